Source: an optimization exercise on an open RTL-to-GDS flow (aim: small area). Production flows keep margins and buffers that such runs may drop. Function was checked by simulation only, so behaviour that the tests miss may differ from the original. Runs are listed by start time; runs that overlapped did not see each other's results, and the first one shown may already differ from the original design. The series may have gaps, and a smaller design here may also do less where the tests do not look. Power and IR drop assume default switching activity.

==> flow/design.v <==
`default_nettype none
 `default_nettype none
module j4( input  wire clk
         , input  wire rst                       
         , output reg  [12:0] pc
         , input  wire [15:0] instr
         , output wire io_we                     
         , output wire io_re                     
         , output wire [16-1:0] io_ptr
         , input  wire [16-1:0] io_in
         , output wire [16-1:0] io_out
    );
reg  ds_we;                          
reg  [16-1:0] dst0, _dst0;       
wire [16-1:0] dst1;              
reg  [4-1:0] dsp, _dsp;         
reg  [16-1:0] ds_data [(2**4)-1:0];
always @(posedge clk) begin
    if (ds_we) begin
        ds_data[_dsp] <= dst0;
    end
end
assign dst1 = ds_data[dsp];
always @(*) begin
    casez ({instr[15:13]})
        3'b1??:  
            {ds_we, _dsp} = {1'b1, dsp + 4'b0001};     
        3'b000:  
            {ds_we, _dsp} = {1'b0, dsp + 4'b0000};     
        3'b001:  
            {ds_we, _dsp} = {1'b0, dsp + 4'b0000};     
        3'b010:  
            {ds_we, _dsp} = {1'b0, dsp + 4'b0000};     
        3'b011:  
            {ds_we, _dsp} = {instr[7], dsp + {instr[1], instr[1], instr[1:0]}};
    endcase
end
reg  rs_we;                          
wire [16-1:0] rst0;              
reg  [16-1:0] _rst0;             
reg  [4-1:0] rsp, _rsp;         
reg  [16-1:0] rs_data [(2**4)-1:0];
always @(posedge clk) begin
    if (rs_we) begin
        rs_data[_rsp] <= _rst0;
    end
end
assign rst0 = rs_data[rsp];
always @(*) begin
    casez ({instr[15:13]})
        3'b1??:  
            {rs_we, _rsp} = {1'b0, rsp + 4'b0000};     
        3'b000:  
            {rs_we, _rsp} = {1'b0, rsp + 4'b0000};     
        3'b001:  
            {rs_we, _rsp} = {1'b0, rsp + 4'b0000};     
        3'b010:  
            {rs_we, _rsp} = {1'b1, rsp + 4'b0001};     
        3'b011:  
            {rs_we, _rsp} = {instr[6], rsp + {instr[3], instr[3], instr[3:2]}};
    endcase
end
always @* begin
    casez ({instr[15:8]})
        8'b1??_?_????:
            {_dst0, _rst0} =
                { {{(16 - 15){1'b0}}, instr[14:0]},    
                  rst0                                     
                };
        8'b000_?_????,  
        8'b001_?_????:  
            {_dst0, _rst0} = {dst0, rst0};                 
        8'b010_?_????:  
            {_dst0, _rst0} =
                { dst0,                                    
                  {{(16 - 13){1'b0}}, pc_inc}          
                };
        8'b011_?_0000:
            {_dst0, _rst0} = {dst0, rst0};                 
        8'b011_?_0001:
            {_dst0, _rst0} = {dst1, rst0};                 
        8'b011_?_0010:
            {_dst0, _rst0} = {dst0 + dst1, rst0};          
        8'b011_?_0011:
            {_dst0, _rst0} = {dst0 & dst1, rst0};          
        8'b011_?_0100:
            {_dst0, _rst0} = {dst0 | dst1, rst0};          
        8'b011_?_0101:
            {_dst0, _rst0} = {dst0 ^ dst1, rst0};          
        8'b011_?_0110:
            {_dst0, _rst0} = {~dst0, rst0};                
        8'b011_?_0111:
            {_dst0, _rst0} =
                { {16{(dst0 == dst1)}},                    
                  rst0                                     
                };
        8'b011_?_1000:
            {_dst0, _rst0} =
                { {16{($signed(dst1) < $signed(dst0))}},   
                  rst0                                     
                };
        8'b011_?_1001:
            {_dst0, _rst0} = { dst0 >> 1, rst0};           
        8'b011_?_1010:
            {_dst0, _rst0} = {dst0 - 16'h1, rst0};     
        8'b011_?_1011:
            {_dst0, _rst0} = {rst0, rst0};                 
        8'b011_?_1100:
            {_dst0, _rst0} = {io_in, rst0};                
        8'b011_?_1101:
            {_dst0, _rst0} = {dst0 << 1, rst0};            
        8'b011_?_1110:
            {_dst0, _rst0} =
                { {{(16 - 8){1'b0}}, rsp, dsp},        
                  rst0                                     
                };
        8'b011_?_1111:
            {_dst0, _rst0} =
                { {16{(dst1 < dst0)}},                     
                  rst0                                     
                };
    endcase
end
reg  [12:0] _pc;         
wire [12:0] pc_inc;
assign pc_inc = pc + 1;
always @(*) begin
    casez ({instr[15:13]})
        3'b1??:  
            _pc = pc_inc;
        3'b000:  
            _pc = instr[12:0];
        3'b001:  
            _pc = (|dst0 == 0) ? instr[12:0] : pc_inc;
        3'b010:  
            _pc = instr[12:0];
        3'b011:  
            _pc =  instr[12] ? rst0[12:0] : pc_inc;
    endcase
end
assign io_we = (instr[15:13] == 3'b011) & instr[5];
assign io_re = (instr[15:13] == 3'b011) & (instr[11:8] == 4'hc) & (|dst0[15:14]);
assign io_ptr = dst0;
assign io_out = dst1;
always @(posedge clk) begin
    if (rst)
        { pc , dst0 , dsp , rsp } <= 0;
    else
        { pc , dst0 , dsp , rsp } <= { _pc , _dst0 , _dsp , _rsp };
end
endmodule
==> flow/run.sh <==
#!/bin/bash
# synth_recipe.tcl (not shown) runs the flow's synth.tcl, then flattens the netlist and writes it again
# the make line also repeats each setting of config.mk as NAME=value (left out here)
make -C /OpenROAD-flow-scripts/flow DESIGN_CONFIG=/design/flow/config.mk WORK_HOME=/design/flow/orfs CLKGATE_MAP_FILE= SYNTH_SCRIPT=/design/flow/synth_recipe.tcl finish
==> flow/config.mk <==
export PLATFORM = sky130hd
export DESIGN_NAME = j4
export DESIGN_NICKNAME = j4
export VERILOG_FILES = /design/flow/design.v
export SDC_FILE = /design/flow/constraint.sdc
export NUM_CORES = 4
export LEC_CHECK = 0
export CAP_MARGIN = 20
export CORE_MARGIN = 2
export CORE_UTILIZATION = 40
export SLEW_MARGIN = 20
==> flow/constraint.sdc <==
create_clock -name core_clock -period 6.0 [get_ports {clk}]
set_input_delay 1.2000 -clock core_clock [delete_from_list [all_inputs] [get_ports {clk}]]
set_output_delay 1.2000 -clock core_clock [all_outputs]
set_load 0.01 [all_outputs]
==> results of run 1 <==
[cells in the mapped netlist, types with 9 or more instances]
cell type	count	area share [%]
edfxtp_1	512	62
mux4_2	152	14
nor2_1	95	1.4
nand2_1	81	1.2
ha_1	75	3.8
a21oi_1	57	1.2
o21ai_0	55	1.1
clkbuf_1	49	0.75
inv_1	45	0.69
dfxtp_1	37	3.0
nand3_1	30	0.61
xnor2_1	26	0.93
a221oi_1	25	0.89
a211oi_1	22	0.67
a22oi_1	22	0.67
buf_1	16	0.24
nand2b_1	14	0.36
nor3_1	14	0.28
o22ai_1	13	0.33
nor4_1	12	0.31
xor2_1	12	0.43
nor2b_1	9	0.23
[state kept, by name, indices dropped and copies added (netlist names)]
register  flops
rs_data     256
dst0         16
dsp           4
ds_data     256
pc           13
rsp           4
[power groups by stage]
stage / clock network [uW] / logic (uW) / registers [uW]
4_1_cts: 3420 / 1420 / 4410
6_report: 3350 / 1420 / 4410
3_3_place_gp: 0 / 1390 / 4490
2_1_floorplan: 0 / 868 / 4470
3_5_place_dp: 0 / 1410 / 4490
5_1_grt: 3570 / 1540 / 4420
[cells by family after synthesis]
logic type,after synthesis
AO/OA/AOI/OAI,248
XOR/XNOR,39
adder cells (fa/ha/maj),78
buffers and inverters,120
flip-flops,549
multiplexers,164
AND/OR/NAND/NOR,298
[layout make-up]
class / count / area [um2] / area share, %
Inverter: 47 / 176 / 0.613
Timing Repair Buffer: 182 / 1670 / 5.79
Sequential cell: 549 / 16100 / 56.0
Tap cell: 782 / 978 / 3.40
Multi-Input combinational cell: 827 / 8090 / 28.1
Clock inverter: 37 / 285 / 0.991
Clock buffer: 68 / 1470 / 5.10
[worst max-delay path, stage by stage, from the launching register on]
cell and delay, ns:
dfxtp_4 0.83, mux4_2 0.59, a22o_1 0.24, a221oi_1 0.21
buf_4 0.22, inv_1 0.14, nor2_1 0.25, nand3_1 0.13
xnor2_1 0.16, nand2_1 0.09, ha_1 0.31, a21oi_1 0.19
nand2_1 0.08, o221ai_1 0.36, o21ai_0 0.22, a41oi_1 0.36
o21ai_0 0.19, xnor3_1 0.37, a211oi_1 0.24, nor2_1 0.06
[worst min-delay path by stage]
stage	startpoint	endpoint	slack (ns)	depth (start not counted)
after floorplan	pc[0]$_SDFF_PP0_	pc[0]$_SDFF_PP0_	0.60	1
after global placement	dst0[6]$_SDFFE_PP0P_	dst0[6]$_SDFFE_PP0P_	0.51	2
after detailed placement	dst0[6]$_SDFFE_PP0P_	dst0[6]$_SDFFE_PP0P_	0.54	2
after CTS	dst0[6]$_SDFFE_PP0P_	dst0[6]$_SDFFE_PP0P_	0.55	2
after global routing	dst0[6]$_SDFFE_PP0P_	dst0[6]$_SDFFE_PP0P_	0.58	2
final	dst0[6]$_SDFFE_PP0P_	dst0[6]$_SDFFE_PP0P_	0.56	2
[stage by stage]
stage | utilization (%) | power (uW) | cell area [um2]
final | 47.5 | 9180 | 28800
after global routing | 47.5 | 9520 | 28800
after CTS | 47.5 | 9240 | 28800
after detailed placement | 44.6 | 5900 | 27000
after global placement | 44.6 | 5880 | 27000
after floorplan | - | 5330 | 24600
[metal layers]
metal  wire, um  vias to the layer above
met5          0                        -
met4       1430                        0
li1           -                     6382
met3       4730                       95
met1      28600                     7599
met2      32900                      573
==> metrics.yaml, run 1 <==
postCtsSetupBuffers: 0
holdWs_ns: 0.557
fin_nets: 1775
grt_usage_pct: 21.5
wire_per_inst_um: 27.1
synth_compound_area_share_pct: 6.76
dp_hpwl_um: 44000
tns_ns: 0
period_needed_ns: 5.45
finalCritPeriodShare_pct: 90.8
drv_slew: 0
critPathKind: "reg2reg"
p_comb_share_pct: 15.5
hold_buffers: 0
synth_simple_gate_area_share_pct: 5.71
design.core.area_um2: 60600
async_flop_share_pct: 0
final_cell_mix: "edfxtp_1, mux4_2, buf_4"
cts_buffers: 56
synth_seq_cells: 549
drc: 0
clkTransAtPathRegs_ns: 0.07
antenna_left: 0
setup_viol: 0
worst-r2r-setup-slack_ns: 0.55
cts_resized: 0
internal_power_uw: 6820
max_freq_mhz: 183
irDropWorstVdd_v: 0.000262
final-hold-violation-count: 0
die_w_um: 252
initial_core_util_pct: 40.6
placed_cells: 2385
firstDrtPassIters: 5
power_frac_clock_pct: 36.5
cp-start-kind: "register"
port_buffers: 80
vias: 14600
num_rows: 90
p_sw_uw: 2360
setup_ws_ns: 0.550
synth_xor_area_share_pct: 1.44
synth_adder_area_share_pct: 4.06
synth_top_family_by_area: "multiplexers"
cp-startpoint: "dsp[0]$_SDFF_PP0_"
cp-end-kind: "register"
reg2reg_depth: 19
synth_top_flop_cell: "edfxtp_1"
p_per_area_nw_per_um2: 319
vias_per_cell: 5.88
synth_warnings: 1
grt_pass1_wl_um: 100000
cts_buffer_depth: 3
critPathArrivalTime_ns: 5.91
n_fill_cell: 5187
status: "finished clean"
min_path_type: "reg2reg"
synth_edf_count: 512
syn_area_um2: 24600
area_growth_pct: 17.0
grt_util_met1_pct: 30.1
grt_use_met3_pct: 3.18
netlist_instances: 1496
clk_latency_ns: 0.61
wl_um: 67700
met2_usage_pct: 35.5
crit_required_ns: 6.46
cts_root_buffer: "clkbuf_16"
gp_congestion: 0.888
final_common_cell: "edfxtp_1"
htreeDepth: 2
rr_startpoint: "dsp[0]$_SDFF_PP0_"
relSlewSlack_pct: 23.4
cts_tree: "built"
p_seq_share_pct: 48.0
grt_overflow_total: 0
cts_sinks: 549
switching_share_pct: 25.7
avgSynthCellArea_um2: 16.4
cp-endpoint: "dst0[15]$_SDFFE_PP0P_"
drv_cap: 0
rsz0062_at_grt: "false"
finalClockSkew_ns: 0.0278
ys_seq_area_share_pct: 65.5
die_h_um: 252
drt_iter0_drc: 1275
yosysUniqueCellTypes: 64
io_pins: 81
gr-max-usage-layer: "met2"
grt_max_degree: 46
pre_cts_ws_ns: 0.440
power.leakage_uw: 0.00954
fin_cells: 2492
fp.dieArea_um2: 63500
worst_pin_slew_ns: 1.14
synthMuxAreaShare_pct: 14.5
antenna_found_initial: 0
drive_above_1_share_pct: 22.5
antennaDiodeCount: 0
grt_pass1_vias: 14800
path_max_fanout: 36
worstReg2RegEnd: "dst0[15]$_SDFFE_PP0P_"
==> run 2, diff against run 1 <==
==> flow/design.v (replaced) <==
`default_nettype none
 `default_nettype none
module j4( input  wire clk
         , input  wire rst                       
         , output reg  [12:0] pc
         , input  wire [15:0] instr
         , output wire io_we                     
         , output wire io_re                     
         , output wire [16-1:0] io_ptr
         , input  wire [16-1:0] io_in
         , output wire [16-1:0] io_out
    );
reg  [16-1:0] T;
reg  [4-1:0] dsp, rsp;
reg  [16-1:0] ds [0:15];
reg  [12:0]       rs [0:15];
wire is_lit  = instr[15];
wire is_jmp  = instr[15:13] == 3'b000;
wire is_cjmp = instr[15:13] == 3'b001;
wire is_call = instr[15:13] == 3'b010;
wire is_alu  = instr[15:13] == 3'b011;
wire [3:0] op = instr[11:8];
reg  [16-1:0] N;
reg  [12:0] R;
integer i;
always @* begin
    N = 0;
    R = 0;
    for (i = 0; i < 16; i = i + 1) begin
        N = N | (ds[i] & {16{dsp == i}});
        R = R | (rs[i] & {13{rsp == i}});
    end
end
wire [3:0] dsp_n = dsp + (is_lit ? 4'd1 : is_alu ? {{2{instr[1]}}, instr[1:0]} : 4'd0);
wire [3:0] rsp_n = rsp + (is_call ? 4'd1 : is_alu ? {{2{instr[3]}}, instr[3:2]} : 4'd0);
wire ds_we = is_lit | (is_alu & instr[7]);
wire rs_we = is_call | (is_alu & instr[6]);
wire [12:0] pc_inc = pc + 13'd1;
wire [12:0] rs_wd = is_call ? pc_inc : R;
always @(posedge clk) begin
    for (i = 0; i < 16; i = i + 1) begin
        if (ds_we && dsp_n == i) ds[i] <= T;
        if (rs_we && rsp_n == i) rs[i] <= rs_wd;
    end
end
wire sub = op[3];                                    
wire [16:0] sum = {1'b0, T ^ {16{sub}}} + {1'b0, N} + {16'd0, sub};
wire ult = ~sum[16];                                 
wire slt = (N[15] ^ T[15]) ? N[15] : ult;            
wire eq  = T == N;
reg [16-1:0] alu;
always @* begin
    case (op)
        4'b0000: alu = T;
        4'b0001: alu = N;
        4'b0010: alu = sum[15:0];
        4'b0011: alu = T & N;
        4'b0100: alu = T | N;
        4'b0101: alu = T ^ N;
        4'b0110: alu = ~T;
        4'b0111: alu = {16{eq}};
        4'b1000: alu = {16{slt}};
        4'b1001: alu = {1'b0, T[15:1]};
        4'b1010: alu = T - 16'd1;
        4'b1011: alu = {3'b000, R};
        4'b1100: alu = io_in;
        4'b1101: alu = {T[14:0], 1'b0};
        4'b1110: alu = {8'd0, rsp, dsp};
        default: alu = {16{ult}};
    endcase
end
wire [16-1:0] T_n = is_lit ? {1'b0, instr[14:0]} : is_alu ? alu : T;
reg [12:0] pc_n;
always @* begin
    if (is_lit)       pc_n = pc_inc;
    else if (is_alu)  pc_n = instr[12] ? R : pc_inc;
    else if (is_cjmp) pc_n = (T == 0) ? instr[12:0] : pc_inc;
    else              pc_n = instr[12:0];
end
assign io_we  = is_alu & instr[5];
assign io_re  = is_alu & (op == 4'hc) & (|T[15:14]);
assign io_ptr = T;
assign io_out = N;
always @(posedge clk) begin
    if (rst) begin
        pc <= 0; T <= 0; dsp <= 0; rsp <= 0;
    end else begin
        pc <= pc_n; T <= T_n; dsp <= dsp_n; rsp <= rsp_n;
    end
end
endmodule
==> run 2 against run 1 <==
Effect of this change:
- global-route usage grew 3.2 points
- maximum frequency grew 8.0%
- design area down 7.9%
- cell count grew 6.6%
- combinational power rose by 19%
- count of clock-buffer cells in the layout shrank 5
- sequential share of layout area shrank 0.69 points
- via count is 11% higher
- clock skew up 0.0091 ns
- clock power decreased by 3%
- worst setup slack improved by 0.40 ns
- first-iteration DRC count grew 43%
- critical path type unchanged
==> metrics.yaml, run 2 <==
initial_core_util_pct: 40.3
wire_per_inst_um: 27.9
firstDrtPassIters: 5
holdWs_ns: 0.683
yosysUniqueCellTypes: 89
design.core.area_um2: 56100
tns_ns: 0
postCtsSetupBuffers: 0
vias_per_cell: 6.13
period_needed_ns: 5.05
die_h_um: 242
htreeDepth: 2
num_rows: 87
max_freq_mhz: 198
cts_resized: 0
path_max_fanout: 22
final_cell_area_um2: 26500
critPathKind: "reg2reg"
io_pins: 81
synth_top_area_share_pct: 61.7
grt_max_degree: 35
dp_hpwl_um: 49900
cts_sinks: 501
cts_buffer_depth: 3
largest_register_ff_count: 256
fin_nets: 1944
grt_util_met1_pct: 32.9
drive_above_1_share_pct: 12.7
cts_root_buffer: "clkbuf_16"
area_growth_pct: 17.5
power.leakage_uw: 0.00900
setup_viol: 0
antenna_found_initial: 3
synth_top_flop_cell: "edfxtp_1"
ys_top_cells_by_area: "edfxtp_1, a22oi_1, dfxtp_1"
crit_required_ns: 6.46
cts_buffers: 53
drc: 0
cp-end-kind: "register"
worst_pin_slew_ns: 1.13
clk_latency_ns: 0.62
drv_slew: 0
clkTransAtPathRegs_ns: 0.07
gp_congestion: 0.914
finalCritPeriodShare_pct: 84.1
min_path_type: "reg2reg"
antenna_left: 0
die_w_um: 242
grt_usage_pct: 24.8
synth_edf_count: 464
synth_warnings: 3
synthTopCellsByCount: "edfxtp_1, nor2_1, a22oi_1"
yosysMostFrequentCell: "edfxtp_1"
cp-start-kind: "register"
critPathArrivalTime_ns: 5.51
final_common_cell: "edfxtp_1"
vias: 16300
fp.dieArea_um2: 58300
grt_pass1_vias: 15900
irDropWorstVdd_v: 0.000267
status: "finished clean"
drv_cap: 0
p_per_area_nw_per_um2: 339
regMostFlops: "ds"
yosysTopAreaCell: "edfxtp_1"
setup_ws_ns: 0.953
syn_area_um2: 22600
pre_cts_ws_ns: 0.948
final-hold-violation-count: 0
async_flop_share_pct: 0
drt_iter0_drc: 1826
netlist_instances: 1718
hold_buffers: 0
met2_usage_pct: 40.5
grt_overflow_total: 0
grt_pass1_wl_um: 108000
rsz0062_at_grt: "false"
synth_seq_cells: 501
final_cell_mix: "edfxtp_1, nor2_1, a22oi_1"
cts_tree: "built"
ys_seq_area_share_pct: 65.0
avgSynthCellArea_um2: 13.1
gr-max-usage-layer: "met2"
grt_use_met3_pct: 4.55
port_buffers: 80
wl_um: 74200
relSlewSlack_pct: 24.6
post_dp_cell_area_um2: 24800
finalClockSkew_ns: 0.0369
run 2: cell types whose count changed in the layout (fill, tap and decap cells not counted), moves of 19 or more:
cell / before / now
mux4_2: 152 / 1
mux2i_1: 8 / 27
edfxtp_1: 512 / 464
a221oi_1: 25 / 57
nor2_1: 63 / 127
ha_1: 75 / 52
a22oi_1: 22 / 127
a22o_1: 8 / 35
nand3_1: 29 / 68
run 2: final cells by class:
class	instances	area, um2
Clock inverter	37	370
Tap cell	756	946
Inverter	47	176
Antenna cell	1	2.50
Fill cell	4912	29500
Multi-Input combinational cell	1065	7380
Sequential cell	501	14700
Timing Repair Buffer	187	1620
Clock buffer	63	1360
run 2: where the power goes:
group	switching [uW]	internal [uW]	total, uW
Clock	1400	1860	3250
Combinational	1110	576	1690
Sequential	54.4	4000	4060
run 2: routing by layer:
layer / part of all wire, % / wire (um)
met3: 8.5 / 6320
met1: 40 / 29800
met2: 47 / 35200
met4: 3.8 / 2810
met5: 0.031 / 23
run 2: path summary, 6_finish.rpt:
kind,from,end,slack [ns],depth (start not counted)
setup / recovery,dsp[1]$_SDFF_PP0_,T[5]$_SDFFE_PP0P_,0.95,19
hold / removal,pc[0]$_SDFF_PP0_,pc[0]$_SDFF_PP0_,0.68,3
setup reg to reg,dsp[1]$_SDFF_PP0_,T[5]$_SDFFE_PP0P_,0.95,19
hold reg to reg,pc[0]$_SDFF_PP0_,pc[0]$_SDFF_PP0_,0.68,3
run 2: critical path, cell delays in order (launching register included):
cell       delay [ns]
dfxtp_1          0.66
buf_4            0.40
nor4bb_2         0.12
buf_4            0.19
a22o_1           0.23
a221oi_1         0.22
nand3_1          0.10
nor2_1           0.31
inv_1            0.16
ha_1             0.41
a21o_1           0.21
a21o_1           0.17
a21oi_1          0.12
o21ai_0          0.10
a211oi_1         0.24
and2b_1          0.22
a41oi_2          0.25
a211o_2          0.40
a2111oi_1        0.09
a2111oi_0        0.30
run 2: cells by family (layout without fill, tap and decap cells):
| family | count (synthesis) | after routing | synth area share (%) |
|---|---|---|---|
| flops | 501 | 501 | 65.0 |
| compound gates | 464 | 464 | 15.3 |
| simple gates | 462 | 462 | 10.2 |
| buf+inv | 152 | 334 | 2.86 |
| fa+ha+maj | 55 | 55 | 3.15 |
| xor+xnor | 51 | 51 | 1.98 |
| mux | 33 | 33 | 1.54 |
| other cells | 0 | 1 | 0 |
run 2: metrics by stage:
step,util (%),total power (uW),cells
CTS,47.3,9010,2656
floorplan,-,5090,1718
global placement,44.2,5760,2554
detailed placement,44.2,5790,2556
finish,47.3,9000,2657
global route,47.3,9290,2656
==> run 3, diff against run 2 <==
--- a/flow/config.mk
+++ b/flow/config.mk
@@ -9,3 +9,4 @@
 export CORE_MARGIN = 2
-export CORE_UTILIZATION = 40
+export CORE_UTILIZATION = 65
+export CTS_BUF_LIST = sky130_fd_sc_hd__clkbuf_4 sky130_fd_sc_hd__clkbuf_8
 export SLEW_MARGIN = 20
==> run 3 against run 2 <==
Effect of this change:
- clock power decreased by 12%
- die area decreased by 38%
- design area is 2.4% lower
- total power decreased by 4.3%
- critical endpoint is now T[4]$_SDFFE_PP0P_
- largest power group unchanged
==> metrics.yaml, run 3 <==
grt_usage_pct: 39.8
port_buffers: 80
grt_overflow_total: 0
status: "finished clean"
path_max_fanout: 21
synth_edf_count: 464
grt_max_degree: 35
clkTransAtPathRegs_ns: 0.06
final-hold-violation-count: 0
clk_latency_ns: 0.65
antenna_found_initial: 1
cts_buffer_depth: 3
irDropWorstVdd_v: 0.000250
yosysTopAreaCell: "edfxtp_1"
drive_above_1_share_pct: 14.3
htreeDepth: 3
finalCritPeriodShare_pct: 86.4
synth_top_area_share_pct: 61.7
min_path_type: "reg2reg"
synthTopCellsByCount: "edfxtp_1, nor2_1, a22oi_1"
synth_top_flop_cell: "edfxtp_1"
ys_seq_area_share_pct: 65.0
initial_core_util_pct: 65.7
fp.dieArea_um2: 36200
yosysUniqueCellTypes: 89
antenna_left: 0
fin_nets: 1963
rsz0062_at_grt: "false"
critPathArrivalTime_ns: 5.68
largest_register_ff_count: 256
synth_warnings: 3
p_per_area_nw_per_um2: 332
drv_cap: 0
crit_chain: "nand2b_1 > nor3_1 > buf_4 > a22o_1 > a221oi_1 > nand3_1 > nor2_1 > inv_1 > ha_1 > a21o_1 > a21oi_1 > o21bai_1 > a21oi_1 > a31oi_4 > a41oi_2 > a211o_2 > a2111oi_0 > o21ai_1"
gp_congestion: 0.945
synth_seq_cells: 501
critPathSlowestCell: "dfxtp_1"
tns_ns: 0
firstDrtPassIters: 6
wire_per_inst_um: 29.6
design.core.area_um2: 34400
cts_resized: 0
cts_sinks: 501
cp-start-kind: "register"
drc: 0
max_stage_delay_ns: 0.82
critPathKind: "reg2reg"
crit_required_ns: 6.50
vias_per_cell: 6.98
async_flop_share_pct: 0
final_cell_mix: "edfxtp_1, nor2_1, a22oi_1"
power.leakage_uw: 0.00892
vias: 16700
cts_buffers: 77
netlist_instances: 1718
num_rows: 68
worst_pin_slew_ns: 1.19
wl_um: 70800
period_needed_ns: 5.18
yosysMostFrequentCell: "edfxtp_1"
hold_buffers: 0
io_pins: 81
path_common_cell: "a21oi_1"
grt_pass1_vias: 16200
max_freq_mhz: 193
drt_iter0_drc: 2592
final_common_cell: "edfxtp_1"
grt_pass1_wl_um: 104000
regMostFlops: "ds"
cts_root_buffer: "clkbuf_8"
avgSynthCellArea_um2: 13.1
ys_top_cells_by_area: "edfxtp_1, a22oi_1, dfxtp_1"
relSlewSlack_pct: 20.1
die_h_um: 190
dp_hpwl_um: 47500
syn_area_um2: 22600
utilization_pct: 75.3
postCtsSetupBuffers: 0
cp-end-kind: "register"
die_w_um: 190
cts_tree: "built"
finalClockSkew_ns: 0.0358
drv_slew: 0
area_growth_pct: 14.7
setup_viol: 0
run 3: cell counts after synthesis:
Identical to the previous run, type by type.
run 3: path summary, 6_finish.rpt:
kind / start / end / slack [ns] / depth (start not counted)
max reg2reg: dsp[0]$_SDFF_PP0_ / T[4]$_SDFFE_PP0P_ / 0.82 / 18
max: dsp[0]$_SDFF_PP0_ / T[4]$_SDFFE_PP0P_ / 0.82 / 18
min: pc[0]$_SDFF_PP0_ / pc[0]$_SDFF_PP0_ / 0.63 / 3
min reg2reg: pc[0]$_SDFF_PP0_ / pc[0]$_SDFF_PP0_ / 0.63 / 3
run 3: kinds of logic (layout without fill, tap and decap cells):
group	Yosys count	count (layout)	share of synthesized area, %
AO/OA/AOI/OAI	464	464	15.3
flip-flops	501	501	65.0
adder cells (fa/ha/maj)	55	55	3.15
other	0	1	0
XOR/XNOR	51	51	1.98
AND/OR/NAND/NOR	462	462	10.2
multiplexers	33	33	1.54
buffers and inverters	152	368	2.86
run 3: where the power goes:
group	leakage, uW	switching, uW	internal [uW]
Combinational	0.00355	1120	576
Clock	0.000812	1320	1540
Sequential	0.00455	57.9	4000
run 3: stage by stage:
step / cells / total power [uW] / setup WS [ns] / hold WS (ns) / cell area (um2)
after floorplan: 1718 / 5090 / 1.33 / 0.592 / 22600
after global placement: 2249 / 5740 / 1.06 / 0.524 / 24300
after detailed placement: 2250 / 5760 / 0.979 / 0.595 / 24300
after CTS: 2389 / 8570 / 0.909 / 0.620 / 25900
after global routing: 2390 / 8850 / 0.523 / 0.649 / 25900
final: 2390 / 8610 / 0.816 / 0.625 / 25900
run 3: per-layer routing:
metal	routed length (um)	vias up	track usage (%)
met3	9150	210	8.83
met5	0	-	0
li1	-	7101	-
met4	3200	0	17.4
met1	27000	8071	56.9
met2	31400	1302	59.5
run 3: layout make-up:
class | count | area [um2]
Clock buffer | 106 | 1290
Fill cell | 2194 | 8480
Clock inverter | 33 | 254
Antenna cell | 1 | 2.50
Sequential cell | 501 | 14700
Tap cell | 455 | 569
Inverter | 47 | 176
Timing Repair Buffer | 182 | 1580
Multi-Input combinational cell | 1065 | 7350
run 3: critical path, delay by kind of cell (launching register included):
kind / cells / cell delay [ns]
adder cells (fa/ha/maj): 1 / 0.41
buffers and inverters: 2 / 0.43
flip-flops: 1 / 0.82
AND/OR/NAND/NOR: 4 / 0.91
AO/OA/AOI/OAI: 11 / 2.44
==> run 4, diff against run 3 <==
==> flow/design.v (replaced) <==
`default_nettype none
 `default_nettype none
module j4( input  wire clk
         , input  wire rst                       
         , output reg  [12:0] pc
         , input  wire [15:0] instr
         , output wire io_we                     
         , output wire io_re                     
         , output wire [16-1:0] io_ptr
         , input  wire [16-1:0] io_in
         , output wire [16-1:0] io_out
    );
reg  [16-1:0] T;
reg  [4-1:0] dsp, rsp;
wire is_lit  = instr[15];
wire is_jmp  = instr[15:13] == 3'b000;
wire is_cjmp = instr[15:13] == 3'b001;
wire is_call = instr[15:13] == 3'b010;
wire is_alu  = instr[15:13] == 3'b011;
wire [3:0] op = instr[11:8];
wire [15:0] aop = {16{is_alu}} & (16'd1 << op);   
wire [1:0] dd = is_lit ? 2'b01 : is_alu ? instr[1:0] : 2'b00;
wire [1:0] ee = is_call ? 2'b01 : is_alu ? instr[3:2] : 2'b00;
wire [3:0] dsp_n = dsp + {{2{dd[1]}}, dd};
wire [3:0] rsp_n = rsp + {{2{ee[1]}}, ee};
wire ds_we = is_lit | (is_alu & instr[7]);
wire rs_we = is_call | (is_alu & instr[6]);
wire [15:0] ds_wr, rs_wr;        
wire [15:0] ds_sn, rs_sn;        
genvar g, b;
generate for (g = 0; g < 16; g = g + 1) begin: DEC
    assign ds_wr[g] = ds_we & (dsp_n == g);
    assign rs_wr[g] = rs_we & (rsp_n == g);
    assign ds_sn[g] = ~(dsp == g);
    assign rs_sn[g] = ~((rsp == g) & ~is_call);
end endgenerate
wire [12:0] pc_inc = pc + 13'd1;
wire [16-1:0] N;
wire [12:0] R;                   
wire [16-1:0] ds_q [0:15];
wire [12:0]       rs_q [0:15];
generate for (g = 0; g < 16; g = g + 1) begin: DS
    reg [16-1:0] q;
    always @(posedge clk) if (ds_wr[g]) q <= T;
    assign ds_q[g] = q;
end endgenerate
generate for (g = 0; g < 16; g = g + 1) begin: RS
    reg [12:0] q;
    always @(posedge clk) if (rs_wr[g]) q <= R;
    assign rs_q[g] = q;
end endgenerate
generate for (b = 0; b < 16; b = b + 1) begin: NRD
    wire [15:0] col;
    for (g = 0; g < 16; g = g + 1) begin: C
        assign col[g] = ds_q[g][b];
    end
    wire [7:0] t;
    wire lo, hi;
    for (g = 0; g < 8; g = g + 1) begin: P
        j4_o22ai u (.a1(ds_sn[2*g]), .a2(col[2*g]), .b1(ds_sn[2*g+1]), .b2(col[2*g+1]), .y(t[g]));
    end
    j4_nor4 u0 (.a(t[0]), .b(t[1]), .c(t[2]), .d(t[3]), .y(lo));
    j4_nor4 u1 (.a(t[4]), .b(t[5]), .c(t[6]), .d(t[7]), .y(hi));
    assign N[b] = lo & hi;
end endgenerate
generate for (b = 0; b < 13; b = b + 1) begin: RRD
    wire [15:0] col;
    for (g = 0; g < 16; g = g + 1) begin: C
        assign col[g] = rs_q[g][b];
    end
    wire [7:0] t;
    wire lo, hi;
    for (g = 0; g < 8; g = g + 1) begin: P
        j4_o22ai u (.a1(rs_sn[2*g]), .a2(col[2*g]), .b1(rs_sn[2*g+1]), .b2(col[2*g+1]), .y(t[g]));
    end
    j4_nor4 u0 (.a(t[0]), .b(t[1]), .c(t[2]), .d(t[3]), .y(lo));
    j4_nor4 u1 (.a(t[4]), .b(t[5]), .c(t[6]), .d(t[7]), .y(hi));
    assign R[b] = lo & hi & (~is_call | pc_inc[b]);
end endgenerate
wire sub = aop[7] | aop[8] | aop[15];
wire dec = aop[10];
wire bsel1 = ~sub | dec;         
wire bsel0 = sub | dec;          
wire [16-1:0] B;
wire [16:0] cy;
wire [16-1:0] sum;
assign cy[0] = sub;
generate for (b = 0; b < 16; b = b + 1) begin: ADD
    j4_mux2i ub (.a0(~bsel0), .a1(~bsel1), .s(N[b]), .y(B[b]));
    j4_fa    uf (.a(T[b]), .b(B[b]), .ci(cy[b]), .s(sum[b]), .co(cy[b+1]));
end endgenerate
wire eq  = ~|sum;                                
wire ult = cy[16] & ~eq;                     
wire slt = (N[15] ^ T[15]) ? N[15] : ult;        
wire cmp = (aop[7] & eq) | (aop[8] & slt) | (aop[15] & ult);
wire keep = ~rst & ~is_lit & ~is_alu;            
wire [3:0] tt = rst ? 4'b0000 :
                keep ? 4'b1010 :
                {4{cmp}} |
                ({4{aop[0]}} & 4'b1010) |
                ({4{aop[1]}} & 4'b1100) |
                ({4{aop[3]}} & 4'b1000) |
                ({4{aop[4]}} & 4'b1110) |
                ({4{aop[5]}} & 4'b0110) |
                ({4{aop[6]}} & 4'b0101);
wire e_add = ~rst & (aop[2] | aop[10]);
wire e_shr = ~rst & aop[9];
wire e_shl = ~rst & aop[13];
wire e_r   = ~rst & aop[11];
wire e_in  = ~rst & aop[12];
wire e_lit = ~rst & is_lit;
wire e_ptr = ~rst & aop[14];
wire [16-1:0] Tsh = {1'b0, T[15:1]};
wire [16-1:0] Tsl = {T[14:0], 1'b0};
wire [16-1:0] Rx  = {3'b000, R};
wire [16-1:0] Lx  = {1'b0, instr[14:0]};
wire [16-1:0] Px  = {8'd0, rsp, dsp};
wire [16-1:0] T_n;
generate for (b = 0; b < 16; b = b + 1) begin: TN
    wire lut_n;
    j4_mux4 ul (.d0(~tt[0]), .d1(~tt[1]), .d2(~tt[2]), .d3(~tt[3]), .s0(T[b]), .s1(N[b]), .y(lut_n));
    assign T_n[b] = ~lut_n
                  | (sum[b] & e_add) | (Tsh[b] & e_shr) | (Tsl[b] & e_shl)
                  | (Rx[b] & e_r) | (io_in[b] & e_in) | (Lx[b] & e_lit) | (Px[b] & e_ptr);
end endgenerate
wire tz = ~|T;
wire s_jmp = ~rst & (is_jmp | is_call | (is_cjmp & tz));
wire s_ret = ~rst & is_alu & instr[12];
wire s_inc = ~rst & ~s_jmp & ~s_ret;
wire [12:0] pc_n = ({13{s_inc}} & pc_inc) | ({13{s_jmp}} & instr[12:0]) | ({13{s_ret}} & R);
assign io_we  = is_alu & instr[5];
assign io_re  = aop[12] & (|T[15:14]);
assign io_ptr = T;
assign io_out = N;
always @(posedge clk) begin
    pc  <= pc_n;
    T   <= T_n;
    dsp <= rst ? 4'd0 : dsp_n;
    rsp <= rst ? 4'd0 : rsp_n;
end
endmodule
module j4_o22ai(input wire a1, input wire a2, input wire b1, input wire b2, output wire y);
    assign y = ~((a1 | a2) & (b1 | b2));
endmodule
module j4_nor4(input wire a, input wire b, input wire c, input wire d, output wire y);
    assign y = ~(a | b | c | d);
endmodule
module j4_mux2i(input wire a0, input wire a1, input wire s, output wire y);
    assign y = ~(s ? a1 : a0);
endmodule
module j4_mux4(input wire d0, input wire d1, input wire d2, input wire d3,
               input wire s0, input wire s1, output wire y);
    assign y = s1 ? (s0 ? d3 : d2) : (s0 ? d1 : d0);
endmodule
module j4_fa(input wire a, input wire b, input wire ci, output wire s, output wire co);
    assign {co, s} = a + b + ci;
endmodule
--- a/flow/config.mk
+++ b/flow/config.mk
@@ -9,4 +9,4 @@
 export CORE_MARGIN = 2
-export CORE_UTILIZATION = 65
-export CTS_BUF_LIST = sky130_fd_sc_hd__clkbuf_4 sky130_fd_sc_hd__clkbuf_8
+export CORE_UTILIZATION = 40
 export SLEW_MARGIN = 20
+export SYNTH_HIERARCHICAL = 1
==> run 4 against run 3 <==
Effect of this change:
- now fails the layout checks on setup timing
- sequential power about the same
- critical path depth is 12 higher
- flip-flop and latch count is the same
- synthesized cell count shrank 26%
- maximum frequency decreased by 45%
- largest cell class unchanged
- first-iteration DRC count decreased by 50%
- design area is 3.0% lower
==> metrics.yaml, run 4 <==
status: "complete, but fails checks"
so_faults: "setup timing"
fp.dieArea_um2: 52300
finalClockSkew_ns: 0.0282
path_max_fanout: 6
critPathSlowestCell: "fa_1"
finalCritPeriodShare_pct: 158
grt_usage_pct: 23.2
syn_area_um2: 20200
cts_tree: "built"
gp_congestion: 0.909
drive_above_1_share_pct: 25.5
path_common_cell: "fa_2"
post_dp_cell_area_um2: 23200
internal_power_uw: 6480
relSlewSlack_pct: 21.1
avgSynthCellArea_um2: 16.0
path_depth: 30
crit_family: "adder cells"
largest_register_ff_count: 256
final_common_cell: "edfxtp_1"
synth_top_flop_cell: "edfxtp_1"
yosysUniqueCellTypes: 65
setup_viol: 16
yosysTopAreaCell: "edfxtp_1"
grt_max_degree: 27
num_rows: 82
synthTopCellsByCount: "edfxtp_1, o22ai_1, nand2_1"
drt_iter0_drc: 1285
wl_um: 61500
die_h_um: 229
irDropWorstVdd_v: 0.000293
clkTransAtPathRegs_ns: 0.07
design.core.area_um2: 50000
vias_per_cell: 5.78
whs_path_depth: 3
antenna_left: 0
die_w_um: 229
htreeDepth: 2
crit_required_ns: 6.49
switching_share_pct: 25.5
dp_hpwl_um: 41500
port_buffers: 80
max_stage_delay_ns: 0.46
cp-start-kind: "input pin"
cts_sinks: 501
fin_nets: 1613
drv_slew: 0
max_freq_mhz: 106
async_flop_share_pct: 0
synth_top_area_share_pct: 69.0
p_per_area_nw_per_um2: 346
final_cell_area_um2: 25100
utilization_pct: 50.3
power_frac_clock_pct: 36.7
drc: 0
ys_seq_area_share_pct: 72.6
grt_overflow_total: 0
p_sw_uw: 2220
period_needed_ns: 9.45
n_fill_cell: 4239
worst_pin_slew_ns: 1.17
final-hold-violation-count: 0
critPathKind: "in2reg"
critPathArrivalTime_ns: 9.94
worst-r2r-setup-slack_ns: -3.44
ys_top_cells_by_area: "edfxtp_1, o22ai_1, dfxtp_1"
final_cell_mix: "edfxtp_1, o22ai_1, buf_4"
synth_edf_count: 464
rsz0062_at_grt: "true"
p_seq_share_pct: 46.9
holdWs_ns: 0.670
cts_buffers: 51
grt_pass1_vias: 12800
clk_latency_ns: 0.60
cp-end-kind: "register"
p_comb_share_pct: 16.4
cts_root_buffer: "clkbuf_16"
drv_cap: 0
power.leakage_uw: 0.00834
netlist_instances: 1264
firstDrtPassIters: 6
yosysMostFrequentCell: "edfxtp_1"
setup_ws_ns: -3.45
antenna_found_initial: 4
multi_input_area_um2: 5670
area_growth_pct: 24.4
regMostFlops: "DS.q"
min_path_type: "reg2reg"
cp.buffers_inverters: 2
vias: 13100
synth_seq_cells: 501
wire_per_inst_um: 27.1
io_pins: 81
synth_warnings: 7
initial_core_util_pct: 40.4
cts_buffer_depth: 3
area.sequential_um2: 14700
reg2reg_depth: 32
grt_pass1_wl_um: 88200
-- run 4: cell count changes in the layout (fill, tap and decap cells not counted), moves of 55 or more --
cell / previous run / this run
nand3_1: 68 / 13
o22ai_1: 21 / 233
a22oi_1: 127 / 12
a221oi_1: 57 / 2
nor4_2: 3 / 58
nor2_1: 129 / 54
buf_4: 100 / 163
clkbuf_8: 79 / 1
-- run 4: area by class of cell --
class,instances,share of cell area (%)
timing repair buffer,258,8.69
antenna,1,0.00996
clock buffer,61,5.35
tap,672,3.35
clock inverter,32,1.31
multi-input combinational,724,22.5
sequential,501,58.5
inverter,18,0.269
-- run 4: path summary, 6_finish.rpt --
path                      from            to
max                   instr[8]  T[7]$_DFF_P_
min          dsp[0]$_SDFF_PP0_  T[0]$_DFF_P_
max reg2reg  dsp[0]$_SDFF_PP0_  T[7]$_DFF_P_
min reg2reg  dsp[0]$_SDFF_PP0_  T[0]$_DFF_P_
-- run 4: worst register-to-register path, delay by kind of cell (launching register included) --
kind                     cells  cell delay (ns)
AO/OA/AOI/OAI                6             0.97
flip-flops                   1             0.39
multiplexers                 3             0.67
adder cells (fa/ha/maj)     16             5.73
AND/OR/NAND/NOR              6             1.46
buffers and inverters        1             0.11
-- run 4: through the flow --
step                total power [uW]  setup TNS [ns]  setup WS (ns)  instances
floorplan                       4770          -58.24          -3.83       1264
global placement                5520          -68.79          -4.37       2167
detailed placement              5530          -70.05          -4.46       2167
CTS                             8700          -53.41          -3.43       2263
global route                    8950          -57.40          -3.67       2266
finish                          8690          -53.68          -3.45       2267
-- run 4: power groups by stage --
stage | Clock [uW] | Sequential [uW] | Combinational, uW
after global placement | 0 | 4150 | 1370
after CTS | 3220 | 4080 | 1400
after floorplan | 0 | 4180 | 593
after detailed placement | 0 | 4150 | 1380
after global routing | 3350 | 4090 | 1510
final | 3190 | 4080 | 1430
-- run 4: cells by family after synthesis --
group	Yosys count	synth area share [%]
AO/OA/AOI/OAI	340	11.1
multiplexers	36	2.79
adder cells (fa/ha/maj)	26	2.27
XOR/XNOR	15	0.799
AND/OR/NAND/NOR	307	9.60
buffers and inverters	39	0.861
flip-flops	501	72.6
-- run 4: per-module statistics from Yosys, one instance, submodules excluded --
module / copies in the design / area, um2 / flip-flops and latches / cells
j4_o22ai: 232 / 6.26 / 0 / 1
j4_mux2i: 16 / 10.0 / 0 / 1
j4: 1 / 17200 / 501 / 926
j4_nor4: 58 / 12.5 / 0 / 1
j4_mux4: 16 / 22.5 / 0 / 1
j4_fa: 16 / 20.0 / 0 / 1
-- run 4: repair_timing --
item | 4_1_cts | 5_1_grt
hold buffers | 0 | 0
setup endpoints to repair | 16 | 16
gates resized for setup | 61 | 21
pin swaps | 6 | 3
setup buffers | 4 | 3
-- run 4: per-layer routing --
| layer | wire (um) | vias to the layer above | part of all wire (%) | track usage [%] |
|---|---|---|---|---|
| met2 | 30300 | 500 | 49 | 39.3 |
| li1 | - | 5822 | - | - |
| met3 | 4130 | 106 | 6.7 | 4.02 |
| met1 | 24800 | 6672 | 40 | 30.3 |
| met5 | 29 | - | 0.047 | 0 |
| met4 | 2130 | 4 | 3.5 | 8.05 |
==> run 5, diff against run 4 <==
--- a/flow/design.v
+++ b/flow/design.v
@@ -57,3 +57,2 @@
     wire [7:0] t;
-    wire lo, hi;
     for (g = 0; g < 8; g = g + 1) begin: P
@@ -61,5 +60,3 @@
     end
-    j4_nor4 u0 (.a(t[0]), .b(t[1]), .c(t[2]), .d(t[3]), .y(lo));
-    j4_nor4 u1 (.a(t[4]), .b(t[5]), .c(t[6]), .d(t[7]), .y(hi));
-    assign N[b] = lo & hi;
+    j4_nor8 u0 (.a(t), .y(N[b]));
 end endgenerate
@@ -71,3 +68,2 @@
     wire [7:0] t;
-    wire lo, hi;
     for (g = 0; g < 8; g = g + 1) begin: P
@@ -75,5 +71,5 @@
     end
-    j4_nor4 u0 (.a(t[0]), .b(t[1]), .c(t[2]), .d(t[3]), .y(lo));
-    j4_nor4 u1 (.a(t[4]), .b(t[5]), .c(t[6]), .d(t[7]), .y(hi));
-    assign R[b] = lo & hi & (~is_call | pc_inc[b]);
+    wire rd;
+    j4_nor8 u0 (.a(t), .y(rd));
+    assign R[b] = rd & (~is_call | pc_inc[b]);
 end endgenerate
@@ -84,11 +80,10 @@
 wire [16-1:0] B;
-wire [16:0] cy;
 wire [16-1:0] sum;
-assign cy[0] = sub;
+wire cout;
 generate for (b = 0; b < 16; b = b + 1) begin: ADD
     j4_mux2i ub (.a0(~bsel0), .a1(~bsel1), .s(N[b]), .y(B[b]));
-    j4_fa    uf (.a(T[b]), .b(B[b]), .ci(cy[b]), .s(sum[b]), .co(cy[b+1]));
 end endgenerate
-wire eq  = ~|sum;                                
-wire ult = cy[16] & ~eq;                     
+assign {cout, sum} = {1'b0, T} + {1'b0, B} + {16'd0, sub};
+wire eq  = &(T ^ B);                             
+wire ult = cout & ~eq;                           
 wire slt = (N[15] ^ T[15]) ? N[15] : ult;        
@@ -121,5 +116,7 @@
     j4_mux4 ul (.d0(~tt[0]), .d1(~tt[1]), .d2(~tt[2]), .d3(~tt[3]), .s0(T[b]), .s1(N[b]), .y(lut_n));
-    assign T_n[b] = ~lut_n
-                  | (sum[b] & e_add) | (Tsh[b] & e_shr) | (Tsl[b] & e_shl)
-                  | (Rx[b] & e_r) | (io_in[b] & e_in) | (Lx[b] & e_lit) | (Px[b] & e_ptr);
+    wire x1, x2, x3;
+    j4_a222oi ua (.a1(sum[b]), .a2(e_add), .b1(Tsh[b]), .b2(e_shr), .c1(Tsl[b]), .c2(e_shl), .y(x1));
+    j4_a222oi ub (.a1(Rx[b]), .a2(e_r), .b1(io_in[b]), .b2(e_in), .c1(Lx[b]), .c2(e_lit), .y(x2));
+    assign x3 = ~(Px[b] & e_ptr);
+    j4_nand4 un (.a(x1), .b(x2), .c(x3), .d(lut_n), .y(T_n[b]));
 end endgenerate
@@ -129,3 +126,8 @@
 wire s_inc = ~rst & ~s_jmp & ~s_ret;
-wire [12:0] pc_n = ({13{s_inc}} & pc_inc) | ({13{s_jmp}} & instr[12:0]) | ({13{s_ret}} & R);
+wire [12:0] pc_n;
+generate for (b = 0; b < 13; b = b + 1) begin: PCN
+    wire x;
+    j4_a222oi u (.a1(pc_inc[b]), .a2(s_inc), .b1(instr[b]), .b2(s_jmp), .c1(R[b]), .c2(s_ret), .y(x));
+    assign pc_n[b] = ~x;
+end endgenerate
 assign io_we  = is_alu & instr[5];
@@ -144,4 +146,4 @@
 endmodule
-module j4_nor4(input wire a, input wire b, input wire c, input wire d, output wire y);
-    assign y = ~(a | b | c | d);
+module j4_nor8(input wire [7:0] a, output wire y);
+    assign y = ~|a;
 endmodule
@@ -157 +159,8 @@
 endmodule
+module j4_a222oi(input wire a1, input wire a2, input wire b1, input wire b2,
+                 input wire c1, input wire c2, output wire y);
+    assign y = ~((a1 & a2) | (b1 & b2) | (c1 & c2));
+endmodule
+module j4_nand4(input wire a, input wire b, input wire c, input wire d, output wire y);
+    assign y = ~(a & b & c & d);
+endmodule
==> flow/flow/run.sh (new file) <==
#!/bin/bash
# Layout flow: the standard ORFS flow (standard synthesis unchanged), with
#  - single-drive buf_1 cells as the port buffers,
#  - a clock tree of clkbuf_4/clkbuf_8 with larger sink clusters and no dummy loads.
# make's full output goes to orfs_make.log in the work folder.
set -euo pipefail
bash standard.sh \
  "BUFFER_PORTS_ARGS=-buffer_cell sky130_fd_sc_hd__buf_1" \
  "CTS_ARGS=-sink_clustering_enable -repair_clock_nets -dont_use_dummy_load -sink_clustering_size 20 -sink_clustering_max_diameter 60 -buf_list {sky130_fd_sc_hd__clkbuf_4 sky130_fd_sc_hd__clkbuf_8}" \
  finish > orfs_make.log 2>&1
==> flow/standard.sh (new file) <==
#!/bin/bash
# synth_recipe.tcl (not shown) runs the flow's synth.tcl, then flattens the netlist and writes it again
# the make line also repeats each setting of config.mk as NAME=value (left out here)
make -C /OpenROAD-flow-scripts/flow DESIGN_CONFIG=/design/flow/config.mk WORK_HOME=/design/flow/orfs CLKGATE_MAP_FILE= SYNTH_SCRIPT=/design/flow/synth_recipe.tcl "${@:-finish}"
--- a/flow/config.mk
+++ b/flow/config.mk
@@ -9,3 +9,3 @@
 export CORE_MARGIN = 2
-export CORE_UTILIZATION = 40
+export CORE_UTILIZATION = 65
 export SLEW_MARGIN = 20
removed: flow/run.sh
==> run 5 against run 4 <==
Effect of this change:
- the run now finishes clean
- worst hold slack worse by 0.057 ns
- non-clock buffer count is 97 lower
- critical path depth is 12 lower
- flip-flop and latch count stayed put
- via count is 2.4% lower
- worst setup slack better by 4.2 ns
- first-iteration DRC count is 31% higher
- global-route usage is 9.3 points higher
==> metrics.yaml, run 5 <==
num_rows: 64
cts_tree: "built"
max_stage_delay_ns: 0.54
avgSynthCellArea_um2: 15.8
finalClockSkew_ns: 0.0692
final_cell_mix: "edfxtp_1, o22ai_1, nor2_1"
initial_core_util_pct: 65.7
hold_end: "T[4]$_DFF_P_"
vias_per_cell: 6.87
fp.dieArea_um2: 32200
grt_pass1_vias: 12000
wl_um: 51600
die_h_um: 179
syn_area_um2: 20000
antenna_left: 0
pre_cts_ws_ns: 0.579
worstReg2RegEnd: "T[10]$_DFF_P_"
min_path_type: "reg2reg"
finalCritPeriodShare_pct: 87.1
reg2reg_depth: 18
setup_viol: 0
crit_chain: "nor2b_1 > nand2_1 > buf_4 > o22ai_1 > or4_1 > nor2_1 > mux2i_1 > fa_1 > fa_1 > nand3_1 > a21oi_1 > or3_1 > a21oi_4 > o32ai_1 > o41ai_2 > buf_4 > mux4_2 > nand4_1"
area_growth_pct: 9.43
power_uw: 6690
cp.buffers_inverters: 2
irDropWorstVdd_v: 0.000296
final-hold-violation-count: 0
setup_ws_ns: 0.776
rr_startpoint: "dsp[1]$_SDFF_PP0_"
clk_latency_ns: 0.59
min_from: "rsp[0]$_SDFF_PP0_"
drive_above_1_share_pct: 9.90
worst-r2r-setup-slack_ns: 0.78
yosysUniqueCellTypes: 62
synth_edf_count: 464
crit_family: "simple AND/OR/NAND/NOR gates"
synth_top_flop_cell: "edfxtp_1"
cts_resized: 0
ys_seq_area_share_pct: 73.4
grt_pass1_wl_um: 75100
largest_register_ff_count: 256
htreeDepth: 2
antenna_found_initial: 1
cp-end-kind: "register"
synthTopCellsByCount: "edfxtp_1, o22ai_1, nor2_1"
drc: 0
yosysTopAreaCell: "edfxtp_1"
dp_hpwl_um: 34100
path_max_fanout: 16
fin_nets: 1527
cp-start-kind: "register"
tns_ns: 0
hold_buffers: 0
grt_max_degree: 24
critPathSlowestCell: "dfxtp_1"
firstDrtPassIters: 12
drt_iter0_drc: 1678
power.leakage_uw: 0.00734
regMostFlops: "DS.q"
clkTransAtPathRegs_ns: 0.10
p_per_area_nw_per_um2: 306
max_freq_mhz: 191
rsz0062_at_grt: "false"
relSlewSlack_pct: 21.1
critPathKind: "reg2reg"
crit_required_ns: 6.36
cts_root_buffer: "clkbuf_8"
synth_warnings: 7
postCtsSetupBuffers: 0
die_w_um: 179
wire_per_inst_um: 27.7
synth_seq_cells: 501
cts_sinks: 501
whs_path_depth: 2
final_common_cell: "edfxtp_1"
cts_buffer_depth: 3
cts_buffers: 34
gp_congestion: 0.924
critPathArrivalTime_ns: 5.59
yosysMostFrequentCell: "edfxtp_1"
status: "finished clean"
design.core.area_um2: 30400
port_buffers: 80
grt_overflow_total: 0
netlist_instances: 1266
drv_cap: 0
drv_slew: 0
period_needed_ns: 5.22
vias: 12800
worst_pin_slew_ns: 1.18
io_pins: 81
grt_usage_pct: 32.5
async_flop_share_pct: 0
synth_top_area_share_pct: 69.7
ys_top_cells_by_area: "edfxtp_1, o22ai_1, dfxtp_1"
## run 5: cell count changes after synthesis, sizes merged, moves of 14 or more
| cell | before | now |
|---|---|---|
| fa | 18 | 4 |
| a222oi | 10 | 45 |
| nand4 | 4 | 20 |
| nand2 | 88 | 53 |
| or4 | 4 | 59 |
| ha | 7 | 23 |
| nor2 | 59 | 85 |
| o211ai | 15 | 0 |
| nor4 | 66 | 3 |
## run 5: tightest hold or removal path, cell delays in order, from the launching register on
cell and delay (ns):
dfxtp_1 0.36, nand2_1 0.09, nand4_1 0.09
## run 5: layout make-up
type	instances	area [um2]
flip-flops and latches	501	14700
repair buffers	161	908
inverters	22	82.6
diodes	1	2.50
clock buffers	34	468
fillers	1995	8570
well taps	396	495
multi-input cells	746	5230
## run 5: cells by family after synthesis
logic type	Yosys count	synth area share [%]
simple gates	298	8.05
compound gates	345	12.0
other cells	2	0.0376
flops	501	73.4
fa+ha+maj	27	1.84
buf+inv	31	0.695
xor+xnor	30	1.32
mux	32	2.61
## run 5: per-layer routing
layer / GRT usage [%] / up-vias / part of all wire, %
li1: - / 5715 / -
met1: 43.4 / 6273 / 36
met2: 54.0 / 695 / 50
met3: 5.43 / 107 / 9.5
met4: 13.0 / 0 / 4.2
met5: 0 / - / 0
## run 5: power breakdown
group	switching (uW)	total, uW	internal (uW)
combinational	765	1140	376
clock	955	1470	514
sequential	58.7	4080	4020
total	1780	6690	4910
## run 5: through the flow
step	std cells	util, %	area [um2]	hold WS [ns]
2_1_floorplan	1278	-	20000	0.518
3_3_place_gp	1826	70.3	21400	0.570
3_5_place_dp	1826	70.3	21400	0.592
4_1_cts	1860	71.8	21900	0.624
5_1_grt	1861	71.8	21900	0.651
6_report	1861	71.8	21900	0.614
## run 5: how the worst max path moves through the flow
stage                 startpoint  slack (ns)            end  cells past startpoint
2_1_floorplan          instr[11]        0.26   T[0]$_DFF_P_                     16
3_3_place_gp           instr[14]        0.74   T[5]$_DFF_P_                     16
3_5_place_dp           instr[14]        0.58  T[13]$_DFF_P_                     16
4_1_cts        dsp[1]$_SDFF_PP0_        0.78   T[5]$_DFF_P_                     18
5_1_grt        dsp[1]$_SDFF_PP0_        0.37  T[10]$_DFF_P_                     18
6_report       dsp[1]$_SDFF_PP0_        0.78  T[10]$_DFF_P_                     18
## run 5: Yosys stat by module, one instance, submodules excluded
module / cells inside / copies in the design / cell area [um2]
j4_nand4: 1 / 16 / 6.26
j4_mux4: 1 / 16 / 22.5
j4_nor8: 3 / 29 / 18.8
j4_a222oi: 1 / 45 / 10.0
j4: 854 / 1 / 16900
j4_mux2i: 1 / 16 / 10.0
j4_o22ai: 1 / 232 / 6.26
==> run 6, diff against run 5 <==
--- a/flow/config.mk
+++ b/flow/config.mk
@@ -10,2 +10,3 @@
 export CORE_UTILIZATION = 65
+export GPL_TIMING_DRIVEN = 0
 export SLEW_MARGIN = 20
==> run 6 against run 5 <==
Effect of this change:
- clock skew is 0.012 ns lower
- die area unchanged
- sequential power is 2% higher
- critical path depth unchanged
- flip-flop and latch count unchanged
- via count shrank 0.23%
- wire length down 0.68%
- synthesized area stayed put
- register-to-register slack got worse by 0.46 ns
- total power rose by 0.19%
- critical path type unchanged
- largest power group unchanged
- highest routed layer unchanged
==> metrics.yaml, run 6 <==
status: "finished clean"
rr_startpoint: "dsp[1]$_SDFF_PP0_"
firstDrtPassIters: 12
n_fill_cell: 2017
drc: 0
max_freq_mhz: 176
holdWs_ns: 0.619
power.leakage_uw: 0.00718
final_cell_mix: "edfxtp_1, o22ai_1, buf_1"
clkTransAtPathRegs_ns: 0.10
grt_usage_pct: 32.2
cts_buffers: 36
setup_viol: 0
drive_above_1_share_pct: 10.9
p_per_area_nw_per_um2: 306
crit_family: "simple AND/OR/NAND/NOR gates"
synth_edf_count: 464
avgSynthCellArea_um2: 15.8
fp.dieArea_um2: 32200
whs_path_depth: 2
min_from: "rsp[0]$_SDFF_PP0_"
crit_required_ns: 6.38
setup_ws_ns: 0.312
yosysTopAreaCell: "edfxtp_1"
hold_end: "T[4]$_DFF_P_"
syn_area_um2: 20000
cts_buffer_depth: 3
irDropWorstVdd_v: 0.000278
final_cell_area_um2: 21900
regMostFlops: "DS.q"
area_growth_pct: 9.66
period_needed_ns: 5.69
worst-r2r-setup-slack_ns: 0.31
multi_input_area_um2: 5470
cts_tree: "built"
ys_top_cells_by_area: "edfxtp_1, o22ai_1, dfxtp_1"
relSlewSlack_pct: 31.6
fin_nets: 1485
gp_congestion: 0.894
antennaDiodeCount: 0
yosysMostFrequentCell: "edfxtp_1"
max_stage_delay_ns: 0.63
die_w_um: 179
utilization_pct: 72.0
ys_seq_area_share_pct: 73.4
finalCritPeriodShare_pct: 94.8
worst_pin_slew_ns: 1.03
design.core.area_um2: 30400
final-hold-violation-count: 0
die_h_um: 179
drt_iter0_drc: 1601
path_common_cell: "fa_1"
cp.buffers_inverters: 2
cp-start-kind: "register"
post_dp_cell_area_um2: 21300
vias_per_cell: 7.02
critPathSlowestCell: "dfxtp_1"
critPathKind: "reg2reg"
critPathArrivalTime_ns: 6.07
yosysUniqueCellTypes: 62
synth_warnings: 7
cp-end-kind: "register"
initial_core_util_pct: 65.7
synth_top_area_share_pct: 69.7
final_common_cell: "edfxtp_1"
reg2reg_depth: 18
clk_latency_ns: 0.59
cts_root_buffer: "clkbuf_8"
synth_seq_cells: 501
finalClockSkew_ns: 0.0571
grt_pass1_wl_um: 74600
antenna_left: 0
crit_chain: "nor2b_1 > nand2_2 > o22ai_1 > or4_1 > nor2_2 > mux2i_1 > fa_1 > fa_1 > nand3_1 > a21oi_1 > or3_1 > buf_4 > a21oi_4 > o21ai_2 > o31ai_4 > buf_6 > mux4_2 > nand4_1"
pre_cts_ws_ns: -0.608
port_buffers: 80
htreeDepth: 2
io_pins: 81
cts_sinks: 501
grt_pass1_vias: 12100
min_path_type: "reg2reg"
worstReg2RegEnd: "T[8]$_DFF_P_"
placed_cells: 1776
grt_max_degree: 24
synth_top_flop_cell: "edfxtp_1"
num_rows: 64
drv_cap: 0
synthTopCellsByCount: "edfxtp_1, o22ai_1, nor2_1"
vias: 12800
path_max_fanout: 16
fin_cells: 1818
largest_register_ff_count: 256
netlist_instances: 1266
wl_um: 51200
grt_overflow_total: 0
async_flop_share_pct: 0
antenna_found_initial: 0
drv_slew: 0
dp_hpwl_um: 33200
wire_per_inst_um: 28.2
area.sequential_um2: 14700
-- run 6: metrics by stage --
stage	power, uW	TNS, ns
after floorplan	4830	0
after global placement	5160	-27.35
after detailed placement	5210	-9.54
after CTS	6680	0
after global routing	6910	-0.0368
final	6700	0
-- run 6: logic make-up after synthesis --
kind of cell,count (synthesis),share of synthesized area [%]
other cells,2,0.0376
mux,32,2.61
compound gates,345,12.0
xor+xnor,30,1.32
fa+ha+maj,27,1.84
flops,501,73.4
buf+inv,31,0.695
simple gates,298,8.05
-- run 6: per-module statistics from Yosys, one instance, submodules excluded --
module / times used / cells inside / area [um2]
j4_o22ai: 232 / 1 / 6.26
j4_nor8: 29 / 3 / 18.8
j4: 1 / 854 / 16900
j4_nand4: 16 / 1 / 6.26
j4_mux4: 16 / 1 / 22.5
j4_mux2i: 16 / 1 / 10.0
j4_a222oi: 45 / 1 / 10.0
-- run 6: report_power, final --
group          switching (uW)  total (uW)  leakage (uW)  internal, uW
Sequential                130        4150       0.00451          4020
Clock                     988        1530      0.000259           542
Combinational             664        1020       0.00241           354
-- run 6: area by class of cell --
type,instances,area share [%]
buffer,9,0.257
sequential,501,67.0
inverter,22,0.377
tap,396,2.26
clock buffer,36,2.26
timing repair buffer,108,2.92
multi-input combinational,746,24.9
-- run 6: worst max path at each step --
stage,start,endpoint,slack [ns],depth (start not counted)
6_report,dsp[1]$_SDFF_PP0_,T[8]$_DFF_P_,0.31,18
5_1_grt,dsp[1]$_SDFF_PP0_,T[9]$_DFF_P_,-0.02,18
3_3_place_gp,instr[14],T[2]$_DFF_P_,-1.73,16
2_1_floorplan,instr[11],T[0]$_DFF_P_,0.26,16
4_1_cts,dsp[1]$_SDFF_PP0_,T[8]$_DFF_P_,0.009,18
3_5_place_dp,instr[11],T[3]$_DFF_P_,-0.61,17
-- run 6: what timing repair did --
item                                    in CTS  in global routing
pin swaps                                    3                  2
hold buffers                                 0                  0
gates resized for setup                     13                  8
setup buffers                                4                  2
endpoints found under the setup margin      16                 16
-- run 6: worst register-to-register path, cell delays in order (launching register included) --
cell	delay [ns]
dfxtp_1	0.63
nor2b_1	0.25
nand2_2	0.38
o22ai_1	0.13
or4_1	0.59
nor2_2	0.34
mux2i_1	0.19
fa_1	0.51
fa_1	0.43
nand3_1	0.11
a21oi_1	0.08
or3_1	0.35
buf_4	0.17
a21oi_4	0.15
o21ai_2	0.18
o31ai_4	0.48
buf_6	0.21
mux4_2	0.24
nand4_1	0.09
-- run 6: metal layers --
| metal | vias up | GRT usage (%) | routed length, um |
|---|---|---|---|
| met5 | - | 0 | 0 |
| met4 | 0 | 15.3 | 2510 |
| met3 | 131 | 4.16 | 4380 |
| met2 | 738 | 54.2 | 25600 |
| met1 | 6264 | 42.2 | 18700 |
| li1 | 5627 | - | - |
==> run 7, diff against run 6 <==
--- a/flow/config.mk
+++ b/flow/config.mk
@@ -7,7 +7,6 @@
 export LEC_CHECK = 0
-export CAP_MARGIN = 20
+export CAP_MARGIN = 5
 export CORE_MARGIN = 2
 export CORE_UTILIZATION = 65
-export GPL_TIMING_DRIVEN = 0
-export SLEW_MARGIN = 20
+export SLEW_MARGIN = 5
 export SYNTH_HIERARCHICAL = 1
==> run 7 against run 6 <==
Effect of this change:
- clock skew is 0.0092 ns higher
- sequential power is 2% lower
- cell count grew 2.4%
- critical path depth unchanged
- critical endpoint is now T[10]$_DFF_P_
- global-route usage grew 0.29 points
- die area unchanged
- register-to-register slack better by 0.47 ns
- flip-flop and latch count stayed put
- via count up 0.67%
- clock power down 4%
==> metrics.yaml, run 7 <==
ys_top_cells_by_area: "edfxtp_1, o22ai_1, dfxtp_1"
fin_nets: 1527
finalClockSkew_ns: 0.0663
largest_register_ff_count: 256
firstDrtPassIters: 14
synth_simple_gate_area_share_pct: 8.05
clk_latency_ns: 0.58
tns_ns: 0
ys_seq_area_share_pct: 73.4
wl_um: 51500
status: "finished clean"
synth_warnings: 7
postCtsSetupBuffers: 0
rsz0062_at_grt: "false"
wire_per_inst_um: 27.7
antenna_found_initial: 1
relSlewSlack_pct: 19.4
grt_pass1_wl_um: 75100
grt_pass1_vias: 12000
synth_xor_area_share_pct: 1.32
syn_area_um2: 20000
regMostFlops: "DS.q"
initial_core_util_pct: 65.7
yosysUniqueCellTypes: 62
antenna_left: 0
synthMuxAreaShare_pct: 2.61
critPathKind: "reg2reg"
max_freq_mhz: 192
cp-end-kind: "register"
synth_top_area_share_pct: 69.7
grt_overflow_total: 0
power.leakage_uw: 0.00734
drv_slew: 0
utilization_pct: 71.8
dp_hpwl_um: 34100
placed_cells: 1826
final_cell_mix: "edfxtp_1, o22ai_1, nor2_1"
synthTopCellsByCount: "edfxtp_1, o22ai_1, nor2_1"
grt_max_degree: 24
cts_tree: "built"
cts_buffers: 34
setup_viol: 0
clkTransAtPathRegs_ns: 0.10
num_rows: 64
worst_pin_slew_ns: 1.20
final_common_cell: "edfxtp_1"
holdWs_ns: 0.622
cts_root_buffer: "clkbuf_8"
fin_cells: 1861
synth_top_family_by_area: "compound AO/OA/AOI/OAI gates"
cts_resized: 0
io_pins: 81
yosysTopAreaCell: "edfxtp_1"
cts_sinks: 501
grt_usage_pct: 32.5
fp.dieArea_um2: 32200
design.core.area_um2: 30400
area_growth_pct: 9.40
drv_cap: 0
cp-start-kind: "register"
die_h_um: 179
power_uw: 6680
cts_buffer_depth: 3
crit_required_ns: 6.37
gp_congestion: 0.924
vias_per_cell: 6.90
final-hold-violation-count: 0
irDropWorstVdd_v: 0.000296
p_per_area_nw_per_um2: 306
synth_adder_area_share_pct: 1.84
avgSynthCellArea_um2: 15.8
hold_buffers: 0
min_path_type: "reg2reg"
port_buffers: 80
netlist_instances: 1266
synth_top_flop_cell: "edfxtp_1"
synth_edf_count: 464
drc: 0
htreeDepth: 2
period_needed_ns: 5.21
die_w_um: 179
path_max_fanout: 16
critPathArrivalTime_ns: 5.58
synth_compound_area_share_pct: 12.0
async_flop_share_pct: 0
drt_iter0_drc: 1677
synth_seq_cells: 501
drive_above_1_share_pct: 9.77
finalCritPeriodShare_pct: 86.9
vias: 12800
yosysMostFrequentCell: "edfxtp_1"
## run 7: stage by stage
step	worst slack (ns)	instance area, um2
after floorplan	0.259	20000
after global placement	0.742	21400
after detailed placement	0.579	21400
after CTS	0.785	21900
after global routing	0.371	21900
final	0.786	21900
## run 7: report_power, final
| part | switching [uW] | internal, uW | total [uW] |
|---|---|---|---|
| Sequential | 59.2 | 4020 | 4080 |
| Combinational | 763 | 375 | 1140 |
| Clock | 953 | 514 | 1470 |
## run 7: logic make-up after synthesis
family / after synthesis
adders and majority gates: 27
AOI/OAI and AO/OA: 345
muxes: 32
buffers and inverters: 31
DFF: 501
and+or+nand+nor: 298
other: 2
xor gates and xnor gates: 30
## run 7: critical path: stages, from the launching register on
cell and delay (ns):
dfxtp_1 0.54, nor2b_1 0.14, nand2_1 0.10, buf_4 0.24, o22ai_1 0.11, or4_1 0.46, nor2_1 0.29, mux2i_1 0.18
fa_1 0.49, fa_1 0.45, nand3_1 0.11, a21oi_1 0.07, or3_1 0.48, a21oi_4 0.20, o32ai_1 0.16, o41ai_2 0.39
buf_4 0.25, mux4_2 0.25, nand4_1 0.10
## run 7: modules after synthesis, one instance, submodules excluded, excerpt
| module | area [um2] | cells | flip-flops and latches |
|---|---|---|---|
| j4 | 16900 | 854 | 501 |
| j4_mux4 | 22.5 | 1 | 0 |
| j4_nor8 | 18.8 | 3 | 0 |
| j4_mux2i | 10.0 | 1 | 0 |
| j4_a222oi | 10.0 | 1 | 0 |
| j4_o22ai | 6.26 | 1 | 0 |
## run 7: routing by layer
| metal | track usage (%) | share of wire (%) | up-vias |
|---|---|---|---|
| li1 | - | - | 5716 |
| met1 | 43.4 | 37 | 6322 |
| met2 | 54.0 | 50 | 689 |
| met3 | 5.43 | 9.1 | 118 |
| met4 | 13.0 | 4.4 | 0 |
| met5 | 0 | 0 | - |
## run 7: final timing paths
path              slack [ns]  cells after the start             to         startpoint
setup / recovery        0.79                     18  T[10]$_DFF_P_  dsp[1]$_SDFF_PP0_
hold / removal          0.62                      2   T[4]$_DFF_P_  rsp[0]$_SDFF_PP0_
setup reg to reg        0.79                     18  T[10]$_DFF_P_  dsp[1]$_SDFF_PP0_
hold reg to reg         0.62                      2   T[4]$_DFF_P_  rsp[0]$_SDFF_PP0_
## run 7: area by class of cell
cell class / count / area, um2
Sequential cell: 501 / 14700
Tap cell: 396 / 495
Multi-Input combinational cell: 746 / 5230
Antenna cell: 1 / 2.50
Clock buffer: 34 / 468
Timing Repair Buffer: 161 / 908
Fill cell: 1997 / 8570
Inverter: 22 / 82.6
==> run 8, diff against run 7 <==
--- a/flow/flow/run.sh
+++ b/flow/flow/run.sh
@@ -9,2 +9,3 @@
   "CTS_ARGS=-sink_clustering_enable -repair_clock_nets -dont_use_dummy_load -sink_clustering_size 20 -sink_clustering_max_diameter 60 -buf_list {sky130_fd_sc_hd__clkbuf_4 sky130_fd_sc_hd__clkbuf_8}" \
+  RECOVER_POWER=100 \
   finish > orfs_make.log 2>&1
--- a/flow/config.mk
+++ b/flow/config.mk
@@ -7,6 +7,6 @@
 export LEC_CHECK = 0
-export CAP_MARGIN = 5
+export CAP_MARGIN = 20
 export CORE_MARGIN = 2
 export CORE_UTILIZATION = 65
-export SLEW_MARGIN = 5
+export SLEW_MARGIN = 20
 export SYNTH_HIERARCHICAL = 1
==> run 8 against run 7 <==
Effect of this change:
- worst setup slack lost 0.14 ns
- clock skew about the same
- maximum frequency shrank 2.6%
- via count rose by 0.15%
- count of clock-buffer cells in the layout unchanged
- non-clock buffer count is the same
- synthesized cell count unchanged
- register-to-register slack got worse by 0.14 ns
- flip-flop and latch count unchanged
- largest cell class unchanged
==> metrics.yaml, run 8 <==
status: "finished clean"
final-hold-violation-count: 0
ys_top_cells_by_area: "edfxtp_1, o22ai_1, dfxtp_1"
largest_register_ff_count: 256
vias: 12900
yosysTopAreaCell: "edfxtp_1"
finalClockSkew_ns: 0.0659
design.core.area_um2: 30400
regMostFlops: "DS.q"
io_pins: 81
switching_share_pct: 26.7
drc: 0
critPathKind: "reg2reg"
internal_power_uw: 4890
drive_above_1_share_pct: 6.15
wl_um: 51500
power_uw: 6670
max_stage_delay_ns: 0.54
setup_viol: 0
area_growth_pct: 8.39
die_w_um: 179
finalCritPeriodShare_pct: 89.2
cts_resized: 0
min_from: "rsp[0]$_SDFF_PP0_"
vias_per_cell: 6.91
hold_buffers: 0
synth_edf_count: 464
crit_required_ns: 6.37
gp_congestion: 0.924
path_max_fanout: 16
wire_per_inst_um: 27.7
async_flop_share_pct: 0
cts_buffers: 34
cp-start-kind: "register"
p_comb_share_pct: 16.7
relSlewSlack_pct: 17.1
period_needed_ns: 5.35
crit_chain: "nor2b_1 > nand2_1 > buf_4 > o22ai_1 > or4_1 > nor2_1 > mux2i_1 > fa_1 > fa_1 > nand3_1 > a21oi_1 > or3_1 > a21oi_4 > o32ai_1 > o41ai_2 > clkbuf_2 > mux4_2 > nand4_1"
clkTransAtPathRegs_ns: 0.10
ys_seq_area_share_pct: 73.4
antenna_left: 0
path_common_cell: "fa_1"
htreeDepth: 2
antenna_found_initial: 1
cp.buffers_inverters: 2
final_common_cell: "edfxtp_1"
syn_area_um2: 20000
avgSynthCellArea_um2: 15.8
p_per_area_nw_per_um2: 308
postCtsSetupBuffers: 0
synth_top_flop_cell: "edfxtp_1"
cts_sinks: 501
cts_tree: "built"
power_frac_clock_pct: 22.1
grt_max_degree: 24
cts_root_buffer: "clkbuf_8"
crit_family: "simple AND/OR/NAND/NOR gates"
die_h_um: 179
netlist_instances: 1266
yosysUniqueCellTypes: 62
power.leakage_uw: 0.00712
final_cell_mix: "edfxtp_1, o22ai_1, nor2_1"
p_sw_uw: 1780
dp_hpwl_um: 34100
synth_seq_cells: 501
tns_ns: 0
clk_latency_ns: 0.59
grt_pass1_wl_um: 75100
synth_warnings: 7
grt_overflow_total: 0
synth_top_area_share_pct: 69.7
initial_core_util_pct: 65.7
p_seq_share_pct: 61.2
fp.dieArea_um2: 32200
num_rows: 64
irDropWorstVdd_v: 0.000295
critPathSlowestCell: "dfxtp_1"
worst_pin_slew_ns: 1.24
port_buffers: 80
cp-startpoint: "dsp[1]$_SDFF_PP0_"
synthTopCellsByCount: "edfxtp_1, o22ai_1, nor2_1"
rsz0062_at_grt: "false"
drv_cap: 0
cp-end-kind: "register"
cts_buffer_depth: 3
drt_iter0_drc: 1620
fin_nets: 1527
critPathArrivalTime_ns: 5.72
firstDrtPassIters: 14
max_freq_mhz: 187
grt_usage_pct: 32.5
grt_pass1_vias: 12000
yosysMostFrequentCell: "edfxtp_1"
min_path_type: "reg2reg"
drv_slew: 0
rr_startpoint: "dsp[1]$_SDFF_PP0_"
## run 8: cell counts after synthesis
No cell type changed its count.
## run 8: final cells by class
| type | instances | area [um2] |
|---|---|---|
| clock buffer | 34 | 468 |
| antenna | 1 | 2.50 |
| sequential | 501 | 14700 |
| fill | 2057 | 8770 |
| tap | 396 | 495 |
| multi-input combinational | 746 | 5230 |
| timing repair buffer | 161 | 707 |
| inverter | 22 | 82.6 |
## run 8: kinds of logic (layout without fill, tap and decap cells)
group / after synthesis / in the layout / share of synthesized area, %
flip-flops: 501 / 501 / 73.4
AO/OA/AOI/OAI: 345 / 345 / 12.0
AND/OR/NAND/NOR: 298 / 298 / 8.05
multiplexers: 32 / 32 / 2.61
buffers and inverters: 31 / 217 / 0.695
XOR/XNOR: 30 / 30 / 1.32
adder cells (fa/ha/maj): 27 / 27 / 1.84
other: 2 / 15 / 0.0376
## run 8: modules after synthesis (local to each module, per instance)
module,copies in the design,cells inside
j4,1,854
j4_mux4,16,1
j4_nor8,29,3
j4_a222oi,45,1
j4_mux2i,16,1
j4_nand4,16,1
j4_o22ai,232,1
## run 8: worst register-to-register path, delay by kind of cell (launching register included)
family / cells / cell delay (ns)
multiplexers: 2 / 0.47
AND/OR/NAND/NOR: 7 / 1.70
flip-flops: 1 / 0.54
buffers and inverters: 2 / 0.58
adder cells (fa/ha/maj): 2 / 0.94
AO/OA/AOI/OAI: 5 / 0.92
## run 8: worst paths after layout
path / depth (start not counted) / slack, ns / end
worst max-delay path: 18 / 0.65 / T[10]$_DFF_P_
worst min register to register: 2 / 0.61 / T[4]$_DFF_P_
worst min-delay path: 2 / 0.61 / T[4]$_DFF_P_
worst max register to register: 18 / 0.65 / T[10]$_DFF_P_
## run 8: power by group through the flow
| stage | logic, uW | clock network [uW] | registers [uW] |
|---|---|---|---|
| after global placement | 1100 | 0 | 4150 |
| after floorplan | 647 | 0 | 4180 |
| after detailed placement | 1120 | 0 | 4160 |
| after global routing | 1200 | 1600 | 4090 |
| after CTS | 1120 | 1490 | 4080 |
| final | 1110 | 1470 | 4080 |
## run 8: per-stage QoR
stage / utilization (%) / cells / hold slack [ns] / instance area, um2 / setup slack [ns]
2_1_floorplan: - / 1278 / 0.518 / 20000 / 0.259
3_3_place_gp: 70.3 / 1826 / 0.570 / 21400 / 0.742
3_5_place_dp: 70.3 / 1826 / 0.592 / 21400 / 0.579
4_1_cts: 71.8 / 1860 / 0.624 / 21900 / 0.785
5_1_grt: 71.2 / 1861 / 0.681 / 21700 / 0.237
6_report: 71.2 / 1861 / 0.611 / 21700 / 0.645
## run 8: layer usage
layer  global-route usage (%)  routed length [um]
met1                     43.4               18700
met2                     54.0               25700
met3                     5.43                4790
met4                     13.0                2340
met5                        0                   0
==> run 9, diff against run 8 <==
--- a/flow/design.v
+++ b/flow/design.v
@@ -107,6 +107,2 @@
 wire e_ptr = ~rst & aop[14];
-wire [16-1:0] Tsh = {1'b0, T[15:1]};
-wire [16-1:0] Tsl = {T[14:0], 1'b0};
-wire [16-1:0] Rx  = {3'b000, R};
-wire [16-1:0] Lx  = {1'b0, instr[14:0]};
 wire [16-1:0] Px  = {8'd0, rsp, dsp};
@@ -116,7 +112,22 @@
     j4_mux4 ul (.d0(~tt[0]), .d1(~tt[1]), .d2(~tt[2]), .d3(~tt[3]), .s0(T[b]), .s1(N[b]), .y(lut_n));
-    wire x1, x2, x3;
-    j4_a222oi ua (.a1(sum[b]), .a2(e_add), .b1(Tsh[b]), .b2(e_shr), .c1(Tsl[b]), .c2(e_shl), .y(x1));
-    j4_a222oi ub (.a1(Rx[b]), .a2(e_r), .b1(io_in[b]), .b2(e_in), .c1(Lx[b]), .c2(e_lit), .y(x2));
-    assign x3 = ~(Px[b] & e_ptr);
-    j4_nand4 un (.a(x1), .b(x2), .c(x3), .d(lut_n), .y(T_n[b]));
+    wire x1, x2;
+    if (b == 0)
+        j4_a22oi  ua (.a1(sum[b]), .a2(e_add), .b1(T[b+1]), .b2(e_shr), .y(x1));
+    else if (b == 16-1)
+        j4_a22oi  ua (.a1(sum[b]), .a2(e_add), .b1(T[b-1]), .b2(e_shl), .y(x1));
+    else
+        j4_a222oi ua (.a1(sum[b]), .a2(e_add), .b1(T[b+1]), .b2(e_shr), .c1(T[b-1]), .c2(e_shl), .y(x1));
+    if (b < 13)
+        j4_a222oi ub (.a1(R[b]), .a2(e_r), .b1(io_in[b]), .b2(e_in), .c1(instr[b]), .c2(e_lit), .y(x2));
+    else if (b < 15)
+        j4_a22oi  ub (.a1(io_in[b]), .a2(e_in), .b1(instr[b]), .b2(e_lit), .y(x2));
+    else
+        j4_nand2  ub (.a(io_in[b]), .b(e_in), .y(x2));
+    if (b < 8) begin: P
+        wire x3;
+        j4_nand2 up (.a(Px[b]), .b(e_ptr), .y(x3));
+        j4_nand4 un (.a(x1), .b(x2), .c(x3), .d(lut_n), .y(T_n[b]));
+    end else begin: Q
+        j4_nand3 un (.a(x1), .b(x2), .c(lut_n), .y(T_n[b]));
+    end
 end endgenerate
@@ -166 +177,10 @@
 endmodule
+module j4_a22oi(input wire a1, input wire a2, input wire b1, input wire b2, output wire y);
+    assign y = ~((a1 & a2) | (b1 & b2));
+endmodule
+module j4_nand3(input wire a, input wire b, input wire c, output wire y);
+    assign y = ~(a & b & c);
+endmodule
+module j4_nand2(input wire a, input wire b, output wire y);
+    assign y = ~(a & b);
+endmodule
==> flow/flow/run.sh (replaced) <==
#!/bin/bash
# Layout flow: the standard ORFS flow (standard synthesis unchanged), with
#  - single-drive buf_1 cells as the port buffers,
#  - a clock tree of clkbuf_4/clkbuf_8 with sink clusters of at most 16 flops
#    and 50 um, and no dummy loads,
#  - downsizing of gates off the critical paths after global routing.
# make's full output goes to orfs_make.log in the work folder.
set -euo pipefail
bash standard.sh \
  "BUFFER_PORTS_ARGS=-buffer_cell sky130_fd_sc_hd__buf_1" \
  "CTS_ARGS=-sink_clustering_enable -repair_clock_nets -dont_use_dummy_load -sink_clustering_size 16 -sink_clustering_max_diameter 50 -buf_list {sky130_fd_sc_hd__clkbuf_4 sky130_fd_sc_hd__clkbuf_8}" \
  RECOVER_POWER=100 \
  GPL_KEEP_OVERFLOW=0 \
  finish > orfs_make.log 2>&1
==> run 9 against run 8 <==
Effect of this change:
- the layout now fails its checks (capacitance limit, slew limit)
- clock skew rose by 0.0030 ns
- wire length down 0.76%
- flip-flop and latch count is the same
- first-iteration DRC count grew 11%
- highest routed layer unchanged
- via count shrank 0.45%
- largest cell class unchanged
- count of clock-buffer cells in the layout up 8
- cell count is 2.4% lower
- design area shrank 0.71%
- worst setup slack got worse by 0.41 ns
- combinational power decreased by 9%
- clock power grew 12%
==> metrics.yaml, run 9 <==
final_common_cell: "edfxtp_1"
num_rows: 64
min_from: "rsp[0]$_SDFF_PP0_"
drc: 0
hold_buffers: 0
firstDrtPassIters: 7
finalClockSkew_ns: 0.0689
yosysUniqueCellTypes: 50
n_fill_cell: 2106
finalCritPeriodShare_pct: 96.1
async_flop_share_pct: 0
rr_startpoint: "dsp[2]$_SDFF_PP0_"
power_frac_clock_pct: 24.1
initial_core_util_pct: 65.7
synth_top_flop_cell: "edfxtp_1"
synth_warnings: 7
critPathSlowestCell: "nand4_1"
syn_area_um2: 20000
synth_edf_count: 464
yosysMostFrequentCell: "edfxtp_1"
rsz0062_at_grt: "false"
wire_per_inst_um: 28.2
fp.dieArea_um2: 32200
cts_buffer_depth: 3
p_per_area_nw_per_um2: 316
final_cell_mix: "edfxtp_1, o22ai_1, nor2_1"
internal_power_uw: 4980
period_needed_ns: 5.76
postCtsSetupBuffers: 0
netlist_instances: 1284
area_growth_pct: 7.53
io_pins: 81
grt_overflow_total: 0
max_freq_mhz: 173
drive_above_1_share_pct: 6.20
cts_sinks: 501
avgSynthCellArea_um2: 15.6
crit_required_ns: 6.40
irDropWorstVdd_v: 0.000229
htreeDepth: 2
drt_iter0_drc: 1796
worst-r2r-setup-slack_ns: 0.24
ys_seq_area_share_pct: 73.4
hold_end: "T[4]$_DFF_P_"
synth_top_area_share_pct: 69.7
reg2reg_depth: 15
die_h_um: 179
grt_pass1_vias: 12200
ys_top_cells_by_area: "edfxtp_1, o22ai_1, dfxtp_1"
max_stage_delay_ns: 0.68
antenna_left: 0
path_max_fanout: 16
grt_max_degree: 25
p_sw_uw: 1810
min_path_type: "reg2reg"
yosysTopAreaCell: "edfxtp_1"
antenna_found_initial: 0
critPathKind: "reg2reg"
crit_family: "simple AND/OR/NAND/NOR gates"
relSlewSlack_pct: -7.15
clk_latency_ns: 0.60
cp-start-kind: "register"
vias: 12800
port_buffers: 80
dp_hpwl_um: 33400
design.core.area_um2: 30400
critPathArrivalTime_ns: 6.16
antennaDiodeCount: 0
so_faults: "capacitance limit, slew limit"
fin_nets: 1483
regMostFlops: "DS.q"
cp.buffers_inverters: 0
cts_resized: 0
wl_um: 51200
die_w_um: 179
synth_seq_cells: 501
whs_path_depth: 2
gp_congestion: 0.915
synthTopCellsByCount: "edfxtp_1, o22ai_1, nor2_1"
switching_share_pct: 26.7
largest_register_ff_count: 256
clkTransAtPathRegs_ns: 0.09
status: "complete, but fails checks"
p_comb_share_pct: 14.8
p_seq_share_pct: 61.0
vias_per_cell: 7.05
power_uw: 6790
setup_ws_ns: 0.236
cp-end-kind: "register"
pre_cts_ws_ns: -0.000346
cts_root_buffer: "clkbuf_8"
worst_pin_slew_ns: 1.60
drv_cap: 1
final-hold-violation-count: 0
drv_slew: 14
worstReg2RegEnd: "T[6]$_DFF_P_"
cts_buffers: 42
setup_viol: 0
grt_pass1_wl_um: 74800
cts_tree: "built"
power.leakage_uw: 0.00707
grt_usage_pct: 32.2
crit_chain: "nand4_1 > o22ai_1 > or4_1 > nor2_1 > mux2i_1 > fa_1 > fa_1 > nand3_1 > a21oi_1 > o311ai_0 > o221ai_1 > o21ai_1 > and3_1 > mux4_2 > nand4_1"
==> run 9: per-layer routing <==
metal  wire [um]  GRT usage (%)  vias to the layer above
met5           0              0                        -
met4        1930           12.0                        0
met3        4210           4.45                      113
met2       25200           53.2                      717
met1       19800           44.3                     6344
li1            -              -                     5632
==> run 9: cell type report <==
type | instances | area [um2] | share of cell area, %
tap | 396 | 495 | 2.30
multi-input combinational | 749 | 5260 | 24.5
clock buffer | 42 | 578 | 2.69
inverter | 25 | 93.8 | 0.436
timing repair buffer | 103 | 402 | 1.87
sequential | 501 | 14700 | 68.2
==> run 9: worst max-delay path by stage <==
| stage | cells past startpoint | to | from | slack [ns] |
|---|---|---|---|---|
| 4_1_cts | 16 | T[6]$_DFF_P_ | dsp[3]$_SDFF_PP0_ | 0.25 |
| 5_1_grt | 15 | T[6]$_DFF_P_ | dsp[2]$_SDFF_PP0_ | 0.006 |
| 6_report | 15 | T[6]$_DFF_P_ | dsp[2]$_SDFF_PP0_ | 0.24 |
| 3_3_place_gp | 15 | T[2]$_DFF_P_ | instr[14] | -0.24 |
| 2_1_floorplan | 15 | T[1]$_DFF_P_ | instr[11] | 0.86 |
| 3_5_place_dp | 15 | T[1]$_DFF_P_ | instr[14] | -0.0003 |
==> run 9: kinds of logic (layout without fill, tap and decap cells) <==
family          count (synthesis)  after routing  share of synthesized area, %
buf+inv                        34            170                         0.688
compound gates                343            343                          11.8
simple gates                  318            318                          8.38
xor+xnor                       29             29                          1.27
flops                         501            501                          73.4
fa+ha+maj                      27             27                          1.84
mux                            32             32                          2.60
==> run 9: worst min-delay path, stage by stage, from the launching register on <==
cell	delay, ns
dfxtp_1	0.38
nand2_1	0.09
nand4_1	0.08
==> run 9: metrics by stage <==
stage               instances  area [um2]  hold WS, ns   TNS [ns]  utilization (%)
finish                   1816       21500        0.603          0             70.7
CTS                      1816       21700        0.587          0             71.4
floorplan                1284       20000        0.446          0                -
global route             1816       21500        0.618          0             70.7
global placement         1751       20700        0.562      -3.46             68.2
detailed placement       1774       21200        0.586  -0.000346             69.5
==> run 9: Yosys stat by module, one instance, submodules excluded <==
module	copies in the design	cell area [um2]	cells inside	flip-flops and latches
j4	1	16900	864	501
j4_mux4	16	22.5	1	0
j4_nor8	29	18.8	3	0
j4_a22oi	4	12.5	1	0
j4_a222oi	40	10.0	1	0
j4_mux2i	16	10.0	1	0
j4_nand4	8	6.26	1	0
j4_o22ai	232	6.26	1	0
j4_nand3	8	5.00	1	0
j4_nand2	9	3.75	1	0
==> run 9: power by group through the flow <==
stage | Sequential [uW] | Clock (uW) | Combinational, uW
floorplan | 4180 | 0 | 647
global placement | 4220 | 0 | 956
detailed placement | 4220 | 0 | 998
CTS | 4140 | 1640 | 1000
global route | 4160 | 1770 | 1080
finish | 4140 | 1640 | 1010
==> run 10, diff against run 9 <==
--- a/flow/flow/run.sh
+++ b/flow/flow/run.sh
@@ -12,3 +12,2 @@
   RECOVER_POWER=100 \
-  GPL_KEEP_OVERFLOW=0 \
   finish > orfs_make.log 2>&1
==> run 10 against run 9 <==
Effect of this change:
- the layout still fails its checks (capacitance limit, slew limit)
- first-iteration DRC count is 7.7% lower
- global-route usage shrank 0.065 points
- synthesized area is the same
- worst hold slack lost 0.018 ns
- cell count up 2.3%
- sequential share of layout area is 0.43 points lower
- clock skew decreased by 0.017 ns
- maximum frequency rose by 2.8%
- worst setup slack better by 0.16 ns
- combinational power is 9.9% higher
- synthesized cell count did not move
- count of clock-buffer cells in the layout increased by 1
- critical endpoint unchanged
- largest power group unchanged
- highest routed layer unchanged
==> metrics.yaml, run 10 <==
io_pins: 81
cp.buffers_inverters: 1
synthTopCellsByCount: "edfxtp_1, o22ai_1, nor2_1"
cts_tree: "built"
drt_iter0_drc: 1657
clk_latency_ns: 0.58
final_cell_area_um2: 21600
fp.dieArea_um2: 32200
avgSynthCellArea_um2: 15.6
critPathArrivalTime_ns: 6.01
htreeDepth: 2
antenna_left: 0
yosysMostFrequentCell: "edfxtp_1"
num_rows: 64
synth_top_flop_cell: "edfxtp_1"
worst_pin_slew_ns: 1.65
hold_buffers: 0
drive_above_1_share_pct: 5.47
antenna_found_initial: 0
fin_nets: 1525
vias_per_cell: 6.92
crit_family: "simple AND/OR/NAND/NOR gates"
final_common_cell: "edfxtp_1"
rsz0062_at_grt: "false"
die_w_um: 179
synth_seq_cells: 501
cts_buffers: 43
power.leakage_uw: 0.00715
so_faults: "capacitance limit, slew limit"
synth_top_area_share_pct: 69.7
drv_slew: 28
max_stage_delay_ns: 0.60
clkTransAtPathRegs_ns: 0.09
cts_sinks: 501
initial_core_util_pct: 65.7
yosysUniqueCellTypes: 50
wl_um: 51500
grt_pass1_wl_um: 74600
die_h_um: 179
gp_congestion: 0.875
finalClockSkew_ns: 0.0515
cp-start-kind: "register"
drv_cap: 2
tns_ns: 0
final_cell_mix: "edfxtp_1, o22ai_1, nor2_1"
area_growth_pct: 8.21
firstDrtPassIters: 11
status: "complete, but fails checks"
cts_root_buffer: "clkbuf_8"
irDropWorstVdd_v: 0.000274
ys_top_cells_by_area: "edfxtp_1, o22ai_1, dfxtp_1"
crit_chain: "nor2_1 > nand3_1 > buf_4 > o22ai_1 > or4_1 > nor2_1 > mux2i_1 > fa_1 > fa_1 > nand3_1 > a21oi_1 > o311ai_0 > o221ai_1 > o21ai_1 > and3_1 > mux4_2 > nand4_1"
synth_warnings: 7
relSlewSlack_pct: -10.6
grt_overflow_total: 0
vias: 12800
largest_register_ff_count: 256
synth_edf_count: 464
post_dp_cell_area_um2: 21200
path_max_fanout: 16
grt_pass1_vias: 12100
critPathSlowestCell: "or4_1"
cp-end-kind: "register"
design.core.area_um2: 30400
final-hold-violation-count: 0
regMostFlops: "DS.q"
n_fill_cell: 2050
wire_per_inst_um: 27.7
crit_required_ns: 6.40
syn_area_um2: 20000
grt_max_degree: 25
p_per_area_nw_per_um2: 315
setup_viol: 0
min_path_type: "reg2reg"
worst-r2r-setup-slack_ns: 0.39
critPathKind: "reg2reg"
yosysTopAreaCell: "edfxtp_1"
cts_buffer_depth: 3
ys_seq_area_share_pct: 73.4
grt_usage_pct: 32.1
drc: 0
max_freq_mhz: 178
finalCritPeriodShare_pct: 93.5
dp_hpwl_um: 33000
antennaDiodeCount: 0
netlist_instances: 1284
period_needed_ns: 5.61
port_buffers: 80
async_flop_share_pct: 0
## run 10: cell types whose count changed in the layout (fill, tap and decap cells not counted), sizes merged
| cell | previous run | this run |
|---|---|---|
| clkbuf | 64 | 96 |
| buf | 81 | 91 |
## run 10: modules after synthesis (local to each module, per instance), a selection
| module | cells inside | flip-flops and latches | cell area (um2) | times used |
|---|---|---|---|---|
| j4 | 864 | 501 | 16900 | 1 |
| j4_a222oi | 1 | 0 | 10.0 | 40 |
| j4_a22oi | 1 | 0 | 12.5 | 4 |
| j4_mux2i | 1 | 0 | 10.0 | 16 |
| j4_nand2 | 1 | 0 | 3.75 | 9 |
| j4_nand3 | 1 | 0 | 5.00 | 8 |
| j4_nand4 | 1 | 0 | 6.26 | 8 |
| j4_o22ai | 1 | 0 | 6.26 | 232 |
## run 10: kinds of logic after synthesis
kind of cell | synth area share, %
AO/OA/AOI/OAI | 11.8
XOR/XNOR | 1.27
adder cells (fa/ha/maj) | 1.84
buffers and inverters | 0.688
flip-flops | 73.4
multiplexers | 2.60
AND/OR/NAND/NOR | 8.38
## run 10: power breakdown
group / total [uW] / internal [uW] / switching (uW)
clock: 1640 / 642 / 1000
sequential: 4060 / 4020 / 38.7
combinational: 1110 / 337 / 775
total: 6820 / 5000 / 1810
## run 10: repair_timing
item                       4_1_cts  5_1_grt
setup endpoints to repair        0        1
setup buffers                    0        0
resized for setup                0        1
## run 10: routing by layer
layer  track usage, %  share of wire, %
met3             4.62               9.2
met1             45.2                39
met4             13.6               4.3
met5                0                 0
met2             51.2                48
## run 10: area by class of cell
| type | instances | area, um2 | share of cell area, % |
|---|---|---|---|
| well taps | 396 | 495 | 2.29 |
| flip-flops and latches | 501 | 14700 | 67.8 |
| multi-input cells | 749 | 5200 | 24.0 |
| clock buffers | 43 | 592 | 2.74 |
| repair buffers | 144 | 586 | 2.71 |
| inverters | 25 | 93.8 | 0.434 |
## run 10: final timing paths
kind                                   startpoint      endpoint  cells after the start
worst min-delay path            rsp[0]$_SDFF_PP0_  T[4]$_DFF_P_                      2
worst max register to register  dsp[1]$_SDFF_PP0_  T[6]$_DFF_P_                     17
worst max-delay path            dsp[1]$_SDFF_PP0_  T[6]$_DFF_P_                     17
worst min register to register  rsp[0]$_SDFF_PP0_  T[4]$_DFF_P_                      2
## run 10: stage by stage
step / hold slack, ns / total power (uW) / utilization, % / setup WS, ns / cells
2_1_floorplan: 0.446 / 4820 / - / 0.861 / 1284
3_3_place_gp: 0.565 / 5230 / 69.8 / 0.640 / 1815
3_5_place_dp: 0.579 / 5250 / 69.8 / 0.508 / 1815
4_1_cts: 0.588 / 6830 / 71.7 / 0.498 / 1858
5_1_grt: 0.641 / 7030 / 71.1 / 0.0137 / 1858
6_report: 0.586 / 6820 / 71.1 / 0.393 / 1858
## run 10: tightest hold or removal path: stages, from the launching register on
cell,delay [ns]
dfxtp_1,0.36
nand2_1,0.09
nand4_1,0.08
==> run 11, diff against run 10 <==
--- a/flow/flow/run.sh
+++ b/flow/flow/run.sh
@@ -5,3 +5,4 @@
 #    and 50 um, and no dummy loads,
-#  - downsizing of gates off the critical paths after global routing.
+#  - downsizing of gates off the critical paths after global routing, then
+#    slew and capacitance repair again (flow/post_grt.tcl).
 # make's full output goes to orfs_make.log in the work folder.
@@ -12,2 +13,3 @@
   RECOVER_POWER=100 \
+  "POST_GLOBAL_ROUTE_TCL=$PWD/flow/post_grt.tcl" \
   finish > orfs_make.log 2>&1
==> flow/flow/post_grt.tcl (new file) <==
# After the power recovery at the end of global routing (which downsizes
# gates), repair max slew and max capacitance again, legalize and update the
# global routes of the changed nets.
global_route -start_incremental
repair_design_helper
detailed_placement
global_route -end_incremental
estimate_parasitics -global_routing
check_placement -verbose
write_guides $::env(RESULTS_DIR)/route.guide
==> run 11 against run 10 <==
Effect of this change:
- the run now finishes clean
- count of clock-buffer cells in the layout stayed put
- synthesized area did not move
- worst setup slack improved by 0.0037 ns
- non-clock buffer count is 3 higher
- register-to-register slack hardly changed
- core utilization increased by 0.22 points
- highest routed layer unchanged
==> metrics.yaml, run 11 <==
yosysUniqueCellTypes: 50
finalCritPeriodShare_pct: 93.4
die_w_um: 179
worst_pin_slew_ns: 1.15
max_stage_delay_ns: 0.60
critPathKind: "reg2reg"
hold_buffers: 0
status: "finished clean"
wire_per_inst_um: 27.6
gp_congestion: 0.875
grt_use_met3_pct: 4.62
avgSynthCellArea_um2: 15.6
max_freq_mhz: 178
irDropWorstVdd_v: 0.000270
cp-start-kind: "register"
synth_warnings: 7
area_growth_pct: 8.54
fp.dieArea_um2: 32200
grt_usage_pct: 32.1
htreeDepth: 2
power_uw: 6820
clk_latency_ns: 0.58
die_h_um: 179
ys_seq_area_share_pct: 73.4
drv_slew: 0
design.core.area_um2: 30400
cts_root_buffer: "clkbuf_8"
firstDrtPassIters: 9
cts_buffer_depth: 3
n_fill_cell: 2034
antennaDiodeCount: 0
dp_hpwl_um: 33000
drt_iter0_drc: 1889
async_flop_share_pct: 0
ys_top_cells_by_area: "edfxtp_1, o22ai_1, dfxtp_1"
synth_edf_count: 464
largest_register_ff_count: 256
relSlewSlack_pct: 23.2
min_path_type: "reg2reg"
synth_seq_cells: 501
cts_sinks: 501
antenna_found_initial: 0
crit_required_ns: 6.40
regMostFlops: "DS.q"
critPathArrivalTime_ns: 6.01
grt_util_met1_pct: 45.2
synth_top_area_share_pct: 69.7
clkTransAtPathRegs_ns: 0.10
tns_ns: 0
io_pins: 81
yosysMostFrequentCell: "edfxtp_1"
synthTopCellsByCount: "edfxtp_1, o22ai_1, nor2_1"
drv_cap: 0
final_common_cell: "edfxtp_1"
antenna_left: 0
cts_buffers: 43
yosysTopAreaCell: "edfxtp_1"
period_needed_ns: 5.60
initial_core_util_pct: 65.7
setup_viol: 0
vias_per_cell: 6.95
critPathSlowestCell: "or4_1"
cts_resized: 0
cp-end-kind: "register"
grt_overflow_total: 0
port_buffers: 80
power.leakage_uw: 0.00722
finalClockSkew_ns: 0.0554
drc: 0
crit_chain: "nor2b_1 > nand3_1 > buf_4 > o22ai_1 > or4_1 > nor2_1 > mux2i_1 > fa_1 > fa_1 > nand3_1 > a21oi_1 > o311ai_0 > o221ai_1 > o21ai_1 > and3_1 > mux4_2 > nand4_1"
cts_tree: "built"
num_rows: 64
grt_pass1_wl_um: 74600
met2_usage_pct: 51.2
synth_top_flop_cell: "edfxtp_1"
vias: 12900
drive_above_1_share_pct: 6.89
final_cell_mix: "edfxtp_1, o22ai_1, nor2_1"
wl_um: 51300
syn_area_um2: 20000
gr-max-usage-layer: "met2"
final-hold-violation-count: 0
grt_pass1_vias: 12100
netlist_instances: 1284
grt_max_degree: 25
path_max_fanout: 16
fin_nets: 1528
postCtsSetupBuffers: 0
p_per_area_nw_per_um2: 314
## run 11: per-module statistics from Yosys, one instance, submodules excluded, a selection
module	flip-flops and latches	cells	cell area, um2	copies in the design
j4_nand3	0	1	5.00	8
j4_nor8	0	3	18.8	29
j4_nand2	0	1	3.75	9
j4_nand4	0	1	6.26	8
j4_mux2i	0	1	10.0	16
j4_a22oi	0	1	12.5	4
j4_mux4	0	1	22.5	16
j4_o22ai	0	1	6.26	232
## run 11: cell families (layout without fill, tap and decap cells)
group / Yosys count / after routing / synth area share, %
buffers and inverters: 34 / 215 / 0.688
adder cells (fa/ha/maj): 27 / 27 / 1.84
flip-flops: 501 / 501 / 73.4
AND/OR/NAND/NOR: 318 / 318 / 8.38
XOR/XNOR: 29 / 29 / 1.27
AO/OA/AOI/OAI: 343 / 343 / 11.8
multiplexers: 32 / 32 / 2.60
## run 11: layout make-up
cell class	instances	area (um2)	area share (%)
clock buffer	43	592	2.73
inverter	25	93.8	0.432
multi-input combinational	749	5200	24.0
timing repair buffer	147	647	2.98
tap	396	495	2.28
sequential	501	14700	67.6
## run 11: routing by layer
layer	vias to the layer above	wire [um]
li1	5717	-
met1	6349	19600
met2	743	24400
met3	126	4990
met4	0	2360
met5	-	0
## run 11: final timing paths
check                     from            to  slack (ns)  cells past startpoint
min          rsp[0]$_SDFF_PP0_  T[4]$_DFF_P_        0.59                      2
min reg2reg  rsp[0]$_SDFF_PP0_  T[4]$_DFF_P_        0.59                      2
max          dsp[1]$_SDFF_PP0_  T[6]$_DFF_P_        0.40                     17
max reg2reg  dsp[1]$_SDFF_PP0_  T[6]$_DFF_P_        0.40                     17
## run 11: through the flow
step	util, %	area [um2]	setup WS [ns]	hold slack (ns)	cells
floorplan	-	20000	0.861	0.446	1284
finish	71.3	21700	0.397	0.585	1861
global placement	69.8	21200	0.640	0.565	1815
CTS	71.7	21800	0.498	0.588	1858
detailed placement	69.8	21200	0.508	0.579	1815
## run 11: power by group
part / switching [uW] / total, uW / leakage (uW) / internal [uW]
clock network: 1000 / 1640 / 0.000309 / 642
logic: 773 / 1110 / 0.00238 / 340
registers: 39.0 / 4060 / 0.00454 / 4020
## run 11: worst max-delay path: cells and delay by family, from the launching register on
family	cells	cell delay [ns]
simple gates	7	2.19
flops	1	0.57
fa+ha+maj	2	0.91
compound gates	5	0.94
mux	2	0.53
buf+inv	1	0.27
==> run 12, diff against run 11 <==
--- a/flow/config.mk
+++ b/flow/config.mk
@@ -9,3 +9,3 @@
 export CORE_MARGIN = 2
-export CORE_UTILIZATION = 65
+export CORE_UTILIZATION = 75
 export SLEW_MARGIN = 20
==> run 12 against run 11 <==
Effect of this change:
- clock power is 2% lower
- worst setup slack better by 0.048 ns
- clock skew is 0.0069 ns higher
- worst hold slack better by 0.028 ns
- first-iteration DRC count is 19% higher
- register-to-register slack better by 0.05 ns
- critical path type unchanged
==> metrics.yaml, run 12 <==
tns_ns: 0
htreeDepth: 2
period_needed_ns: 5.56
netlist_instances: 1284
yosysUniqueCellTypes: 50
relSlewSlack_pct: 22.7
final_cell_mix: "edfxtp_1, o22ai_1, nor2_1"
gp_congestion: 0.908
irDropWorstVdd_v: 0.000291
async_flop_share_pct: 0
grt_pass1_vias: 13100
cp-end-kind: "register"
min_from: "rsp[0]$_SDFF_PP0_"
synthMuxAreaShare_pct: 2.60
cp-start-kind: "register"
grt_util_met1_pct: 49.6
setup_viol: 0
die_w_um: 167
design.core.area_um2: 26100
cts_buffers: 41
synth_compound_area_share_pct: 11.8
avgSynthCellArea_um2: 15.6
grt_use_met3_pct: 7.07
drive_above_1_share_pct: 6.59
status: "finished clean"
cts_buffer_depth: 3
io_pins: 81
placed_cells: 1751
wl_um: 53500
max_freq_mhz: 180
synth_adder_area_share_pct: 1.84
syn_area_um2: 20000
critPathArrivalTime_ns: 5.96
synth_top_area_share_pct: 69.7
utilization_pct: 82.4
clkTransAtPathRegs_ns: 0.09
synth_xor_area_share_pct: 1.27
critPathKind: "reg2reg"
synth_top_flop_cell: "edfxtp_1"
fin_nets: 1520
cts_tree: "built"
cts_root_buffer: "clkbuf_8"
ys_top_cells_by_area: "edfxtp_1, o22ai_1, dfxtp_1"
worst_pin_slew_ns: 1.16
drv_cap: 0
hold_buffers: 0
grt_overflow_total: 0
cp-startpoint: "dsp[1]$_SDFF_PP0_"
die_h_um: 167
cts_sinks: 501
grt_usage_pct: 38.4
crit_required_ns: 6.40
path_max_fanout: 16
vias_per_cell: 7.60
cts_resized: 0
drt_iter0_drc: 2251
drv_slew: 0
initial_core_util_pct: 76.5
n_fill_cell: 1365
ys_seq_area_share_pct: 73.4
synth_seq_cells: 501
min_path_type: "reg2reg"
dp_hpwl_um: 34300
p_per_area_nw_per_um2: 315
finalClockSkew_ns: 0.0623
num_rows: 59
final_common_cell: "edfxtp_1"
antenna_left: 0
fp.dieArea_um2: 28000
postCtsSetupBuffers: 0
antennaDiodeCount: 0
synth_top_family_by_area: "compound AO/OA/AOI/OAI gates"
fin_cells: 1792
holdWs_ns: 0.613
yosysMostFrequentCell: "edfxtp_1"
firstDrtPassIters: 28
drc: 0
gr-max-usage-layer: "met2"
grt_pass1_wl_um: 79200
synth_simple_gate_area_share_pct: 8.38
synthTopCellsByCount: "edfxtp_1, o22ai_1, nor2_1"
synth_edf_count: 464
power.leakage_uw: 0.00718
port_buffers: 80
met2_usage_pct: 62.1
area_growth_pct: 7.71
antenna_found_initial: 1
finalCritPeriodShare_pct: 92.6
largest_register_ff_count: 256
grt_max_degree: 25
vias: 13600
wire_per_inst_um: 29.9
yosysTopAreaCell: "edfxtp_1"
clk_latency_ns: 0.60
final-hold-violation-count: 0
rr_startpoint: "dsp[1]$_SDFF_PP0_"
regMostFlops: "DS.q"
synth_warnings: 7
## run 12: cell counts after synthesis
Identical to the previous run, type by type.
## run 12: path summary, 6_finish.rpt
kind                                       to  slack (ns)  depth (start not counted)
worst max-delay path            T[13]$_DFF_P_        0.44                         15
worst min-delay path             T[4]$_DFF_P_        0.61                          2
worst max register to register  T[13]$_DFF_P_        0.44                         15
worst min register to register   T[4]$_DFF_P_        0.61                          2
## run 12: layout make-up
cell class,count,area (um2),area share (%)
Tap cell,335,419,1.95
Timing Repair Buffer,141,584,2.71
Clock buffer,41,564,2.62
Multi-Input combinational cell,749,5200,24.2
Sequential cell,501,14700,68.1
Inverter,25,93.8,0.436
## run 12: report_power, final
| part | total (uW) | switching (uW) | leakage, uW | internal (uW) |
|---|---|---|---|---|
| clock | 1600 | 990 | 0.000295 | 613 |
| sequential | 4070 | 44.3 | 0.00454 | 4020 |
| combinational | 1120 | 782 | 0.00235 | 341 |
| total | 6790 | 1820 | 0.00718 | 4980 |
## run 12: critical path, cell delays in order (launching register included)
cell and delay, ns:
dfxtp_1 0.56, nor2b_1 0.18, nand3_1 0.58, o22ai_1 0.18
or4_1 0.64, nor2_1 0.44, mux2i_1 0.15, ha_1 0.39
nand4_1 0.18, or4_1 0.62, o311ai_0 0.15, o221ai_1 0.19
o21ai_1 0.22, and3_1 0.49, mux4_2 0.32, nand3_1 0.08
## run 12: logic make-up after synthesis
family | count (synthesis)
and+or+nand+nor | 318
AOI/OAI and AO/OA | 343
DFF | 501
adders and majority gates | 27
buffers and inverters | 34
muxes | 32
xor gates and xnor gates | 29
## run 12: stage by stage
| stage | area [um2] | setup slack (ns) | total power, uW |
|---|---|---|---|
| 6_report | 21500 | 0.444 | 6790 |
| 3_3_place_gp | 21100 | 0.721 | 5210 |
| 3_5_place_dp | 21100 | 0.559 | 5240 |
| 2_1_floorplan | 20000 | 0.861 | 4820 |
| 4_1_cts | 21700 | 0.559 | 6760 |
## run 12: metal layers
metal  part of all wire [%]  wire length (um)
met5                  0.028                15
met4                    7.6              4070
met3                     12              6530
met2                     47             25300
met1                     33             17600
## run 12: Yosys stat by module (local to each module, per instance), a selection
module / cells / copies in the design / area, um2
j4: 864 / 1 / 16900
j4_a22oi: 1 / 4 / 12.5
j4_mux2i: 1 / 16 / 10.0
j4_a222oi: 1 / 40 / 10.0
j4_nand4: 1 / 8 / 6.26
j4_o22ai: 1 / 232 / 6.26
j4_nand3: 1 / 8 / 5.00
==> run 13, diff against run 12 <==
==> flow/flow/run.sh (replaced) <==
#!/bin/bash
# Layout flow: the standard ORFS flow (standard synthesis unchanged), with
#  - single-drive buf_1 cells as the port buffers,
#  - a clock tree of clkbuf_4 cells with sink clusters of at most 10 flops
#    and 40 um, and no dummy loads,
#  - downsizing of gates off the critical paths after global routing, then
#    slew and capacitance repair again (flow/post_grt.tcl).
# make's full output goes to orfs_make.log in the work folder.
set -euo pipefail
bash standard.sh \
  "BUFFER_PORTS_ARGS=-buffer_cell sky130_fd_sc_hd__buf_1" \
  "CTS_ARGS=-sink_clustering_enable -repair_clock_nets -dont_use_dummy_load -sink_clustering_size 10 -sink_clustering_max_diameter 40 -buf_list {sky130_fd_sc_hd__clkbuf_4}" \
  RECOVER_POWER=100 \
  "POST_GLOBAL_ROUTE_TCL=$PWD/flow/post_grt.tcl" \
  finish > orfs_make.log 2>&1
--- a/flow/config.mk
+++ b/flow/config.mk
@@ -9,3 +9,3 @@
 export CORE_MARGIN = 2
-export CORE_UTILIZATION = 75
+export CORE_UTILIZATION = 65
 export SLEW_MARGIN = 20
==> run 13 against run 12 <==
Effect of this change:
- clock skew grew 0.029 ns
- wire length is 3.3% lower
- combinational power is essentially flat
- synthesized cell count unchanged
- core utilization down 12 points
- sequential power about the same
- die area rose by 15%
- worst setup slack got worse by 0.076 ns
- register-to-register slack worse by 0.08 ns
- total power down 2.6%
- maximum frequency fell by 1.4%
- clock power fell by about 10%
- largest cell class unchanged
==> metrics.yaml, run 13 <==
whs_path_depth: 2
yosysUniqueCellTypes: 50
irDropWorstVdd_v: 0.000216
die_h_um: 179
hold_buffers: 0
regMostFlops: "DS.q"
vias: 13200
grt_pass1_wl_um: 75200
p_seq_share_pct: 61.4
max_freq_mhz: 178
cts_resized: 0
p_per_area_nw_per_um2: 307
worst-r2r-setup-slack_ns: 0.37
firstDrtPassIters: 11
grt_max_degree: 25
finalClockSkew_ns: 0.0909
power_uw: 6620
cts_root_buffer: "clkbuf_4"
final_common_cell: "edfxtp_1"
cts_buffers: 58
drt_iter0_drc: 1719
grt_overflow_total: 0
max_stage_delay_ns: 0.60
avgSynthCellArea_um2: 15.6
num_rows: 64
placed_cells: 1815
path_depth: 17
gp_congestion: 0.875
port_buffers: 80
htreeDepth: 2
crit_chain: "nor2b_1 > nand3_1 > buf_4 > o22ai_1 > or4_1 > nor2_1 > mux2i_1 > fa_1 > fa_1 > nand3_1 > a21oi_1 > o311ai_0 > o221ai_1 > o21ai_1 > and3_1 > mux4_2 > nand4_1"
drv_slew: 0
fin_nets: 1543
die_w_um: 179
fp.dieArea_um2: 32200
tns_ns: 0
largest_register_ff_count: 256
setup_viol: 0
cts_buffer_depth: 3
final_cell_mix: "edfxtp_1, o22ai_1, nor2_1"
cp.buffers_inverters: 1
drv_cap: 0
holdWs_ns: 0.598
antenna_found_initial: 1
grt_pass1_vias: 12200
finalCritPeriodShare_pct: 93.9
worst_pin_slew_ns: 1.11
relSlewSlack_pct: 26.2
period_needed_ns: 5.63
cp-start-kind: "register"
worstReg2RegEnd: "T[7]$_DFF_P_"
critPathSlowestCell: "or4_1"
status: "finished clean"
crit_required_ns: 6.57
area_growth_pct: 7.77
dp_hpwl_um: 33000
crit_family: "simple AND/OR/NAND/NOR gates"
ys_top_cells_by_area: "edfxtp_1, o22ai_1, dfxtp_1"
cts_sinks: 501
wl_um: 51700
synth_warnings: 7
wire_per_inst_um: 27.6
min_path_type: "reg2reg"
p_sw_uw: 1810
vias_per_cell: 7.01
utilization_pct: 70.8
internal_power_uw: 4800
yosysMostFrequentCell: "edfxtp_1"
synthTopCellsByCount: "edfxtp_1, o22ai_1, nor2_1"
ys_seq_area_share_pct: 73.4
synth_edf_count: 464
async_flop_share_pct: 0
yosysTopAreaCell: "edfxtp_1"
power_frac_clock_pct: 21.8
drc: 0
synth_top_flop_cell: "edfxtp_1"
critPathArrivalTime_ns: 6.20
min_from: "rsp[0]$_SDFF_PP0_"
antenna_left: 0
cp-end-kind: "register"
p_comb_share_pct: 16.9
power.leakage_uw: 0.00718
reg2reg_depth: 17
initial_core_util_pct: 65.7
clk_latency_ns: 0.75
clkTransAtPathRegs_ns: 0.11
synth_top_area_share_pct: 69.7
area.sequential_um2: 14700
switching_share_pct: 27.4
design.core.area_um2: 30400
drive_above_1_share_pct: 7.84
hold_end: "T[4]$_DFF_P_"
postCtsSetupBuffers: 0
io_pins: 81
critPathKind: "reg2reg"
synth_seq_cells: 501
rr_startpoint: "dsp[1]$_SDFF_PP0_"
fin_cells: 1877
cts_tree: "built"
netlist_instances: 1284
multi_input_area_um2: 5200
n_fill_cell: 2096
path_max_fanout: 16
final-hold-violation-count: 0
syn_area_um2: 20000
grt_usage_pct: 32.4
-- run 13: cells by family (layout without fill, tap and decap cells) --
| kind of cell | Yosys count | count (layout) | synth area share [%] |
|---|---|---|---|
| AO/OA/AOI/OAI | 343 | 343 | 11.8 |
| XOR/XNOR | 29 | 29 | 1.27 |
| adder cells (fa/ha/maj) | 27 | 27 | 1.84 |
| multiplexers | 32 | 32 | 2.60 |
| AND/OR/NAND/NOR | 318 | 318 | 8.38 |
| other | 0 | 1 | 0 |
| buffers and inverters | 34 | 230 | 0.688 |
| flip-flops | 501 | 501 | 73.4 |
-- run 13: final cells by class --
class                   count  share of cell area [%]
repair buffers            147                    3.00
inverters                  25                   0.435
clock buffers              58                    2.02
well taps                 396                    2.30
diodes                      1                  0.0116
multi-input cells         749                    24.1
flip-flops and latches    501                    68.1
-- run 13: per-module statistics from Yosys, one instance, submodules excluded --
module | cell area (um2) | cells inside | flops+latches | copies in the design
j4_nor8 | 18.8 | 3 | 0 | 29
j4_nand4 | 6.26 | 1 | 0 | 8
j4_nand2 | 3.75 | 1 | 0 | 9
j4_a222oi | 10.0 | 1 | 0 | 40
j4 | 16900 | 864 | 501 | 1
j4_mux4 | 22.5 | 1 | 0 | 16
j4_a22oi | 12.5 | 1 | 0 | 4
j4_o22ai | 6.26 | 1 | 0 | 232
j4_nand3 | 5.00 | 1 | 0 | 8
j4_mux2i | 10.0 | 1 | 0 | 16
-- run 13: per-stage QoR --
stage / area [um2] / worst slack, ns
after floorplan: 20000 / 0.861
after global placement: 21200 / 0.640
after detailed placement: 21200 / 0.508
after CTS: 21700 / 0.472
final: 21600 / 0.368
-- run 13: worst max-delay path by stage --
stage / from / slack [ns] / end
2_1_floorplan: instr[11] / 0.86 / T[1]$_DFF_P_
3_5_place_dp: instr[8] / 0.51 / T[1]$_DFF_P_
6_report: dsp[1]$_SDFF_PP0_ / 0.37 / T[7]$_DFF_P_
4_1_cts: dsp[1]$_SDFF_PP0_ / 0.47 / T[7]$_DFF_P_
3_3_place_gp: instr[8] / 0.64 / T[2]$_DFF_P_
-- run 13: metal layers --
metal / share of wire (%) / wire, um / GRT usage (%)
met1: 38 / 19900 / 45.4
met2: 48 / 24700 / 51.4
met3: 9.5 / 4940 / 5.13
met4: 4.3 / 2250 / 13.9
met5: 0 / 0 / 0
-- run 13: worst reg2reg max path: stages (launching register included) --
cell,delay [ns]
dfxtp_1,0.57
nor2b_1,0.17
nand3_1,0.42
buf_4,0.28
o22ai_1,0.09
or4_1,0.60
nor2_1,0.29
mux2i_1,0.18
fa_1,0.50
fa_1,0.42
nand3_1,0.12
a21oi_1,0.12
o311ai_0,0.31
o221ai_1,0.18
o21ai_1,0.21
and3_1,0.53
mux4_2,0.36
nand4_1,0.10
-- run 13: power by group through the flow --
| stage | logic [uW] | registers, uW | clock network, uW |
|---|---|---|---|
| floorplan | 647 | 4180 | 0 |
| global placement | 1100 | 4130 | 0 |
| detailed placement | 1110 | 4140 | 0 |
| CTS | 1120 | 4060 | 1450 |
| finish | 1120 | 4060 | 1440 |
==> run 14, diff against run 13 <==
--- a/flow/design.v
+++ b/flow/design.v
@@ -75,30 +75,45 @@
 end endgenerate
-wire sub = aop[7] | aop[8] | aop[15];
-wire dec = aop[10];
-wire bsel1 = ~sub | dec;         
-wire bsel0 = sub | dec;          
-wire [16-1:0] B;
-wire [16-1:0] sum;
-wire cout;
-generate for (b = 0; b < 16; b = b + 1) begin: ADD
+wire sub  = aop[7] | aop[8] | aop[15];
+wire ones = aop[10] | aop[13];
+wire bsel1 = aop[2] | ones;      
+wire bsel0 = sub | ones;         
+wire keep = ~is_lit & ~is_alu;   
+wire [3:0] tt = rst ? 4'b0000 :
+                ({4{keep | aop[0]}} & 4'b1010) |
+                ({4{aop[1]}}        & 4'b1100) |
+                ({4{aop[2] | aop[5]}} & 4'b0110) |
+                ({4{aop[3]}}        & 4'b1000) |
+                ({4{aop[4]}}        & 4'b1110) |
+                ({4{aop[6] | aop[10]}} & 4'b0101) |
+                ({4{sub}}           & 4'b1001);
+wire [16-1:0] p, gen, B, sum;
+generate for (b = 0; b < 16; b = b + 1) begin: PG
+    j4_mux4  ul (.d0(tt[0]), .d1(tt[1]), .d2(tt[2]), .d3(tt[3]), .s0(T[b]), .s1(N[b]), .y(p[b]));
     j4_mux2i ub (.a0(~bsel0), .a1(~bsel1), .s(N[b]), .y(B[b]));
+    assign gen[b] = T[b] & B[b];
 end endgenerate
-assign {cout, sum} = {1'b0, T} + {1'b0, B} + {16'd0, sub};
-wire eq  = &(T ^ B);                             
-wire ult = cout & ~eq;                           
+wire [16:0] kg [0:4];
+wire [16:0] kp [0:4];
+assign kg[0] = {gen, sub};
+assign kp[0] = {p, 1'b0};
+genvar l;
+generate for (l = 0; l < 4; l = l + 1) begin: KS
+    for (b = 0; b <= 16; b = b + 1) begin: K
+        if (b >= (1 << l)) begin: M
+            assign kg[l+1][b] = kg[l][b] | (kp[l][b] & kg[l][b - (1 << l)]);
+            assign kp[l+1][b] = kp[l][b] & kp[l][b - (1 << l)];
+        end else begin: C
+            assign kg[l+1][b] = kg[l][b];
+            assign kp[l+1][b] = kp[l][b];
+        end
+    end
+end endgenerate
+wire [16:0] cy = kg[4];      
+assign sum = p ^ cy[16-1:0];
+wire eq  = &p;                                   
+wire ult = cy[16] & ~eq;                     
 wire slt = (N[15] ^ T[15]) ? N[15] : ult;        
-wire cmp = (aop[7] & eq) | (aop[8] & slt) | (aop[15] & ult);
-wire keep = ~rst & ~is_lit & ~is_alu;            
-wire [3:0] tt = rst ? 4'b0000 :
-                keep ? 4'b1010 :
-                {4{cmp}} |
-                ({4{aop[0]}} & 4'b1010) |
-                ({4{aop[1]}} & 4'b1100) |
-                ({4{aop[3]}} & 4'b1000) |
-                ({4{aop[4]}} & 4'b1110) |
-                ({4{aop[5]}} & 4'b0110) |
-                ({4{aop[6]}} & 4'b0101);
-wire e_add = ~rst & (aop[2] | aop[10]);
+wire cmpv = ~rst & ((aop[7] & eq) | (aop[8] & slt) | (aop[15] & ult));
+wire e_sum = ~rst & (keep | (|aop[6:0]) | aop[10] | aop[13]);
 wire e_shr = ~rst & aop[9];
-wire e_shl = ~rst & aop[13];
 wire e_r   = ~rst & aop[11];
@@ -110,11 +125,7 @@
 generate for (b = 0; b < 16; b = b + 1) begin: TN
-    wire lut_n;
-    j4_mux4 ul (.d0(~tt[0]), .d1(~tt[1]), .d2(~tt[2]), .d3(~tt[3]), .s0(T[b]), .s1(N[b]), .y(lut_n));
-    wire x1, x2;
-    if (b == 0)
-        j4_a22oi  ua (.a1(sum[b]), .a2(e_add), .b1(T[b+1]), .b2(e_shr), .y(x1));
-    else if (b == 16-1)
-        j4_a22oi  ua (.a1(sum[b]), .a2(e_add), .b1(T[b-1]), .b2(e_shl), .y(x1));
+    wire x1, x2, x3;
+    if (b < 16-1)
+        j4_a22oi  ua (.a1(sum[b]), .a2(e_sum), .b1(T[b+1]), .b2(e_shr), .y(x1));
     else
-        j4_a222oi ua (.a1(sum[b]), .a2(e_add), .b1(T[b+1]), .b2(e_shr), .c1(T[b-1]), .c2(e_shl), .y(x1));
+        j4_nand2  ua (.a(sum[b]), .b(e_sum), .y(x1));
     if (b < 13)
@@ -125,9 +136,7 @@
         j4_nand2  ub (.a(io_in[b]), .b(e_in), .y(x2));
-    if (b < 8) begin: P
-        wire x3;
-        j4_nand2 up (.a(Px[b]), .b(e_ptr), .y(x3));
-        j4_nand4 un (.a(x1), .b(x2), .c(x3), .d(lut_n), .y(T_n[b]));
-    end else begin: Q
-        j4_nand3 un (.a(x1), .b(x2), .c(lut_n), .y(T_n[b]));
-    end
+    if (b < 8)
+        j4_a21oi  uc (.a1(Px[b]), .a2(e_ptr), .b1(cmpv), .y(x3));
+    else
+        assign x3 = ~cmpv;
+    j4_nand3 un (.a(x1), .b(x2), .c(x3), .y(T_n[b]));
 end endgenerate
@@ -186 +195,4 @@
 endmodule
+module j4_a21oi(input wire a1, input wire a2, input wire b1, output wire y);
+    assign y = ~((a1 & a2) | b1);
+endmodule
--- a/flow/flow/run.sh
+++ b/flow/flow/run.sh
@@ -5,4 +5,5 @@
 #    and 40 um, and no dummy loads,
-#  - downsizing of gates off the critical paths after global routing, then
-#    slew and capacitance repair again (flow/post_grt.tcl).
+#  - downsizing of gates off the critical paths after global routing
+#    (ORFS's power recovery), then slew and capacitance repair again and a
+#    greedy area recovery that keeps a setup slack margin (flow/post_grt.tcl).
 # make's full output goes to orfs_make.log in the work folder.
==> flow/flow/post_grt.tcl (replaced) <==
# Runs after global routing and the power recovery (which downsizes gates).
# 1. Repair max slew and max capacitance again.
# 2. Greedy area recovery: each combinational gate or non-clock buffer is
#    swapped for the smallest lower drive strength of the same cell family
#    that keeps the worst setup slack above a margin and adds no slew or
#    capacitance violation. Flip-flops, clock-tree cells, tie and tap cells
#    are left as they are.
# 3. Legalize and update the global routes of the changed nets.
set slack_margin 0.15e-9  ;# seconds

proc drc_count {} {
  return [expr [sta::max_slew_violation_count] + [sta::max_capacitance_violation_count]]
}

global_route -start_incremental
repair_design_helper

set lib_cells {}
foreach lc [get_lib_cells sky130_fd_sc_hd__tt_025C_1v80/*] { lappend lib_cells [get_name $lc] }
set base_drc [drc_count]
set n_swapped 0
foreach inst [get_cells *] {
  set cell [get_property $inst ref_name]
  if {![regexp {^(sky130_fd_sc_hd__[a-z0-9]+)_([0-9]+)$} $cell -> family size]} continue
  if {[regexp {__(df|edf|sdf|dl|clkbuf|clkinv|tap|fill|decap|conb|diode)} $family]} continue
  set smaller {}
  foreach s {0 1 2 4 6 8 12 16} {
    if {$s < $size && [lsearch -exact $lib_cells "${family}_$s"] >= 0} { lappend smaller "${family}_$s" }
  }
  foreach cand $smaller {
    replace_cell $inst $cand
    if {[sta::worst_slack_cmd max] >= $slack_margin && [drc_count] <= $base_drc} {
      incr n_swapped
      break
    }
    replace_cell $inst $cell
  }
}
puts "Area recovery: downsized $n_swapped instances"

detailed_placement
global_route -end_incremental
estimate_parasitics -global_routing
check_placement -verbose
write_guides $::env(RESULTS_DIR)/route.guide
==> run 14 against run 13 <==
Effect of this change:
- still clean
- via count fell by 1.1%
- first-iteration DRC count fell by 3.0%
- register-to-register slack improved by 0.47 ns
==> metrics.yaml, run 14 <==
whs_path_depth: 2
drv_cap: 0
firstDrtPassIters: 7
crit_family: "compound AO/OA/AOI/OAI gates"
grt_pass1_wl_um: 76100
synth_compound_area_share_pct: 12.7
die_w_um: 179
drive_above_1_share_pct: 5.45
clkTransAtPathRegs_ns: 0.07
irDropWorstVdd_v: 0.000221
num_rows: 64
clk_latency_ns: 0.75
setup_viol: 0
crit_chain: "nor2_1 > nand3_1 > o22ai_1 > or4_1 > nor2_1 > clkbuf_1 > mux4_1 > ha_1 > a21oi_1 > o21ai_0 > a31oi_1 > o21ai_0 > a41oi_1 > xnor2_1 > a22oi_1 > nand3_1"
reg2reg_depth: 16
multi_input_area_um2: 5040
cp-start-kind: "register"
async_flop_share_pct: 0
die_h_um: 179
critPathSlowestCell: "nand3_1"
area_growth_pct: 6.81
cp-end-kind: "register"
switching_share_pct: 25.4
path_max_fanout: 16
synth_top_area_share_pct: 69.8
period_needed_ns: 5.16
port_buffers: 80
synth_top_flop_cell: "edfxtp_1"
synth_seq_cells: 501
wl_um: 52600
synth_adder_area_share_pct: 0.702
drt_iter0_drc: 1667
largest_register_ff_count: 256
met2_usage_pct: 53.3
synth_warnings: 7
max_stage_delay_ns: 0.63
grt_overflow_total: 0
drc: 0
worst-r2r-setup-slack_ns: 0.84
final_common_cell: "edfxtp_1"
fin_nets: 1514
n_fill_cell: 2121
vias_per_cell: 6.97
yosysUniqueCellTypes: 60
synthMuxAreaShare_pct: 2.61
ys_top_cells_by_area: "edfxtp_1, o22ai_1, dfxtp_1"
grt_pass1_vias: 12600
cp.buffers_inverters: 1
postCtsSetupBuffers: 0
avgSynthCellArea_um2: 15.7
drv_slew: 0
worst_pin_slew_ns: 1.25
grt_use_met3_pct: 4.60
rr_startpoint: "dsp[1]$_SDFF_PP0_"
power_frac_clock_pct: 23.5
finalCritPeriodShare_pct: 86.0
antenna_left: 0
final-hold-violation-count: 0
vias: 13000
p_per_area_nw_per_um2: 292
io_pins: 81
antenna_found_initial: 1
yosysTopAreaCell: "edfxtp_1"
relSlewSlack_pct: 16.2
finalClockSkew_ns: 0.0792
yosysMostFrequentCell: "edfxtp_1"
post_dp_cell_area_um2: 21200
utilization_pct: 70.1
initial_core_util_pct: 65.6
final_cell_mix: "edfxtp_1, o22ai_1, buf_1"
netlist_instances: 1271
max_freq_mhz: 194
internal_power_uw: 4640
power_uw: 6220
status: "finished clean"
p_sw_uw: 1580
regMostFlops: "DS.q"
synth_simple_gate_area_share_pct: 8.33
min_path_type: "reg2reg"
min_from: "rsp[0]$_SDFF_PP0_"
worstReg2RegEnd: "T[13]$_DFF_P_"
hold_end: "T[4]$_DFF_P_"
p_comb_share_pct: 11.6
synthTopCellsByCount: "edfxtp_1, o22ai_1, nor2_1"
synth_xor_area_share_pct: 1.55
cts_resized: 0
cts_tree: "built"
grt_max_degree: 24
synth_edf_count: 464
crit_required_ns: 6.53
cts_root_buffer: "clkbuf_4"
area.sequential_um2: 14700
dp_hpwl_um: 32700
wire_per_inst_um: 28.1
design.core.area_um2: 30400
critPathKind: "reg2reg"
gr-max-usage-layer: "met2"
ys_seq_area_share_pct: 73.5
critPathArrivalTime_ns: 5.69
cts_sinks: 501
final_cell_area_um2: 21300
grt_util_met1_pct: 43.5
hold_buffers: 0
synth_top_family_by_area: "compound AO/OA/AOI/OAI gates"
grt_usage_pct: 32.6
p_seq_share_pct: 64.9
gp_congestion: 0.894
tns_ns: 0
fp.dieArea_um2: 32100
syn_area_um2: 20000
cts_buffer_depth: 3
cts_buffers: 60
htreeDepth: 2
power.leakage_uw: 0.00713
[run 14: changes by cell type after synthesis, moves of 7 or more]
cell      before  now
a22oi_2        4   17
ha_1          23    8
nand2_1       59   49
a21oi_2        0    8
nand3_1       30   41
xnor2_1       22   15
o31a_1         0   12
o21a_1        15    1
a222oi_1      40   26
nand4_1       14    5
[run 14: layer usage]
layer	vias to the layer above	share of wire [%]
met3	131	9.8
li1	5757	-
met2	759	48
met4	0	4.7
met5	-	0
met1	6367	38
[run 14: power by group through the flow]
stage                     sequential, uW  combinational (uW)  clock, uW
after detailed placement            4110                 748          0
after global placement              4110                 737          0
final                               4040                 724       1460
after floorplan                     4120                 407          0
after CTS                           4030                 751       1470
[run 14: area by class of cell]
| cell class | instances | area share (%) |
|---|---|---|
| flip-flops and latches | 501 | 68.8 |
| multi-input cells | 738 | 23.6 |
| repair buffers | 148 | 2.72 |
| well taps | 396 | 2.32 |
| clock buffers | 60 | 2.11 |
| inverters | 21 | 0.370 |
| diodes | 3 | 0.0352 |
[run 14: worst max-delay path by stage]
stage / from / to / slack [ns] / cells after the start
detailed placement: instr[14] / T[13]$_DFF_P_ / 0.81 / 14
floorplan: instr[8] / T[13]$_DFF_P_ / 1.39 / 17
CTS: dsp[1]$_SDFF_PP0_ / T[8]$_DFF_P_ / 1.07 / 13
global placement: instr[9] / T[13]$_DFF_P_ / 0.61 / 15
finish: dsp[1]$_SDFF_PP0_ / T[13]$_DFF_P_ / 0.84 / 16
[run 14: cell families (layout without fill, tap and decap cells)]
kind of cell,after synthesis,in the layout
DFF,501,501
AOI/OAI and AO/OA,358,358
and+or+nand+nor,306,306
xor gates and xnor gates,32,32
muxes,32,32
buffers and inverters,32,229
adders and majority gates,10,10
other,0,3
[run 14: tightest hold or removal path, cell delays in order, from the launching register on]
cell and delay [ns]:
dfxtp_1 0.43, a21oi_1 0.10, nand3_1 0.08
[run 14: modules after synthesis (local to each module, per instance), a selection]
module | flip-flops and latches | area (um2) | cells
j4_nand2 | 0 | 3.75 | 1
j4_a21oi | 0 | 8.76 | 1
j4_mux4 | 0 | 22.5 | 1
j4_a22oi | 0 | 12.5 | 1
j4 | 501 | 16800 | 851
j4_a222oi | 0 | 10.0 | 1
[run 14: through the flow]
step | setup slack (ns) | instances | hold slack [ns]
finish | 0.840 | 1867 | 0.642
CTS | 1.07 | 1863 | 0.628
detailed placement | 0.813 | 1803 | 0.612
global placement | 0.609 | 1802 | 0.587
floorplan | 1.39 | 1271 | 0.461
==> run 15, diff against run 14 <==
--- a/flow/flow/post_grt.tcl
+++ b/flow/flow/post_grt.tcl
@@ -9,2 +9,7 @@
 set slack_margin 0.15e-9  ;# seconds
+
+proc master_area {name} {
+  set m [[ord::get_db] findMaster $name]
+  return [expr [$m getWidth] * [$m getHeight]]
+}
 
@@ -27,3 +32,5 @@
   foreach s {0 1 2 4 6 8 12 16} {
-    if {$s < $size && [lsearch -exact $lib_cells "${family}_$s"] >= 0} { lappend smaller "${family}_$s" }
+    set cand "${family}_$s"
+    if {$s < $size && [lsearch -exact $lib_cells $cand] >= 0
+        && [master_area $cand] < [master_area $cell]} { lappend smaller $cand }
   }
==> run 15 against run 14 <==
Effect of this change:
- highest routed layer unchanged
- largest power group unchanged
- wire length shrank 0.48%
- clock skew down 0.0036 ns
- design area decreased by 0.28%
- first-iteration DRC count is 6.1% lower
- critical endpoint unchanged
- via count up 0.11%
- combinational power hardly changed
- total power barely moved
- core utilization fell by 0.20 points
- sequential power barely moved
- global-route usage stayed put
- worst setup slack better by 0.038 ns
- flip-flop and latch count is the same
==> metrics.yaml, run 15 <==
status: "finished clean"
worst_pin_slew_ns: 1.19
area_growth_pct: 6.51
drv_cap: 0
cts_buffer_depth: 3
cts_root_buffer: "clkbuf_4"
setup_viol: 0
grt_overflow_total: 0
gp_congestion: 0.894
avgSynthCellArea_um2: 15.7
hold_buffers: 0
grt_usage_pct: 32.6
firstDrtPassIters: 7
path_max_fanout: 16
irDropWorstVdd_v: 0.000222
yosysTopAreaCell: "edfxtp_1"
vias_per_cell: 6.98
cts_tree: "built"
netlist_instances: 1271
synthTopCellsByCount: "edfxtp_1, o22ai_1, nor2_1"
cp-start-kind: "register"
grt_pass1_wl_um: 76100
power.leakage_uw: 0.00703
n_fill_cell: 2129
wl_um: 52300
synth_top_flop_cell: "edfxtp_1"
clk_latency_ns: 0.74
placed_cells: 1803
cp.buffers_inverters: 1
die_w_um: 179
final_common_cell: "edfxtp_1"
port_buffers: 80
vias: 13000
max_stage_delay_ns: 0.63
grt_max_degree: 24
synth_edf_count: 464
max_freq_mhz: 195
die_h_um: 179
cts_resized: 0
final-hold-violation-count: 0
clkTransAtPathRegs_ns: 0.07
final_cell_mix: "edfxtp_1, o22ai_1, buf_1"
regMostFlops: "DS.q"
crit_chain: "nor2_1 > nand3_1 > o22ai_1 > or4_1 > nor2_1 > clkbuf_1 > mux4_2 > ha_1 > a21oi_1 > o21ai_0 > a31oi_1 > o21ai_0 > a41oi_1 > xnor2_1 > a22oi_1 > nand3_1"
period_needed_ns: 5.12
num_rows: 64
yosysMostFrequentCell: "edfxtp_1"
finalClockSkew_ns: 0.0756
synth_warnings: 7
crit_family: "compound AO/OA/AOI/OAI gates"
tns_ns: 0
design.core.area_um2: 30400
fp.dieArea_um2: 32100
largest_register_ff_count: 256
critPathSlowestCell: "nand3_1"
initial_core_util_pct: 65.6
drc: 0
fin_cells: 1867
grt_pass1_vias: 12600
cts_sinks: 501
finalCritPeriodShare_pct: 85.4
critPathArrivalTime_ns: 5.66
cts_buffers: 60
antenna_left: 0
antenna_found_initial: 1
post_dp_cell_area_um2: 21200
async_flop_share_pct: 0
htreeDepth: 2
wire_per_inst_um: 28.0
synth_top_area_share_pct: 69.8
ys_seq_area_share_pct: 73.5
min_path_type: "reg2reg"
postCtsSetupBuffers: 0
fin_nets: 1514
p_per_area_nw_per_um2: 292
crit_required_ns: 6.53
cp-end-kind: "register"
synth_seq_cells: 501
drt_iter0_drc: 1565
yosysUniqueCellTypes: 60
syn_area_um2: 20000
final_cell_area_um2: 21300
io_pins: 81
drv_slew: 0
critPathKind: "reg2reg"
relSlewSlack_pct: 20.6
drive_above_1_share_pct: 6.68
dp_hpwl_um: 32700
ys_top_cells_by_area: "edfxtp_1, o22ai_1, dfxtp_1"
## run 15: cell counts after synthesis
No cell type changed its count.
## run 15: layout make-up
cell class	instances	area, um2	share of cell area (%)
inverters	21	78.8	0.371
diodes	3	7.51	0.0353
repair buffers	148	579	2.72
multi-input cells	738	4980	23.4
well taps	396	495	2.33
clock buffers	60	450	2.12
flip-flops and latches	501	14700	69.0
## run 15: routing by layer
metal	part of all wire [%]	track usage [%]	wire length, um	vias up
met5	0	0	0	-
met2	48	53.3	25000	740
li1	-	-	-	5729
met4	5.0	15.8	2640	0
met3	9.2	4.60	4800	131
met1	38	43.5	19900	6428
## run 15: modules after synthesis, one instance, submodules excluded
module     flops+latches  times used  area, um2  cells inside
j4_nand2               0           2       3.75             1
j4_a22oi               0          17       12.5             1
j4_a21oi               0           8       8.76             1
j4_a222oi              0          26       10.0             1
j4_nand3               0          16       5.00             1
j4_o22ai               0         232       6.26             1
j4_nor8                0          29       18.8             3
j4_mux4                0          16       22.5             1
j4_mux2i               0          16       10.0             1
j4                   501           1      16800           851
## run 15: cell families after synthesis
group	synth area share, %
and+or+nand+nor	8.33
DFF	73.5
muxes	2.61
buffers and inverters	0.620
adders and majority gates	0.702
AOI/OAI and AO/OA	12.7
xor gates and xnor gates	1.55
## run 15: final timing paths
path,slack (ns),to,cells past startpoint,startpoint
worst max-delay path,0.88,T[13]$_DFF_P_,16,dsp[1]$_SDFF_PP0_
worst min-delay path,0.64,T[4]$_DFF_P_,2,rsp[0]$_SDFF_PP0_
worst max register to register,0.88,T[13]$_DFF_P_,16,dsp[1]$_SDFF_PP0_
worst min register to register,0.64,T[4]$_DFF_P_,2,rsp[0]$_SDFF_PP0_
## run 15: worst reg2reg max path, stage by stage (launching register included)
cell,delay (ns)
dfxtp_1,0.56
nor2_1,0.18
nand3_1,0.63
o22ai_1,0.15
or4_1,0.61
nor2_1,0.13
clkbuf_1,0.29
mux4_2,0.41
ha_1,0.22
a21oi_1,0.20
o21ai_0,0.20
a31oi_1,0.33
o21ai_0,0.31
a41oi_1,0.34
xnor2_1,0.09
a22oi_1,0.19
nand3_1,0.11
## run 15: through the flow
step                utilization (%)  hold slack, ns  setup slack, ns  total power [uW]
finish                         69.9           0.641            0.878              6220
global placement               69.7           0.587            0.609              4840
detailed placement             69.8           0.612            0.813              4860
CTS                            71.3           0.628             1.07              6250
floorplan                         -           0.461             1.39              4530
## run 15: where the power goes
group | switching (uW) | internal [uW]
Sequential | 47.5 | 3990
Combinational | 530 | 197
Clock | 1000 | 456
==> run 16, diff against run 15 <==
--- a/flow/config.mk
+++ b/flow/config.mk
@@ -10,2 +10,3 @@
 export CORE_UTILIZATION = 65
+export GPL_TIMING_DRIVEN = 0
 export SLEW_MARGIN = 20
==> run 16 against run 15 <==
Effect of this change:
- non-clock buffer count shrank 24
- critical path depth shrank 1
- first-iteration DRC count shrank 1.7%
- count of clock-buffer cells in the layout is the same
- via count shrank 0.84%
- clock power is essentially flat
- combinational power shrank 7.4%
- total power shrank 0.31%
- design area shrank 0.58%
- maximum frequency shrank 7.4%
- worst hold slack lost 0.13 ns
- synthesized area is the same
- critical endpoint unchanged
==> metrics.yaml, run 16 <==
cts_buffers: 60
synth_top_flop_cell: "edfxtp_1"
cp-start-kind: "input pin"
final-hold-violation-count: 0
cts_tree: "built"
critPathKind: "in2reg"
p_per_area_nw_per_um2: 293
setup_viol: 0
path_max_fanout: 16
grt_overflow_total: 0
cts_resized: 0
die_w_um: 179
port_buffers: 80
n_fill_cell: 2150
final_cell_area_um2: 21100
finalCritPeriodShare_pct: 92.2
cts_sinks: 501
tns_ns: 0
worst_pin_slew_ns: 1.34
grt_usage_pct: 32.3
synth_seq_cells: 501
period_needed_ns: 5.53
vias: 12900
grt_max_degree: 24
antenna_found_initial: 2
grt_pass1_wl_um: 75100
final_common_cell: "edfxtp_1"
drt_iter0_drc: 1538
design.core.area_um2: 30400
power.leakage_uw: 0.00694
wire_per_inst_um: 27.9
drive_above_1_share_pct: 5.47
fp.dieArea_um2: 32100
drc: 0
drv_cap: 0
fin_nets: 1490
post_dp_cell_area_um2: 21200
status: "finished clean"
num_rows: 64
cts_root_buffer: "clkbuf_4"
firstDrtPassIters: 10
htreeDepth: 2
postCtsSetupBuffers: 0
syn_area_um2: 20000
synth_edf_count: 464
hold_buffers: 0
max_freq_mhz: 181
relSlewSlack_pct: 10.5
cp-end-kind: "register"
irDropWorstVdd_v: 0.000233
vias_per_cell: 7.02
regMostFlops: "DS.q"
pre_cts_ws_ns: 0.554
grt_pass1_vias: 12300
wl_um: 51300
netlist_instances: 1271
yosysUniqueCellTypes: 60
clkTransAtPathRegs_ns: 0.11
antenna_left: 0
synth_top_area_share_pct: 69.8
finalClockSkew_ns: 0.0663
final_cell_mix: "edfxtp_1, o22ai_1, buf_1"
avgSynthCellArea_um2: 15.7
critPathArrivalTime_ns: 6.12
die_h_um: 179
ys_seq_area_share_pct: 73.5
initial_core_util_pct: 65.6
min_path_type: "reg2reg"
io_pins: 81
setup_ws_ns: 0.466
cts_buffer_depth: 3
synthTopCellsByCount: "edfxtp_1, o22ai_1, nor2_1"
crit_required_ns: 6.59
drv_slew: 0
largest_register_ff_count: 256
gp_congestion: 0.917
yosysTopAreaCell: "edfxtp_1"
area_growth_pct: 5.90
dp_hpwl_um: 33300
clk_latency_ns: 0.74
async_flop_share_pct: 0
yosysMostFrequentCell: "edfxtp_1"
synth_warnings: 7
ys_top_cells_by_area: "edfxtp_1, o22ai_1, dfxtp_1"
-- run 16: changes by cell type in the layout (fill, tap and decap cells not counted) --
cell	previous run	this run
diode_2	3	1
clkbuf_2	19	0
nor3_2	1	0
buf_1	93	91
dfxtp_2	0	1
nor3_1	6	7
dfxtp_1	37	36
clkbuf_1	36	33
-- run 16: cell type report --
type	instances	area, um2	share of cell area [%]
flip-flops and latches	501	14700	69.4
plain buffers	11	41.3	0.195
well taps	396	495	2.34
inverters	21	78.8	0.373
repair buffers	113	424	2.01
multi-input cells	738	4980	23.5
clock buffers	60	450	2.13
diodes	1	2.50	0.0118
-- run 16: where the power goes --
part / switching, uW / internal, uW / total [uW]
combinational: 483 / 190 / 673
clock: 998 / 457 / 1460
sequential: 83.1 / 3990 / 4070
-- run 16: modules after synthesis (local to each module, per instance), a selection --
module	area [um2]	flip-flops and latches	cells inside
j4_nand3	5.00	0	1
j4_a22oi	12.5	0	1
j4_a21oi	8.76	0	1
j4_o22ai	6.26	0	1
j4_nand2	3.75	0	1
j4_nor8	18.8	0	3
j4_mux2i	10.0	0	1
-- run 16: cells by family (layout without fill, tap and decap cells) --
kind of cell             count (synthesis)  after routing  share of synthesized area [%]
adder cells (fa/ha/maj)                 10             10                          0.702
buffers and inverters                   32            205                          0.620
AND/OR/NAND/NOR                        306            306                           8.33
other                                    0              1                              0
flip-flops                             501            501                           73.5
XOR/XNOR                                32             32                           1.55
AO/OA/AOI/OAI                          358            358                           12.7
multiplexers                            32             32                           2.61
-- run 16: metrics by stage --
stage | hold WS (ns) | std cells | utilization, % | total power, uW
floorplan | 0.461 | 1271 | - | 4530
global placement | 0.491 | 1747 | 68.2 | 4810
detailed placement | 0.491 | 1774 | 69.7 | 4850
CTS | 0.517 | 1834 | 71.2 | 6240
finish | 0.513 | 1841 | 69.5 | 6200
-- run 16: critical path, stage by stage --
cell,delay (ns)
buf_1,0.19
clkbuf_1,0.43
nand2_1,0.21
nor3_1,0.65
nor2b_1,0.93
mux4_2,0.45
ha_1,0.16
a21oi_1,0.06
o21ai_0,0.33
a31oi_1,0.21
o21ai_0,0.61
a41oi_1,0.22
xnor2_1,0.17
a22oi_1,0.18
nand3_1,0.11
-- run 16: routing by layer --
metal | vias up | part of all wire [%] | track usage (%)
li1 | 5678 | - | -
met2 | 741 | 49 | 52.9
met3 | 145 | 8.8 | 4.73
met5 | - | 0.021 | 0
met4 | 2 | 4.3 | 13.1
met1 | 6353 | 38 | 44.0
-- run 16: worst paths after layout --
path / from / slack [ns] / to / depth (start not counted)
max: instr[13] / 0.47 / T[13]$_DFF_P_ / 15
min: dsp[3]$_SDFF_PP0_ / 0.51 / T[3]$_DFF_P_ / 2
max reg2reg: dsp[3]$_SDFF_PP0_ / 0.82 / T[13]$_DFF_P_ / 16
min reg2reg: dsp[3]$_SDFF_PP0_ / 0.51 / T[3]$_DFF_P_ / 2
==> run 17, diff against run 16 <==
--- a/flow/design.v
+++ b/flow/design.v
@@ -94,4 +94,4 @@
 end endgenerate
-wire [16:0] kg [0:4];
-wire [16:0] kp [0:4];
+wire [16:0] kg [0:7];
+wire [16:0] kp [0:7];
 assign kg[0] = {gen, sub};
@@ -99,7 +99,8 @@
 genvar l;
-generate for (l = 0; l < 4; l = l + 1) begin: KS
+generate for (l = 0; l < 7; l = l + 1) begin: BK
+    localparam integer D = (l < 4) ? (1 << l) : (1 << (6 - l));
     for (b = 0; b <= 16; b = b + 1) begin: K
-        if (b >= (1 << l)) begin: M
-            assign kg[l+1][b] = kg[l][b] | (kp[l][b] & kg[l][b - (1 << l)]);
-            assign kp[l+1][b] = kp[l][b] & kp[l][b - (1 << l)];
+        if ((l < 4) ? ((b % (2*D)) == 2*D - 1) : (((b + 1) % (2*D)) == D && b > D)) begin: M
+            assign kg[l+1][b] = kg[l][b] | (kp[l][b] & kg[l][b - D]);
+            assign kp[l+1][b] = kp[l][b] & kp[l][b - D];
         end else begin: C
@@ -110,3 +111,3 @@
 end endgenerate
-wire [16:0] cy = kg[4];      
+wire [16:0] cy = kg[7];      
 assign sum = p ^ cy[16-1:0];
--- a/flow/flow/run.sh
+++ b/flow/flow/run.sh
@@ -5,5 +5,4 @@
 #    and 40 um, and no dummy loads,
-#  - downsizing of gates off the critical paths after global routing
-#    (ORFS's power recovery), then slew and capacitance repair again and a
-#    greedy area recovery that keeps a setup slack margin (flow/post_grt.tcl).
+#  - after global routing, slew and capacitance repair again and a greedy
+#    area recovery that keeps a setup slack margin (flow/post_grt.tcl).
 # make's full output goes to orfs_make.log in the work folder.
@@ -13,3 +12,2 @@
   "CTS_ARGS=-sink_clustering_enable -repair_clock_nets -dont_use_dummy_load -sink_clustering_size 10 -sink_clustering_max_diameter 40 -buf_list {sky130_fd_sc_hd__clkbuf_4}" \
-  RECOVER_POWER=100 \
   "POST_GLOBAL_ROUTE_TCL=$PWD/flow/post_grt.tcl" \
--- a/flow/flow/post_grt.tcl
+++ b/flow/flow/post_grt.tcl
@@ -1,3 +1,3 @@
-# Runs after global routing and the power recovery (which downsizes gates).
-# 1. Repair max slew and max capacitance again.
+# Runs after global routing.
+# 1. Repair max slew and max capacitance again (after the timing repair).
 # 2. Greedy area recovery: each combinational gate or non-clock buffer is
==> run 17 against run 16 <==
Effect of this change:
- first-iteration DRC count rose by 13%
- register-to-register slack worse by 0.56 ns
- global-route usage grew 0.28 points
- combinational power increased by 3%
- still clean on timing, DRC and antenna
- critical path depth grew 4
- highest routed layer is now met4
- cell count shrank 2.3%
- non-clock buffer count decreased by 16
==> metrics.yaml, run 17 <==
status: "finished clean"
syn_area_um2: 19700
period_needed_ns: 5.76
async_flop_share_pct: 0
htreeDepth: 2
port_buffers: 80
worst-r2r-setup-slack_ns: 0.26
worstReg2RegEnd: "T[5]$_DFF_P_"
grt_pass1_vias: 12300
yosysTopAreaCell: "edfxtp_1"
gp_congestion: 0.899
irDropWorstVdd_v: 0.000262
fin_nets: 1461
synthTopCellsByCount: "edfxtp_1, o22ai_1, nor2_1"
synth_seq_cells: 501
yosysUniqueCellTypes: 53
final_common_cell: "edfxtp_1"
largest_register_ff_count: 256
antenna_left: 0
final_cell_area_um2: 21000
postCtsSetupBuffers: 0
clk_latency_ns: 0.76
grt_usage_pct: 32.6
regMostFlops: "DS.q"
drt_iter0_drc: 1731
synth_top_flop_cell: "edfxtp_1"
p_per_area_nw_per_um2: 296
post_dp_cell_area_um2: 20900
clkTransAtPathRegs_ns: 0.10
io_pins: 81
cts_buffers: 59
critPathKind: "in2reg"
min_from: "pc[0]$_DFF_P_"
initial_core_util_pct: 66.3
yosysMostFrequentCell: "edfxtp_1"
setup_viol: 0
finalCritPeriodShare_pct: 96.0
cp-end-kind: "register"
rr_startpoint: "dsp[2]$_SDFF_PP0_"
power_uw: 6210
die_h_um: 178
cp-start-kind: "input pin"
path_max_fanout: 16
crit_required_ns: 6.63
fp.dieArea_um2: 31800
n_fill_cell: 2022
max_freq_mhz: 174
synth_warnings: 7
ys_seq_area_share_pct: 74.3
drc: 0
grt_overflow_total: 0
cts_buffer_depth: 3
grt_pass1_wl_um: 74900
cts_resized: 1
vias_per_cell: 7.11
drive_above_1_share_pct: 7.75
cts_sinks: 501
final-hold-violation-count: 0
drv_cap: 0
worst_pin_slew_ns: 1.36
power.leakage_uw: 0.00688
reg2reg_depth: 18
ys_top_cells_by_area: "edfxtp_1, o22ai_1, dfxtp_1"
finalClockSkew_ns: 0.0857
avgSynthCellArea_um2: 15.8
num_rows: 63
relSlewSlack_pct: 8.98
cts_root_buffer: "clkbuf_4"
grt_max_degree: 24
firstDrtPassIters: 8
synth_edf_count: 464
design.core.area_um2: 29800
wire_per_inst_um: 28.4
holdWs_ns: 0.666
final_cell_mix: "edfxtp_1, o22ai_1, buf_1"
critPathArrivalTime_ns: 6.39
min_path_type: "reg2reg"
dp_hpwl_um: 33300
cp-endpoint: "T[5]$_DFF_P_"
wl_um: 51100
vias: 12800
cp-startpoint: "instr[14]"
antenna_found_initial: 3
cts_tree: "built"
area_growth_pct: 6.48
netlist_instances: 1248
drv_slew: 0
synth_top_area_share_pct: 70.6
die_w_um: 178
hold_buffers: 0
-- run 17: changes by cell type after synthesis, sizes merged, moves of 4 or more --
cell    previous run  this run
o21a               1        14
ha                 8        16
and2              10         1
inv               21        29
nand2b            11         6
nand3             41        36
o31a              12         1
xor2              13         4
and3               9         5
nor2              84        90
o21ai             11         6
-- run 17: metal layers --
| layer | vias up | GRT usage (%) | wire [um] |
|---|---|---|---|
| li1 | 5541 | - | - |
| met1 | 6336 | 43.5 | 19300 |
| met2 | 780 | 53.9 | 24900 |
| met3 | 130 | 5.37 | 4790 |
| met4 | 0 | 13.7 | 2110 |
| met5 | - | 0 | 0 |
-- run 17: critical path, cell delays in order --
cell and delay (ns):
buf_1 0.35, nor2b_4 0.33, nand2_1 0.15, or2_2 0.32
clkbuf_1 0.18, a21oi_1 0.91, mux4_2 0.44, ha_1 0.15
a21o_1 0.11, a31oi_1 0.12, o221ai_1 0.34, a222oi_1 0.19
o21ai_1 0.21, ha_1 0.18, a21oi_1 0.05, nor4b_1 0.51
o31a_1 0.41, a21oi_1 0.09, nand3_1 0.12
-- run 17: logic make-up after synthesis --
kind of cell    after synthesis  share of synthesized area [%]
compound gates              343                           12.2
xor+xnor                     22                           1.13
fa+ha+maj                    18                           1.22
buf+inv                      37                          0.703
flops                       501                           74.3
mux                          32                           2.64
simple gates                295                           7.84
-- run 17: report_power, final --
group	internal [uW]	switching (uW)
sequential	3990	86.6
combinational	189	502
clock	449	1000
total	4630	1590
-- run 17: area by class of cell --
type	instances	area, um2	area share [%]
antenna	2	5.00	0.0238
buffer	8	30.0	0.143
clock buffer	59	443	2.11
inverter	29	109	0.518
multi-input combinational	710	4900	23.3
sequential	501	14700	69.8
tap	390	488	2.32
timing repair buffer	100	375	1.79
-- run 17: per-module statistics from Yosys, one instance, submodules excluded --
| module | cells | times used |
|---|---|---|
| j4_a22oi | 1 | 17 |
| j4_mux4 | 1 | 16 |
| j4 | 828 | 1 |
| j4_o22ai | 1 | 232 |
| j4_nand3 | 1 | 16 |
| j4_a222oi | 1 | 26 |
| j4_nor8 | 3 | 29 |
| j4_a21oi | 1 | 8 |
| j4_mux2i | 1 | 16 |
| j4_nand2 | 1 | 2 |
-- run 17: metrics by stage --
step	setup TNS (ns)	utilization, %	std cells	setup WS (ns)
2_1_floorplan	0	-	1248	1.03
3_3_place_gp	-3.16	68.9	1718	-0.338
3_5_place_dp	-3.49	70.1	1738	-0.324
4_1_cts	0	71.6	1797	0.232
6_report	0	70.6	1799	0.242
-- run 17: worst min path at each step --
stage / slack (ns) / endpoint / cells after the start
2_1_floorplan: 0.54 / T[7]$_DFF_P_ / 2
3_3_place_gp: 0.60 / T[4]$_DFF_P_ / 2
3_5_place_dp: 0.61 / T[4]$_DFF_P_ / 2
4_1_cts: 0.65 / T[8]$_DFF_P_ / 3
6_report: 0.67 / pc[0]$_DFF_P_ / 3
==> run 18, diff against run 17 <==
--- a/flow/flow/run.sh
+++ b/flow/flow/run.sh
@@ -6,3 +6,4 @@
 #  - after global routing, slew and capacitance repair again and a greedy
-#    area recovery that keeps a setup slack margin (flow/post_grt.tcl).
+#    area recovery that keeps a setup slack margin, then setup repair
+#    (flow/post_grt.tcl).
 # make's full output goes to orfs_make.log in the work folder.
--- a/flow/flow/post_grt.tcl
+++ b/flow/flow/post_grt.tcl
@@ -1,3 +1,3 @@
-# Runs after global routing.
-# 1. Repair max slew and max capacitance again (after the timing repair).
+# Runs after global routing and the power recovery (which downsizes gates).
+# 1. Repair max slew and max capacitance again.
 # 2. Greedy area recovery: each combinational gate or non-clock buffer is
@@ -8,2 +8,4 @@
 # 3. Legalize and update the global routes of the changed nets.
+# 4. Repair setup timing towards a small margin, where the estimates used in
+#    step 2 were optimistic, and legalize and route again.
 set slack_margin 0.15e-9  ;# seconds
@@ -50,2 +52,9 @@
 estimate_parasitics -global_routing
+
+# give the critical paths back a setup margin where the recovery was optimistic
+repair_timing -setup -setup_margin 0.1 -skip_last_gasp -verbose
+global_route -start_incremental
+detailed_placement
+global_route -end_incremental
+estimate_parasitics -global_routing
 check_placement -verbose
==> run 18 against run 17 <==
Effect of this change:
- combinational power hardly changed
- sequential power about the same
- via count barely moved
- clock power about the same
- count of clock-buffer cells in the layout is the same
- worst setup slack gained 0.12 ns
- sequential share of layout area down 0.087 points
- highest routed layer unchanged
==> metrics.yaml, run 18 <==
synth_seq_cells: 501
fin_nets: 1462
grt_pass1_vias: 12300
clkTransAtPathRegs_ns: 0.10
synth_edf_count: 464
num_rows: 63
dp_hpwl_um: 33300
hold_buffers: 0
max_freq_mhz: 177
ys_seq_area_share_pct: 74.3
cp-start-kind: "register"
postCtsSetupBuffers: 0
cts_buffers: 59
gp_congestion: 0.899
critPathArrivalTime_ns: 6.20
die_w_um: 178
grt_use_met3_pct: 5.37
fp.dieArea_um2: 31800
critPathKind: "reg2reg"
vias_per_cell: 7.10
setup_viol: 0
final_cell_area_um2: 21100
final_cell_mix: "edfxtp_1, o22ai_1, buf_1"
regMostFlops: "DS.q"
synth_top_area_share_pct: 70.6
grt_max_degree: 24
cp-startpoint: "dsp[1]$_SDFF_PP0_"
worst_pin_slew_ns: 1.34
syn_area_um2: 19700
cts_root_buffer: "clkbuf_4"
relSlewSlack_pct: 10.6
grt_pass1_wl_um: 74900
cp-end-kind: "register"
vias: 12800
initial_core_util_pct: 66.3
drive_above_1_share_pct: 8.10
port_buffers: 80
yosysUniqueCellTypes: 53
status: "finished clean"
drc: 0
wire_per_inst_um: 28.3
drv_cap: 0
reg2reg_depth: 18
cts_tree: "built"
async_flop_share_pct: 0
die_h_um: 178
setup_ws_ns: 0.363
rr_startpoint: "dsp[1]$_SDFF_PP0_"
post_dp_cell_area_um2: 20900
largest_register_ff_count: 256
finalCritPeriodShare_pct: 94.0
synth_warnings: 7
avgSynthCellArea_um2: 15.8
power_uw: 6220
synthTopCellsByCount: "edfxtp_1, o22ai_1, nor2_1"
final-hold-violation-count: 0
design.core.area_um2: 29800
p_per_area_nw_per_um2: 295
cts_sinks: 501
htreeDepth: 2
gr-max-usage-layer: "met2"
wl_um: 51000
crit_required_ns: 6.57
grt_usage_pct: 32.6
min_path_type: "reg2reg"
min_from: "pc[0]$_DFF_P_"
pre_cts_ws_ns: -0.324
finalClockSkew_ns: 0.0926
cts_resized: 1
grt_util_met1_pct: 43.5
period_needed_ns: 5.64
cts_buffer_depth: 3
path_max_fanout: 16
power.leakage_uw: 0.00689
final_common_cell: "edfxtp_1"
firstDrtPassIters: 9
irDropWorstVdd_v: 0.000265
clk_latency_ns: 0.76
yosysTopAreaCell: "edfxtp_1"
grt_overflow_total: 0
area_growth_pct: 6.61
ys_top_cells_by_area: "edfxtp_1, o22ai_1, dfxtp_1"
met2_usage_pct: 53.9
io_pins: 81
antenna_found_initial: 3
drt_iter0_drc: 1673
utilization_pct: 70.7
drv_slew: 0
yosysMostFrequentCell: "edfxtp_1"
netlist_instances: 1248
whs_path_depth: 3
synth_top_flop_cell: "edfxtp_1"
tns_ns: 0
antenna_left: 0
[run 18: cell counts after synthesis]
No cell type changed its count.
[run 18: logic make-up after synthesis]
kind of cell	Yosys count	share of synthesized area, %
buffers and inverters	37	0.703
multiplexers	32	2.64
adder cells (fa/ha/maj)	18	1.22
AO/OA/AOI/OAI	343	12.2
flip-flops	501	74.3
XOR/XNOR	22	1.13
AND/OR/NAND/NOR	295	7.84
[run 18: final timing paths]
check | end | slack [ns]
worst max-delay path | T[5]$_DFF_P_ | 0.36
worst max register to register | T[5]$_DFF_P_ | 0.36
worst min register to register | pc[0]$_DFF_P_ | 0.66
worst min-delay path | pc[0]$_DFF_P_ | 0.66
[run 18: layout make-up]
cell class                      instances  area (um2)
Clock buffer                           59         443
Fill cell                            2015        8740
Antenna cell                            2        5.00
Buffer                                  8        30.0
Timing Repair Buffer                  101         383
Inverter                               29         109
Sequential cell                       501       14700
Tap cell                              390         488
Multi-Input combinational cell        710        4920
[run 18: per-stage QoR]
| stage | hold slack (ns) | instances |
|---|---|---|
| after floorplan | 0.538 | 1248 |
| after global placement | 0.601 | 1718 |
| after detailed placement | 0.607 | 1738 |
| after CTS | 0.649 | 1797 |
| final | 0.661 | 1800 |
[run 18: worst max-delay path: stages (launching register included)]
cell and delay [ns]:
dfxtp_1 0.63, nor2_1 0.24, nand3_2 0.44, o22ai_1 0.16, or4_1 0.53, nor2_1 0.45, mux4_2 0.41, ha_1 0.21
a21o_1 0.17, a31oi_1 0.25, o221ai_1 0.24, a222oi_1 0.44, o21ai_1 0.14, ha_1 0.20, a21oi_1 0.14, nor4b_1 0.10
o31a_1 0.42, a21oi_1 0.19, nand3_1 0.09
[run 18: modules after synthesis, one instance, submodules excluded]
module,flops+latches,cells
j4_nand3,0,1
j4_a222oi,0,1
j4,501,828
j4_a21oi,0,1
j4_o22ai,0,1
j4_a22oi,0,1
j4_mux2i,0,1
j4_mux4,0,1
j4_nor8,0,3
j4_nand2,0,1
[run 18: per-layer routing]
| metal | vias to the layer above | part of all wire [%] | wire (um) |
|---|---|---|---|
| li1 | 5540 | - | - |
| met1 | 6377 | 38 | 19500 |
| met2 | 727 | 49 | 24900 |
| met3 | 137 | 8.8 | 4470 |
| met4 | 0 | 4.1 | 2100 |
| met5 | - | 0 | 0 |
[run 18: where the power goes]
part / switching, uW / leakage (uW) / internal (uW) / total (uW)
combinational: 503 / 0.00206 / 190 / 692
clock: 1000 / 0.000271 / 449 / 1450
sequential: 86.7 / 0.00455 / 3990 / 4070
total: 1590 / 0.00689 / 4630 / 6220
==> run 19, diff against run 18 <==
--- a/flow/design.v
+++ b/flow/design.v
@@ -177,5 +177,2 @@
 endmodule
-module j4_fa(input wire a, input wire b, input wire ci, output wire s, output wire co);
-    assign {co, s} = a + b + ci;
-endmodule
 module j4_a222oi(input wire a1, input wire a2, input wire b1, input wire b2,
@@ -183,5 +180,2 @@
     assign y = ~((a1 & a2) | (b1 & b2) | (c1 & c2));
-endmodule
-module j4_nand4(input wire a, input wire b, input wire c, input wire d, output wire y);
-    assign y = ~(a & b & c & d);
 endmodule
--- a/flow/flow/post_grt.tcl
+++ b/flow/flow/post_grt.tcl
@@ -1,2 +1,2 @@
-# Runs after global routing and the power recovery (which downsizes gates).
+# Runs after global routing.
 # 1. Repair max slew and max capacitance again.
==> run 19 against run 18 <==
Effect of this change:
- critical endpoint unchanged
- highest routed layer unchanged
- via count stayed put
- cell count unchanged
- largest cell class unchanged
- sequential power barely moved
==> metrics.yaml, run 19 <==
fin_nets: 1462
p_seq_share_pct: 65.5
fp.dieArea_um2: 31800
synth_edf_count: 464
crit_required_ns: 6.57
cp-startpoint: "dsp[1]$_SDFF_PP0_"
vias: 12800
drt_iter0_drc: 1673
synth_seq_cells: 501
regMostFlops: "DS.q"
cts_buffers: 59
num_rows: 63
gp_congestion: 0.899
internal_power_uw: 4630
area_growth_pct: 6.61
crit_chain: "nor2_1 > nand3_2 > o22ai_1 > or4_1 > nor2_1 > mux4_2 > ha_1 > a21o_1 > a31oi_1 > o221ai_1 > a222oi_1 > o21ai_1 > ha_1 > a21oi_1 > nor4b_1 > o31a_1 > a21oi_1 > nand3_1"
ys_top_cells_by_area: "edfxtp_1, o22ai_1, dfxtp_1"
max_stage_delay_ns: 0.63
grt_pass1_vias: 12300
p_sw_uw: 1590
n_fill_cell: 2015
cts_buffer_depth: 3
finalCritPeriodShare_pct: 94.0
tns_ns: 0
path_max_fanout: 16
cts_root_buffer: "clkbuf_4"
critPathKind: "reg2reg"
hold_buffers: 0
final-hold-violation-count: 0
crit_family: "compound AO/OA/AOI/OAI gates"
power_frac_clock_pct: 23.3
multi_input_area_um2: 4920
whs_path_depth: 3
die_w_um: 178
final_common_cell: "edfxtp_1"
drive_above_1_share_pct: 8.10
synthTopCellsByCount: "edfxtp_1, o22ai_1, nor2_1"
synth_warnings: 7
p_per_area_nw_per_um2: 295
clkTransAtPathRegs_ns: 0.10
critPathArrivalTime_ns: 6.20
period_needed_ns: 5.64
netlist_instances: 1248
relSlewSlack_pct: 10.6
grt_max_degree: 24
port_buffers: 80
yosysMostFrequentCell: "edfxtp_1"
critPathSlowestCell: "dfxtp_1"
cp-end-kind: "register"
antenna_found_initial: 3
cts_tree: "built"
grt_overflow_total: 0
clk_latency_ns: 0.76
htreeDepth: 2
switching_share_pct: 25.6
design.core.area_um2: 29800
synth_top_area_share_pct: 70.6
hold_end: "pc[0]$_DFF_P_"
final_cell_mix: "edfxtp_1, o22ai_1, buf_1"
area.sequential_um2: 14700
min_path_type: "reg2reg"
wl_um: 51000
worst_pin_slew_ns: 1.34
initial_core_util_pct: 66.3
min_from: "pc[0]$_DFF_P_"
cp-start-kind: "register"
power_uw: 6220
reg2reg_depth: 18
holdWs_ns: 0.661
utilization_pct: 70.7
cp.buffers_inverters: 0
fin_cells: 1800
antenna_left: 0
dp_hpwl_um: 33300
postCtsSetupBuffers: 0
yosysTopAreaCell: "edfxtp_1"
drv_slew: 0
synth_top_flop_cell: "edfxtp_1"
placed_cells: 1738
syn_area_um2: 19700
finalClockSkew_ns: 0.0926
drc: 0
rr_startpoint: "dsp[1]$_SDFF_PP0_"
grt_usage_pct: 32.6
vias_per_cell: 7.10
die_h_um: 178
cts_sinks: 501
firstDrtPassIters: 9
yosysUniqueCellTypes: 53
io_pins: 81
power.leakage_uw: 0.00689
async_flop_share_pct: 0
p_comb_share_pct: 11.1
wire_per_inst_um: 28.3
grt_pass1_wl_um: 74900
irDropWorstVdd_v: 0.000265
largest_register_ff_count: 256
avgSynthCellArea_um2: 15.8
worst-r2r-setup-slack_ns: 0.36
status: "finished clean"
max_freq_mhz: 177
ys_seq_area_share_pct: 74.3
setup_viol: 0
cts_resized: 1
drv_cap: 0
worstReg2RegEnd: "T[5]$_DFF_P_"
run 19: cell counts after synthesis:
Identical to the previous run, type by type.
run 19: worst max-delay path by stage:
| stage | endpoint | depth (start not counted) | slack [ns] |
|---|---|---|---|
| finish | T[5]$_DFF_P_ | 18 | 0.36 |
| CTS | T[5]$_DFF_P_ | 18 | 0.23 |
| detailed placement | T[0]$_DFF_P_ | 19 | -0.32 |
| global placement | T[5]$_DFF_P_ | 20 | -0.34 |
| floorplan | T[0]$_DFF_P_ | 19 | 1.03 |
run 19: Yosys stat by module, one instance, submodules excluded:
module     cells inside  cell area [um2]  flops+latches
j4_a21oi              1             8.76              0
j4_mux4               1             22.5              0
j4                  828            16600            501
j4_nand2              1             3.75              0
j4_a22oi              1             12.5              0
j4_o22ai              1             6.26              0
j4_mux2i              1             10.0              0
j4_a222oi             1             10.0              0
j4_nor8               3             18.8              0
j4_nand3              1             5.00              0
run 19: metrics by stage:
step / instance area [um2] / worst slack, ns
2_1_floorplan: 19700 / 1.03
3_3_place_gp: 20500 / -0.338
3_5_place_dp: 20900 / -0.324
4_1_cts: 21300 / 0.232
6_report: 21100 / 0.363
run 19: cells by family after synthesis:
family,count (synthesis),share of synthesized area (%)
muxes,32,2.64
xor gates and xnor gates,22,1.13
and+or+nand+nor,295,7.84
buffers and inverters,37,0.703
AOI/OAI and AO/OA,343,12.2
DFF,501,74.3
adders and majority gates,18,1.22
run 19: tightest hold or removal path: stages, from the launching register on:
cell and delay [ns]:
dfxtp_1 0.39, inv_1 0.10, a222oi_1 0.10, inv_1 0.05
run 19: metal layers:
layer,global-route usage [%],wire length (um),up-vias
li1,-,-,5540
met1,43.5,19500,6377
met2,53.9,24900,727
met3,5.37,4470,137
met4,13.7,2100,0
met5,0,0,-
run 19: power by group through the flow:
stage	Combinational [uW]	Clock, uW	Sequential [uW]
6_report	692	1450	4070
4_1_cts	706	1460	4070
3_5_place_dp	704	0	4150
3_3_place_gp	657	0	4150
2_1_floorplan	395	0	4120
run 19: cell type report:
type                       instances  area share (%)
clock buffer                      59            2.10
multi-input combinational        710            23.4
sequential                       501            69.7
tap                              390            2.32
buffer                             8           0.143
antenna                            2          0.0238
timing repair buffer             101            1.82
inverter                          29           0.517

## what the ideal ports hide
In the flow no input, the clock included, has a driving cell. The finished layouts below were timed again as built, in two steps. Step 1 (the two cells are an assumption about what drives the block):
set clk [get_ports {clk}]
set_driving_cell -lib_cell sky130_fd_sc_hd__clkbuf_16 $clk
set_driving_cell -lib_cell sky130_fd_sc_hd__buf_2 [delete_from_list [all_inputs] $clk]
Step 2 also shifts input and output timing later by t, the mid clock arrival at the registers, as if the neighbouring blocks saw the same clock. Three values: ideal ports, drivers, drivers and shift; two values: the first two.
run	t (ns)	slack for setup (ns)	hold WS [ns]	worst setup path after step 2	latest minus earliest clock arrival (ns)
run 1	0.654	0.550 / 0.550 / 0.280	0.557 / 0.557 / 0.557	input to register	0.028 / 0.028
run 2	0.653	0.953 / 0.953 / 0.816	0.683 / 0.683 / 0.683	input to register	0.043 / 0.042
run 3	0.689	0.816 / 0.801 / 0.816	0.625 / 0.625 / 0.625	register to register	0.037 / 0.037
run 4	0.641	-3.452 / -3.501 / -4.141	0.670 / 0.670 / 0.670	input to register	0.029 / 0.029
run 5	0.601	0.776 / 0.776 / 0.493	0.614 / 0.614 / 0.614	input to register	0.069 / 0.069
run 6	0.611	0.312 / 0.312 / -0.217	0.619 / 0.619 / 0.619	input to register	0.057 / 0.057
run 7	0.600	0.786 / 0.786 / 0.490	0.622 / 0.622 / 0.622	input to register	0.066 / 0.066
run 8	0.604	0.645 / 0.645 / 0.373	0.611 / 0.611 / 0.611	input to register	0.066 / 0.066
run 9	0.611	0.236 / 0.236 / -0.143	0.603 / 0.603 / 0.603	input to register	0.070 / 0.069
run 10	0.601	0.393 / 0.393 / 0.300	0.586 / 0.586 / 0.586	input to register	0.054 / 0.055
run 11	0.604	0.397 / 0.397 / 0.271	0.585 / 0.585 / 0.585	input to register	0.060 / 0.060
run 12	0.603	0.444 / 0.444 / 0.422	0.613 / 0.613 / 0.613	input to register	0.082 / 0.082
run 13	0.758	0.368 / 0.368 / 0.278	0.598 / 0.598 / 0.598	input to register	0.101 / 0.101
run 14	0.758	0.840 / 0.835 / 0.077	0.642 / 0.642 / 0.642	input to register	0.080 / 0.081
run 15	0.754	0.878 / 0.876 / 0.122	0.641 / 0.641 / 0.641	input to register	0.077 / 0.076
run 16	0.752	0.466 / 0.495 / -0.257	0.513 / 0.513 / 0.513	input to register	0.079 / 0.079
run 17	0.764	0.242 / 0.250 / -0.514	0.666 / 0.666 / 0.666	input to register	0.099 / 0.099
run 18	0.768	0.363 / 0.363 / -0.308	0.661 / 0.661 / 0.661	input to register	0.106 / 0.105
run 19	0.768	0.363 / 0.363 / -0.308	0.661 / 0.661 / 0.661	input to register	0.106 / 0.105
For run 14, which loses most, drivers alone change the setup slack by -0.005 ns; drivers and shift together by -0.763 ns.
